Context: an optimization exercise on an open-source flow, tuned for small area. The choices shown serve that exercise and are no tape-out recipe.
RTL that was checked went through simulation tests only; none was proved equivalent to the original.
Runs are listed by start time; runs that overlapped did not see each other's results, and the first one shown may already differ from the original design.
Not every run is shown, and edits may drop behaviour that the tests do not exercise.
No functional check of the RTL was part of run 2.
No activity file was given, so power comes from the tool's default toggle rates.

<file path="config.mk">
export PLATFORM = sky130hd
export DESIGN_NAME = MIPS_CP1_13
export DESIGN_NICKNAME = MIPS_CP1_13
export VERILOG_FILES = /design/flow/design.v
export SDC_FILE = /design/flow/constraint.sdc
export NUM_CORES = 4
export LEC_CHECK = 0
export CAP_MARGIN = 20
export CORE_MARGIN = 2
export CORE_UTILIZATION = 40
export SLEW_MARGIN = 20
</file>
<file path="constraint.sdc">
create_clock -name core_clock -period 10.0 [get_ports {clk}]
set_input_delay 2.0000 -clock core_clock [delete_from_list [all_inputs] [get_ports {clk}]]
set_output_delay 2.0000 -clock core_clock [all_outputs]
set_load 0.01 [all_outputs]
</file>
<file path="design.v">
package definitions;
typedef enum logic {
  ENABLE  = 1'b1,
  DISABLE = 1'b0
} Signal;
parameter MemAddrWidth = 4;
parameter RegAddrWidth = 5;
typedef logic[RegAddrWidth-1:0]  RegAddr;
typedef logic[31:0] Register;
typedef enum logic[5:0]{
  RTYPE = 6'h00,   
  J     = 6'h02,
  BEQ   = 6'h04,
  ADDI  = 6'h08,
  LW    = 6'h23,
  SW    = 6'h2b,
  ADDS  = 6'h11,
  LWC1  = 6'h31,
  SWC1  = 6'h39
} OpCode;
typedef enum logic[1:0]{
  ALU_RTYPE = 2'b00,
  ALU_ADD = 2'b01,
  ALU_SUB = 2'b10,
  ALU_DC = 2'b11
} alu_control_signals;
typedef enum logic[2:0]{
  ALU_O_ADD = 3'b000,
  ALU_O_SUB = 3'b001,
  ALU_O_AND = 3'b010,
  ALU_O_OR = 3'b011,
  ALU_O_XOR = 3'b100
} alu_operation;
typedef enum logic[5:0]{
  ADD = 6'h20,
  SUB = 6'h22,
  AND = 6'h24,
  OR  = 6'h25
} Funct;
typedef logic[7:0]  ProgramCounter;
typedef logic[31:0] Instruction;
typedef logic[4:0]  ShAmt;
typedef logic[15:0] Immediate;
typedef logic[25:0] JumpAddr;
typedef struct packed {
  OpCode  opcode;
  RegAddr rs;
  RegAddr rt;
  RegAddr rd;
  ShAmt   shamt;
  Funct   funct;
} RType;
typedef struct packed {
  OpCode   opcode;
  RegAddr  rs;
  RegAddr  rt;
  Immediate imm;
} IType;
typedef struct packed {
  OpCode   opcode;
  JumpAddr addr;
} JType;
typedef struct packed{
  OpCode opcode;
  ShAmt fmt;
  RegAddr ft;
  RegAddr fs;
  RegAddr fd;
  Funct funct;
} FRType;
typedef struct packed {
  Signal reg_write;
  Signal mem_to_reg;
  Signal fpu_write;
} WB_ctrl;
typedef struct packed {
  Signal read_mem;
  Signal write_mem;
  Signal branch;
  Signal jmp;
  Signal fpu_to_mem;
} M_ctrl;
typedef struct packed {
  WB_ctrl wb;
} MW_ctrl;
typedef struct packed {
  alu_control_signals alu_op;
  Signal  alu_src;
  Signal  reg_dst;
} X_ctrl;
typedef struct packed {
  MW_ctrl mw;
  M_ctrl  m;
} XM_ctrl;
typedef struct packed {
  Signal start;
} FPU_ctrl;
typedef struct packed {
  XM_ctrl  xm;
  X_ctrl   x;
  FPU_ctrl fpu;
} DX_ctrl;
typedef struct packed {
  ProgramCounter pc;
  ProgramCounter pc_jmp;
  RegAddr  rs_a;
  Register rs_d;
  RegAddr  rt_a;
  Register rt_d;
  RegAddr  rd_a;
  RegAddr  fs_a;
  Register fs_d;
  RegAddr  ft_a;
  Register ft_d;
  RegAddr  fd_a;
  Register imm;
} DX_data;
typedef struct packed {
  Signal         stall;
  Signal         branch;
  Signal         alu_zero;
  Signal         jmp;
  ProgramCounter pc_branch;
  ProgramCounter pc_jmp;
} IF_input;
typedef struct packed {
  ProgramCounter pc;
} IF_output;
typedef struct packed {
  Signal write;
  Signal fp_write;
} D_control;
typedef struct packed {
  Register       rd;
  RegAddr        dst;
  Register       fd;
  RegAddr        fpu_dst;
  Instruction    instr;
  ProgramCounter pc;
} D_input;
typedef struct packed {
  Register       rs;
  RegAddr        rs_a;
  Register       rt;
  RegAddr        rt_a;
  RegAddr        rd_a;
  Register       fs;
  RegAddr        fs_a;
  Register       ft;
  RegAddr        ft_a;
  RegAddr        fd_a;
  ProgramCounter pc_jmp;
} D_output;
typedef struct packed {
  X_ctrl          ctrl;
  ProgramCounter  pc;
  Register        imm;
  Register        rs;
  Register        rt;
  RegAddr         rs_addr;
  RegAddr         rt_addr;
  RegAddr         rd_addr;
} X_input;
typedef struct packed {
  Signal          zero;
  ProgramCounter  pc_branch;
  Register        alu;
  Register        rt;
  RegAddr         rt_addr;
  RegAddr         dst_addr;
} X_output;
typedef struct packed{
  Register        fs;
  Register        ft;
  ProgramCounter  pc;
  X_ctrl          ctrl;
  RegAddr 	  fs_addr;
  RegAddr 	  ft_addr;
  RegAddr 	  fd_addr;
} FPU_input;
typedef struct packed{
  Register	  ft;
  RegAddr     dst;
} FPU_output;
typedef struct packed {
  Register addr;
  Register alu_val; 
  Register fpu_val;
  RegAddr  dst;
  RegAddr fpu_dst;
  Signal   alu_zero;
  ProgramCounter pc_branch;
} XM_data;
typedef struct packed {
  Signal read;
  Signal write;
  Register addr;
  Register val;
} M_input;
typedef struct packed {
  Register val;
} M_output;
typedef struct packed {
  Register mem;
  Register alu;
  Register fpu;
  RegAddr  dst;
  RegAddr fpu_dst;
} WB_input;
typedef struct packed {
  Register val;
  RegAddr  dst;
  Register fpu_val;
  RegAddr  fpu_dst;
} WB_output;
typedef struct packed{
  RegAddr Drs;
  RegAddr Drt;
  RegAddr Drd;
  RegAddr Xrs;
  RegAddr Xrt;
  RegAddr Xrd;
  RegAddr Mrs;
  RegAddr Mrt;
  RegAddr Mrd;
  Signal  read_mem;
  RegAddr Dfs;
  RegAddr Dft;
  RegAddr Cfd;
  RegAddr Ofd;
  RegAddr Afd;
} Hazard_input;
typedef struct packed{
  Signal fwdXX_rs;
  Signal fwdXX_rt;
  Signal fwdMX_rs;
  Signal fwdMX_rt;
  Signal fwdMM_rt;
  Signal stallD;
  Signal stallIF;
} Hazard_output;
typedef logic        Sign;
typedef logic [ 7:0] Exponent;
typedef logic [22:0] Mantissa;
typedef logic [23:0] Mantissa_ext;
typedef struct packed {
    Sign     sign;
    Exponent exp;
    Mantissa mnt;
} Float32;
typedef struct packed {
    Sign         sign;
    Exponent     exp;
    Mantissa_ext mnt;
} Float32_ext;
typedef struct packed {
    logic op;
    Float32 a;
    Float32 b;
    RegAddr dst;
} Compare_in;
typedef struct packed {
    logic        op;
    logic        flip;
    Float32 gt;
    Float32 lt;
    Exponent e_dif;
    RegAddr dst;
} Operate_in;
typedef struct packed {
    logic        op;
    logic        flip;
    Sign         sign;
    Exponent     exp;
    logic [24:0] mnt;
    RegAddr dst;
} Align_in;
typedef struct packed {
    Float32 val;
    RegAddr dst;
} Align_out;
endpackage  
module IF(
  input  wire      clk,
  input  definitions::Signal    reset,   
  input  definitions::IF_input  in,
  output definitions::IF_output out
);
wire pc_src;
assign pc_src = in.branch & in.alu_zero;
definitions::ProgramCounter _pc;
assign out.pc = _pc;
always_ff@(posedge clk) begin
  if(reset == definitions::ENABLE)
    _pc <= 0;
  else if (in.jmp == definitions::ENABLE)
    _pc <= in.pc_jmp;
  else if (in.stall == definitions::ENABLE)
    _pc <= _pc;
  else if (pc_src == 1'b1)
    _pc <= in.pc_branch;
  else
    _pc <= out.pc + 1;
end
endmodule
module FD(
	input wire clk,
	input wire rst,
	input definitions::Signal bubble,
	input definitions::Signal stall,
	input definitions::ProgramCounter next_pc_i,
	input definitions::Instruction instr_i,
	output definitions::ProgramCounter next_pc_o,
	output definitions::Instruction instr_o
);
always_ff@(posedge clk) begin
	if(bubble) begin
		next_pc_o <= definitions::ProgramCounter'(0);
		instr_o <= definitions::Instruction'(0);
	end
	else if(stall) begin
		next_pc_o <= next_pc_o;
		instr_o   <= instr_o;
	end
	else begin
		next_pc_o <= next_pc_i;
		instr_o   <= instr_i;
	end
end
endmodule
module D(
    input wire        clk,
    input definitions::Signal      reset,
    input  definitions::D_control  ctrl,
    input  definitions::D_input    in,
    output definitions::D_output   out
);
definitions::RegAddr rs, rt, rd;
definitions::RegAddr fs, ft, fd;
assign out.rs_a = rs;
assign out.rt_a = rt;
assign out.rd_a = rd;
assign out.fs_a = fs;
assign out.ft_a = ft;
assign out.fd_a = fd;
definitions::Register rf_rs, rf_rt;
definitions::Register rf_fs, rf_ft;
assign out.rs   = (in.dst == rs && ctrl.write   ) ? in.rd : rf_rs;
assign out.rt   = (in.dst == rt && ctrl.write   ) ? in.rd : rf_rt;
assign out.fs   = (in.fpu_dst == rs && ctrl.fp_write   ) ? in.fd : rf_fs;
assign out.ft   = (in.fpu_dst == rt && ctrl.fp_write   ) ? in.fd : rf_ft;
definitions::RType instr_r;
assign instr_r = definitions::RType'(in.instr);
definitions::IType instr_i;
assign instr_i = definitions::IType'(in.instr);
definitions::JType instr_j;
assign instr_j = definitions::JType'(in.instr);
definitions::FRType instr_fr;
assign instr_fr = definitions::FRType'(in.instr);
definitions::OpCode opcode;
assign opcode = definitions::OpCode'(in.instr[31:26]);
RegisterFile RF(
    .clk(clk),
    .reset(reset),
    .write(ctrl.write),
    .rd_i(in.rd),
    .rs(rs),
    .rt(rt),
    .rd(in.dst),
    .rs_o(rf_rs),
    .rt_o(rf_rt)
);
RegisterFile FP_RF(
    .clk(clk),
    .reset(reset),
    .write(ctrl.fp_write),
    .rd_i(in.fd),
    .rs(fs),
    .rt(ft),
    .rd(in.fpu_dst),
    .rs_o(rf_fs),
    .rt_o(rf_ft)
);
always_comb begin
    out.pc_jmp <= definitions::ProgramCounter'(in.instr[7:0]);
    case(opcode)
        definitions::RTYPE: begin   
            rs    = instr_r.rs;
            rt    = instr_r.rt;
            rd    = instr_r.rd;
        end
        definitions::ADDI: begin   
            rs    = instr_i.rs;
            rt    = definitions::RegAddr'(0);   
            rd    = instr_i.rt;  
        end
        definitions::BEQ: begin   
            rs    = instr_i.rs;
            rt    = instr_i.rt;
            rd    = definitions::RegAddr'(0);   
        end
        definitions::LW: begin   
            rs    = instr_i.rs;
            rt    = definitions::RegAddr'(0);   
            rd    = instr_i.rt;
        end
        definitions::SW: begin   
            rs    = instr_i.rs;
            rt    = instr_i.rt;
            rd    = definitions::RegAddr'(0);   
        end
        definitions::LWC1: begin
            rs = instr_i.rs;
            rt = definitions::RegAddr'(0);
            rd = definitions::RegAddr'(0);
        end
        definitions::SWC1: begin
            rs = instr_i.rs;
            rt = definitions::RegAddr'(0);
            rd = definitions::RegAddr'(0);
        end
        default: begin  
            rs    = definitions::RegAddr'(0);
            rt    = definitions::RegAddr'(0);
            rd    = definitions::RegAddr'(0);
        end
    endcase
    case( opcode )   
        definitions::LWC1: begin
            fs = definitions::RegAddr'(0);
            ft = definitions::RegAddr'(0);
            fd = instr_i.rt;
        end
        definitions::SWC1: begin
            fs = definitions::RegAddr'(0);
            ft = instr_i.rt;
            fd = definitions::RegAddr'(0);
        end
        definitions::ADDS: begin
            fs = instr_fr.fs;
            ft = instr_fr.ft;
            fd = instr_fr.fd;
        end
        default begin
            fs = definitions::RegAddr'(0);
            ft = definitions::RegAddr'(0);
            fd = definitions::RegAddr'(0);
        end
    endcase
end
endmodule
module RegisterFile(
    input wire      clk,
    input definitions::Signal    reset,  
    input definitions::Signal    write,
    input definitions::Register  rd_i,
    input definitions::RegAddr   rs,
    input definitions::RegAddr   rt,
    input definitions::RegAddr   rd,
    output definitions::Register rs_o,
    output definitions::Register rt_o
);
parameter bus_size = 2**definitions::RegAddrWidth;
definitions::Register regs [(bus_size - 1):0];
assign rs_o = regs[rs];
assign rt_o = regs[rt];
integer i;
always_ff @ (posedge clk) begin
    if (reset == definitions::ENABLE) for (i=0; i<bus_size; i=i+1)
                              regs[i]  <= 0;
    else if (write == definitions::ENABLE) regs[rd] <= rd_i;
    else                      regs[rd] <= regs[rd];
end
endmodule
module Controller(
	input [5:0] opCode,		 
	output definitions::DX_ctrl signals
);
definitions::alu_control_signals ALUop;		 
definitions::Signal aluSrc;
definitions::Signal reg_dst;		 
definitions::Signal reg_write;		 
definitions::Signal read_mem;		 
definitions::Signal write_mem;		 
definitions::Signal memToReg;		 
definitions::Signal jmp;		 
definitions::Signal branch;
definitions::Signal fpu_write; 		 
definitions::Signal fpu_to_mem;		 
definitions::Signal fpu_start;
definitions::WB_ctrl wb_ctrl;
assign wb_ctrl.reg_write  = reg_write;
assign wb_ctrl.mem_to_reg = memToReg;
assign wb_ctrl.fpu_write  = fpu_write;
definitions::M_ctrl m_ctrl;
assign m_ctrl.read_mem = read_mem;
assign m_ctrl.write_mem = write_mem;
assign m_ctrl.branch = branch;
assign m_ctrl.jmp = jmp;
assign m_ctrl.fpu_to_mem = fpu_to_mem;
definitions::MW_ctrl mw_ctrl;
assign mw_ctrl.wb = wb_ctrl;
definitions::X_ctrl x_ctrl;
assign x_ctrl.alu_op = ALUop;
assign x_ctrl.alu_src = aluSrc;
assign x_ctrl.reg_dst = reg_dst;
definitions::XM_ctrl xm_ctrl;
assign xm_ctrl.mw = mw_ctrl;
assign xm_ctrl.m  = m_ctrl;
definitions::FPU_ctrl fpu_ctrl;
assign fpu_ctrl.start = fpu_start;
definitions::DX_ctrl dx_ctrl;
assign dx_ctrl.xm = xm_ctrl;
assign dx_ctrl.x = x_ctrl;
assign dx_ctrl.fpu = fpu_ctrl;
assign signals = dx_ctrl;
always_comb								   
  begin
 	 case (opCode)   			    
		6'b00_0000: begin		 
				ALUop = definitions::ALU_RTYPE;			
				aluSrc = definitions::DISABLE;
				reg_write = definitions::ENABLE;		 
				read_mem = definitions::DISABLE;		 
				write_mem = definitions::DISABLE;
				memToReg = definitions::DISABLE;		 
				jmp = definitions::DISABLE;
				branch = definitions::DISABLE;
				reg_dst = definitions::ENABLE;
				fpu_write = definitions::DISABLE;
				fpu_to_mem = definitions::DISABLE;
				fpu_start = definitions::DISABLE;
			end
		6'b00_1000: begin	
				ALUop = definitions::ALU_ADD;			
				aluSrc = definitions::ENABLE;
				reg_write = definitions::ENABLE;		
				read_mem = definitions::DISABLE;		
				write_mem = definitions::DISABLE;
				memToReg = definitions::DISABLE;		
				jmp = definitions::DISABLE;
				branch = definitions::DISABLE;
				reg_dst = definitions::DISABLE;	
				fpu_write = definitions::DISABLE;
				fpu_to_mem = definitions::DISABLE;
				fpu_start = definitions::DISABLE;	
			end
		6'b00_0100: begin	
				ALUop = definitions::ALU_SUB;				
				aluSrc = definitions::DISABLE;
				reg_write = definitions::DISABLE;		
				read_mem = definitions::DISABLE;		
				write_mem = definitions::DISABLE;
				memToReg = definitions::DISABLE;		
				jmp = definitions::DISABLE;
				branch = definitions::ENABLE;
				reg_dst = definitions::ENABLE;
				fpu_write = definitions::DISABLE;
				fpu_to_mem = definitions::DISABLE;
				fpu_start = definitions::DISABLE;
			end
		6'b10_0011: begin					
				ALUop = definitions::ALU_ADD;		
				aluSrc = definitions::ENABLE;
				reg_write = definitions::ENABLE;		
				read_mem = definitions::ENABLE;		
				write_mem = definitions::DISABLE;
				memToReg = definitions::ENABLE;		
				jmp = definitions::DISABLE;
				branch = definitions::DISABLE;
				reg_dst = definitions::DISABLE;
				fpu_write = definitions::DISABLE;
				fpu_to_mem = definitions::DISABLE;
				fpu_start = definitions::DISABLE;
			end
		6'b10_1011: begin					
				ALUop = definitions::ALU_ADD;		
				aluSrc = definitions::ENABLE;
				reg_write = definitions::DISABLE;		
				read_mem = definitions::DISABLE;		
				write_mem = definitions::ENABLE;
				memToReg = definitions::DISABLE;		
				jmp = definitions::DISABLE;
				branch = definitions::DISABLE;
				reg_dst = definitions::DISABLE;
				fpu_write = definitions::DISABLE;
				fpu_to_mem = definitions::DISABLE;
				fpu_start = definitions::DISABLE;
			end
		6'b00_0010: begin
				ALUop = definitions::ALU_ADD;
				aluSrc = definitions::DISABLE;
				reg_write = definitions::DISABLE;
				read_mem = definitions::DISABLE;
				write_mem = definitions::DISABLE;
				memToReg = definitions::DISABLE;
				jmp = definitions::ENABLE;
				branch = definitions::DISABLE;
				reg_dst = definitions::DISABLE;
				fpu_write = definitions::DISABLE;
				fpu_to_mem = definitions::DISABLE;
				fpu_start = definitions::DISABLE;
		end
		6'b01_0001: begin
				ALUop = definitions::ALU_ADD;
				aluSrc = definitions::DISABLE;
				reg_write = definitions::DISABLE;
				read_mem = definitions::DISABLE;
				write_mem = definitions::DISABLE;
				memToReg = definitions::DISABLE;
				jmp = definitions::DISABLE;
				branch = definitions::DISABLE;
				reg_dst = definitions::ENABLE;
				fpu_write = definitions::ENABLE;
				fpu_to_mem = definitions::DISABLE;
				fpu_start = definitions::ENABLE;
		end
		6'b11_0001: begin
				ALUop = definitions::ALU_ADD;
				aluSrc = definitions::ENABLE;
				reg_write = definitions::DISABLE;
				read_mem = definitions::ENABLE;
				write_mem = definitions::DISABLE;
				memToReg = definitions::ENABLE;
				jmp = definitions::DISABLE;
				branch = definitions::DISABLE;
				reg_dst = definitions::DISABLE;
				fpu_write = definitions::ENABLE;
				fpu_to_mem = definitions::DISABLE;
				fpu_start = definitions::DISABLE;
		end
		6'b11_1001: begin
				ALUop = definitions::ALU_ADD;
				aluSrc = definitions::ENABLE;
				reg_write = definitions::DISABLE;
				read_mem = definitions::DISABLE;
				write_mem = definitions::ENABLE;
				memToReg = definitions::DISABLE;
				jmp = definitions::DISABLE;
				branch = definitions::DISABLE;
				reg_dst = definitions::DISABLE;
				fpu_write = definitions::DISABLE;
				fpu_to_mem = definitions::ENABLE;
				fpu_start = definitions::DISABLE;
		end
		default: begin
				ALUop = definitions::ALU_ADD;
				aluSrc = definitions::DISABLE;
				reg_write = definitions::DISABLE;
				read_mem = definitions::DISABLE;
				write_mem = definitions::DISABLE;
				memToReg = definitions::DISABLE;
				jmp = definitions::DISABLE;
				branch = definitions::DISABLE;
				reg_dst = definitions::DISABLE;
				fpu_write = definitions::DISABLE;
				fpu_to_mem = definitions::DISABLE;
				fpu_start = definitions::DISABLE;
			end
   	 endcase
  end
endmodule 
module DX(
  input  wire clk,
  input  wire rst,
  input  definitions::Signal stall,
  input  definitions::Signal bubble,
  input  definitions::DX_ctrl ctrl,
  input  definitions::DX_data data_i,
  output definitions::ProgramCounter pc_jmp,
  output definitions::XM_ctrl xm_ctrl,
  output definitions::X_input x_data,
  output definitions::Compare_in cmp_in,
  output definitions::Register ft
);
always_ff @(posedge clk) begin
  if(rst | bubble) begin
    pc_jmp  <= definitions::ProgramCounter'(0);
    xm_ctrl <= definitions::XM_ctrl'(0);
    x_data  <= definitions::X_input'(0);
    cmp_in  <= definitions::Compare_in'(0);
    ft      <= definitions::Register'(0);
  end
  else if (stall) begin
    pc_jmp  <= pc_jmp;
    xm_ctrl <= xm_ctrl;
    x_data  <= x_data;
    cmp_in  <= cmp_in;
    ft      <= ft;
  end
  else begin
    pc_jmp         <= data_i.pc_jmp;
    xm_ctrl        <= ctrl.xm;
    x_data.ctrl    <= ctrl.x;
    x_data.pc      <= data_i.pc;
    x_data.rs      <= data_i.rs_d;
    x_data.rt      <= data_i.rt_d;
    x_data.rs_addr <= data_i.rs_a;
    x_data.rt_addr <= data_i.rt_a;
    x_data.rd_addr <= data_i.rd_a;
    x_data.imm     <= data_i.imm;
    cmp_in.op      <= 0;
    cmp_in.a       <= definitions::Float32'(data_i.fs_d);
    cmp_in.b       <= definitions::Float32'(data_i.ft_d);
    cmp_in.dst     <= data_i.fd_a; 
    ft             <= data_i.ft_d;  
  end
end
endmodule
module DXForwarding(
  input  definitions::Signal bubble,
  input  definitions::Signal fwdX_rs,
  input  definitions::Signal fwdX_rt,
  input  definitions::Signal fwdM_rs,
  input  definitions::Signal fwdM_rt,
  input  definitions::Register M_d,
  input  definitions::Register X_d,
  input  definitions::X_input dx_out,
  input  definitions::XM_ctrl dx_xm_ctrl,
  output definitions::X_input x_in,
  output definitions::XM_ctrl xm_ctrl
);
definitions::X_input _x_in;
assign x_in = (bubble) ? definitions::X_input'(0) : _x_in;
assign xm_ctrl = (bubble) ? definitions::XM_ctrl'(0) : dx_xm_ctrl;
assign _x_in.ctrl    = dx_out.ctrl;
assign _x_in.pc      = dx_out.pc;
assign _x_in.rs      = (fwdX_rs) ? X_d : (fwdM_rs) ? M_d : dx_out.rs;
assign _x_in.rt      = (fwdX_rt) ? X_d : (fwdM_rt) ? M_d : dx_out.rt;
assign _x_in.rs_addr = dx_out.rs_addr;
assign _x_in.rt_addr = dx_out.rt_addr;
assign _x_in.rd_addr = dx_out.rd_addr;
assign _x_in.imm     = dx_out.imm;
endmodule
module X(
	input  definitions::X_input  in,
	output definitions::X_output out
);
assign out.pc_branch = in.pc + in.imm + 1;
assign out.dst_addr  = in.rd_addr;
assign out.rt        = in.rt;
assign out.rt_addr   = in.rt_addr;
definitions::alu_operation alu_controller_out;
wire [31:0] alu_b = in.ctrl.alu_src ? in.imm : in.rt;
wire alu_zero;
assign out.zero = definitions::Signal'(alu_zero);
ALU_Controller alu_c(
	.func(in.imm[5:0]), 
	.op(in.ctrl.alu_op),
	.alu_op(alu_controller_out)
);
alu alu_x(
	.rs_i(in.rs),
	.rt_i(alu_b),
	.op_i(alu_controller_out),
	.result_o(out.alu),
	.zero(alu_zero)
);
endmodule
module ALU_Controller(	input [5:0] func,
			input definitions::alu_control_signals op,
			output definitions::alu_operation alu_op);
always_comb
begin
	alu_op = definitions::ALU_O_ADD;	 
	case(op)
		2'b00:		 
		begin
			case(func)
				6'b10_0000: alu_op = definitions::ALU_O_ADD;
				6'b10_0010: alu_op = definitions::ALU_O_SUB;
				6'b10_0100: alu_op = definitions::ALU_O_AND;
				6'b10_0101: alu_op = definitions::ALU_O_OR;
				6'b10_0110: alu_op = definitions::ALU_O_XOR;
			endcase
		end
		2'b01:		 
		begin
			alu_op = definitions::ALU_O_ADD;
		end
		2'b10:		 
		begin
			alu_op = definitions::ALU_O_SUB;
		end
		default:
		begin
		end
	endcase
end
endmodule
module alu (	input  [31:0] rs_i,
            	input  [31:0] rt_i,
            	input  definitions::alu_operation op_i,
           	output logic [31:0] result_o,
		output logic zero);
definitions::alu_operation op3; 	                   
assign op3 = op_i;		 
always_comb							
  begin
	result_o = 'd0;        
  case (op3)   						
	definitions::ALU_O_OR: begin					
		result_o = rs_i | rt_i;
		end
	definitions::ALU_O_AND: begin					
		result_o = rs_i & rt_i;
		end
	definitions::ALU_O_ADD: begin					
		result_o = rs_i + rt_i;
		end
	definitions::ALU_O_SUB: begin
		result_o = rs_i - rt_i;
		end
	definitions::ALU_O_XOR: begin
		result_o = rs_i ^ rt_i;
		end
  endcase
  zero = ~(|result_o);
  end
endmodule 
module XM(	input wire clk,
		input wire rst,
		input definitions::Signal bubble,
		input definitions::XM_ctrl ctrl,
		input definitions::X_output x_out,
		input definitions::Register ft,
		input definitions::ProgramCounter pc_jmp,
		input definitions::Operate_in cmp_out,
		output definitions::MW_ctrl mw_ctrl,
		output definitions::M_ctrl  m_ctrl,
		output definitions::XM_data  xm_data,
		output definitions::RegAddr m_src,
		output definitions::ProgramCounter pc_jmp_o,
		output definitions::Operate_in op_in
);
always_ff @ (posedge clk) begin
if(bubble) begin
	mw_ctrl <= definitions::MW_ctrl'(0);
	m_ctrl <= definitions::M_ctrl'(0);
	xm_data <= definitions::XM_data'(0);
	m_src <= definitions::RegAddr'(0);
	pc_jmp_o <= definitions::ProgramCounter'(0);
    op_in <= definitions::Operate_in'(0);
end
else begin
	mw_ctrl          <= ctrl.mw;
	m_ctrl           <= ctrl.m;
	xm_data.dst       <= (rst) ? definitions::RegAddr'(0) : x_out.dst_addr;
	xm_data.fpu_dst   <= definitions::RegAddr'(0);
	xm_data.addr      <= x_out.alu;
	xm_data.alu_val   <= x_out.rt;
    xm_data.fpu_val   <= ft;
	xm_data.alu_zero  <= x_out.zero;
	xm_data.pc_branch <= x_out.pc_branch;
	m_src            <= x_out.rt_addr;
	pc_jmp_o         <= pc_jmp;
        op_in <= cmp_out;
end
end
endmodule
module XMForwarding(
  input definitions::Signal fwdM_rt,
  input definitions::Register M_d,
  input  definitions::XM_data   xm_data,
  input  definitions::Signal   read_mem,
  input  definitions::Signal   write_mem,
  input  definitions::Signal   fpu_to_mem,
  output definitions::M_input  m_in
);
assign m_in.read  = read_mem;
assign m_in.write = write_mem;
assign m_in.addr = xm_data.addr;
assign m_in.val = (fpu_to_mem) ? xm_data.fpu_val : xm_data.alu_val;
endmodule
module FP_C(
    input  definitions::Compare_in in,
    output definitions::Operate_in out
);
assign out.op  = in.op;
assign out.dst = in.dst;
float_cmp f_cmp(
    .a(in.a),   .b(in.b),
    .gt(out.gt), .lt(out.lt),
    .e_dif(out.e_dif),
    .flip(out.flip)
);
endmodule
module float_cmp(
    input  definitions::Float32   a, b,
    output definitions::Float32   gt, lt,
    output definitions::Exponent  e_dif,
    output           flip
);
wire e_cmp;
assign e_cmp = (a.exp > b.exp);
assign e_dif = (e_cmp) ? (a.exp - b.exp) : (b.exp - a.exp);
wire m_cmp;
assign m_cmp = (a.mnt > b.mnt);
wire m_priority;
assign m_priority = (e_dif == 0) & m_cmp;
assign flip = ~(e_cmp | m_priority);
assign gt = (flip) ? b : a;
assign lt = (flip) ? a : b;
endmodule
module FP_O(
    input  definitions::Operate_in in,
    output definitions::Align_in   out
);
definitions::Mantissa_ext gt_m_ext, lt_m_ext;
operand_align align(
    .gt(in.gt),
    .lt(in.lt),
    .e_dif(in.e_dif),
    .gt_m_ext(gt_m_ext),
    .lt_m_ext(lt_m_ext)
);
wire action;
assign action = in.gt.sign ^ in.lt.sign ^ in.op;
assign out.op   = in.op;
assign out.flip = in.flip;
assign out.dst  = in.dst;
assign out.sign = in.gt.sign;
assign out.exp  = in.gt.exp;
assign out.mnt  = (action) ? (gt_m_ext - lt_m_ext) : (gt_m_ext + lt_m_ext);
endmodule
module operand_align(
    input  definitions::Float32      gt, lt,
    input  definitions::Exponent     e_dif,
    output definitions::Mantissa_ext gt_m_ext, lt_m_ext
);
wire gt_lead, lt_lead;
assign gt_lead = |{gt.exp, gt.mnt};
assign lt_lead = |{lt.exp, lt.mnt};
definitions::Mantissa_ext lt_m_tmp;
assign gt_m_ext = {gt_lead, gt.mnt};
assign lt_m_tmp = {lt_lead, lt.mnt};
mantissa_shifter shifter(
    .e(e_dif),
    .m(lt_m_tmp),
    .o(lt_m_ext)
);
endmodule
module mantissa_shifter(
    input  [7:0]  e,
    input  [23:0] m,
    output [23:0] o
);
wire [23:0] layers [5:0];
assign layers[0] = e[0] ? {0, m[23:1]} : m;
genvar i;
for (i = 1; i < 5; i++) begin
    assign layers[i] = e[i] ? {0, layers[i-1][23:(2**i)]} : layers[i-1];
end
assign layers[5] = (|e[7:5]) ? 24'b0 : layers[4];
assign o = layers[5];
endmodule
module FP_A(
    input  definitions::Align_in  in,
    output definitions::Align_out out
);
wire [4:0]  sh_amt;
mantissa_positioner m_pos(
    .m(in.mnt),
    .r(out.val.mnt),
    .e(sh_amt)
);
wire is_not_zero;
assign is_not_zero = |in.mnt;
assign out.val.exp = (is_not_zero) ? (in.exp - sh_amt + 1) : 8'b0;
assign out.val.sign = in.sign ^ (in.flip & in.op);
assign out.dst = in.dst;
endmodule
module mantissa_positioner(
    input  [24:0] m,
    output [22:0] r,
    output [4:0]  e
);
wire [24:0] layers [5:0];
assign layers[5] = m;
genvar i;
for (i = 4; i >= 0; i--) begin
    parameter width  = 24 - 2**i;
    assign e[i]      = ~(|layers[i+1][24:(width + 1)]);
    assign layers[i] = (e[i]) ? {layers[i+1][width:0], {(2**i){1'b0}}} : layers[i+1] ;
end
assign r = layers[0][23:1];
endmodule
module MW(
	input wire      clk,
	input wire      rst,
	input definitions::MW_ctrl   ctrl,
	input definitions::WB_input  data_i,
        input definitions::Align_in op_out,
	output definitions::WB_ctrl  wb_ctrl,
	output definitions::WB_input wb_data,
	output definitions::Align_in align_in
);
	always_ff @(posedge clk) begin
		if(rst) begin
			wb_ctrl <= definitions::WB_ctrl'(0);
			wb_data <= definitions::WB_input'(0);
			align_in <= definitions::Align_in'(0);
		end
		else begin
			wb_ctrl <= ctrl.wb;
			wb_data <= data_i;
			align_in <= op_out;
		end
	end
endmodule
module WB(
	input  definitions::WB_ctrl   ctrl,
	input  definitions::WB_input  in,
	input  definitions::Align_out align_out,
	output definitions::WB_output out
);
	assign out.val     = ( ctrl.mem_to_reg ) ? in.mem : in.alu;
	assign out.dst     = in.dst;
	assign out.fpu_dst = align_out.dst;
	assign out.fpu_val = ( ctrl.mem_to_reg ) ? in.mem : align_out.val;
endmodule
module Hazard(
	input  definitions::Hazard_input  h_i,
	output definitions::Hazard_output h_o
);
assign h_o.fwdXX_rs = (h_i.Xrd == 5'b0) ? definitions::DISABLE : (h_i.Xrd == h_i.Drs) ? definitions::ENABLE : definitions::DISABLE;
assign h_o.fwdXX_rt = (h_i.Xrd == 5'b0) ? definitions::DISABLE : (h_i.Xrd == h_i.Drt) ? definitions::ENABLE : definitions::DISABLE;
assign h_o.fwdMX_rs = (h_i.Mrd == 5'b0) ? definitions::DISABLE : (h_i.Mrd == h_i.Drs) ? definitions::ENABLE : definitions::DISABLE;
assign h_o.fwdMX_rt = (h_i.Mrd == 5'b0) ? definitions::DISABLE : (h_i.Mrd == h_i.Drt) ? definitions::ENABLE : definitions::DISABLE;
assign h_o.fwdMM_rt = definitions::DISABLE;
definitions::Signal stall_load_use;
assign stall_load_use = (h_i.Xrd == 5'b0) ? definitions::DISABLE : (h_i.read_mem == definitions::DISABLE) ? definitions::DISABLE : (h_i.Xrd == h_i.Drs || h_i.Xrd == h_i.Drt) ? definitions::ENABLE : definitions::DISABLE;
definitions::Signal stall_fpu, stall_fpu_cmp, stall_fpu_op, stall_fpu_align;
assign stall_fpu_cmp   = (h_i.Cfd == 5'b0) ? definitions::DISABLE : (h_i.Cfd == h_i.Dfs | h_i.Cfd == h_i.Dft) ? definitions::ENABLE : definitions::DISABLE;
assign stall_fpu_op    = (h_i.Ofd == 5'b0) ? definitions::DISABLE : (h_i.Ofd == h_i.Dfs | h_i.Ofd == h_i.Dft) ? definitions::ENABLE : definitions::DISABLE;
assign stall_fpu_align = (h_i.Afd == 5'b0) ? definitions::DISABLE : (h_i.Afd == h_i.Dfs | h_i.Afd == h_i.Dft) ? definitions::ENABLE : definitions::DISABLE;
assign stall_fpu   = definitions::Signal'( stall_fpu_cmp | stall_fpu_op | stall_fpu_align );
assign h_o.stallD  = definitions::Signal'( stall_load_use | stall_fpu );
assign h_o.stallIF  = h_o.stallD; 
endmodule
module MIPS_CP1_13(
  input clk,
        rst,
  output [7:0]  imem_addr,
  input  [31:0] imem_rdata,
  output        dmem_re,
  output        dmem_we,
  output [31:0] dmem_addr,
  output [31:0] dmem_wdata,
  input  [31:0] dmem_rdata
);
definitions::Signal reset;
assign reset = definitions::Signal'(rst);
definitions::Signal stall;
wire [5:0] opcode = d_in.instr[31:26];
wire [1:0] x_op;
wire reg_dst;
wire alu_src;
definitions::Signal reg_write;
wire _reg_write;
assign reg_write = definitions::Signal'(_reg_write);
definitions::Signal mem_read;
wire _mem_read;
assign mem_read = definitions::Signal'(_mem_read);
definitions::Signal mem_write;
wire _mem_write;
assign mem_write = definitions::Signal'(_mem_write);
wire mem_to_reg;
wire branch;
wire alu_zero;
wire jmp;
definitions::ProgramCounter _pc_branch, pc_jmp;
definitions::ProgramCounter pc;
definitions::Instruction instr;
definitions::RType instr_r; assign instr_r = definitions::RType'(instr);
definitions::JType instr_j; assign instr_j = definitions::JType'(instr);
definitions::IType instr_i; assign instr_i = definitions::IType'(instr);
definitions::FRType instr_fr; assign instr_fr = definitions::FRType'(instr);
assign pc_jmp = instr_j.addr[7:0];
definitions::IF_input  if_in;
definitions::IF_output if_out;
definitions::D_control d_ctrl;
definitions::D_input   d_in;
definitions::D_output  d_out;
definitions::DX_ctrl dx_ctrl;
definitions::XM_ctrl dx_xm_ctrl;
definitions::DX_data dx_in;
definitions::Signal dx_bubble;
definitions::X_input dx_out;
definitions::ProgramCounter dx_pc_jmp;
definitions::Register dx_xm_ft;
definitions::X_input  x_in;
definitions::X_output x_out;
definitions::X_ctrl   x_ctrl;
definitions::XM_ctrl xm_ctrl;
definitions::M_input  m_in;
definitions::M_output m_out;
definitions::M_ctrl m_ctrl;
definitions::XM_data xm_data;
definitions::ProgramCounter xm_pc_jmp;
definitions::MW_ctrl  mw_ctrl;
definitions::WB_input mw_data;
definitions::WB_input  wb_in;
definitions::WB_output wb_out;
definitions::WB_ctrl   wb_ctrl;
definitions::Hazard_input h_i;
definitions::Hazard_output h_o;
definitions::Compare_in cmp_in;
definitions::Operate_in cmp_out;
definitions::Operate_in op_in;
definitions::Align_in   op_out;
definitions::Align_in   align_in;
definitions::Align_out  align_out;
assign if_in.stall    = h_o.stallIF;
assign if_in.branch   = m_ctrl.branch;
assign if_in.jmp      = m_ctrl.jmp;
assign d_ctrl.write = wb_ctrl.reg_write;
assign d_ctrl.fp_write = wb_ctrl.fpu_write;
assign if_in.alu_zero  = xm_data.alu_zero;
assign if_in.pc_branch = xm_data.pc_branch;
assign if_in.pc_jmp    = xm_pc_jmp;
assign d_in.rd       = wb_out.val;
assign d_in.dst      = wb_out.dst;
assign d_in.fd       = wb_out.fpu_val;
assign d_in.fpu_dst  = wb_out.fpu_dst;
assign mw_data.mem = m_out.val;
assign mw_data.alu = xm_data.addr;
assign mw_data.fpu = xm_data.fpu_val;
assign mw_data.dst = xm_data.dst;
assign mw_data.fpu_dst = xm_data.fpu_dst;
assign dx_bubble = (if_in.jmp | (if_in.branch & if_in.alu_zero)) ? definitions::ENABLE : definitions::DISABLE;
assign dx_in.rs_a   = d_out.rs_a;
assign dx_in.rs_d   = d_out.rs;
assign dx_in.rt_a   = d_out.rt_a;
assign dx_in.rt_d   = d_out.rt;
assign dx_in.rd_a   = d_out.rd_a;
assign dx_in.fs_d   = d_out.fs;
assign dx_in.fs_a   = d_out.fs_a;
assign dx_in.ft_d   = d_out.ft;
assign dx_in.ft_a   = d_out.ft_a;
assign dx_in.fd_a   = d_out.fd_a;
assign dx_in.imm    = {{16{d_in.instr[15]}}, d_in.instr[15:0]};
assign dx_in.pc_jmp = d_out.pc_jmp;
assign h_i.Drs = dx_out.rs_addr;     
assign h_i.Drt = dx_out.rt_addr;     
assign h_i.Xrd = xm_data.dst;   
assign h_i.read_mem = m_ctrl.read_mem;
assign h_i.Mrd = wb_in.dst;     
assign h_i.Dfs = d_out.fs_a;
assign h_i.Dft = d_out.ft_a;
assign h_i.Cfd =   cmp_in.dst;
assign h_i.Ofd =    op_in.dst;
assign h_i.Afd = align_in.dst;
assign imem_addr  = if_out.pc;
assign instr      = imem_rdata;
assign dmem_re    = m_in.read;
assign dmem_we    = m_in.write;
assign dmem_addr  = m_in.addr;
assign dmem_wdata = m_in.val;
assign m_out.val  = dmem_rdata;
IF fetch(
	.clk(clk),
	.reset(reset),
	.in(if_in),
	.out(if_out)
);
FD fetch_decode_buffer(
	.clk(clk),
	.rst(rst),
	.stall(h_o.stallIF),
	.bubble(dx_bubble),
	.next_pc_i(if_out.pc),
	.instr_i(instr),
	.next_pc_o(dx_in.pc),
	.instr_o(d_in.instr)
);
D decode(
	.clk(clk),
	.reset(reset),
	.ctrl(d_ctrl),
	.in(d_in),
	.out(d_out)
);
Controller control(
	.opCode(opcode),
	.signals(dx_ctrl)
);
DX decode_execute_buffer(
	.clk(clk),
	.rst(rst),
	.stall(h_o.stallD),
	.bubble(dx_bubble),
	.ctrl(dx_ctrl),
	.data_i(dx_in),
	.pc_jmp(dx_pc_jmp),
	.xm_ctrl(dx_xm_ctrl),
	.x_data(dx_out),
    .cmp_in(cmp_in),
	.ft(dx_xm_ft)
);
definitions::Register m_d_forward;
assign m_d_forward = (wb_ctrl.mem_to_reg == definitions::ENABLE) ? wb_in.mem : wb_in.alu;
definitions::Signal dxf_bubble;
assign dxf_bubble = definitions::Signal'(dx_bubble | h_o.stallD);
DXForwarding dx_forward(
	.bubble(dxf_bubble),
	.fwdX_rs(h_o.fwdXX_rs),
	.fwdX_rt(h_o.fwdXX_rt),
	.fwdM_rs(h_o.fwdMX_rs),
	.fwdM_rt(h_o.fwdMX_rt),
	.M_d(m_d_forward),
	.X_d(xm_data.addr),
	.dx_out(dx_out),
	.dx_xm_ctrl(dx_xm_ctrl),
	.xm_ctrl(xm_ctrl),
	.x_in(x_in)
);
FP_C fpu_compare(
	.in(cmp_in),
	.out(cmp_out)
);
X execute(
	.in(x_in),
	.out(x_out)
);
XM execute_mem_buffer(
	.clk(clk),
	.rst(rst),
	.bubble(dx_bubble),
	.ctrl(xm_ctrl),
	.x_out(x_out),
	.ft(dx_xm_ft),
	.pc_jmp(dx_pc_jmp),
	.cmp_out(cmp_out),
	.mw_ctrl(mw_ctrl),
	.m_ctrl(m_ctrl),
	.xm_data(xm_data),
	.m_src(h_i.Xrt),
	.pc_jmp_o(xm_pc_jmp),
	.op_in(op_in)
);
XMForwarding xm_forward(
	.fwdM_rt(h_o.fwdMM_rt),
	.M_d(wb_out.val),
	.xm_data(xm_data),
	.read_mem(m_ctrl.read_mem),
	.write_mem(m_ctrl.write_mem),
	.fpu_to_mem(m_ctrl.fpu_to_mem),
	.m_in(m_in)
);
FP_O fpu_operate(
	.in(op_in),
	.out(op_out)
);
MW mem_writeback_buffer(
	.clk(clk),
	.rst(rst),
	.ctrl(mw_ctrl),
	.data_i(mw_data),
	.op_out(op_out),
	.wb_ctrl(wb_ctrl),
	.wb_data(wb_in),
	.align_in(align_in)
);
FP_A fpu_align(
	.in(align_in),
	.out(align_out)
);
WB writeback(
	.ctrl(wb_ctrl),
	.in(wb_in),
	.align_out(align_out),
	.out(wb_out)
);
Hazard hazard(
	.h_i(h_i),
	.h_o(h_o)
);
endmodule
</file>
<file path="run.sh">
#!/bin/bash
# synth_recipe.tcl (not shown) runs the flow's synth.tcl, then flattens the netlist and writes it again
# the make line also repeats each setting of config.mk as NAME=value (left out here)
make -C /OpenROAD-flow-scripts/flow DESIGN_CONFIG=/design/flow/config.mk WORK_HOME=/design/flow/orfs CLKGATE_MAP_FILE= SYNTH_SCRIPT=/design/flow/synth_recipe.tcl finish
</file>
==> impl_results.rst, run 1 <==
.. list-table::
   :header-rows: 1

   * - Metric
     - Value
   * - Power Density
     - approximately 340 mW/mm^2
   * - Largest net degree at the start of global routing
     - 161
   * - Crit path arrival time
     - a little over 9000 ps
   * - Drc violations
     - 0
   * - Via count of the first global-routing pass
     - 113000
   * - #FFs+latches synth
     - 2591
   * - Fin. max-slew vios
     - 0
   * - Height of the die
     - 597 um
   * - Placed instance count
     - approximately 19000
   * - TritonCTS clock tree
     - yes
   * - Setup repair after global routing missed its margin
     - no
   * - Yosys cell types
     - approximately 100
   * - Largest area contributor in the synthesized netlist
     - sky130_fd_sc_hd__edfxtp_1
   * - Dominant combinational cell family by area after synthesis
     - simple AND/OR/NAND/NOR gates
   * - DPL Wire Length
     - 366 mm
   * - Gpl congestion
     - ~0.97
   * - Hold buffer count at cts
     - 0
   * - Filler cells
     - 33000
   * - Final Instance Area
     - 0.156 mm^2
   * - Area Overhead vs Synth
     - 11.0%
   * - Number of buffers on the longest clock path
     - 4
   * - Setup violators final
     - 0
   * - Clock latency at the later pin of the worst-skew pair
     - around 950 ps
   * - Final-report hold violation count
     - 0
   * - Count of cells resized by post-cts repair
     - 0
   * - Synth top area cells
     - sky130_fd_sc_hd__edfxtp_1 (44%), sky130_fd_sc_hd__dfxtp_1 (7.7%), sky130_fd_sc_hd__nand2_1 (7.4%)
   * - Status
     - complete, no violations
   * - Top fanout value on the critical path
     - 13
   * - Portion of netlist area occupied by mux cells
     - 8.01%
   * - Num Clock Sinks
     - roughly 2600
   * - Number of standard-cell rows in the floorplan
     - ~220
   * - Width of the die
     - 597 um
   * - Leftover overflow at the end of global routing
     - 0
   * - Wire length of the first global-routing pass
     - 838 mm
   * - Post-synthesis compound-gate area fraction
     - 11.0%
   * - Seq/Total Area, Yosys
     - 51.5%
   * - Proportion of netlist area held by the largest area contributor
     - a little over two fifths
   * - Routed wirelength normalized by instance count
     - approximately 31 um
   * - Share of cells above drive strength 1
     - 10.1%
   * - Total Negative Setup Slacks
     - 0 ps
   * - Vias
     - 122000
   * - All-layer global routing usage
     - between 30% and 40%
   * - Minimum period implied by the final worst setup slack
     - 8400 ps
   * - Netlist Area Pre-Place
     - 0.141 mm^2
   * - Type of the worst min-delay path
     - reg2reg
   * - Asr flop ratio synth
     - 0%
   * - Post-route total power
     - 52800 uW
   * - Area of the core
     - approximately 0.35 mm^2
   * - Initial antenna violation count
     - 24
   * - Standard cell area after detailed placement
     - 0.146 mm^2
   * - Clock tree root buffer cell
     - sky130_fd_sc_hd__clkbuf_16
   * - Number of nets in the layout
     - 14800
   * - Final wirelength
     - 595 mm
   * - Overall die area
     - 0.356 mm^2
   * - Headroom to the max-slew limit
     - between 10% and 20%
   * - Port buffer count
     - 139
   * - Reported leakage power
     - 0.0562 uW
   * - Post-synth EDFFs
     - ~2000
   * - Level count of the clock H-tree
     - 5
   * - Count of buffers added by post-CTS timing repair for setup
     - 0
   * - Number of buffers created by CTS
     - 300
   * - Synth Area in Adders
     - under 10%
   * - Type of element launching the critical path
     - flop
   * - Crit path max-delay cell type
     - sky130_fd_sc_hd__dfxtp_1
   * - Net count after synthesis
     - 15400
   * - Total number of yosys warnings
     - 12
   * - Clock-pin slew on the worst setup and hold paths
     - approximately 50 ps
   * - Xor and xnor area share after synthesis
     - a little over 1%
   * - Slew at the pin closest to its max-slew limit
     - 1340 ps
   * - Simple-gate share of the synthesized area
     - 22.3%
   * - Longest individual stage delay on the worst path
     - 640 ps
   * - Count of placed standard cells in the final layout, fillers left out
     - 19400
   * - Most common flop cell mapped by yosys
     - sky130_fd_sc_hd__edfxtp_1
   * - Ports
     - 140
   * - Remaining antenna violation count after routing
     - 0
   * - Peak Freq
     - 119 MHz
   * - Nature of the critical path endpoint
     - flop
   * - Max cap viols
     - 0
   * - Most frequent cell after synthesis
     - sky130_fd_sc_hd__nand2_1
   * - Required time at the worst-slack endpoint
     - 10840 ps
   * - Final worst-path cycle share
     - a little over four fifths
   * - Cell count after synthesis
     - 15100
   * - Category of the most critical setup path
     - reg2reg
   * - Syn_area_per_cell
     - a little over 9 um^2
   * - Effective utilization at floorplan
     - 40.2%
   * - Number of DRC violations after detailed-routing iteration 0
     - around 19000
   * - Max Clock Skew
     - 99.2 ps
   * - Pre-Repair DR Iteration Count
     - 10
   * - Top cells by instance count after synthesis
     - sky130_fd_sc_hd__nand2_1 (2790), sky130_fd_sc_hd__nor2_1 (2784), sky130_fd_sc_hd__edfxtp_1 (2048)
   * - Maximum VDD drop
     - 439 uV
   * - Ratio of routed vias to standard cells
     - 6.30
   * - Crit-path most repeated cell
     - sky130_fd_sc_hd__nand2_1
==> worst paths after layout <==
| path | to | slack (ps) | start | cells past startpoint |
|---|---|---|---|---|
| setup / recovery | execute_mem_buffer.xm_data[8] | 1600 | fetch_decode_buffer.instr_o[29] | 31 |
| hold / removal | decode_execute_buffer.x_data[115] | 450 | fetch_decode_buffer.next_pc_o[4] | 2 |
| setup reg to reg | execute_mem_buffer.xm_data[8] | 1600 | fetch_decode_buffer.instr_o[29] | 31 |
| hold reg to reg | decode_execute_buffer.x_data[115] | 450 | fetch_decode_buffer.next_pc_o[4] | 2 |
==> state kept, by name, summed over array words and instances, names as in the netlist <==
name,flops
execute_mem_buffer.mw_ctrl,3
fetch_decode_buffer.next_pc_o,8
mem_writeback_buffer.wb_ctrl,3
decode_execute_buffer.xm_ctrl,7
decode.RF.regs,1024
execute_mem_buffer.pc_jmp_o,8
execute_mem_buffer.xm_data,110
decode_execute_buffer.cmp_in,38
mem_writeback_buffer.wb_data,69
execute_mem_buffer.m_ctrl,4
execute_mem_buffer.op_in,77
decode.FP_RF.regs,1024
mem_writeback_buffer.align_in,39
decode_execute_buffer.ft,31
fetch._pc,8
decode_execute_buffer.x_data,106
fetch_decode_buffer.instr_o,32
==> critical path: cells and delay by family, from the launching register on <==
family / cells / cell delay, ps
flops: 1 / 640
xor+xnor: 3 / 660
fa+ha+maj: 2 / 630
compound gates: 12 / 3130
simple gates: 13 / 3050
buf+inv: 1 / 170
==> power breakdown <==
group / internal, uW / switching (uW) / total (uW)
registers: 12700 / 1270 / 14000
logic: 8470 / 19300 / 27800
clock network: 6380 / 4710 / 11100
==> layer usage <==
| metal | routed length [um] | up-vias | global-route usage, % | part of all wire, % |
|---|---|---|---|---|
| li1 | - | 52500 | - | - |
| met1 | 227000 | 59500 | 44.2 | 38 |
| met2 | 251000 | 8502 | 47.1 | 42 |
| met3 | 77800 | 1445 | 7.71 | 13 |
| met4 | 39300 | 8 | 18.0 | 6.6 |
| met5 | 38 | - | 0 | 0.0064 |
==> placed cells by master (no fill, tap or decap), drive strengths merged, types with 178 or more instances in the layout <==
master  count
edfxtp   2048
nor2     2787
nand3     986
clkbuf    398
mux2i     360
dfxtp     543
ha        178
buf       387
nand2    2790
mux4      285
a21oi     725
o21ai     423
o221ai    339
a211oi    198
and3      291
a31oi     240
==> kinds of logic (layout without fill, tap and decap cells) <==
kind of cell	Yosys count	after routing
flops	2591	2591
xor+xnor	165	165
mux	755	755
other cells	0	9
compound gates	2387	2387
simple gates	7443	7443
fa+ha+maj	184	184
buf+inv	1617	1226
==> metrics by stage <==
stage | utilization [%] | hold slack, ps | worst slack (ps)
4_1_cts | 44.6 | 450 | 1730
6_report | 44.6 | 449 | 1600
2_1_floorplan | - | 414 | 3300
3_3_place_gp | 41.9 | 420 | 1710
5_1_grt | 44.6 | 463 | 974
3_5_place_dp | 41.9 | 436 | 1780
==> final cells by class <==
type                       instances  area [um^2]  share of cell area (%)
sequential                      2591        72400                    46.4
multi-input combinational      10900        63200                    40.5
antenna                            9         22.5                  0.0144
tap                             4599         5750                    3.69
clock inverter                   140         1310                   0.840
inverter                         163          614                   0.393
timing repair buffer             526         4500                    2.88
clock buffer                     397         8300                    5.32
==> run 2, diff against run 1 <==
==> design.v (replaced) <==
module MIPS_CP1_13(
  input clk,
        rst,
  output [7:0]  imem_addr,
  input  [31:0] imem_rdata,
  output        dmem_re,
  output        dmem_we,
  output [31:0] dmem_addr,
  output [31:0] dmem_wdata,
  input  [31:0] dmem_rdata
);
reg  [7:0]  pc;
reg  [31:0] fd_instr;
reg         fd_at_pc;
reg         dx_rtype, dx_beq, dx_alusrc, dx_regw, dx_read, dx_write, dx_jmp, dx_fpw;
reg  [4:0]  dx_rs, dx_rt, dx_rd, dx_fd;
reg  [31:0] dx_a, dx_b;
reg  [15:0] dx_imm;
reg  [7:0]  dx_target;
reg         xm_regw, xm_read, xm_write, xm_fpw, xm_jmp, xm_brt;
reg  [4:0]  xm_dst, xm_fd;
reg  [31:0] xm_addr, xm_sdata;
reg  [7:0]  xm_target;
reg         xm_flip;
reg         mw_regw, mw_fpw;
reg  [4:0]  mw_dst, mw_fd;
reg  [31:0] mw_val;
wire bubble = xm_jmp | xm_brt;
wire [5:0] op = fd_instr[31:26];
wire is_r    = (op == 6'h00);
wire is_j    = (op == 6'h02);
wire is_beq  = (op == 6'h04);
wire is_addi = (op == 6'h08);
wire is_adds = (op == 6'h11);
wire is_lw   = (op == 6'h23);
wire is_sw   = (op == 6'h2b);
wire is_lwc1 = (op == 6'h31);
wire is_swc1 = (op == 6'h39);
wire [4:0] f_rs = fd_instr[25:21];
wire [4:0] f_rt = fd_instr[20:16];
wire [4:0] f_rd = fd_instr[15:11];
wire [4:0] f_sh = fd_instr[10:6];
wire use_rs = is_r | is_addi | is_beq | is_lw | is_sw | is_lwc1 | is_swc1;
wire use_rt = is_r | is_beq | is_sw;
wire [4:0] d_rs = use_rs ? f_rs : 5'd0;
wire [4:0] d_rt = use_rt ? f_rt : 5'd0;
wire [4:0] d_rd = is_r ? f_rd : (is_addi | is_lw) ? f_rt : 5'd0;
wire [4:0] d_fd = is_lwc1 ? f_rt : is_adds ? f_sh : 5'd0;
wire [4:0] d_fs = is_adds ? f_rd : 5'd0;
wire [4:0] d_ft = (is_adds | is_swc1) ? f_rt : 5'd0;
wire load_use = (xm_dst != 5'd0) & xm_read & ((xm_dst == dx_rs) | (xm_dst == dx_rt));
wire st_c = (dx_fd != 5'd0) & ((dx_fd == d_fs) | (dx_fd == d_ft));
wire st_o = (xm_fd != 5'd0) & ((xm_fd == d_fs) | (xm_fd == d_ft));
wire st_a = (mw_fd != 5'd0) & ((mw_fd == d_fs) | (mw_fd == d_ft));
wire stall = load_use | st_c | st_o | st_a;
assign imem_addr = pc;
always @(posedge clk) begin
  if (rst)         pc <= 8'd0;
  else if (xm_jmp) pc <= xm_target;
  else if (stall)  pc <= pc;
  else if (xm_brt) pc <= xm_target;
  else             pc <= pc + 8'd1;
end
always @(posedge clk) begin
  if (bubble)      fd_instr <= 32'd0;
  else if (!stall) fd_instr <= imem_rdata;
  fd_at_pc <= rst | (fd_at_pc & stall);
end
wire        wb_fp0 = mw_fpw & (mw_fd == 5'd0);
wire        fileA  = is_adds;
wire [4:0]  idxA   = is_adds ? f_rd : f_rs;
wire        bypA   = is_adds ? wb_fp0 : (mw_regw & (mw_dst == f_rs));
wire        fileB  = is_adds | is_swc1;
wire        bypB   = fileB ? wb_fp0 : (mw_regw & (mw_dst == f_rt));
wire [63:0] selA = ({63'd0, ~bypA} << {fileA, idxA});
wire [63:0] selB = ({63'd0, ~bypB} << {fileB, f_rt});
wire [63:0] wsel = ({63'd0, mw_regw} << {1'b0, mw_dst}) | ({63'd0, mw_fpw} << {1'b1, mw_fd});
wire [31:0] wdata = rst ? 32'd0 : mw_val;
wire [2047:0] rfq;
wire [31:0] rd_a, rd_b;
genvar g, b;
generate
  for (b = 0; b < 32; b = b + 1) begin : rbit
    wire [20:0] ya, yb;
    for (g = 0; g < 21; g = g + 1) begin : grp
      rf_aoi3 ua(.a1(selA[3*g]),   .b1(rfq[(3*g)*32+b]),
                 .a2(selA[3*g+1]), .b2(rfq[(3*g+1)*32+b]),
                 .a3(selA[3*g+2]), .b3(rfq[(3*g+2)*32+b]), .y(ya[g]));
      rf_aoi3 ub(.a1(selB[3*g]),   .b1(rfq[(3*g)*32+b]),
                 .a2(selB[3*g+1]), .b2(rfq[(3*g+1)*32+b]),
                 .a3(selB[3*g+2]), .b3(rfq[(3*g+2)*32+b]), .y(yb[g]));
    end
    assign rd_a[b] = ~(&ya) | (selA[63] & rfq[63*32+b]) | (bypA & mw_val[b]);
    assign rd_b[b] = ~(&yb) | (selB[63] & rfq[63*32+b]) | (bypB & mw_val[b]);
  end
endgenerate
generate
  for (g = 0; g < 64; g = g + 1) begin : row
    reg [31:0] q;
    always @(posedge clk)
      if (rst | wsel[g]) q <= wdata;
    assign rfq[g*32 +: 32] = q;
  end
endgenerate
always @(posedge clk) begin
  if (rst | bubble) begin
    dx_rtype <= 1'b0; dx_beq <= 1'b0; dx_alusrc <= 1'b0; dx_regw <= 1'b0;
    dx_read  <= 1'b0; dx_write <= 1'b0; dx_jmp <= 1'b0; dx_fpw <= 1'b0;
    dx_rs <= 5'd0; dx_rt <= 5'd0; dx_rd <= 5'd0; dx_fd <= 5'd0;
  end else if (!stall) begin
    dx_rtype  <= is_r;
    dx_beq    <= is_beq;
    dx_alusrc <= is_addi | is_lw | is_sw | is_lwc1 | is_swc1 | is_adds;
    dx_regw   <= is_r | is_addi | is_lw;
    dx_read   <= is_lw | is_lwc1;
    dx_write  <= is_sw | is_swc1;
    dx_jmp    <= is_j;
    dx_fpw    <= is_adds | is_lwc1;
    dx_rs <= d_rs; dx_rt <= d_rt; dx_rd <= d_rd; dx_fd <= d_fd;
  end
end
always @(posedge clk) begin
  if (!stall) begin
    dx_a   <= rd_a;
    dx_b   <= rd_b;
    dx_imm <= is_adds ? 16'd0 : fd_instr[15:0];
    dx_target <= is_j ? fd_instr[7:0] : pc + fd_instr[7:0] + {7'd0, fd_at_pc};
  end
end
wire xbub = bubble | stall;
wire fwdX_rs = (xm_dst != 5'd0) & (xm_dst == dx_rs);
wire fwdX_rt = (xm_dst != 5'd0) & (xm_dst == dx_rt);
wire fwdM_rs = (mw_dst != 5'd0) & (mw_dst == dx_rs);
wire fwdM_rt = (mw_dst != 5'd0) & (mw_dst == dx_rt);
wire [31:0] x_a = fwdX_rs ? xm_addr : fwdM_rs ? mw_val : dx_a;
wire [31:0] x_b = fwdX_rt ? xm_addr : fwdM_rt ? mw_val : dx_b;
wire [31:0] imm32 = {{16{dx_imm[15]}}, dx_imm};
wire [31:0] alu_b = dx_alusrc ? imm32 : x_b;
wire [5:0]  funct = dx_imm[5:0];
wire alu_sub = dx_beq | (dx_rtype & (funct == 6'h22));
wire [31:0] alu_sum = x_a + (alu_b ^ {32{alu_sub}}) + {31'd0, alu_sub};
reg [31:0] alu;
always @* begin
  alu = alu_sum;
  if (dx_rtype & ~dx_beq) begin
    case (funct)
      6'h24:   alu = x_a & alu_b;
      6'h25:   alu = x_a | alu_b;
      6'h26:   alu = x_a ^ alu_b;
      default: alu = alu_sum;
    endcase
  end
end
wire alu_zero = (alu == 32'd0);
wire fcmp = ~(dx_a[30:0] > dx_b[30:0]);
always @(posedge clk) begin
  if (bubble) begin
    xm_regw <= 1'b0; xm_read <= 1'b0; xm_write <= 1'b0; xm_fpw <= 1'b0;
    xm_jmp <= 1'b0; xm_brt <= 1'b0;
    xm_dst <= 5'd0; xm_fd <= 5'd0;
  end else begin
    xm_regw  <= dx_regw  & ~xbub;
    xm_read  <= dx_read  & ~xbub;
    xm_write <= dx_write & ~xbub;
    xm_fpw   <= dx_fpw   & ~xbub;
    xm_jmp   <= dx_jmp   & ~xbub;
    xm_brt   <= dx_beq   & ~xbub & alu_zero;
    xm_dst   <= (rst | xbub) ? 5'd0 : dx_rd;
    xm_fd    <= dx_fd;
  end
  xm_addr   <= alu;
  xm_sdata  <= x_b;
  xm_flip   <= fcmp;
  xm_target <= dx_target;
end
assign dmem_re    = xm_read;
assign dmem_we    = xm_write;
assign dmem_addr  = xm_addr;
assign dmem_wdata = xm_sdata;
wire [31:0] fgt   = xm_flip ? xm_sdata : xm_addr;
wire [31:0] flt   = xm_flip ? xm_addr : xm_sdata;
wire [7:0]  e_dif = fgt[30:23] - flt[30:23];
wire [23:0] lt_m  = {|flt[30:0], flt[22:0]};
wire [23:0] lt_sh = lt_m >> e_dif;
wire        action = xm_addr[31] ^ xm_sdata[31];
wire [23:0] gt_m = {|fgt[30:0], fgt[22:0]};
wire [24:0] f_mnt = {1'b0, gt_m} + ({1'b0, lt_sh} ^ {25{action}}) + {24'd0, action};
wire [24:0] ly5 = f_mnt;
wire        s4  = ~(|ly5[24:9]);
wire [24:0] ly4 = s4 ? {ly5[8:0], 16'd0} : ly5;
wire        s3  = ~(|ly4[24:17]);
wire [24:0] ly3 = s3 ? {ly4[16:0], 8'd0} : ly4;
wire        s2  = ~(|ly3[24:21]);
wire [24:0] ly2 = s2 ? {ly3[20:0], 4'd0} : ly3;
wire        s1  = ~(|ly2[24:23]);
wire [24:0] ly1 = s1 ? {ly2[22:0], 2'd0} : ly2;
wire        s0  = ~ly1[24];
wire [24:0] ly0 = s0 ? {ly1[23:0], 1'd0} : ly1;
wire [4:0]  sh  = {s4, s3, s2, s1, s0};
wire [7:0]  f_exp = (|f_mnt) ? (fgt[30:23] - {3'd0, sh} + 8'd1) : 8'd0;
wire [31:0] fres  = {fgt[31], f_exp, ly0[23:1]};
wire xm_adds = xm_fpw & ~xm_read;
always @(posedge clk) begin
  if (rst) begin
    mw_regw <= 1'b0; mw_fpw <= 1'b0; mw_dst <= 5'd0; mw_fd <= 5'd0;
  end else begin
    mw_regw <= xm_regw; mw_fpw <= xm_fpw; mw_dst <= xm_dst; mw_fd <= xm_fd;
  end
  mw_val <= xm_read ? dmem_rdata : xm_adds ? fres : xm_addr;
end
endmodule
module rf_aoi3(
  input  a1, b1, a2, b2, a3, b3,
  output y
);
assign y = ~((a1 & b1) | (a2 & b2) | (a3 & b3));
endmodule
--- a/config.mk
+++ b/config.mk
@@ -6,6 +6,14 @@
 export NUM_CORES = 4
 export LEC_CHECK = 0
 export CAP_MARGIN = 20
+export CELL_PAD_IN_SITES_DETAIL_PLACEMENT = 1
+export CELL_PAD_IN_SITES_GLOBAL_PLACEMENT = 1
 export CORE_MARGIN = 2
-export CORE_UTILIZATION = 40
+export CORE_UTILIZATION = 35
+export CTS_BUF_LIST = sky130_fd_sc_hd__clkbuf_8 sky130_fd_sc_hd__clkbuf_16
+export CTS_CLUSTER_DIAMETER = 100
+export CTS_CLUSTER_SIZE = 25
+export PLACE_DENSITY = 0.5
 export SLEW_MARGIN = 20
+export SYNTH_HIERARCHICAL = 1
+export SYNTH_MINIMUM_KEEP_SIZE = 0
==> run 2 against run 1 <==
Against the previous run: still clean; clock power fell by 49%; critical path depth increased by 15; design area decreased by 25%; combinational power shrank 2%; non-clock buffer count shrank 1; sequential power rose by about 10%; fmax shrank 9.7%; via count fell by 34%; sequential share of layout area is 12 points higher; synthesized cell count down 54%; largest cell class unchanged; largest power group unchanged.
==> impl_results.rst, run 2 <==
.. list-table::
   :header-rows: 1

   * - Metric
     - Value
   * - Number of DRC violations after detailed-routing iteration 0
     - 17600 (was 19200)
   * - Level count of the clock H-tree
     - 3 (was 5)
   * - Drc violations
     - 0 (unchanged)
   * - Synth top area cells
     - sky130_fd_sc_hd__edfxtp_1 (62%), sky130_fd_sc_hd__a222oi_1 (13%), sky130_fd_sc_hd__dfxtp_1 (3.9%) (was sky130_fd_sc_hd__edfxtp_1 (44%), sky130_fd_sc_hd__dfxtp_1 (7.7%), sky130_fd_sc_hd__nand2_1 (7.4%))
   * - Via count of the first global-routing pass
     - 77300 (was 113000)
   * - Initial antenna violation count
     - 48 (was 24)
   * - Final wirelength
     - 501 mm (was 595 mm)
   * - Most flops, register
     - row.q
   * - Asr flop ratio synth
     - 0% (unchanged)
   * - Area Overhead vs Synth
     - 13.4% (was 11.0%)
   * - Total Negative Setup Slacks
     - 0 ps (unchanged)
   * - Clock tree root buffer cell
     - sky130_fd_sc_hd__clkbuf_16 (unchanged)
   * - Headroom to the max-slew limit
     - 8.28% (was 10.0%)
   * - Status
     - complete, no violations (unchanged)
   * - Peak Freq
     - 107 MHz (was 119 MHz)
   * - Ratio of routed vias to standard cells
     - 6.99 (was 6.30)
   * - Height of the die
     - 547 um (was 597 um)
   * - Crit-path most repeated cell
     - sky130_fd_sc_hd__ha_1 (was sky130_fd_sc_hd__nand2_1)
   * - Sequential cell area
     - 0.0682 mm^2 (was 0.0724 mm^2)
   * - Netlist Area Pre-Place
     - 0.103 mm^2 (was 0.141 mm^2)
   * - Effective utilization at floorplan
     - 35.1% (was 40.2%)
   * - Multi-input combinational cell area
     - 0.0354 mm^2 (was 0.0632 mm^2)
   * - Final worst-path cycle share
     - 93.1% (was 84.0%)
   * - Vias
     - 80200 (was 122000)
   * - Yosys cell types
     - 101 (was 104)
   * - Number of buffers created by CTS
     - 118 (was 300)
   * - Nature of the critical path endpoint
     - flop (unchanged)
   * - All-layer global routing usage
     - 32.2% (was 32.4%)
   * - Top cells by instance count after synthesis
     - sky130_fd_sc_hd__edfxtp_1 (2136), sky130_fd_sc_hd__a222oi_1 (1344), sky130_fd_sc_hd__nand2_1 (411) (was sky130_fd_sc_hd__nand2_1 (2790), sky130_fd_sc_hd__nor2_1 (2784), sky130_fd_sc_hd__edfxtp_1 (2048))
   * - Count of buffers added by post-CTS timing repair for setup
     - 0 (unchanged)
   * - Remaining antenna violation count after routing
     - 0 (unchanged)
   * - Routed wirelength normalized by instance count
     - 43.7 um (was 30.7 um)
   * - Seq/Total Area, Yosys
     - 66.2% (was 51.5%)
   * - Most common flop cell mapped by yosys
     - sky130_fd_sc_hd__edfxtp_1 (unchanged)
   * - Max Clock Skew
     - 108 ps (was 99.2 ps)
   * - Slew at the pin closest to its max-slew limit
     - 1370 ps (was 1340 ps)
   * - Most frequent cell after synthesis
     - sky130_fd_sc_hd__edfxtp_1 (was sky130_fd_sc_hd__nand2_1)
   * - Total number of yosys warnings
     - 7 (was 12)
   * - Max cap viols
     - 0 (unchanged)
   * - Type of the worst min-delay path
     - reg2reg (unchanged)
   * - Type of element launching the critical path
     - flop (unchanged)
   * - Largest area contributor in the synthesized netlist
     - sky130_fd_sc_hd__edfxtp_1 (unchanged)
   * - Setup violators final
     - 0 (unchanged)
   * - Syn_area_per_cell
     - 14.6 um^2 (was 9.29 um^2)
   * - Crit path max-delay cell type
     - sky130_fd_sc_hd__fa_1 (was sky130_fd_sc_hd__dfxtp_1)
   * - Pre-Repair DR Iteration Count
     - 12 (was 10)
   * - Proportion of netlist area held by the largest area contributor
     - 62.2% (was 43.7%)
   * - Largest net degree at the start of global routing
     - 70 (was 161)
   * - Commonest cells after routing, fill and taps aside
     - sky130_fd_sc_hd__edfxtp_1 (2136), sky130_fd_sc_hd__a222oi_1 (1344), sky130_fd_sc_hd__nand2_1 (408) (was sky130_fd_sc_hd__nor2_1 (2773), sky130_fd_sc_hd__nand2_1 (2744), sky130_fd_sc_hd__edfxtp_1 (2048))
   * - Power Density
     - 414 mW/mm^2 (was 338 mW/mm^2)
   * - Leftover overflow at the end of global routing
     - 0 (unchanged)
   * - Wire length of the first global-routing pass
     - 670 mm (was 838 mm)
   * - Net count after synthesis
     - 7285 (was 15400)
   * - Clock latency at the later pin of the worst-skew pair
     - 970 ps (was 950 ps)
   * - Share of cells above drive strength 1
     - 12.1% (was 10.1%)
   * - Minimum period implied by the final worst setup slack
     - 9310 ps (was 8400 ps)
   * - Crit path arrival time
     - 10030 ps (was 9250 ps)
   * - Commonest non-fill, non-tap cell in the layout
     - sky130_fd_sc_hd__edfxtp_1 (was sky130_fd_sc_hd__nor2_1)
   * - Ports
     - 140 (unchanged)
   * - Number of buffers on the longest clock path
     - 4 (unchanged)
   * - Width of the die
     - 547 um (was 597 um)
   * - Number of standard-cell rows in the floorplan
     - 199 (was 217)
   * - Category of the most critical setup path
     - reg2reg (unchanged)
   * - Filler cells
     - 29600 (was 33000)
   * - DPL Wire Length
     - 312 mm (was 366 mm)
   * - #FFs+latches synth
     - 2338 (was 2591)
   * - Post-layout utilization of the core
     - 39.8% (was 44.6%)
   * - Post-route total power
     - 48400 uW (was 52800 uW)
   * - Reported leakage power
     - 0.0398 uW (was 0.0562 uW)
   * - Required time at the worst-slack endpoint
     - 10720 ps (was 10840 ps)
   * - Gpl congestion
     - 0.953 (was 0.974)
   * - Clock-pin slew on the worst setup and hold paths
     - 100 ps (was 50 ps)
   * - Final-report hold violation count
     - 0 (unchanged)
   * - Post-synth EDFFs
     - 2136 (was 2048)
   * - Longest individual stage delay on the worst path
     - 480 ps (was 640 ps)
   * - Max FFs per register
     - 2048
   * - Overall die area
     - 0.299 mm^2 (was 0.356 mm^2)
   * - Top fanout value on the critical path
     - 9 (was 13)
   * - Num Clock Sinks
     - 2338 (was 2591)
   * - Port buffer count
     - 139 (unchanged)
   * - Maximum VDD drop
     - 351 uV (was 439 uV)
   * - Number of nets in the layout
     - 7731 (was 14800)
   * - Worst-case hold slack
     - 346 ps (was 449 ps)
   * - Area of the core
     - 0.294 mm^2 (was 0.350 mm^2)
   * - TritonCTS clock tree
     - yes (unchanged)
   * - Fin. max-slew vios
     - 0 (unchanged)
   * - Cell count after synthesis
     - 7040 (was 15100)
[run 2: layer usage]
| metal | routed length [um] | track usage, % | vias to the layer above |
|---|---|---|---|
| li1 | - | - | 32200 |
| met1 | 197000 | 43.4 | 42100 |
| met2 | 225000 | 50.5 | 5072 |
| met3 | 53500 | 6.49 | 794 |
| met4 | 24600 | 13.3 | 40 |
| met5 | 272 | 0 | - |
[run 2: repair_timing]
action / in CTS / in global routing
hold buffers: 0 / 0
gates cloned: 0 / 0
resized for setup: 1 / 33
endpoints found under the setup margin: 1 / 6
[run 2: cells by family after synthesis]
group | after synthesis | synth area share, %
multiplexers | 231 | 2.61
adder cells (fa/ha/maj) | 179 | 2.22
AND/OR/NAND/NOR | 1598 | 7.73
XOR/XNOR | 179 | 1.54
flip-flops | 2338 | 66.2
AO/OA/AOI/OAI | 2171 | 18.5
buffers and inverters | 344 | 1.30
[run 2: per-stage QoR]
step                      area [um^2]  instances  setup slack (ps)
final                          117000      11500               691
after global routing           117000      11400             -3.81
after CTS                      117000      11400              47.7
after detailed placement       113000      11300             -16.5
after global placement         113000      11300               108
after floorplan                103000       7040              19.0
[run 2: layout make-up]
| class | instances | share of cell area, % |
|---|---|---|
| diodes | 20 | 0.0428 |
| clock buffers | 120 | 2.57 |
| repair buffers | 525 | 3.70 |
| well taps | 3919 | 4.20 |
| multi-input cells | 4358 | 30.3 |
| inverters | 145 | 0.466 |
| flip-flops and latches | 2338 | 58.4 |
| clock inverters | 43 | 0.399 |
[run 2: per-module statistics from Yosys, one instance, submodules excluded]
module | cell area (um^2) | cells inside | copies in the design | flip-flops and latches
MIPS_CP1_13 | 89600 | 5696 | 1 | 2338
rf_aoi3 | 10.0 | 1 | 1344 | 0
[run 2: path summary, 6_finish.rpt]
check / to / slack, ps / from / cells past startpoint
setup reg to reg: mw_val[30] / 690 / xm_flip / 46
setup / recovery: mw_val[30] / 690 / xm_flip / 46
hold / removal: xm_target[4] / 350 / dx_target[4] / 0
hold reg to reg: xm_target[4] / 350 / dx_target[4] / 0
[run 2: critical path: cells and delay by family (launching register included)]
kind,cells,cell delay (ps)
and+or+nand+nor,10,1370
DFF,1,430
AOI/OAI and AO/OA,20,4060
muxes,1,290
buffers and inverters,5,440
xor gates and xnor gates,4,610
adders and majority gates,6,1950
[run 2: power breakdown]
part | switching, uW | total [uW] | leakage (uW) | internal, uW
combinational | 18400 | 27300 | 0.0145 | 8910
clock | 3370 | 5670 | 0.00175 | 2300
sequential | 1650 | 15400 | 0.0235 | 13800
==> run 3, diff against run 2 <==
--- a/design.v
+++ b/design.v
@@ -22,6 +22,7 @@
 reg  [31:0] xm_addr, xm_sdata;
 reg  [7:0]  xm_target;
 reg         xm_flip;
+reg  [7:0]  xm_edif;
 reg         mw_regw, mw_fpw;
 reg  [4:0]  mw_dst, mw_fd;
 reg  [31:0] mw_val;
@@ -138,7 +139,8 @@
 wire [31:0] alu_b = dx_alusrc ? imm32 : x_b;
 wire [5:0]  funct = dx_imm[5:0];
 wire alu_sub = dx_beq | (dx_rtype & (funct == 6'h22));
-wire [31:0] alu_sum = x_a + (alu_b ^ {32{alu_sub}}) + {31'd0, alu_sub};
+wire [31:0] alu_sum;
+add32 u_alu_add(.a(x_a), .b(alu_b ^ {32{alu_sub}}), .cin(alu_sub), .s(alu_sum));
 reg [31:0] alu;
 always @* begin
   alu = alu_sum;
@@ -153,6 +155,7 @@
 end
 wire alu_zero = (alu == 32'd0);
 wire fcmp = ~(dx_a[30:0] > dx_b[30:0]);
+wire [7:0] fdif = fcmp ? (dx_b[30:23] - dx_a[30:23]) : (dx_a[30:23] - dx_b[30:23]);
 always @(posedge clk) begin
   if (bubble) begin
     xm_regw <= 1'b0; xm_read <= 1'b0; xm_write <= 1'b0; xm_fpw <= 1'b0;
@@ -171,6 +174,7 @@
   xm_addr   <= alu;
   xm_sdata  <= x_b;
   xm_flip   <= fcmp;
+  xm_edif   <= fdif;
   xm_target <= dx_target;
 end
 assign dmem_re    = xm_read;
@@ -179,12 +183,12 @@
 assign dmem_wdata = xm_sdata;
 wire [31:0] fgt   = xm_flip ? xm_sdata : xm_addr;
 wire [31:0] flt   = xm_flip ? xm_addr : xm_sdata;
-wire [7:0]  e_dif = fgt[30:23] - flt[30:23];
 wire [23:0] lt_m  = {|flt[30:0], flt[22:0]};
-wire [23:0] lt_sh = lt_m >> e_dif;
+wire [23:0] lt_sh = lt_m >> xm_edif;
 wire        action = xm_addr[31] ^ xm_sdata[31];
 wire [23:0] gt_m = {|fgt[30:0], fgt[22:0]};
-wire [24:0] f_mnt = {1'b0, gt_m} + ({1'b0, lt_sh} ^ {25{action}}) + {24'd0, action};
+wire [24:0] f_mnt;
+add25 u_fp_add(.a({1'b0, gt_m}), .b({1'b0, lt_sh} ^ {25{action}}), .cin(action), .s(f_mnt));
 wire [24:0] ly5 = f_mnt;
 wire        s4  = ~(|ly5[24:9]);
 wire [24:0] ly4 = s4 ? {ly5[8:0], 16'd0} : ly5;
@@ -215,3 +219,45 @@
 );
 assign y = ~((a1 & b1) | (a2 & b2) | (a3 & b3));
 endmodule
+module add32(
+  input  [31:0] a, b,
+  input         cin,
+  output [31:0] s
+);
+reg [31:0] G, P;
+integer l, i;
+always @* begin
+  G = a & b; P = a ^ b;
+  G[0] = G[0] | (P[0] & cin);
+  for (l = 1; l < 32; l = l * 2)
+    for (i = 2*l - 1; i < 32; i = i + 2*l) begin
+      G[i] = G[i] | (P[i] & G[i-l]); P[i] = P[i] & P[i-l];
+    end
+  for (l = 8; l >= 1; l = l / 2)
+    for (i = 3*l - 1; i < 32; i = i + 2*l) begin
+      G[i] = G[i] | (P[i] & G[i-l]); P[i] = P[i] & P[i-l];
+    end
+end
+assign s = (a ^ b) ^ {G[30:0], cin};
+endmodule
+module add25(
+  input  [24:0] a, b,
+  input         cin,
+  output [24:0] s
+);
+reg [24:0] G, P;
+integer l, i;
+always @* begin
+  G = a & b; P = a ^ b;
+  G[0] = G[0] | (P[0] & cin);
+  for (l = 1; l < 25; l = l * 2)
+    for (i = 2*l - 1; i < 25; i = i + 2*l) begin
+      G[i] = G[i] | (P[i] & G[i-l]); P[i] = P[i] & P[i-l];
+    end
+  for (l = 8; l >= 1; l = l / 2)
+    for (i = 3*l - 1; i < 25; i = i + 2*l) begin
+      G[i] = G[i] | (P[i] & G[i-l]); P[i] = P[i] & P[i-l];
+    end
+end
+assign s = (a ^ b) ^ {G[23:0], cin};
+endmodule
==> run 3 against run 2 <==
Against the previous run: setup slack worse by 56 ps; register-to-register slack worse by 60 ps; routed wire length down 0.28%; global-route usage down 0.083 points; synthesized cell count down 1.3%; non-clock buffer count down 46; clock power up 3.5%; fmax down 0.60%; critical path depth down 6; total power down 20%; worst hold slack better by 4.4 ps.
==> impl_results.rst, run 3 <==
.. list-table::
   :header-rows: 1

   * - Metric
     - Value
   * - Status
     - complete, no violations (unchanged)
   * - Post-layout utilization of the core
     - 39.7% (was 39.8%)
   * - Nature of the critical path endpoint
     - flop (unchanged)
   * - Netlist Area Pre-Place
     - 0.103 mm^2 (about the same)
   * - Final Worst Setup Slack
     - 634 ps (was 691 ps)
   * - Category of the most critical setup path
     - reg2reg (unchanged)
   * - Max cap viols
     - 0 (unchanged)
   * - Pre-Repair DR Iteration Count
     - 13 (was 12)
   * - Vias
     - 78500 (was 80200)
   * - Number of nets in the layout
     - 7618 (was 7731)
   * - Top fanout value on the critical path
     - 7 (was 9)
   * - Hold Startpoint
     - dx_target[6] (was dx_target[4])
   * - Initial antenna violation count
     - 29 (was 48)
   * - Max Clock Skew
     - 115 ps (was 108 ps)
   * - Height of the die
     - 546 um (was 547 um)
   * - Ratio of routed vias to standard cells
     - 6.93 (was 6.99)
   * - Commonest non-fill, non-tap cell in the layout
     - sky130_fd_sc_hd__edfxtp_1 (unchanged)
   * - Most frequent cell after synthesis
     - sky130_fd_sc_hd__edfxtp_1 (unchanged)
   * - Setup violators final
     - 0 (unchanged)
   * - Hold buffer count at cts
     - 0 (unchanged)
   * - Area Overhead vs Synth
     - 13.1% (was 13.4%)
   * - Final-report hold violation count
     - 0 (unchanged)
   * - Overall die area
     - 0.298 mm^2 (was 0.299 mm^2)
   * - Post-Place Worst Slack
     - 626 ps (was -16.5 ps)
   * - Area of the core
     - 0.293 mm^2 (was 0.294 mm^2)
   * - Crit Reg-Reg Startpoint
     - xm_addr[11] (was xm_flip)
   * - Type of the worst min-delay path
     - reg2reg (unchanged)
   * - Max FFs per register
     - 2048 (unchanged)
   * - Switching part of the total power
     - 43.8% (was 48.4%)
   * - Count of buffers added by post-CTS timing repair for setup
     - 0 (unchanged)
   * - Critical path origin
     - xm_addr[11] (was xm_flip)
   * - Syn_area_per_cell
     - 14.8 um^2 (was 14.6 um^2)
   * - Total number of yosys warnings
     - 9 (was 7)
   * - Number of buffers on the longest clock path
     - 4 (unchanged)
   * - TritonCTS clock tree
     - yes (unchanged)
   * - #FFs+latches synth
     - 2346 (was 2338)
   * - Routed wirelength normalized by instance count
     - 44.1 um (was 43.7 um)
   * - Maximum VDD drop
     - 350 uV (was 351 uV)
   * - Reported net switching power
     - 16900 uW (was 23400 uW)
   * - DPL Wire Length
     - 312 mm (about the same)
   * - Yosys cell types
     - 93 (was 101)
   * - Port buffer count
     - 139 (unchanged)
   * - Headroom to the max-slew limit
     - 16.6% (was 8.28%)
   * - Crit path max-delay cell type
     - sky130_fd_sc_hd__fa_1 (unchanged)
   * - Hold worst-path end
     - xm_target[6] (was xm_target[4])
   * - Number of standard-cell rows in the floorplan
     - 199 (unchanged)
   * - Asr flop ratio synth
     - 0% (unchanged)
   * - Effective utilization at floorplan
     - 35.1% (about the same)
   * - Width of the die
     - 546 um (was 547 um)
   * - Largest net degree at the start of global routing
     - 69 (was 70)
   * - Minimum period implied by the final worst setup slack
     - 9370 ps (was 9310 ps)
   * - Worst R2R Setup Slack
     - 630 ps (was 690 ps)
   * - Number of DRC violations after detailed-routing iteration 0
     - 17300 (was 17600)
   * - Wire length of the first global-routing pass
     - 667 mm (was 670 mm)
   * - Combinational Power Share
     - 45.7% (was 56.5%)
   * - Ports
     - 140 (unchanged)
   * - Most common flop cell mapped by yosys
     - sky130_fd_sc_hd__edfxtp_1 (unchanged)
   * - All-layer global routing usage
     - 32.1% (was 32.2%)
   * - Proportion of netlist area held by the largest area contributor
     - 62.3% (was 62.2%)
   * - Setup repair after global routing missed its margin
     - no
   * - Drc violations
     - 0 (unchanged)
   * - Clock power share
     - 15.2% (was 11.7%)
   * - Cell count after synthesis
     - 6950 (was 7040)
   * - Commonest cells after routing, fill and taps aside
     - sky130_fd_sc_hd__edfxtp_1 (2136), sky130_fd_sc_hd__a222oi_1 (1344), sky130_fd_sc_hd__nand2_1 (340) (was sky130_fd_sc_hd__edfxtp_1 (2136), sky130_fd_sc_hd__a222oi_1 (1344), sky130_fd_sc_hd__nand2_1 (408))
   * - Leftover overflow at the end of global routing
     - 0 (unchanged)
   * - Number of buffers created by CTS
     - 119 (was 118)
   * - Crit path arrival time
     - 10150 ps (was 10030 ps)
   * - Logic depth of the worst register-to-register path
     - 40 (was 46)
   * - Required time at the worst-slack endpoint
     - 10780 ps (was 10720 ps)
   * - Synth top area cells
     - sky130_fd_sc_hd__edfxtp_1 (62%), sky130_fd_sc_hd__a222oi_1 (13%), sky130_fd_sc_hd__dfxtp_1 (4.1%) (was sky130_fd_sc_hd__edfxtp_1 (62%), sky130_fd_sc_hd__a222oi_1 (13%), sky130_fd_sc_hd__dfxtp_1 (3.9%))
   * - Part of the power in registers
     - 39.1% (was 31.8%)
   * - Crit Reg-Reg Endpoint
     - mw_val[30] (unchanged)
   * - Total Negative Setup Slacks
     - 0 ps (unchanged)
   * - Peak Freq
     - 107 MHz (about the same)
   * - Reported leakage power
     - 0.0398 uW (about the same)
   * - Slew at the pin closest to its max-slew limit
     - 1250 ps (was 1370 ps)
   * - Via count of the first global-routing pass
     - 76000 (was 77300)
   * - Seq/Total Area, Yosys
     - 66.4% (was 66.2%)
   * - Top cells by instance count after synthesis
     - sky130_fd_sc_hd__edfxtp_1 (2136), sky130_fd_sc_hd__a222oi_1 (1344), sky130_fd_sc_hd__nor2_1 (401) (was sky130_fd_sc_hd__edfxtp_1 (2136), sky130_fd_sc_hd__a222oi_1 (1344), sky130_fd_sc_hd__nand2_1 (411))
   * - Gpl congestion
     - 0.950 (was 0.953)
   * - Post-synth EDFFs
     - 2136 (unchanged)
   * - Clock latency at the later pin of the worst-skew pair
     - 990 ps (was 970 ps)
   * - Final wirelength
     - 500 mm (was 501 mm)
   * - Clock tree root buffer cell
     - sky130_fd_sc_hd__clkbuf_16 (unchanged)
   * - Power Density
     - 331 mW/mm^2 (was 414 mW/mm^2)
   * - Clock-pin slew on the worst setup and hold paths
     - 100 ps (about the same)
   * - Type of element launching the critical path
     - flop (unchanged)
   * - Fin. max-slew vios
     - 0 (unchanged)
   * - Most flops, register
     - row.q (unchanged)
   * - Net count after synthesis
     - 7221 (was 7285)
   * - Final worst-path cycle share
     - 93.7% (was 93.1%)
   * - Level count of the clock H-tree
     - 3 (unchanged)
   * - Share of cells above drive strength 1
     - 11.6% (was 12.1%)
   * - Longest individual stage delay on the worst path
     - 480 ps (about the same)
   * - Largest area contributor in the synthesized netlist
     - sky130_fd_sc_hd__edfxtp_1 (unchanged)
   * - Num Clock Sinks
     - 2346 (was 2338)
   * - Remaining antenna violation count after routing
     - 0 (unchanged)
   * - Internal power
     - 21700 uW (was 25000 uW)
   * - Number of cells on the worst hold path
     - 0 (unchanged)
[run 3: timing repair]
item,in CTS,in global routing
endpoints found under the hold margin,0,0
setup endpoints to repair,0,1
resized for setup,0,1
[run 3: critical path: cells and delay by family (launching register included)]
kind	cells	cell delay (ps)
compound gates	19	4160
xor+xnor	2	340
fa+ha+maj	6	1880
buf+inv	5	500
flops	1	420
simple gates	8	1890
[run 3: cell type report]
| type | count | area [um^2] |
|---|---|---|
| diodes | 11 | 27.5 |
| multi-input cells | 4211 | 34800 |
| fillers | 29700 | 177000 |
| clock inverters | 54 | 628 |
| clock buffers | 122 | 3040 |
| inverters | 190 | 713 |
| repair buffers | 479 | 3940 |
| well taps | 3919 | 4900 |
| flip-flops and latches | 2346 | 68400 |
[run 3: stage by stage]
| step | std cells | total power (uW) | area, um^2 | hold WS (ps) |
|---|---|---|---|---|
| floorplan | 6950 | 24400 | 103000 | 323 |
| global placement | 11100 | 32300 | 113000 | 331 |
| detailed placement | 11100 | 32700 | 113000 | 329 |
| CTS | 11300 | 38500 | 116000 | 353 |
| global route | 11300 | 40100 | 116000 | 367 |
| finish | 11300 | 38600 | 116000 | 350 |
[run 3: cell families after synthesis]
kind of cell | Yosys count | synth area share (%)
DFF | 2346 | 66.4
adders and majority gates | 205 | 2.75
muxes | 237 | 2.41
other | 1 | 0.00364
AOI/OAI and AO/OA | 2111 | 18.3
xor gates and xnor gates | 145 | 1.23
and+or+nand+nor | 1512 | 7.38
buffers and inverters | 393 | 1.51
[run 3: worst max-delay path by stage]
stage | endpoint | slack [ps] | depth (start not counted)
floorplan | mw_val[30] | 1650 | 42
global placement | mw_val[30] | 660 | 40
detailed placement | mw_val[30] | 630 | 40
CTS | mw_val[30] | 570 | 40
global route | mw_val[30] | 4 | 40
finish | mw_val[30] | 630 | 40
[run 3: routing by layer]
metal / vias to the layer above / global-route usage [%] / part of all wire, % / wire length [um]
met5: - / 0 / 0.039 / 197
met1: 41500 / 42.8 / 39 / 197000
met3: 703 / 7.32 / 11 / 53600
met2: 4653 / 50.4 / 45 / 226000
li1: 31600 / - / - / -
met4: 26 / 13.1 / 4.7 / 23300
[run 3: power groups by stage]
stage                     Combinational [uW]  Sequential (uW)  Clock (uW)
after floorplan                         9690            14700           0
after global placement                 17300            15100           0
after detailed placement               17400            15200           0
after CTS                              17500            15000        5930
after global routing                   18600            15300        6240
final                                  17600            15100        5870
[run 3: per-module statistics from Yosys, one instance, submodules excluded]
| module | flops+latches | cells | cell area (um^2) | times used |
|---|---|---|---|---|
| MIPS_CP1_13 | 2346 | 5335 | 87100 | 1 |
| rf_aoi3 | 0 | 1 | 10.0 | 1344 |
| add25 | 0 | 119 | 1030 | 1 |
| add32 | 0 | 152 | 1390 | 1 |
==> run 4, diff against run 3 <==
--- a/design.v
+++ b/design.v
@@ -139,21 +139,21 @@
 wire [31:0] alu_b = dx_alusrc ? imm32 : x_b;
 wire [5:0]  funct = dx_imm[5:0];
 wire alu_sub = dx_beq | (dx_rtype & (funct == 6'h22));
-wire [31:0] alu_sum;
-add32 u_alu_add(.a(x_a), .b(alu_b ^ {32{alu_sub}}), .cin(alu_sub), .s(alu_sum));
+wire [31:0] alu_sum, alu_p, alu_g;
+add32 u_alu_add(.a(x_a), .b(alu_b ^ {32{alu_sub}}), .cin(alu_sub), .s(alu_sum), .p(alu_p), .g(alu_g));
 reg [31:0] alu;
 always @* begin
   alu = alu_sum;
   if (dx_rtype & ~dx_beq) begin
     case (funct)
-      6'h24:   alu = x_a & alu_b;
-      6'h25:   alu = x_a | alu_b;
-      6'h26:   alu = x_a ^ alu_b;
+      6'h24:   alu = alu_g;
+      6'h25:   alu = alu_g | alu_p;
+      6'h26:   alu = alu_p;
       default: alu = alu_sum;
     endcase
   end
 end
-wire alu_zero = (alu == 32'd0);
+wire alu_zero = &alu_p;
 wire fcmp = ~(dx_a[30:0] > dx_b[30:0]);
 wire [7:0] fdif = fcmp ? (dx_b[30:23] - dx_a[30:23]) : (dx_a[30:23] - dx_b[30:23]);
 always @(posedge clk) begin
@@ -222,8 +222,12 @@
 module add32(
   input  [31:0] a, b,
   input         cin,
-  output [31:0] s
-);
+  output [31:0] s,
+  output [31:0] p,    
+  output [31:0] g     
+);
+assign p = a ^ b;
+assign g = a & b;
 reg [31:0] G, P;
 integer l, i;
 always @* begin
==> flow/run.sh (new file) <==
#!/bin/bash
# Layout flow: the standard ORFS flow (standard.sh, unchanged synthesis,
# floorplan, power grid, placement, routing), with two placement/CTS options:
#  - port buffers use the smallest buffer cell (sky130_fd_sc_hd__buf_1)
#  - clock tree synthesis without dummy balancing loads, with the same
#    sink clustering as config.mk asks for
# The full make/ORFS output goes to flow_standard.log in the work folder;
# ORFS's per-step logs stay under orfs/logs/.
set -euo pipefail
LOG="$PWD/flow_standard.log"
if ! bash standard.sh \
    "BUFFER_PORTS_ARGS=-buffer_cell sky130_fd_sc_hd__buf_1" \
    "CTS_ARGS=-sink_clustering_enable -repair_clock_nets -dont_use_dummy_load -sink_clustering_size 25 -sink_clustering_max_diameter 100 -buf_list {sky130_fd_sc_hd__clkbuf_8 sky130_fd_sc_hd__clkbuf_16}" \
    finish > "$LOG" 2>&1; then
  tail -50 "$LOG"
  exit 1
fi
tail -5 "$LOG"
==> standard.sh (new file) <==
#!/bin/bash
# synth_recipe.tcl (not shown) runs the flow's synth.tcl, then flattens the netlist and writes it again
# the make line also repeats each setting of config.mk as NAME=value (left out here)
make -C /OpenROAD-flow-scripts/flow DESIGN_CONFIG=/design/flow/config.mk WORK_HOME=/design/flow/orfs CLKGATE_MAP_FILE= SYNTH_SCRIPT=/design/flow/synth_recipe.tcl "${@:-finish}"
removed: run.sh
==> run 4 against run 3 <==
Against the previous run: cell count is 3.3% lower; largest cell class unchanged; largest power group unchanged; worst hold slack got worse by 4.6 ps; via count decreased by 0.66%; fmax down 1.7%; highest routed layer unchanged; clock power is 9.5% lower; register-to-register slack lost 160 ps; still clean on timing, DRC and antenna; clock-buffer cell count decreased by 2; routed wire length shrank 0.80%.
==> impl_results.rst, run 4 <==
.. list-table::
   :header-rows: 1

   * - Metric
     - Value
   * - Minimum period implied by the final worst setup slack
     - 9520 ps (was 9370 ps)
   * - Setup violators final
     - 0 (unchanged)
   * - Post-synth EDFFs
     - 2136 (unchanged)
   * - Routed wirelength normalized by instance count
     - 45.2 um (was 44.1 um)
   * - Crit path max-delay cell type
     - sky130_fd_sc_hd__or4_1 (was sky130_fd_sc_hd__fa_1)
   * - Number of buffers on the longest clock path
     - 4 (unchanged)
   * - Effective utilization at floorplan
     - 35.2% (was 35.1%)
   * - Worst-case hold slack
     - 346 ps (was 350 ps)
   * - Via count of the first global-routing pass
     - 74700 (was 76000)
   * - Proportion of netlist area held by the largest area contributor
     - 63.2% (was 62.3%)
   * - Power Density
     - 386 mW/mm^2 (was 331 mW/mm^2)
   * - Most frequent cell after synthesis
     - sky130_fd_sc_hd__edfxtp_1 (unchanged)
   * - Level count of the clock H-tree
     - 3 (unchanged)
   * - Leftover overflow at the end of global routing
     - 0 (unchanged)
   * - Sequential cell area
     - 0.0683 mm^2 (was 0.0684 mm^2)
   * - Overall die area
     - 0.294 mm^2 (was 0.298 mm^2)
   * - Number of nets in the layout
     - 7375 (was 7618)
   * - Number of buffers created by CTS
     - 120 (was 119)
   * - TritonCTS clock tree
     - yes (unchanged)
   * - Largest area contributor in the synthesized netlist
     - sky130_fd_sc_hd__edfxtp_1 (unchanged)
   * - Total Negative Setup Slacks
     - 0 ps (unchanged)
   * - Area Overhead vs Synth
     - 11.8% (was 13.1%)
   * - Final wirelength
     - 496 mm (was 500 mm)
   * - Area of the core
     - 0.288 mm^2 (was 0.293 mm^2)
   * - Share of cells above drive strength 1
     - 12.3% (was 11.6%)
   * - Number of DRC violations after detailed-routing iteration 0
     - 18500 (was 17300)
   * - Net count after synthesis
     - 6967 (was 7221)
   * - Fin. max-slew vios
     - 0 (unchanged)
   * - Final worst-path cycle share
     - 95.2% (was 93.7%)
   * - Vias
     - 78000 (was 78500)
   * - Remaining antenna violation count after routing
     - 0 (unchanged)
   * - #FFs+latches synth
     - 2346 (unchanged)
   * - Ratio of routed vias to standard cells
     - 7.12 (was 6.93)
   * - Maximum VDD drop
     - 475 uV (was 350 uV)
   * - Final-report hold violation count
     - 0 (unchanged)
   * - Type of the worst min-delay path
     - reg2reg (unchanged)
   * - Largest net degree at the start of global routing
     - 98 (was 69)
   * - Combined buffer and inverter count along the critical path
     - 6 (was 5)
   * - Crit Reg-Reg Startpoint
     - xm_addr[5] (was xm_addr[11])
   * - Filler cells
     - 29000 (was 29700)
   * - Worst R2R Setup Slack
     - 480 ps (was 630 ps)
   * - Headroom to the max-slew limit
     - 4.45% (was 16.6%)
   * - Width of the die
     - 543 um (was 546 um)
   * - Commonest non-fill, non-tap cell in the layout
     - sky130_fd_sc_hd__edfxtp_1 (unchanged)
   * - Max Clock Skew
     - 87.9 ps (was 115 ps)
   * - Most common flop cell mapped by yosys
     - sky130_fd_sc_hd__edfxtp_1 (unchanged)
   * - Peak Freq
     - 105 MHz (was 107 MHz)
   * - All-layer global routing usage
     - 32.4% (was 32.1%)
   * - Top cells by instance count after synthesis
     - sky130_fd_sc_hd__edfxtp_1 (2136), sky130_fd_sc_hd__a222oi_1 (1345), sky130_fd_sc_hd__nand2_1 (427) (was sky130_fd_sc_hd__edfxtp_1 (2136), sky130_fd_sc_hd__a222oi_1 (1344), sky130_fd_sc_hd__nor2_1 (401))
   * - Setup crit end
     - mw_val[30] (unchanged)
   * - Synth top area cells
     - sky130_fd_sc_hd__edfxtp_1 (63%), sky130_fd_sc_hd__a222oi_1 (13%), sky130_fd_sc_hd__dfxtp_1 (4.1%) (was sky130_fd_sc_hd__edfxtp_1 (62%), sky130_fd_sc_hd__a222oi_1 (13%), sky130_fd_sc_hd__dfxtp_1 (4.1%))
   * - Height of the die
     - 543 um (was 546 um)
   * - DPL Wire Length
     - 308 mm (was 312 mm)
   * - Commonest cells after routing, fill and taps aside
     - sky130_fd_sc_hd__edfxtp_1 (2136), sky130_fd_sc_hd__a222oi_1 (1345), sky130_fd_sc_hd__nand2_1 (425) (was sky130_fd_sc_hd__edfxtp_1 (2136), sky130_fd_sc_hd__a222oi_1 (1344), sky130_fd_sc_hd__nand2_1 (340))
   * - Clock latency at the later pin of the worst-skew pair
     - 940 ps (was 990 ps)
   * - Ports
     - 140 (unchanged)
   * - Gpl congestion
     - 0.936 (was 0.950)
   * - Slew at the pin closest to its max-slew limit
     - 1420 ps (was 1250 ps)
   * - Category of the most critical setup path
     - reg2reg (unchanged)
   * - Asr flop ratio synth
     - 0% (unchanged)
   * - Critical path origin
     - xm_addr[5] (was xm_addr[11])
   * - Status
     - complete, no violations (unchanged)
   * - Multi-input combinational cell area
     - 0.0337 mm^2 (was 0.0348 mm^2)
   * - Crit Reg-Reg Endpoint
     - mw_val[30] (unchanged)
   * - Type of element launching the critical path
     - flop (unchanged)
   * - Nature of the critical path endpoint
     - flop (unchanged)
   * - Longest individual stage delay on the worst path
     - 600 ps (was 480 ps)
   * - Clock-pin slew on the worst setup and hold paths
     - 90 ps (was 100 ps)
   * - Standard cell area after detailed placement
     - 0.110 mm^2 (was 0.113 mm^2)
   * - Levels on crit path
     - 39 (was 40)
   * - Netlist Area Pre-Place
     - 0.101 mm^2 (was 0.103 mm^2)
   * - Clock tree root buffer cell
     - sky130_fd_sc_hd__clkbuf_16 (unchanged)
   * - Num Clock Sinks
     - 2346 (unchanged)
   * - Wire length of the first global-routing pass
     - 660 mm (was 667 mm)
   * - Number of standard-cell rows in the floorplan
     - 197 (was 199)
   * - CP delay by family, top
     - compound AO/OA/AOI/OAI gates (unchanged)
   * - Seq/Total Area, Yosys
     - 67.3% (was 66.4%)
   * - Cell count after synthesis
     - 6756 (was 6950)
   * - Top fanout value on the critical path
     - 10 (was 7)
   * - Initial antenna violation count
     - 47 (was 29)
   * - Syn_area_per_cell
     - 15.0 um^2 (was 14.8 um^2)
   * - Final Instance Area
     - 0.113 mm^2 (was 0.116 mm^2)
   * - Drc violations
     - 0 (unchanged)
   * - Reported leakage power
     - 0.0379 uW (was 0.0398 uW)
   * - Max FFs per register
     - 2048 (unchanged)
   * - Total number of yosys warnings
     - 9 (unchanged)
   * - Pre-Repair DR Iteration Count
     - 10 (was 13)
   * - Crit path arrival time
     - 10320 ps (was 10150 ps)
   * - Port buffer count
     - 139 (unchanged)
   * - Yosys cell types
     - 97 (was 93)
   * - Logic depth of the worst register-to-register path
     - 39 (was 40)
   * - Max cap viols
     - 0 (unchanged)
   * - Required time at the worst-slack endpoint
     - 10790 ps (was 10780 ps)
   * - Most flops, register
     - row.q (unchanged)
[run 4: what timing repair did]
action                                  4_1_cts  5_1_grt
buffers inserted                              0        0
endpoints found under the setup margin        0        1
hold buffers                                  0        0
resized for setup                             0        8
endpoints found under the hold margin         0        0
[run 4: per-module statistics from Yosys, one instance, submodules excluded]
module,cells inside,times used,area [um^2]
MIPS_CP1_13,5127,1,85500
add25,132,1,1140
add32,153,1,1400
rf_aoi3,1,1344,10.0
[run 4: worst reg2reg max path: cells and delay by family, from the launching register on]
kind	cells	cell delay [ps]
flip-flops	1	340
AO/OA/AOI/OAI	17	3640
buffers and inverters	6	860
XOR/XNOR	3	540
adder cells (fa/ha/maj)	5	1840
AND/OR/NAND/NOR	8	2190
[run 4: kinds of logic after synthesis]
logic type                 synth area share [%]
DFF                                        67.3
AOI/OAI and AO/OA                          18.1
and+or+nand+nor                            7.37
buffers and inverters                      1.26
muxes                                      2.56
xor gates and xnor gates                   1.30
adders and majority gates                  2.05
other                                   0.00369
[run 4: layout make-up]
cell class / instances / area share [%]
diodes: 14 / 0.0309
clock buffers: 120 / 2.65
inverters: 129 / 0.427
multi-input cells: 4081 / 29.7
flip-flops and latches: 2346 / 60.2
well taps: 3781 / 4.17
repair buffers: 486 / 2.79
[run 4: power breakdown]
part	leakage (uW)	switching, uW	internal (uW)
Sequential	0.0236	1520	13800
Clock	0.00148	3180	2130
Combinational	0.0129	16100	7020
Total	0.0379	20800	23000
[run 4: per-stage QoR]
step / worst slack (ps) / power (uW) / utilization (%) / instances
after detailed placement: 270 / 38100 / 38.3 / 10800
after global routing: -29.6 / 45400 / 39.3 / 10900
after CTS: 211 / 43400 / 39.3 / 10900
after floorplan: 701 / 27400 / - / 6756
final: 476 / 43800 / 39.4 / 11000
after global placement: 392 / 37800 / 38.3 / 10800
[run 4: worst min-delay path by stage]
stage / slack (ps) / startpoint / depth (start not counted) / to
after global routing: 350 / dx_target[2] / 0 / xm_target[2]
after global placement: 320 / dx_target[0] / 0 / xm_target[0]
after CTS: 350 / dx_target[3] / 0 / xm_target[3]
after floorplan: 320 / dx_target[0] / 0 / xm_target[0]
final: 350 / dx_target[5] / 0 / xm_target[5]
after detailed placement: 330 / dx_target[1] / 0 / xm_target[1]
[run 4: routing by layer]
metal | wire length, um | global-route usage, %
met3 | 54900 | 7.16
met2 | 223000 | 50.7
met5 | 273 | 0
met4 | 23500 | 13.1
met1 | 194000 | 43.6
==> run 5, diff against run 4 <==
--- a/flow/run.sh
+++ b/flow/run.sh
@@ -10,7 +10,7 @@
 LOG="$PWD/flow_standard.log"
 if ! bash standard.sh \
     "BUFFER_PORTS_ARGS=-buffer_cell sky130_fd_sc_hd__buf_1" \
-    "CTS_ARGS=-sink_clustering_enable -repair_clock_nets -dont_use_dummy_load -sink_clustering_size 25 -sink_clustering_max_diameter 100 -buf_list {sky130_fd_sc_hd__clkbuf_8 sky130_fd_sc_hd__clkbuf_16}" \
+    "CTS_ARGS=-sink_clustering_enable -repair_clock_nets -dont_use_dummy_load -sink_clustering_size 15 -sink_clustering_max_diameter 80 -buf_list {sky130_fd_sc_hd__clkbuf_8}" \
     finish > "$LOG" 2>&1; then
   tail -50 "$LOG"
   exit 1
--- a/config.mk
+++ b/config.mk
@@ -10,9 +10,9 @@
 export CELL_PAD_IN_SITES_GLOBAL_PLACEMENT = 1
 export CORE_MARGIN = 2
 export CORE_UTILIZATION = 35
-export CTS_BUF_LIST = sky130_fd_sc_hd__clkbuf_8 sky130_fd_sc_hd__clkbuf_16
-export CTS_CLUSTER_DIAMETER = 100
-export CTS_CLUSTER_SIZE = 25
+export CTS_BUF_LIST = sky130_fd_sc_hd__clkbuf_8
+export CTS_CLUSTER_DIAMETER = 80
+export CTS_CLUSTER_SIZE = 15
 export PLACE_DENSITY = 0.5
 export SLEW_MARGIN = 20
 export SYNTH_HIERARCHICAL = 1
==> run 5 against run 4 <==
Against the previous run: cell count up 0.58%; design area down 0.39%; setup slack worse by 38 ps; clock-buffer cell count up 67; sequential power about the same; sequential cell count unchanged; register-to-register slack worse by 40 ps; critical endpoint unchanged.
==> impl_results.rst, run 5 <==
.. list-table::
   :header-rows: 1

   * - Metric
     - Value
   * - Share of cells above drive strength 1
     - 13.1% (was 12.3%)
   * - Ratio of routed vias to standard cells
     - 7.08 (was 7.12)
   * - Post-synth EDFFs
     - 2136 (unchanged)
   * - Met2 layer wire length in the routed design
     - 223 mm (about the same)
   * - Hold buffer count at cts
     - 0 (unchanged)
   * - Wire length of the first global-routing pass
     - 663 mm (was 660 mm)
   * - Type of element launching the critical path
     - flop (unchanged)
   * - Max Clock Skew
     - 144 ps (was 87.9 ps)
   * - Worst-case hold slack
     - 345 ps (was 346 ps)
   * - Height of the die
     - 543 um (unchanged)
   * - Slew at the pin closest to its max-slew limit
     - 1410 ps (was 1420 ps)
   * - Seq/Total Area, Yosys
     - 67.3% (unchanged)
   * - Clock-pin slew on the worst setup and hold paths
     - 90 ps (about the same)
   * - Reported leakage power
     - 0.0378 uW (was 0.0379 uW)
   * - Highest signal layer in the routed design
     - met5 (unchanged)
   * - Nature of the critical path endpoint
     - flop (unchanged)
   * - #FFs+latches synth
     - 2346 (unchanged)
   * - Largest net degree at the start of global routing
     - 98 (unchanged)
   * - Minimum period implied by the final worst setup slack
     - 9560 ps (was 9520 ps)
   * - Leftover overflow at the end of global routing
     - 0 (unchanged)
   * - Type of the worst min-delay path
     - reg2reg (unchanged)
   * - Number of standard-cell rows in the floorplan
     - 197 (unchanged)
   * - Placed instance count
     - 10800 (unchanged)
   * - Final wirelength
     - 498 mm (was 496 mm)
   * - Clock tree root buffer cell
     - sky130_fd_sc_hd__clkbuf_8 (was sky130_fd_sc_hd__clkbuf_16)
   * - Most frequent cell after synthesis
     - sky130_fd_sc_hd__edfxtp_1 (unchanged)
   * - Area Overhead vs Synth
     - 11.4% (was 11.8%)
   * - Ports
     - 140 (unchanged)
   * - Max cap viols
     - 0 (unchanged)
   * - Final worst-path cycle share
     - 95.6% (was 95.2%)
   * - DPL Wire Length
     - 308 mm (unchanged)
   * - Required time at the worst-slack endpoint
     - 10850 ps (was 10790 ps)
   * - Power Density
     - 384 mW/mm^2 (was 386 mW/mm^2)
   * - Proportion of netlist area held by the largest area contributor
     - 63.2% (unchanged)
   * - Port buffer count
     - 139 (unchanged)
   * - Crit path arrival time
     - 10410 ps (was 10320 ps)
   * - Net count after synthesis
     - 6967 (unchanged)
   * - Number of cells on the worst hold path
     - 0 (unchanged)
   * - Area of the core
     - 0.288 mm^2 (unchanged)
   * - Commonest cells after routing, fill and taps aside
     - sky130_fd_sc_hd__edfxtp_1 (2136), sky130_fd_sc_hd__a222oi_1 (1345), sky130_fd_sc_hd__nand2_1 (425) (unchanged)
   * - Syn_area_per_cell
     - 15.0 um^2 (unchanged)
   * - Yosys cell types
     - 97 (unchanged)
   * - Commonest non-fill, non-tap cell in the layout
     - sky130_fd_sc_hd__edfxtp_1 (unchanged)
   * - Gpl congestion
     - 0.936 (unchanged)
   * - Via count of the first global-routing pass
     - 75300 (was 74700)
   * - Setup violators final
     - 0 (unchanged)
   * - Largest area contributor in the synthesized netlist
     - sky130_fd_sc_hd__edfxtp_1 (unchanged)
   * - Final-report hold violation count
     - 0 (unchanged)
   * - Max FFs per register
     - 2048 (unchanged)
   * - Status
     - complete, no violations (unchanged)
   * - Routed metal-1 wirelength
     - 194 mm (about the same)
   * - Overall die area
     - 0.294 mm^2 (unchanged)
   * - Number of DRC violations after detailed-routing iteration 0
     - 18100 (was 18500)
   * - Effective utilization at floorplan
     - 35.2% (unchanged)
   * - Logic depth of the worst register-to-register path
     - 39 (unchanged)
   * - Total number of yosys warnings
     - 9 (unchanged)
   * - Peak Freq
     - 105 MHz (about the same)
   * - Category of the most critical setup path
     - reg2reg (unchanged)
   * - Number of nets in the layout
     - 7442 (was 7375)
   * - Width of the die
     - 543 um (unchanged)
   * - Post-Place Worst Slack
     - 270 ps (unchanged)
   * - Vias
     - 78000 (about the same)
   * - TritonCTS clock tree
     - yes (unchanged)
   * - Crit path max-delay cell type
     - sky130_fd_sc_hd__or4_1 (unchanged)
   * - Num Clock Sinks
     - 2346 (unchanged)
   * - Cell count after synthesis
     - 6756 (unchanged)
   * - Initial antenna violation count
     - 48 (was 47)
   * - Most common flop cell mapped by yosys
     - sky130_fd_sc_hd__edfxtp_1 (unchanged)
   * - Top cells by instance count after synthesis
     - sky130_fd_sc_hd__edfxtp_1 (2136), sky130_fd_sc_hd__a222oi_1 (1345), sky130_fd_sc_hd__nand2_1 (427) (unchanged)
   * - Post-layout utilization of the core
     - 39.2% (was 39.4%)
   * - Most flops, register
     - row.q (unchanged)
   * - Headroom to the max-slew limit
     - 4.90% (was 4.45%)
   * - Top fanout value on the critical path
     - 10 (unchanged)
   * - Fin. max-slew vios
     - 0 (unchanged)
   * - Number of buffers on the longest clock path
     - 4 (unchanged)
   * - Pre-Repair DR Iteration Count
     - 13 (was 10)
   * - Maximum VDD drop
     - 482 uV (was 475 uV)
   * - Number of buffers created by CTS
     - 187 (was 120)
   * - Longest individual stage delay on the worst path
     - 590 ps (was 600 ps)
   * - Remaining antenna violation count after routing
     - 0 (unchanged)
   * - Synth top area cells
     - sky130_fd_sc_hd__edfxtp_1 (63%), sky130_fd_sc_hd__a222oi_1 (13%), sky130_fd_sc_hd__dfxtp_1 (4.1%) (unchanged)
   * - Met3 WL post-DR
     - 57.0 mm (was 54.9 mm)
   * - Asr flop ratio synth
     - 0% (unchanged)
   * - Count of placed standard cells in the final layout, fillers left out
     - 11000 (about the same)
   * - Routed wirelength normalized by instance count
     - 45.1 um (was 45.2 um)
   * - Level count of the clock H-tree
     - 4 (was 3)
   * - All-layer global routing usage
     - 32.6% (was 32.4%)
   * - Clock latency at the later pin of the worst-skew pair
     - 1080 ps (was 940 ps)
   * - Netlist Area Pre-Place
     - 0.101 mm^2 (unchanged)
   * - Drc violations
     - 0 (unchanged)
   * - Final Worst Setup Slack
     - 439 ps (was 476 ps)
==> run 5: cell counts after synthesis <==
Identical to the previous run, type by type.
==> run 5: final cells by class <==
type	instances	area [um^2]
Timing Repair Buffer	486	3170
Clock buffer	187	2570
Inverter	129	484
Antenna cell	11	27.5
Tap cell	3781	4730
Multi-Input combinational cell	4081	33700
Sequential cell	2346	68300
Fill cell	29100	175000
==> run 5: path summary, 6_finish.rpt <==
kind                startpoint      endpoint  slack (ps)
hold / removal    dx_target[5]  xm_target[5]         340
hold reg to reg   dx_target[5]  xm_target[5]         340
setup / recovery    xm_addr[5]    mw_val[30]         440
setup reg to reg    xm_addr[5]    mw_val[30]         440
==> run 5: critical path, delay by kind of cell (launching register included) <==
family / cells / cell delay, ps
flip-flops: 1 / 340
buffers and inverters: 6 / 850
adder cells (fa/ha/maj): 5 / 1830
AND/OR/NAND/NOR: 8 / 2200
AO/OA/AOI/OAI: 17 / 3650
XOR/XNOR: 3 / 530
==> run 5: kinds of logic (layout without fill, tap and decap cells) <==
kind of cell | after synthesis | after routing | synth area share (%)
buffers and inverters | 329 | 802 | 1.26
DFF | 2346 | 2346 | 67.3
adders and majority gates | 145 | 145 | 2.05
and+or+nand+nor | 1502 | 1502 | 7.37
other | 1 | 12 | 0.00369
muxes | 226 | 226 | 2.56
xor gates and xnor gates | 149 | 149 | 1.30
AOI/OAI and AO/OA | 2058 | 2058 | 18.1
==> run 5: metal layers <==
metal	global-route usage (%)	vias to the layer above
met2	50.7	5079
met4	13.3	32
met3	7.67	823
met5	0	-
met1	43.6	41000
li1	-	31100
==> run 5: repair_timing <==
action,in CTS,in global routing
resized for setup,0,9
setup buffers,0,0
setup endpoints to repair,0,1
==> run 5: metrics by stage <==
| step | cell area [um^2] | setup TNS [ps] | power, uW |
|---|---|---|---|
| final | 113000 | 0 | 43400 |
| after floorplan | 101000 | 0 | 27400 |
| after global placement | 110000 | 0 | 37800 |
| after CTS | 113000 | 0 | 43000 |
| after detailed placement | 110000 | 0 | 38100 |
| after global routing | 113000 | -48.0 | 45100 |
==> run 5: power by group <==
| part | leakage [uW] | internal, uW | switching [uW] |
|---|---|---|---|
| logic | 0.0129 | 7020 | 16100 |
| registers | 0.0236 | 13800 | 1520 |
| clock network | 0.00134 | 1670 | 3250 |
==> run 5: per-module statistics from Yosys (local to each module, per instance) <==
module       cells inside  times used  flops+latches  cell area, um^2
rf_aoi3                 1        1344              0             10.0
MIPS_CP1_13          5127           1           2346            85500
add25                 132           1              0             1140
add32                 153           1              0             1400
==> run 6, diff against run 5 <==
--- a/design.v
+++ b/design.v
@@ -21,8 +21,6 @@
 reg  [4:0]  xm_dst, xm_fd;
 reg  [31:0] xm_addr, xm_sdata;
 reg  [7:0]  xm_target;
-reg         xm_flip;
-reg  [7:0]  xm_edif;
 reg         mw_regw, mw_fpw;
 reg  [4:0]  mw_dst, mw_fd;
 reg  [31:0] mw_val;
@@ -136,11 +134,20 @@
 wire [31:0] x_a = fwdX_rs ? xm_addr : fwdM_rs ? mw_val : dx_a;
 wire [31:0] x_b = fwdX_rt ? xm_addr : fwdM_rt ? mw_val : dx_b;
 wire [31:0] imm32 = {{16{dx_imm[15]}}, dx_imm};
-wire [31:0] alu_b = dx_alusrc ? imm32 : x_b;
+wire dx_adds = dx_fpw & ~dx_read;
+wire fcmp  = ~(dx_a[30:0] > dx_b[30:0]);
+wire fswap = dx_adds & fcmp;
+wire [7:0] fdif = fcmp ? (dx_b[30:23] - dx_a[30:23]) : (dx_a[30:23] - dx_b[30:23]);
+wire [31:0] flt   = fcmp ? dx_a : dx_b;
+wire [23:0] lt_m  = {|flt[30:0], flt[22:0]};
+wire [23:0] lt_sh = lt_m >> fdif;
+wire        action = dx_a[31] ^ dx_b[31];
+wire [31:0] alu_a = x_a & {32{~fswap}};
+wire [31:0] alu_b = (dx_alusrc & ~fswap) ? imm32 : x_b;
 wire [5:0]  funct = dx_imm[5:0];
 wire alu_sub = dx_beq | (dx_rtype & (funct == 6'h22));
 wire [31:0] alu_sum, alu_p, alu_g;
-add32 u_alu_add(.a(x_a), .b(alu_b ^ {32{alu_sub}}), .cin(alu_sub), .s(alu_sum), .p(alu_p), .g(alu_g));
+add32 u_alu_add(.a(alu_a), .b(alu_b ^ {32{alu_sub}}), .cin(alu_sub), .s(alu_sum), .p(alu_p), .g(alu_g));
 reg [31:0] alu;
 always @* begin
   alu = alu_sum;
@@ -154,8 +161,6 @@
   end
 end
 wire alu_zero = &alu_p;
-wire fcmp = ~(dx_a[30:0] > dx_b[30:0]);
-wire [7:0] fdif = fcmp ? (dx_b[30:23] - dx_a[30:23]) : (dx_a[30:23] - dx_b[30:23]);
 always @(posedge clk) begin
   if (bubble) begin
     xm_regw <= 1'b0; xm_read <= 1'b0; xm_write <= 1'b0; xm_fpw <= 1'b0;
@@ -172,23 +177,17 @@
     xm_fd    <= dx_fd;
   end
   xm_addr   <= alu;
-  xm_sdata  <= x_b;
-  xm_flip   <= fcmp;
-  xm_edif   <= fdif;
+  xm_sdata  <= dx_adds ? {7'd0, action, lt_sh} : x_b;
   xm_target <= dx_target;
 end
 assign dmem_re    = xm_read;
 assign dmem_we    = xm_write;
 assign dmem_addr  = xm_addr;
 assign dmem_wdata = xm_sdata;
-wire [31:0] fgt   = xm_flip ? xm_sdata : xm_addr;
-wire [31:0] flt   = xm_flip ? xm_addr : xm_sdata;
-wire [23:0] lt_m  = {|flt[30:0], flt[22:0]};
-wire [23:0] lt_sh = lt_m >> xm_edif;
-wire        action = xm_addr[31] ^ xm_sdata[31];
+wire [31:0] fgt  = xm_addr;
 wire [23:0] gt_m = {|fgt[30:0], fgt[22:0]};
 wire [24:0] f_mnt;
-add25 u_fp_add(.a({1'b0, gt_m}), .b({1'b0, lt_sh} ^ {25{action}}), .cin(action), .s(f_mnt));
+add25 u_fp_add(.a({1'b0, gt_m}), .b({1'b0, xm_sdata[23:0]} ^ {25{xm_sdata[24]}}), .cin(xm_sdata[24]), .s(f_mnt));
 wire [24:0] ly5 = f_mnt;
 wire        s4  = ~(|ly5[24:9]);
 wire [24:0] ly4 = s4 ? {ly5[8:0], 16'd0} : ly5;
==> run 6 against run 5 <==
Against the previous run: still clean on timing, DRC and antenna; critical path depth down 7; worst hold slack got worse by 3.3 ps; fmax rose by 14%; sequential power is essentially flat; largest power group unchanged; highest routed layer unchanged.
==> impl_results.rst, run 6 <==
.. list-table::
   :header-rows: 1

   * - Metric
     - Value
   * - Power Density
     - 350 mW/mm^2 (was 384 mW/mm^2)
   * - Synth Area in Adders
     - 2.07% (was 2.05%)
   * - Crit path arrival time
     - 9360 ps (was 10410 ps)
   * - #FFs+latches synth
     - 2337 (was 2346)
   * - Number of standard-cell rows in the floorplan
     - 197 (unchanged)
   * - Vias
     - 78200 (was 78000)
   * - Seq/Total Area, Yosys
     - 67.2% (was 67.3%)
   * - Most common flop cell mapped by yosys
     - sky130_fd_sc_hd__edfxtp_1 (unchanged)
   * - Type of element launching the critical path
     - flop (unchanged)
   * - Final wirelength
     - 498 mm (about the same)
   * - Post-synth EDFFs
     - 2136 (unchanged)
   * - Setup violators final
     - 0 (unchanged)
   * - Slew at the pin closest to its max-slew limit
     - 1360 ps (was 1410 ps)
   * - Number of cells on the worst hold path
     - 0 (unchanged)
   * - Status
     - complete, no violations (unchanged)
   * - Most frequent cell after synthesis
     - sky130_fd_sc_hd__edfxtp_1 (unchanged)
   * - Yosys cell types
     - 101 (was 97)
   * - Area Overhead vs Synth
     - 11.0% (was 11.4%)
   * - Pre-Repair DR Iteration Count
     - 10 (was 13)
   * - Final worst-path cycle share
     - 84.0% (was 95.6%)
   * - Worst-case hold slack
     - 341 ps (was 345 ps)
   * - Fin. max-slew vios
     - 0 (unchanged)
   * - Xor and xnor area share after synthesis
     - 1.32% (was 1.30%)
   * - Largest area contributor in the synthesized netlist
     - sky130_fd_sc_hd__edfxtp_1 (unchanged)
   * - Ports
     - 140 (unchanged)
   * - Logic depth of the worst register-to-register path
     - 32 (was 39)
   * - Port buffer count
     - 139 (unchanged)
   * - Crit Reg-Reg Endpoint
     - mw_val[30] (unchanged)
   * - Remaining antenna violation count after routing
     - 0 (unchanged)
   * - Max cap viols
     - 0 (unchanged)
   * - Effective utilization at floorplan
     - 35.2% (about the same)
   * - Crit path max-delay cell type
     - sky130_fd_sc_hd__or4_1 (unchanged)
   * - DPL Wire Length
     - 305 mm (was 308 mm)
   * - Hold buffer count at cts
     - 0 (unchanged)
   * - Drc violations
     - 0 (unchanged)
   * - Most flops, register
     - row.q (unchanged)
   * - Level count of the clock H-tree
     - 4 (unchanged)
   * - Final-report hold violation count
     - 0 (unchanged)
   * - Nature of the critical path endpoint
     - flop (unchanged)
   * - Headroom to the max-slew limit
     - 8.87% (was 4.90%)
   * - Required time at the worst-slack endpoint
     - 10960 ps (was 10850 ps)
   * - All-layer global routing usage
     - 32.6% (about the same)
   * - Simple-gate share of the synthesized area
     - 7.50% (was 7.37%)
   * - Critical path origin
     - xm_sdata[24] (was xm_addr[5])
   * - Via count of the first global-routing pass
     - 75800 (was 75300)
   * - Longest individual stage delay on the worst path
     - 660 ps (was 590 ps)
   * - Number of nets in the layout
     - 7402 (was 7442)
   * - Asr flop ratio synth
     - 0% (unchanged)
   * - Routed wirelength normalized by instance count
     - 45.4 um (was 45.1 um)
   * - Worst R2R Setup Slack
     - 1600 ps (was 440 ps)
   * - TritonCTS clock tree
     - yes (unchanged)
   * - Count of cells resized by post-cts repair
     - 0 (unchanged)
   * - Maximum VDD drop
     - 328 uV (was 482 uV)
   * - Area of the core
     - 0.288 mm^2 (about the same)
   * - Share of cells above drive strength 1
     - 12.0% (was 13.1%)
   * - Reported leakage power
     - 0.0377 uW (was 0.0378 uW)
   * - Total number of yosys warnings
     - 9 (unchanged)
   * - Num Clock Sinks
     - 2337 (was 2346)
   * - Dominant combinational cell family by area after synthesis
     - compound AO/OA/AOI/OAI gates (unchanged)
   * - Category of the most critical setup path
     - reg2reg (unchanged)
   * - Number of buffers on the longest clock path
     - 4 (unchanged)
   * - Crit Reg-Reg Startpoint
     - xm_sdata[24] (was xm_addr[5])
   * - Netlist Area Pre-Place
     - 0.101 mm^2 (about the same)
   * - Cell count after synthesis
     - 6773 (was 6756)
   * - Commonest cells after routing, fill and taps aside
     - sky130_fd_sc_hd__edfxtp_1 (2136), sky130_fd_sc_hd__a222oi_1 (1344), sky130_fd_sc_hd__nand2_1 (437) (was sky130_fd_sc_hd__edfxtp_1 (2136), sky130_fd_sc_hd__a222oi_1 (1345), sky130_fd_sc_hd__nand2_1 (425))
   * - Hold worst-path end
     - xm_target[6] (was xm_target[5])
   * - Wire length of the first global-routing pass
     - 663 mm (about the same)
   * - Max Clock Skew
     - 162 ps (was 144 ps)
   * - Setup repair after global routing missed its margin
     - no
   * - Peak Freq
     - 119 MHz (was 105 MHz)
   * - Proportion of netlist area held by the largest area contributor
     - 63.2% (about the same)
   * - Clock-pin slew on the worst setup and hold paths
     - 110 ps (was 90 ps)
   * - Syn_area_per_cell
     - 15.0 um^2 (about the same)
   * - Height of the die
     - 542 um (was 543 um)
   * - Minimum period implied by the final worst setup slack
     - 8400 ps (was 9560 ps)
   * - Total Negative Setup Slacks
     - 0 ps (unchanged)
   * - Gpl congestion
     - 0.933 (was 0.936)
   * - Number of DRC violations after detailed-routing iteration 0
     - 17500 (was 18100)
   * - Synth top area cells
     - sky130_fd_sc_hd__edfxtp_1 (63%), sky130_fd_sc_hd__a222oi_1 (13%), sky130_fd_sc_hd__dfxtp_1 (4.0%) (was sky130_fd_sc_hd__edfxtp_1 (63%), sky130_fd_sc_hd__a222oi_1 (13%), sky130_fd_sc_hd__dfxtp_1 (4.1%))
   * - Clock latency at the later pin of the worst-skew pair
     - 1110 ps (was 1080 ps)
   * - Portion of netlist area occupied by mux cells
     - 2.17% (was 2.56%)
   * - Hold Startpoint
     - dx_target[6] (was dx_target[5])
   * - Net count after synthesis
     - 6986 (was 6967)
   * - Commonest non-fill, non-tap cell in the layout
     - sky130_fd_sc_hd__edfxtp_1 (unchanged)
   * - Initial antenna violation count
     - 26 (was 48)
   * - Count of buffers added by post-CTS timing repair for setup
     - 0 (unchanged)
   * - Max FFs per register
     - 2048 (unchanged)
   * - Width of the die
     - 542 um (was 543 um)
   * - Top fanout value on the critical path
     - 21 (was 10)
   * - Overall die area
     - 0.294 mm^2 (about the same)
   * - Clock tree root buffer cell
     - sky130_fd_sc_hd__clkbuf_8 (unchanged)
   * - Top cells by instance count after synthesis
     - sky130_fd_sc_hd__edfxtp_1 (2136), sky130_fd_sc_hd__a222oi_1 (1344), sky130_fd_sc_hd__nand2_1 (441) (was sky130_fd_sc_hd__edfxtp_1 (2136), sky130_fd_sc_hd__a222oi_1 (1345), sky130_fd_sc_hd__nand2_1 (427))
   * - Number of buffers created by CTS
     - 191 (was 187)
   * - Ratio of routed vias to standard cells
     - 7.12 (was 7.08)
   * - Leftover overflow at the end of global routing
     - 0 (unchanged)
   * - Largest net degree at the start of global routing
     - 69 (was 98)
   * - Post-synthesis compound-gate area fraction
     - 18.3% (was 18.1%)
   * - Type of the worst min-delay path
     - reg2reg (unchanged)
[run 6: cell types whose count changed in the layout (fill, tap and decap cells not counted), sizes merged, moves of 13 or more]
cell and change:
mux2 -45, buf -43, xor2 +32, o21ai -31, xnor2 -27, nor2 +25, a211oi +23, a21oi +20
a31oi +17, nand2 +13
[run 6: worst max-delay path by stage]
stage / end / slack [ps]
global placement: mw_val[30] / 1520
detailed placement: mw_val[30] / 1530
global route: mw_val[30] / 1010
finish: mw_val[30] / 1600
floorplan: mw_val[30] / 2700
CTS: mw_val[30] / 1430
[run 6: kinds of logic after synthesis]
kind of cell	after synthesis
muxes	187
xor gates and xnor gates	153
AOI/OAI and AO/OA	2067
DFF	2337
and+or+nand+nor	1532
adders and majority gates	147
buffers and inverters	349
other	1
[run 6: layout make-up]
class                           count  area, um^2
Timing Repair Buffer              443        2810
Tap cell                         3781        4730
Multi-Input combinational cell   4087       33700
Fill cell                       29000      176000
Clock buffer                      191        2630
Antenna cell                       12        30.0
Inverter                          129         487
Sequential cell                  2337       68200
[run 6: layer usage]
metal	wire length, um	vias to the layer above	GRT usage [%]
li1	-	31000	-
met1	197000	41200	44.0
met2	218000	5118	49.5
met3	54800	849	7.38
met4	27900	12	16.0
met5	86	-	0
[run 6: where the power goes]
| part | switching, uW | total [uW] | internal (uW) |
|---|---|---|---|
| registers | 1750 | 15400 | 13700 |
| clock network | 3280 | 4990 | 1700 |
| logic | 13500 | 19000 | 5460 |
| total | 18600 | 39400 | 20900 |
[run 6: modules after synthesis (local to each module, per instance)]
| module | flops+latches | copies in the design | cells |
|---|---|---|---|
| rf_aoi3 | 0 | 1344 | 1 |
| add32 | 0 | 1 | 153 |
| add25 | 0 | 1 | 119 |
| MIPS_CP1_13 | 2337 | 1 | 5157 |
[run 6: worst max-delay path: cells and delay by family (launching register included)]
| kind | cells | cell delay [ps] |
|---|---|---|
| xor gates and xnor gates | 3 | 490 |
| AOI/OAI and AO/OA | 13 | 2820 |
| DFF | 1 | 570 |
| and+or+nand+nor | 4 | 1850 |
| buffers and inverters | 6 | 600 |
| adders and majority gates | 6 | 1960 |
[run 6: per-stage QoR]
stage | setup slack [ps] | power (uW) | area, um^2 | std cells | util [%]
CTS | 1430 | 39000 | 112000 | 11000 | 39.0
floorplan | 2700 | 24900 | 101000 | 6773 | -
global route | 1010 | 40700 | 113000 | 11000 | 39.0
finish | 1600 | 39400 | 113000 | 11000 | 39.1
global placement | 1520 | 33800 | 110000 | 10800 | 38.1
detailed placement | 1530 | 34100 | 110000 | 10800 | 38.1
==> run 7, diff against run 6 <==
--- a/config.mk
+++ b/config.mk
@@ -9,11 +9,11 @@
 export CELL_PAD_IN_SITES_DETAIL_PLACEMENT = 1
 export CELL_PAD_IN_SITES_GLOBAL_PLACEMENT = 1
 export CORE_MARGIN = 2
-export CORE_UTILIZATION = 35
+export CORE_UTILIZATION = 45
 export CTS_BUF_LIST = sky130_fd_sc_hd__clkbuf_8
 export CTS_CLUSTER_DIAMETER = 80
 export CTS_CLUSTER_SIZE = 15
-export PLACE_DENSITY = 0.5
+export PLACE_DENSITY = 0.55
 export SLEW_MARGIN = 20
 export SYNTH_HIERARCHICAL = 1
 export SYNTH_MINIMUM_KEEP_SIZE = 0
==> run 7 against run 6 <==
Against the previous run: clock power is 4.4% lower; non-clock buffer count is 7 higher; die area is 22% lower; global-route usage is 7.5 points higher; via count is 1.1% higher.
==> impl_results.rst, run 7 <==
.. list-table::
   :header-rows: 1

   * - Metric
     - Value
   * - Leftover overflow at the end of global routing
     - 0 (unchanged)
   * - Post-synth EDFFs
     - 2136 (unchanged)
   * - Filler cells
     - 21700 (was 29000)
   * - Syn_area_per_cell
     - 15.0 um^2 (unchanged)
   * - Synth top area cells
     - sky130_fd_sc_hd__edfxtp_1 (63%), sky130_fd_sc_hd__a222oi_1 (13%), sky130_fd_sc_hd__dfxtp_1 (4.0%) (unchanged)
   * - Minimum period implied by the final worst setup slack
     - 8470 ps (was 8400 ps)
   * - Vias
     - 79100 (was 78200)
   * - Post-layout utilization of the core
     - 49.6% (was 39.1%)
   * - Number of DRC violations after detailed-routing iteration 0
     - 19500 (was 17500)
   * - Headroom to the max-slew limit
     - 9.76% (was 8.87%)
   * - Category of the most critical setup path
     - reg2reg (unchanged)
   * - Total number of yosys warnings
     - 9 (unchanged)
   * - Final worst-path cycle share
     - 84.7% (was 84.0%)
   * - Number of buffers created by CTS
     - 182 (was 191)
   * - Max FFs per register
     - 2048 (unchanged)
   * - Number of buffers on the longest clock path
     - 3 (was 4)
   * - Asr flop ratio synth
     - 0% (unchanged)
   * - Port buffer count
     - 139 (unchanged)
   * - DPL Wire Length
     - 296 mm (was 305 mm)
   * - Level count of the clock H-tree
     - 4 (unchanged)
   * - Area Overhead vs Synth
     - 9.86% (was 11.0%)
   * - Final Worst Setup Slack
     - 1530 ps (was 1600 ps)
   * - Net count after synthesis
     - 6986 (unchanged)
   * - Initial antenna violation count
     - 36 (was 26)
   * - Max Clock Skew
     - 130 ps (was 162 ps)
   * - Wire length of the first global-routing pass
     - 639 mm (was 663 mm)
   * - Ratio of routed vias to standard cells
     - 7.76 (was 7.12)
   * - Gpl congestion
     - 0.961 (was 0.933)
   * - Slew at the pin closest to its max-slew limit
     - 1340 ps (was 1360 ps)
   * - Overall die area
     - 0.229 mm^2 (was 0.294 mm^2)
   * - Crit path max-delay cell type
     - sky130_fd_sc_hd__or4_1 (unchanged)
   * - Most frequent cell after synthesis
     - sky130_fd_sc_hd__edfxtp_1 (unchanged)
   * - Number of standard-cell rows in the floorplan
     - 174 (was 197)
   * - TritonCTS clock tree
     - yes (unchanged)
   * - Effective utilization at floorplan
     - 45.2% (was 35.2%)
   * - Seq/Total Area, Yosys
     - 67.2% (unchanged)
   * - Final-report hold violation count
     - 0 (unchanged)
   * - Required time at the worst-slack endpoint
     - 10890 ps (was 10960 ps)
   * - Via count of the first global-routing pass
     - 75800 (about the same)
   * - Total Negative Setup Slacks
     - 0 ps (unchanged)
   * - Width of the die
     - 479 um (was 542 um)
   * - Status
     - complete, no violations (unchanged)
   * - Maximum VDD drop
     - 339 uV (was 328 uV)
   * - Hold buffer count at cts
     - 0 (unchanged)
   * - Ports
     - 140 (unchanged)
   * - Remaining antenna violation count after routing
     - 0 (unchanged)
   * - Type of the worst min-delay path
     - reg2reg (unchanged)
   * - Top fanout value on the critical path
     - 26 (was 21)
   * - Multi-input combinational cell area
     - 0.0336 mm^2 (was 0.0337 mm^2)
   * - Height of the die
     - 479 um (was 542 um)
   * - Final wirelength
     - 474 mm (was 498 mm)
   * - Clock latency at the later pin of the worst-skew pair
     - 1040 ps (was 1110 ps)
   * - Most common flop cell mapped by yosys
     - sky130_fd_sc_hd__edfxtp_1 (unchanged)
   * - Pre-Repair DR Iteration Count
     - 12 (was 10)
   * - Crit path arrival time
     - 9360 ps (about the same)
   * - Setup repair after global routing missed its margin
     - no (unchanged)
   * - Fin. max-slew vios
     - 0 (unchanged)
   * - Standard cell area after detailed placement
     - 0.109 mm^2 (was 0.110 mm^2)
   * - Nature of the critical path endpoint
     - flop (unchanged)
   * - Yosys cell types
     - 101 (unchanged)
   * - Largest net degree at the start of global routing
     - 67 (was 69)
   * - Netlist Area Pre-Place
     - 0.101 mm^2 (unchanged)
   * - Num Clock Sinks
     - 2337 (unchanged)
   * - Most flops, register
     - row.q (unchanged)
   * - Top cells by instance count after synthesis
     - sky130_fd_sc_hd__edfxtp_1 (2136), sky130_fd_sc_hd__a222oi_1 (1344), sky130_fd_sc_hd__nand2_1 (441) (unchanged)
   * - Type of element launching the critical path
     - flop (unchanged)
   * - All-layer global routing usage
     - 40.1% (was 32.6%)
   * - Reported leakage power
     - 0.0377 uW (about the same)
   * - Final Instance Area
     - 0.111 mm^2 (was 0.113 mm^2)
   * - Post-Place Worst Slack
     - 1690 ps (was 1530 ps)
   * - Drc violations
     - 0 (unchanged)
   * - Largest area contributor in the synthesized netlist
     - sky130_fd_sc_hd__edfxtp_1 (unchanged)
   * - Sequential cell area
     - 0.0682 mm^2 (unchanged)
   * - Max cap viols
     - 0 (unchanged)
   * - Count of cells resized by post-cts repair
     - 0 (unchanged)
   * - Count of buffers added by post-CTS timing repair for setup
     - 0 (unchanged)
   * - #FFs+latches synth
     - 2337 (unchanged)
   * - Cell count after synthesis
     - 6773 (unchanged)
   * - Clock-pin slew on the worst setup and hold paths
     - 100 ps (was 110 ps)
   * - Power Density
     - 350 mW/mm^2 (about the same)
   * - Peak Freq
     - 118 MHz (was 119 MHz)
   * - Setup violators final
     - 0 (unchanged)
   * - Clock tree root buffer cell
     - sky130_fd_sc_hd__clkbuf_8 (unchanged)
   * - Commonest non-fill, non-tap cell in the layout
     - sky130_fd_sc_hd__edfxtp_1 (unchanged)
   * - Worst-case hold slack
     - 348 ps (was 341 ps)
   * - Area of the core
     - 0.224 mm^2 (was 0.288 mm^2)
   * - Number of nets in the layout
     - 7400 (was 7402)
   * - Commonest cells after routing, fill and taps aside
     - sky130_fd_sc_hd__edfxtp_1 (2136), sky130_fd_sc_hd__a222oi_1 (1344), sky130_fd_sc_hd__nand2_1 (439) (was sky130_fd_sc_hd__edfxtp_1 (2136), sky130_fd_sc_hd__a222oi_1 (1344), sky130_fd_sc_hd__nand2_1 (437))
   * - Proportion of netlist area held by the largest area contributor
     - 63.2% (unchanged)
   * - Longest individual stage delay on the worst path
     - 640 ps (was 660 ps)
   * - Routed wirelength normalized by instance count
     - 46.5 um (was 45.4 um)
   * - Share of cells above drive strength 1
     - 11.9% (was 12.0%)
[run 7: cells by family after synthesis]
kind of cell,count (synthesis),synth area share [%]
AND/OR/NAND/NOR,1532,7.50
other,1,0.00370
AO/OA/AOI/OAI,2067,18.3
buffers and inverters,349,1.46
XOR/XNOR,153,1.32
adder cells (fa/ha/maj),147,2.07
multiplexers,187,2.17
flip-flops,2337,67.2
[run 7: critical path: cells and delay by family, from the launching register on]
family,cells,cell delay (ps)
compound gates,13,2940
xor+xnor,3,540
fa+ha+maj,5,1860
buf+inv,5,810
flops,1,350
simple gates,4,1780
[run 7: per-layer routing]
| metal | GRT usage, % | share of wire (%) |
|---|---|---|
| met3 | 11.7 | 14 |
| met5 | 0 | 0.021 |
| met2 | 59.3 | 43 |
| met1 | 53.8 | 37 |
| met4 | 20.6 | 6.1 |
[run 7: per-stage QoR]
stage               std cells  total power (uW)
global route            10200             40200
detailed placement       9993             33600
finish                  10200             39000
global placement         9993             33300
CTS                     10200             38300
floorplan                6773             24900
[run 7: cell type report]
type | count | share of cell area, %
inverter | 129 | 0.437
tap | 2992 | 3.36
timing repair buffer | 450 | 2.57
clock buffer | 182 | 2.25
multi-input combinational | 4087 | 30.2
antenna | 16 | 0.0359
sequential | 2337 | 61.2
[run 7: path summary, 6_finish.rpt]
kind	startpoint	slack, ps	end	depth (start not counted)
setup / recovery	xm_sdata[24]	1530	mw_val[30]	30
hold reg to reg	dx_target[3]	350	xm_target[3]	0
hold / removal	dx_target[3]	350	xm_target[3]	0
setup reg to reg	xm_sdata[24]	1530	mw_val[30]	30
[run 7: power breakdown]
group | switching [uW] | internal, uW | total, uW
logic | 13300 | 5500 | 18800
registers | 1740 | 13700 | 15400
clock network | 3140 | 1620 | 4770
total | 18200 | 20800 | 39000
[run 7: per-module statistics from Yosys (local to each module, per instance)]
module	flops+latches	cell area, um^2	cells inside
add32	0	1400	153
MIPS_CP1_13	2337	85500	5157
add25	0	1030	119
rf_aoi3	0	10.0	1
==> run 8, diff against run 7 <==
--- a/config.mk
+++ b/config.mk
@@ -9,11 +9,11 @@
 export CELL_PAD_IN_SITES_DETAIL_PLACEMENT = 1
 export CELL_PAD_IN_SITES_GLOBAL_PLACEMENT = 1
 export CORE_MARGIN = 2
-export CORE_UTILIZATION = 45
+export CORE_UTILIZATION = 55
 export CTS_BUF_LIST = sky130_fd_sc_hd__clkbuf_8
 export CTS_CLUSTER_DIAMETER = 80
 export CTS_CLUSTER_SIZE = 15
-export PLACE_DENSITY = 0.55
+export PLACE_DENSITY = 0.65
 export SLEW_MARGIN = 20
 export SYNTH_HIERARCHICAL = 1
 export SYNTH_MINIMUM_KEEP_SIZE = 0
==> run 8 against run 7 <==
Against the previous run: still clean on timing, DRC and antenna; synthesized cell count unchanged; via count increased by 2.5%; first-iteration DRC count increased by 22%; setup slack improved by 92 ps; non-clock buffer count decreased by 12; largest power group unchanged; sequential power about the same; fmax increased by 1.1%; clock power decreased by 3%.
==> impl_results.rst, run 8 <==
.. list-table::
   :header-rows: 1

   * - Metric
     - Value
   * - Max Clock Skew
     - 105 ps (was 130 ps)
   * - Initial antenna violation count
     - 27 (was 36)
   * - Clock-pin slew on the worst setup and hold paths
     - 100 ps (about the same)
   * - Category of the most critical setup path
     - reg2reg (unchanged)
   * - Drc violations
     - 0 (unchanged)
   * - Total Negative Setup Slacks
     - 0 ps (unchanged)
   * - Crit path arrival time
     - 9230 ps (was 9360 ps)
   * - Largest area contributor in the synthesized netlist
     - sky130_fd_sc_hd__edfxtp_1 (unchanged)
   * - Level count of the clock H-tree
     - 4 (unchanged)
   * - Effective utilization at floorplan
     - 55.4% (was 45.2%)
   * - All-layer global routing usage
     - 46.9% (was 40.1%)
   * - Setup violators final
     - 0 (unchanged)
   * - Number of nets in the layout
     - 7383 (was 7400)
   * - Count of placed standard cells in the final layout, fillers left out
     - 9643 (was 10200)
   * - Asr flop ratio synth
     - 0% (unchanged)
   * - Number of buffers on the longest clock path
     - 3 (unchanged)
   * - Vias
     - 81000 (was 79100)
   * - Final worst-path cycle share
     - 83.8% (was 84.7%)
   * - Top cells by instance count after synthesis
     - sky130_fd_sc_hd__edfxtp_1 (2136), sky130_fd_sc_hd__a222oi_1 (1344), sky130_fd_sc_hd__nand2_1 (441) (unchanged)
   * - Commonest cells after routing, fill and taps aside
     - sky130_fd_sc_hd__edfxtp_1 (2136), sky130_fd_sc_hd__a222oi_1 (1344), sky130_fd_sc_hd__nand2_1 (440) (was sky130_fd_sc_hd__edfxtp_1 (2136), sky130_fd_sc_hd__a222oi_1 (1344), sky130_fd_sc_hd__nand2_1 (439))
   * - Peak Freq
     - 119 MHz (was 118 MHz)
   * - Reported leakage power
     - 0.0376 uW (was 0.0377 uW)
   * - Top fanout value on the critical path
     - 26 (unchanged)
   * - Post-route total power
     - 38500 uW (was 39000 uW)
   * - Num Clock Sinks
     - 2337 (unchanged)
   * - Largest net degree at the start of global routing
     - 72 (was 67)
   * - Seq/Total Area, Yosys
     - 67.2% (unchanged)
   * - Post-Place Worst Slack
     - 1720 ps (was 1690 ps)
   * - Synth top area cells
     - sky130_fd_sc_hd__edfxtp_1 (63%), sky130_fd_sc_hd__a222oi_1 (13%), sky130_fd_sc_hd__dfxtp_1 (4.0%) (unchanged)
   * - Max FFs per register
     - 2048 (unchanged)
   * - Ratio of routed vias to standard cells
     - 8.40 (was 7.76)
   * - TritonCTS clock tree
     - yes (unchanged)
   * - Syn_area_per_cell
     - 15.0 um^2 (unchanged)
   * - Wire length of the first global-routing pass
     - 616 mm (was 639 mm)
   * - Remaining antenna violation count after routing
     - 0 (unchanged)
   * - Type of element launching the critical path
     - flop (unchanged)
   * - Worst-case hold slack
     - 355 ps (was 348 ps)
   * - Minimum period implied by the final worst setup slack
     - 8380 ps (was 8470 ps)
   * - Most frequent cell after synthesis
     - sky130_fd_sc_hd__edfxtp_1 (unchanged)
   * - Cell count after synthesis
     - 6773 (unchanged)
   * - Crit path max-delay cell type
     - sky130_fd_sc_hd__or4_4 (was sky130_fd_sc_hd__or4_1)
   * - Final Worst Setup Slack
     - 1620 ps (was 1530 ps)
   * - Routed wirelength normalized by instance count
     - 46.7 um (was 46.5 um)
   * - Area Overhead vs Synth
     - 8.93% (was 9.86%)
   * - Type of the worst min-delay path
     - reg2reg (unchanged)
   * - Width of the die
     - 433 um (was 479 um)
   * - Hold buffer count at cts
     - 0 (unchanged)
   * - Number of DRC violations after detailed-routing iteration 0
     - 23800 (was 19500)
   * - Leftover overflow at the end of global routing
     - 0 (unchanged)
   * - Most flops, register
     - row.q (unchanged)
   * - Number of buffers created by CTS
     - 177 (was 182)
   * - Clock tree root buffer cell
     - sky130_fd_sc_hd__clkbuf_8 (unchanged)
   * - Count of buffers added by post-CTS timing repair for setup
     - 0 (unchanged)
   * - Area of the core
     - 0.183 mm^2 (was 0.224 mm^2)
   * - Power Density
     - 349 mW/mm^2 (was 350 mW/mm^2)
   * - Via count of the first global-routing pass
     - 78000 (was 75800)
   * - Most common flop cell mapped by yosys
     - sky130_fd_sc_hd__edfxtp_1 (unchanged)
   * - Clock latency at the later pin of the worst-skew pair
     - 1010 ps (was 1040 ps)
   * - Required time at the worst-slack endpoint
     - 10850 ps (was 10890 ps)
   * - Number of standard-cell rows in the floorplan
     - 157 (was 174)
   * - Ports
     - 140 (unchanged)
   * - Fin. max-slew vios
     - 0 (unchanged)
   * - Worst R2R Setup Slack
     - 1620 ps (was 1530 ps)
   * - Count of cells resized by post-cts repair
     - 0 (unchanged)
   * - Status
     - complete, no violations (unchanged)
   * - Port buffer count
     - 139 (unchanged)
   * - Headroom to the max-slew limit
     - 13.8% (was 9.76%)
   * - Total number of yosys warnings
     - 9 (unchanged)
   * - Longest individual stage delay on the worst path
     - 490 ps (was 640 ps)
   * - Maximum VDD drop
     - 324 uV (was 339 uV)
   * - Post-synth EDFFs
     - 2136 (unchanged)
   * - DPL Wire Length
     - 272 mm (was 296 mm)
   * - Overall die area
     - 0.188 mm^2 (was 0.229 mm^2)
   * - Final wirelength
     - 450 mm (was 474 mm)
   * - Nature of the critical path endpoint
     - flop (unchanged)
   * - Slew at the pin closest to its max-slew limit
     - 1280 ps (was 1340 ps)
   * - #FFs+latches synth
     - 2337 (unchanged)
   * - Share of cells above drive strength 1
     - 11.5% (was 11.9%)
   * - Setup repair after global routing missed its margin
     - no (unchanged)
   * - Height of the die
     - 433 um (was 479 um)
   * - Max cap viols
     - 0 (unchanged)
   * - Pre-Repair DR Iteration Count
     - 14 (was 12)
   * - Commonest non-fill, non-tap cell in the layout
     - sky130_fd_sc_hd__edfxtp_1 (unchanged)
   * - Gpl congestion
     - 1.05 (was 0.961)
   * - Placed instance count
     - 9449 (was 9993)
   * - Yosys cell types
     - 101 (unchanged)
   * - Net count after synthesis
     - 6986 (unchanged)
   * - Netlist Area Pre-Place
     - 0.101 mm^2 (unchanged)
   * - Proportion of netlist area held by the largest area contributor
     - 63.2% (unchanged)
   * - Final-report hold violation count
     - 0 (unchanged)
## run 8: cell counts after synthesis
No cell type changed its count.
## run 8: power by group
group	switching, uW	internal [uW]	leakage [uW]
Sequential	1870	13700	0.0235
Clock	3050	1580	0.00127
Combinational	12900	5450	0.0128
Total	17800	20700	0.0376
## run 8: per-module statistics from Yosys, one instance, submodules excluded
module / area, um^2 / copies in the design
add32: 1400 / 1
MIPS_CP1_13: 85500 / 1
add25: 1030 / 1
rf_aoi3: 10.0 / 1344
## run 8: area by class of cell
cell class / count / area [um^2]
Fill cell: 17000 / 72600
Sequential cell: 2337 / 68200
Antenna cell: 11 / 27.5
Multi-Input combinational cell: 4087 / 33400
Inverter: 129 / 487
Timing Repair Buffer: 438 / 2820
Tap cell: 2464 / 3080
Clock buffer: 177 / 2440
## run 8: path summary, 6_finish.rpt
kind | cells after the start | start | to
min reg2reg | 0 | dx_target[1] | xm_target[1]
min | 0 | dx_target[1] | xm_target[1]
max reg2reg | 30 | xm_sdata[24] | mw_val[30]
max | 30 | xm_sdata[24] | mw_val[30]
## run 8: layer usage
layer  vias up  wire length (um)  share of wire [%]  track usage (%)
li1      31000                 -                  -                -
met1     40500            149000                 33             59.9
met2      7989            191000                 42             68.0
met3      1537             69100                 15             14.8
met4        10             40800                9.1             33.4
met5         -                69              0.015                0
## run 8: cell families (layout without fill, tap and decap cells)
logic type      after synthesis  after routing  synth area share [%]
compound gates             2067           2067                  18.3
xor+xnor                    153            153                  1.32
fa+ha+maj                   147            147                  2.07
buf+inv                     349            744                  1.46
flops                      2337           2337                  67.2
mux                         187            187                  2.17
other cells                   1             12               0.00370
simple gates               1532           1532                  7.50
## run 8: critical path, delay by kind of cell, from the launching register on
family | cells | cell delay (ps)
compound gates | 15 | 3820
fa+ha+maj | 5 | 1810
simple gates | 5 | 1210
xor+xnor | 3 | 560
buf+inv | 2 | 500
flops | 1 | 370
## run 8: metrics by stage
step	util, %	cell area, um^2
after detailed placement	58.9	108000
after global routing	60.3	110000
after global placement	58.9	108000
final	60.3	110000
after CTS	60.2	110000
after floorplan	-	101000
==> run 9, diff against run 8 <==
--- a/config.mk
+++ b/config.mk
@@ -9,11 +9,11 @@
 export CELL_PAD_IN_SITES_DETAIL_PLACEMENT = 1
 export CELL_PAD_IN_SITES_GLOBAL_PLACEMENT = 1
 export CORE_MARGIN = 2
-export CORE_UTILIZATION = 55
+export CORE_UTILIZATION = 50
 export CTS_BUF_LIST = sky130_fd_sc_hd__clkbuf_8
 export CTS_CLUSTER_DIAMETER = 80
 export CTS_CLUSTER_SIZE = 15
-export PLACE_DENSITY = 0.65
+export PLACE_DENSITY = 0.6
 export SLEW_MARGIN = 20
 export SYNTH_HIERARCHICAL = 1
 export SYNTH_MINIMUM_KEEP_SIZE = 0
==> run 9 against run 8 <==
Against the previous run: cell count is 2.2% higher; first-iteration DRC count is 9.9% lower; design area is 0.29% higher; utilization is 5.5 points lower; synthesized cell count stayed put; combinational power hardly changed; via count is 1.6% lower; setup slack worse by 150 ps; fmax is 1.8% lower; highest routed layer unchanged.
==> impl_results.rst, run 9 <==
.. list-table::
   :header-rows: 1

   * - Metric
     - Value
   * - Status
     - complete, no violations (unchanged)
   * - Net count after synthesis
     - 6986 (unchanged)
   * - Clock latency at the later pin of the worst-skew pair
     - 1030 ps (was 1010 ps)
   * - Area of the core
     - 0.202 mm^2 (was 0.183 mm^2)
   * - Most common flop cell mapped by yosys
     - sky130_fd_sc_hd__edfxtp_1 (unchanged)
   * - Portion of netlist area occupied by mux cells
     - 2.17% (unchanged)
   * - Reported leakage power
     - 0.0376 uW (about the same)
   * - Asr flop ratio synth
     - 0% (unchanged)
   * - All-layer global routing usage
     - 43.0% (was 46.9%)
   * - Wire length of the first global-routing pass
     - 619 mm (was 616 mm)
   * - Hold buffer count at cts
     - 0 (unchanged)
   * - Max cap viols
     - 0 (unchanged)
   * - Clock-pin slew on the worst setup and hold paths
     - 100 ps (about the same)
   * - Initial antenna violation count
     - 34 (was 27)
   * - Most frequent cell after synthesis
     - sky130_fd_sc_hd__edfxtp_1 (unchanged)
   * - Minimum period implied by the final worst setup slack
     - 8530 ps (was 8380 ps)
   * - Via count of the first global-routing pass
     - 77300 (was 78000)
   * - Headroom to the max-slew limit
     - 7.09% (was 13.8%)
   * - Synth top area cells
     - sky130_fd_sc_hd__edfxtp_1 (63%), sky130_fd_sc_hd__a222oi_1 (13%), sky130_fd_sc_hd__dfxtp_1 (4.0%) (unchanged)
   * - Remaining antenna violation count after routing
     - 0 (unchanged)
   * - Num Clock Sinks
     - 2337 (unchanged)
   * - Port buffer count
     - 139 (unchanged)
   * - Number of buffers on the longest clock path
     - 3 (unchanged)
   * - Xor and xnor area share after synthesis
     - 1.32% (unchanged)
   * - Category of the most critical setup path
     - reg2reg (unchanged)
   * - Commonest cells after routing, fill and taps aside
     - sky130_fd_sc_hd__edfxtp_1 (2136), sky130_fd_sc_hd__a222oi_1 (1344), sky130_fd_sc_hd__nand2_1 (439) (was sky130_fd_sc_hd__edfxtp_1 (2136), sky130_fd_sc_hd__a222oi_1 (1344), sky130_fd_sc_hd__nand2_1 (440))
   * - Setup repair after global routing missed its margin
     - no (unchanged)
   * - Worst-case hold slack
     - 348 ps (was 355 ps)
   * - Overall die area
     - 0.206 mm^2 (was 0.188 mm^2)
   * - Required time at the worst-slack endpoint
     - 10850 ps (about the same)
   * - Post-synthesis compound-gate area fraction
     - 18.3% (unchanged)
   * - Fin. max-slew vios
     - 0 (unchanged)
   * - Crit path arrival time
     - 9380 ps (was 9230 ps)
   * - Final-report hold violation count
     - 0 (unchanged)
   * - Drc violations
     - 0 (unchanged)
   * - Ratio of routed vias to standard cells
     - 8.09 (was 8.40)
   * - Count of cells resized by post-cts repair
     - 0 (unchanged)
   * - TritonCTS clock tree
     - yes (unchanged)
   * - Clock tree root buffer cell
     - sky130_fd_sc_hd__clkbuf_8 (unchanged)
   * - Type of the worst min-delay path
     - reg2reg (unchanged)
   * - Syn_area_per_cell
     - 15.0 um^2 (unchanged)
   * - Final worst-path cycle share
     - 85.3% (was 83.8%)
   * - Level count of the clock H-tree
     - 4 (unchanged)
   * - Cell count after synthesis
     - 6773 (unchanged)
   * - Peak Freq
     - 117 MHz (was 119 MHz)
   * - CP delay by family, top
     - compound AO/OA/AOI/OAI gates (unchanged)
   * - Seq/Total Area, Yosys
     - 67.2% (unchanged)
   * - Maximum VDD drop
     - 373 uV (was 324 uV)
   * - Nature of the critical path endpoint
     - flop (unchanged)
   * - Netlist Area Pre-Place
     - 0.101 mm^2 (unchanged)
   * - Dominant combinational cell family by area after synthesis
     - compound AO/OA/AOI/OAI gates (unchanged)
   * - Width of the die
     - 454 um (was 433 um)
   * - Routed wirelength normalized by instance count
     - 46.3 um (was 46.7 um)
   * - Yosys cell types
     - 101 (unchanged)
   * - Top cells by instance count after synthesis
     - sky130_fd_sc_hd__edfxtp_1 (2136), sky130_fd_sc_hd__a222oi_1 (1344), sky130_fd_sc_hd__nand2_1 (441) (unchanged)
   * - Slew at the pin closest to its max-slew limit
     - 1380 ps (was 1280 ps)
   * - DPL Wire Length
     - 273 mm (was 272 mm)
   * - Most flops, register
     - row.q (unchanged)
   * - Area Overhead vs Synth
     - 9.24% (was 8.93%)
   * - Number of buffers created by CTS
     - 176 (was 177)
   * - Commonest non-fill, non-tap cell in the layout
     - sky130_fd_sc_hd__edfxtp_1 (unchanged)
   * - Post-synth EDFFs
     - 2136 (unchanged)
   * - Pre-Repair DR Iteration Count
     - 14 (unchanged)
   * - Power Density
     - 348 mW/mm^2 (was 349 mW/mm^2)
   * - #FFs+latches synth
     - 2337 (unchanged)
   * - Synth Area in Adders
     - 2.07% (unchanged)
   * - Number of DRC violations after detailed-routing iteration 0
     - 21400 (was 23800)
   * - Type of element launching the critical path
     - flop (unchanged)
   * - Total number of yosys warnings
     - 9 (unchanged)
   * - Top fanout value on the critical path
     - 25 (was 26)
   * - Longest individual stage delay on the worst path
     - 750 ps (was 490 ps)
   * - Leftover overflow at the end of global routing
     - 0 (unchanged)
   * - Combined buffer and inverter count along the critical path
     - 6 (was 2)
   * - Vias
     - 79700 (was 81000)
   * - Setup violators final
     - 0 (unchanged)
   * - Simple-gate share of the synthesized area
     - 7.50% (unchanged)
   * - Number of standard-cell rows in the floorplan
     - 165 (was 157)
   * - Final wirelength
     - 456 mm (was 450 mm)
   * - Max Clock Skew
     - 127 ps (was 105 ps)
   * - Count of buffers added by post-CTS timing repair for setup
     - 0 (unchanged)
   * - Crit path max-delay cell type
     - sky130_fd_sc_hd__dfxtp_1 (was sky130_fd_sc_hd__or4_4)
   * - Largest area contributor in the synthesized netlist
     - sky130_fd_sc_hd__edfxtp_1 (unchanged)
   * - Gpl congestion
     - 0.996 (was 1.05)
   * - Number of nets in the layout
     - 7384 (was 7383)
   * - Ports
     - 140 (unchanged)
   * - Largest net degree at the start of global routing
     - 109 (was 72)
   * - Height of the die
     - 454 um (was 433 um)
   * - Max FFs per register
     - 2048 (unchanged)
   * - Total Negative Setup Slacks
     - 0 ps (unchanged)
   * - Proportion of netlist area held by the largest area contributor
     - 63.2% (unchanged)
   * - Share of cells above drive strength 1
     - 11.7% (was 11.5%)
   * - Effective utilization at floorplan
     - 50.2% (was 55.4%)
-- run 9: cell count changes in the layout (fill, tap and decap cells not counted), moves of 2 or more --
| cell | previous run | this run |
|---|---|---|
| sky130_fd_sc_hd__nor4_2 | 17 | 25 |
| sky130_fd_sc_hd__nor2_4 | 109 | 112 |
| sky130_fd_sc_hd__nor4_1 | 84 | 75 |
| sky130_fd_sc_hd__clkbuf_4 | 1 | 3 |
| sky130_fd_sc_hd__nor2_2 | 27 | 23 |
| sky130_fd_sc_hd__buf_4 | 291 | 295 |
-- run 9: per-layer routing --
metal | up-vias | GRT usage (%) | wire length, um
met5 | - | 0.117 | 172
li1 | 31000 | - | -
met2 | 6796 | 63.2 | 197000
met4 | 24 | 29.3 | 37200
met3 | 1272 | 12.3 | 63700
met1 | 40700 | 55.2 | 159000
-- run 9: layout make-up --
type                            count  area [um^2]
Timing Repair Buffer              440         2800
Antenna cell                       12         30.0
Fill cell                       19100        91100
Sequential cell                  2337        68200
Tap cell                         2672         3340
Clock buffer                      176         2420
Multi-Input combinational cell   4087        33500
Inverter                          129          487
-- run 9: cell families after synthesis --
kind of cell             after synthesis
multiplexers                         187
AO/OA/AOI/OAI                       2067
XOR/XNOR                             153
adder cells (fa/ha/maj)              147
buffers and inverters                349
flip-flops                          2337
other                                  1
AND/OR/NAND/NOR                     1532
-- run 9: path summary, 6_finish.rpt --
kind / endpoint / startpoint / cells after the start / slack, ps
max: mw_val[30] / xm_sdata[24] / 34 / 1470
min: xm_target[5] / dx_target[5] / 0 / 350
max reg2reg: mw_val[30] / xm_sdata[24] / 34 / 1470
min reg2reg: xm_target[5] / dx_target[5] / 0 / 350
-- run 9: through the flow --
stage	total power, uW	instances	setup WS, ps	instance area (um^2)	utilization, %
after floorplan	24900	6773	2700	101000	-
after global placement	32600	9660	1470	108000	53.6
after detailed placement	33000	9660	1490	108000	53.6
after CTS	37500	9836	1490	111000	54.8
after global routing	39600	9847	860	111000	54.9
final	38600	9853	1470	111000	54.9
-- run 9: worst register-to-register path, delay by kind of cell, from the launching register on --
kind                       cells  cell delay [ps]
adders and majority gates      6             1950
buffers and inverters          6              730
DFF                            1              750
AOI/OAI and AO/OA             14             3180
xor gates and xnor gates       3              540
and+or+nand+nor                5             1300
-- run 9: modules after synthesis (local to each module, per instance) --
module,area [um^2],flops+latches,copies in the design
rf_aoi3,10.0,0,1344
add25,1030,0,1
add32,1400,0,1
MIPS_CP1_13,85500,2337,1
-- run 9: power by group --
group | switching [uW] | internal, uW | total [uW]
clock | 3090 | 1570 | 4670
sequential | 1790 | 13700 | 15500
combinational | 13000 | 5450 | 18400
total | 17900 | 20700 | 38600

-- afterwards: timing with drivers on the ports --
The results above use ideal ports. As a check the final layouts listed here were re-extracted and re-timed, cells and wires unchanged.
Step 1 sets driving cells, clkbuf_16 on the clock port and buf_2 on the other inputs (assumed; they add their load-dependent delay and slew).
Step 2 moves the port delays by t, midway between the first and last clock arrival at a register: inputs arrive t later, outputs are due t later. That takes back most of the time a late clock gives input paths.
Slacks: no drivers / after step 1 / after step 2; pairs: no drivers / after step 1.
run | t, ns | setup WS [ns] | worst slew at a driven data input, ns
run 1 | 1.015 | 1.595 / 1.595 / 1.595 | 0.13
run 2 | 1.010 | 0.691 / 0.691 / 0.691 | 0.08
run 3 | 1.015 | 0.634 / 0.634 / 0.634 | 0.05
run 4 | 0.998 | 0.476 / 0.476 / 0.476 | 0.07
run 5 | 1.121 | 0.439 / 0.439 / 0.439 | 0.07
run 6 | 1.131 | 1.595 / 1.595 / 1.595 | 0.07
run 7 | 1.075 | 1.529 / 1.529 / 1.529 | 0.12
run 8 | 1.073 | 1.621 / 1.621 / 1.621 | 0.05
run 9 | 1.069 | 1.466 / 1.466 / 1.466 | 0.13
After both steps setup and hold are still met in every run listed.
